This is an optimization exercise on Yosys and OpenROAD, whose aim is small area, a short achievable clock period and few clock cycles per item, not a production implementation.
Only simulation tests tie the RTL to the original design; equivalence was not proved.
Runs are listed by start time; runs that overlapped did not see each other's results, and the first one shown may already differ from the original design.
The series may have gaps, and a smaller design here may also do less where the tests do not look.
No activity file was given, so power comes from the tool's default toggle rates.

==> flow/design.v <==
module deserializer (
    input wire clk,              
    input wire reset_n,          
    input wire ser_in,           
    input wire data_ready,       
    output wire [7:0] data_out,   
    output reg valid             
);
    reg [7:0] shift_reg;         
    reg [2:0] bit_cnt;           
    assign data_out = (valid)? shift_reg : 8'b00;
    always @(posedge clk or negedge reset_n) begin
        if (!reset_n) begin
            shift_reg <= 8'b0;
            bit_cnt <= 3'b000;
            valid <= 1'b0;
        end else begin
            valid <= 1'b0;
            if (data_ready) begin
                shift_reg <= {shift_reg[6:0], ser_in};   
                bit_cnt <= bit_cnt + 1;
                if (bit_cnt == 3'b111) begin
                    valid <= 1'b1;           
                    bit_cnt <= 3'b000;
                end 
            end
        end
    end
endmodule
module controller(
    input wire clk,
    input wire reset_n,
    input wire [1:0] mode,
    input wire [7:0] incoming_data,
    input wire incoming_data_valid,
    output reg [7:0] data_in_w,
    output reg [7:0] data_in_n,
    output reg [7:0] data_in_b,
    output reg [7:0] data_in_p1,
    output reg [7:0] data_in_p2,
    output reg we_w,
    output reg we_n,
    output reg we_b,
    output reg we_p1,
    output reg we_p2,
    output wire [18:0] addr_w,
    output wire [9:0] addr_n,
    output wire [9:0] addr_b,
    output wire [9:0] addr_p1,
    output wire [9:0] addr_p2,
    input  wire [7:0] data_out_w,
    input  wire [7:0] data_out_n,
    input  wire [7:0] data_out_b,
    input  wire [7:0] data_out_p1,
    input  wire [7:0] data_out_p2,
    output reg [3:0] result_data,
    output reg       result_valid,
    output reg [7:0] result_score
    );
    integer i;
    reg [4:0]   state, next_state;
    reg [18:0]  w_counter, w_counter_next;
    reg [9:0]   b_counter, b_counter_next;
    reg [9:0]   n_counter, n_counter_next;  
    reg [9:0]   p1_counter, p1_counter_next;
    reg [9:0]   p2_counter, p2_counter_next;
    reg [9:0]   r_counter, r_counter_next;
    reg [15:0]  acc, acc_next;
    reg [9:0]   mac_counter, mac_counter_next;
    reg [7:0]   node, node_next;
    reg [7:0]   weight, weight_next;
    reg [7:0] result_reg, result_reg_next;
    reg [7:0] MAX_VALUE, MAX_VALUE_NEXT;
    reg [9:0] MAX_INDEX, MAX_INDEX_NEXT;
    reg [3:0] result_data_next;
    reg       result_valid_next;
    reg [7:0] result_score_next;
    wire signed [15:0] sacc     = acc;
    wire signed [15:0] sacc_m6  = sacc + 16'sd6144;
    wire signed [15:0] sacc_sh9 = sacc >>> 9;
    wire signed [15:0] sacc_p3  = sacc - 16'sd3072;
    reg  [7:0] sig_out;
    always @(*) begin
        if (sacc < -16'sd6144)
            sig_out = 8'd0;
        else if (sacc < -16'sd3072)
            sig_out = 8'd10 + sacc_m6[15:8];
        else if (sacc < 16'sd3072)
            sig_out = 8'd128 + sacc_sh9[7:0];
        else if (sacc < 16'sd6144)
            sig_out = 8'd245 + sacc_p3[15:8];
        else
            sig_out = 8'd255;
    end
    parameter IDLE          = 5'b00000;
    parameter LOAD          = 5'b00001;
    parameter READ_L1       = 5'b00010;
    parameter BIAS_L1       = 5'b00011;
    parameter NODE_L1       = 5'b00100;
    parameter WEIGHT_L1     = 5'b00101;
    parameter MAC_L1        = 5'b00110;
    parameter WRITE_L1      = 5'b00111;
    parameter READ_L2       = 5'b01000;
    parameter BIAS_L2       = 5'b01001;
    parameter NODE_L2       = 5'b01010;
    parameter WEIGHT_L2     = 5'b01011;
    parameter MAC_L2	    = 5'b01100;
    parameter WRITE_L2      = 5'b01101;
    parameter READ_L3       = 5'b01110;
    parameter BIAS_L3       = 5'b01111;
    parameter NODE_L3       = 5'b10000;
    parameter WEIGHT_L3     = 5'b10001;
    parameter MAC_L3	    = 5'b10010;
    parameter WRITE_L3      = 5'b10011;
    parameter CHECK         = 5'b10100;
    parameter RESULT	    = 5'b10101;
    parameter WAIT1         = 5'b10110;
    parameter WAIT2         = 5'b10111;
    parameter WAIT3         = 5'b11000;
    parameter WAIT4         = 5'b11001;
    parameter WAIT5         = 5'b11010;
    parameter WAIT6         = 5'b11011;
    assign addr_n = n_counter;
    assign addr_w = w_counter;
    assign addr_b = b_counter;
    assign addr_p1 = p1_counter;
    assign addr_p2 = p2_counter;
    always @(posedge clk or negedge reset_n)begin
        if (!reset_n)begin
            state               <= IDLE;
            w_counter           <= 19'b0;
            b_counter           <= 10'b0;
            n_counter           <= 10'b0;
            p1_counter          <= 10'b0;
            p2_counter          <= 10'b0;
            r_counter           <= 10'b0;
            acc                 <= 16'b0;
            mac_counter         <= 10'b0;
            node                <= 8'b0;
            weight              <= 8'b0;
            MAX_VALUE           <= 8'b0;
            MAX_INDEX           <= 10'b0;
            result_reg          <= 8'b0;
            result_data         <= 4'b0;
            result_valid        <= 1'b0;
            result_score        <= 8'b0;
        end else begin
            state               <= next_state;
            w_counter           <= w_counter_next;
            b_counter           <= b_counter_next;
            n_counter           <= n_counter_next;
            p1_counter          <= p1_counter_next;
            p2_counter          <= p2_counter_next;
            r_counter           <= r_counter_next;
            acc                 <= acc_next;
            mac_counter         <= mac_counter_next;
            node                <= node_next;
            weight              <= weight_next;
            MAX_VALUE           <= MAX_VALUE_NEXT;
            MAX_INDEX           <= MAX_INDEX_NEXT;
            result_reg          <= result_reg_next;
            result_data         <= result_data_next;
            result_valid        <= result_valid_next;
            result_score        <= result_score_next;
        end
    end
    always @(*)begin
        next_state              = state;
        w_counter_next          = w_counter;
        b_counter_next          = b_counter;
        n_counter_next          = n_counter;
        p1_counter_next          = p1_counter;
        p2_counter_next         = p2_counter;
        r_counter_next          = r_counter;
        acc_next                = acc;
        mac_counter_next        = mac_counter;
        node_next               = node;
        weight_next             = weight;
        MAX_VALUE_NEXT          = MAX_VALUE;
        MAX_INDEX_NEXT          = MAX_INDEX;
        result_reg_next         = result_reg;
        result_data_next        = result_data;
        result_valid_next       = 1'b0;
        result_score_next       = result_score;
        we_w                    = 1'b0;
        we_n                    = 1'b0;
        we_b                    = 1'b0;
        we_p1                   = 1'b0;
        we_p2                   = 1'b0;
        data_in_w               = 8'b0;
        data_in_n               = 8'b0;
        data_in_b               = 8'b0;
        data_in_p1              = 8'b0;
        data_in_p2              = 8'b0;
        case(state)
	    IDLE:	begin
	    			if (mode == 2'b01)begin			         
	    				w_counter_next = 0;
	    				next_state = LOAD;
	    			end else if (mode == 2'b10)begin		 
	    				b_counter_next = 0;
	    				next_state = LOAD;
	    			end else if (mode == 2'b11)begin         
	    			    n_counter_next = 0;
	    			    b_counter_next = 0;
	    			    w_counter_next = 0;
	    			    p1_counter_next = 0;
	    			    p2_counter_next = 0;
	    				next_state = READ_L1;
	    			end 
	    		end
	    LOAD:	begin
	    			if(w_counter < 281700 && mode == 2'b01)begin
                        	if(incoming_data_valid)begin
                        		data_in_w = incoming_data;
                        		we_w = 1'b1;
                        		w_counter_next = w_counter + 1;
                    		end 
                    end else if (b_counter < 460 && mode == 2'b10)begin
                            if(incoming_data_valid)begin
                        		data_in_b = incoming_data;
                        		we_b = 1'b1;
                        		b_counter_next = b_counter + 1;
                    		end 
                    end else begin
                        next_state = IDLE;
                    end
	    		end
            READ_L1:   begin
                    if(n_counter < 784)begin
                        if(incoming_data_valid)begin
                            data_in_n = incoming_data;
                            we_n = 1'b1;
                            n_counter_next = n_counter + 1;
                        end
                    end else begin
                        n_counter_next = 0;
                        next_state = BIAS_L1;
                    end
                    end
            WAIT1:  begin
                    next_state = BIAS_L1;
                    end 
            BIAS_L1 : begin
                    acc_next = {8'b0, data_out_b};
                    next_state = WAIT2;
                    end
            WAIT2:  begin
                    next_state = NODE_L1;
                    end        
            NODE_L1: begin
                   weight_next = data_out_w;
                   node_next = data_out_n;
                   next_state = MAC_L1;
                   w_counter_next = w_counter + 1;
                   end            
            MAC_L1:     begin
                    if (n_counter < 784)begin
                            acc_next = acc + (node*weight);
                            n_counter_next = n_counter + 1;
                            next_state = WEIGHT_L1;
                    end else begin
                        next_state = WRITE_L1;
                        mac_counter_next = mac_counter + 1;
                        n_counter_next = 0;
			            b_counter_next = b_counter + 1;
			            w_counter_next = w_counter - 1;
                    end
                    end
            WEIGHT_L1: begin
                        next_state = WAIT2;
                        end
             WRITE_L1: begin
                    data_in_p1 = sig_out;
                    we_p1 = 1'b1;
                    if (mac_counter < 300)begin
			             next_state = WAIT1;
			             p1_counter_next = p1_counter + 1;
                    end else begin
                        mac_counter_next = 10'b0;
                        b_counter_next = 300;
                        p1_counter_next = 0;
                        w_counter_next = 235200;
                        next_state = WAIT3;   
                        end
                    end
             WAIT3 : begin             
                        next_state = BIAS_L2;
                        end
             BIAS_L2:   begin
                        acc_next = {8'b0, data_out_b};                         
                        next_state = WAIT4;
                        end
            WAIT4 : begin
                    next_state = NODE_L2;
                    end
            NODE_L2:    begin
                        node_next = data_out_p1;                                     
                        weight_next = data_out_w;                                  
                        w_counter_next = w_counter + 1;
                        next_state = MAC_L2;                       
                        end
	        MAC_L2:     begin
                        if (p1_counter < 300)begin
                            acc_next = acc + (node*weight);
                            p1_counter_next = p1_counter + 1;
                            next_state = WEIGHT_L2;
                        end else begin
                            next_state = WRITE_L2;
                            mac_counter_next = mac_counter + 1;
                            p1_counter_next = 0;
			                b_counter_next = b_counter + 1;
			                w_counter_next = w_counter - 1;
                        end
                        end
            WEIGHT_L2: begin            
                        next_state = WAIT4;
                       end 
	        WRITE_L2: begin
                    data_in_p2 = sig_out;
                    we_p2 = 1'b1;
                    if (mac_counter < 150)begin
			            next_state = WAIT3;
			            p2_counter_next = p2_counter + 1;
                    end else begin
                        mac_counter_next = 10'b0;
                        b_counter_next = 450;
                        p2_counter_next = 0;
                        w_counter_next = 280200;
                        next_state = WAIT5;   
                        end
                    end
             WAIT5 : begin
                        next_state = BIAS_L3;
                    end
             BIAS_L3:   begin
                        acc_next = {8'b0, data_out_b};                         
                        next_state = WAIT6;
                        end
            WAIT6:    begin
                        next_state = NODE_L3;                       
                        end
            NODE_L3:  begin
                        node_next = data_out_p2;                                     
                        weight_next = data_out_w;                                   
                        next_state = MAC_L3;
                        w_counter_next = w_counter + 1;
                        end
	        MAC_L3:     begin
                        if (p2_counter < 150)begin
                            acc_next = acc + (node*weight);
                            p2_counter_next = p2_counter + 1;
                            next_state = WEIGHT_L3;
                        end else begin
                            next_state = WRITE_L3;
                            mac_counter_next = mac_counter + 1;
                            b_counter_next = b_counter + 1;
                            p2_counter_next = 0;
                            w_counter_next = w_counter - 1;
                        end
                        end
              WEIGHT_L3: begin
                         next_state = WAIT6;
                         end
              WRITE_L3: begin
                    result_reg_next = sig_out;
                    next_state = RESULT;
                    r_counter_next = r_counter + 1;
                    end
        	RESULT: begin
            		if (result_reg > MAX_VALUE) begin
                			MAX_VALUE_NEXT = result_reg;
                			MAX_INDEX_NEXT = r_counter - 10'd1;
        			end
        		if (r_counter < 10)begin
        			next_state = WAIT5;
        		end else begin 
        		r_counter_next = 0;
        		if (MAX_INDEX_NEXT == 0)
        			result_data_next = 4'b1111;			 
        		else
        			result_data_next = MAX_INDEX_NEXT[3:0];	 
        		result_score_next = MAX_VALUE_NEXT;
        		result_valid_next = 1'b1;
        		MAX_VALUE_NEXT = 8'b0;
        		MAX_INDEX_NEXT = 10'b0;
        		mac_counter_next = 10'b0;
        		w_counter_next = 19'b0;
        		b_counter_next = 10'b0;
        		n_counter_next = 10'b0;
        		p1_counter_next = 10'b0;
        		p2_counter_next = 10'b0;
        		next_state = READ_L1;
        		end
            end
        	default:
			next_state = IDLE;
        endcase 
        end
endmodule
module mlp_top (
    input  wire        clk,
    input  wire        reset_n,
    input  wire        ser_data,
    input  wire        data_ready,
    input  wire [1:0]  mode,
    output wire [18:0] w_addr,
    output wire        w_we,
    output wire [7:0]  w_wdata,
    input  wire [7:0]  w_rdata,
    output wire [9:0]  n_addr,
    output wire        n_we,
    output wire [7:0]  n_wdata,
    input  wire [7:0]  n_rdata,
    output wire [9:0]  b_addr,
    output wire        b_we,
    output wire [7:0]  b_wdata,
    input  wire [7:0]  b_rdata,
    output wire [9:0]  p1_addr,
    output wire        p1_we,
    output wire [7:0]  p1_wdata,
    input  wire [7:0]  p1_rdata,
    output wire [9:0]  p2_addr,
    output wire        p2_we,
    output wire [7:0]  p2_wdata,
    input  wire [7:0]  p2_rdata,
    output wire [3:0]  result_data,
    output wire        result_valid,
    output wire [7:0]  result_score
);
    wire [7:0] incoming_data;
    wire       incoming_data_valid;
    reg  [7:0] w_rdata_q;
    always @(posedge clk) begin
        w_rdata_q <= w_rdata;
    end
    deserializer u_des (
        .clk(clk),
        .reset_n(reset_n),
        .ser_in(ser_data),
        .data_ready(data_ready),
        .data_out(incoming_data),
        .valid(incoming_data_valid)
    );
    controller mlp (
        .clk(clk),
        .reset_n(reset_n),
        .mode(mode),
        .incoming_data(incoming_data),
        .incoming_data_valid(incoming_data_valid),
        .data_in_w(w_wdata),
        .data_in_n(n_wdata),
        .data_in_p1(p1_wdata),
        .data_in_p2(p2_wdata),
        .data_in_b(b_wdata),
        .we_w(w_we),
        .we_n(n_we),
        .we_b(b_we),
        .we_p1(p1_we),
        .we_p2(p2_we),
        .addr_w(w_addr),
        .addr_n(n_addr),
        .addr_b(b_addr),
        .addr_p1(p1_addr),
        .addr_p2(p2_addr),
        .data_out_w(w_rdata_q),
        .data_out_n(n_rdata),
        .data_out_b(b_rdata),
        .data_out_p1(p1_rdata),
        .data_out_p2(p2_rdata),
        .result_data(result_data),
        .result_valid(result_valid),
        .result_score(result_score)
    );
endmodule
==> flow/run.sh <==
#!/bin/bash
# synth_recipe.tcl (not shown) runs the flow's synth.tcl, then flattens the netlist and writes it again
# the make line also repeats each setting of config.mk as NAME=value (left out here)
make -C /OpenROAD-flow-scripts/flow DESIGN_CONFIG=/design/flow/config.mk WORK_HOME=/design/flow/orfs CLKGATE_MAP_FILE= SYNTH_SCRIPT=/design/flow/synth_recipe.tcl finish
==> flow/config.mk <==
export PLATFORM = sky130hd
export DESIGN_NAME = mlp_top
export DESIGN_NICKNAME = mlp_top
export VERILOG_FILES = /design/flow/design.v
export SDC_FILE = /design/flow/constraint.sdc
export NUM_CORES = 4
export LEC_CHECK = 0
export CAP_MARGIN = 20
export CORE_MARGIN = 2
export CORE_UTILIZATION = 40
export SLEW_MARGIN = 20
==> flow/constraint.sdc <==
create_clock -name core_clock -period 7.0 [get_ports {clk}]
set_input_delay 1.4000 -clock core_clock [delete_from_list [all_inputs] [get_ports {clk}]]
set_output_delay 1.4000 -clock core_clock [all_outputs]
set_load 0.01 [all_outputs]
==> results of run 1 <==
## critical path, stage by stage
cell and delay, ns:
clkdlybuf4s50_1 0.53, ha_1 0.18, inv_1 0.08, nor3_1 0.29, nand2_1 0.10, nor2_1 0.45, and2_1 0.21, clkdlybuf4s50_1 0.54
## how the worst max path moves through the flow
stage                            start                       to  slack [ns]  depth (start not counted)
5_1_grt        mlp.acc[11]$_DFFE_PN0P_              p2_wdata[3]        1.60                          8
4_1_cts                        mode[0]               b_wdata[7]        1.81                          9
3_3_place_gp                   mode[0]               b_wdata[4]        1.89                          9
6_report                       mode[1]               b_wdata[2]        1.82                          8
2_1_floorplan  mlp.node[5]$_DFFE_PN0P_  mlp.acc[15]$_DFFE_PN0P_        2.15                         18
3_5_place_dp                   mode[0]               b_wdata[7]        1.81                          9
## cells by family after synthesis
logic type                 count (synthesis)
AOI/OAI and AO/OA                        406
and+or+nand+nor                          529
xor gates and xnor gates                  52
DFF                                      175
muxes                                     34
buffers and inverters                    194
adders and majority gates                133
## cells in the final DEF (no fill, tap or decap), types with 8 or more instances in the layout
master           netlist  routed
and3_1                33      33
xnor2_1               27      27
fa_1                  51      51
o21ai_0              146     146
nor3_1                25      25
a22oi_1               11      11
buf_4                  0      12
dfxtp_1                8       8
and2_1                67      67
o31ai_1               21      20
inv_1                132     132
mux2i_1                9       9
xor2_1                25      25
a21o_1                15      15
o21a_1                12      12
clkbuf_16              0      17
nor2_1               109     109
nor2b_1               20      20
a31oi_1               19      19
a211oi_1              15      15
nand2_1              161     161
dfrtp_1              167     167
a21oi_1               63      63
o211ai_1               8       8
nand3_1               30      30
clkdlybuf4s50_1        0     161
ha_1                  82      82
a22o_1                20      20
nand2b_1              26      26
nand4_1               10      10
o22ai_1               10      10
mux2_2                25      25
## layer usage
layer	share of wire [%]	track usage, %	vias up
li1	-	-	5584
met1	49	29.54	5472
met2	44	31.90	294
met3	5.5	4.225	23
met4	1.2	5.102	0
met5	0	0	-
## layout make-up
type / count / area [um2]
flip-flops and latches: 175 / 4339
clock buffers: 20 / 446.7
clock inverters: 12 / 175.2
repair buffers: 174 / 1713
well taps: 442 / 553.0
multi-input cells: 1154 / 8184
fillers: 3126 / 16700
inverters: 135 / 506.7
## per-stage QoR
step | utilization, % | setup slack [ns]
floorplan | - | 2.151
global placement | 46.84 | 1.890
detailed placement | 46.88 | 1.811
CTS | 48.78 | 1.806
global route | 48.80 | 1.605
finish | 48.80 | 1.821
## where the power goes
group | switching, mW | internal (mW)
registers | 0.118 | 1.09
logic | 1.10 | 0.849
clock network | 0.443 | 0.583
## cell usage after synthesis, types with 4 or more instances
cell type	instances	area, um2
buf_2	13	65.06
a22o_1	20	175.2
xnor2_1	27	236.5
a2111oi_0	6	52.55
inv_1	132	495.5
and2_1	67	419.2
ha_1	82	1026
nand2_1	161	604.3
a21boi_0	4	30.03
o221ai_1	5	43.79
a22oi_1	11	82.58
mux2_2	25	281.5
o21ai_0	146	730.7
nand3b_1	4	30.03
nor3_1	25	125.1
dfrtp_1	167	4179
nand3_1	30	150.1
a211oi_1	15	112.6
or2_2	4	25.02
dfxtp_1	8	160.2
buf_6	4	45.04
mux2i_1	9	90.09
or3_1	6	37.54
buf_1	6	22.52
xor2_1	25	219.0
nor4_1	6	37.54
o21bai_1	6	45.04
fa_1	51	1021
o22ai_1	10	62.56
nand4_1	10	62.56
o41ai_1	5	43.79
o211ai_1	8	60.06
o21ai_1	6	30.03
a21oi_1	63	315.3
nand2b_1	26	162.7
o21a_1	12	90.09
a31oi_1	19	118.9
nor2b_1	20	125.1
a211o_1	5	43.79
and3_1	33	206.5
clkbuf_1	36	135.1
o31ai_1	21	157.7
a21o_1	15	112.6
nor2_1	109	409.1
==> run_results.csv, run 1 <==
group,metric,value,unit
final_layout,fin_cells,2112,
pwr,ir_worst_vdd,0.2054,mV
route,wl,34120,um
outcome,outcome,"complete, no violations",
sta,hold_ws,0.4610,ns
clocking,postCtsHoldBufs,0,
clocking,h-tree-depth,4,
final_layout,fin_area,0.01592,mm2
setup_path,r2r_start,"mlp.node[1]$_DFFE_PN0P_",
final_layout,largest_reg_flops,19,
synthesis,netlist_area,0.01328,mm2
clocking,root_buffer,"clkbuf_16",
sta,period_share,73.99,%
synthesis,synth-edff-count,0,
sta,worst_pin_slew,0.9824,ns
global_routing,grt_max_degree,74,
min_path,holdPathStages,1,
route,dr.first_iter.drc_count,980,
pwr,power_density,262.4,mW/mm2
sta,fin_crit,5.179,ns
synthesis,synth_cells,1523,
synthesis,synth_xor_area_share,3.429,%
sta,rsz0062_at_grt,"false",
sta,slew_headroom,34.51,%
setup_path,critPathRequiredTime,5.60,ns
sta,hold_viol,0,
synthesis,yosys.area_share.simple,20.11,%
clocking,clkSinkCount,175,
setup_path,start_kind,"input port",
final_layout,max_flop_register,"mlp.w_counter",
setup_path,regToRegSetupSlack,1.88,ns
placed_design,placed_cell_area,0.01529,mm2
final_layout,largestRegisters,"mlp.w_counter (19), mlp.acc (16)",
clocking,cts_resized,0,
clocking,cts_buffers,17,
global_routing,grt_pass1_vias,10960,
floorplan,io-pin-count,163,
synthesis,avgSynthCellArea,8.720,um2
setup_path,rr_endpoint,"mlp.acc[15]$_DFFE_PN0P_",
synthesis,synth.distinct_cells,85,
route,drc,0,
global_routing,gr-usage-all-layers,20.61,%
synthesis,async_flop_share,95.43,%
synthesis,seq_area_frac_synth,32.67,%
synthesis,synth_top_family_by_area,"simple AND/OR/NAND/NOR gates",
floorplan,core-area,0.03262,mm2
clocking,cts.path.max_buffers,2,
sta,fmax,0.1931,GHz
min_path,hold-path-endpoint,"mlp.weight[0]$_DFFE_PN0P_",
synthesis,synth_seq_cells,175,
global_routing,overflow,0,
final_layout,nNetsFinal,1836,
final_layout,antennaDiodeCount,0,
placed_design,port_buffers,162,
route,post_drt_wl_per_cell,16.15,um
sta,setup_viol,0,
route,viasPerCell,5.385,
sta,finalMaxSlewViolations,0,
route,final_antenna_net_count,0,
floorplan,die_area,0.03467,mm2
synthesis,synth_compound_area_share,19.75,%
placed_design,place.gp.congestion,0.8658,
synthesis,ys.flop_type,"dfrtp_1",
clocking,clk_pin_slew_worst_paths,0.07,ns
global_routing,grt_first_pass_wirelength,56860,um
final_layout,drive_gt1_share,5.808,%
synthesis,synthAdderAreaFrac,15.41,%
clocking,cts_tree,"yes",
sta,setup_tns,0,ns
setup_path,crit_path_end_kind,"output port",
sta,clock_skew,0.01328,ns
placed_design,place_inst,2080,
run,max_cap_violations,0,
final_layout,syn2layout_area_growth,19.86,%
floorplan,initial_core_util,40.71,%
min_path,worstHoldStart,"w_rdata_q[0]$_DFF_P_",
floorplan,die_w,186.2,um
min_path,hold_path_class,"reg2reg",
pwr,fin_total_pwr,4.178,mW
synthesis,yosys_warnings,3,
floorplan,die_h,186.2,um
pwr,p_leak,7.122,nW
route,dr.pass1.iters,5,
setup_path,ff2ff_path_depth,17,
route,vias,11370,
placed_design,dp_hpwl,25460,um
setup_path,worstPathArrival,3.78,ns
setup_path,path_max_fanout,9,
floorplan,rows,66,
setup_path,criticalPathCategory,"in2out",
clocking,clk_latency,0.44,ns
synthesis,synthMuxAreaShare,2.798,%
global_routing,antenna_found_initial,0,
clocking,postCtsSetupBuffers,0,
Testbench counts, summed over its fixed seeds: cycles 9,086,744, images 8.
==> inputs of run 2 (changes only) <==
==> flow/design.v (replaced) <==
module deserializer (
    input  wire       clk,
    input  wire       reset_n,
    input  wire       ser_in,
    input  wire       data_ready,
    input  wire       ld,
    input  wire [7:0] ld_data,
    output reg  [7:0] data_out,
    output reg        valid
);
    reg [2:0] bit_cnt;
    always @(posedge clk or negedge reset_n) begin
        if (!reset_n) begin
            bit_cnt <= 3'd0;
            valid   <= 1'b0;
        end else begin
            valid <= data_ready & (&bit_cnt);
            if (data_ready)
                bit_cnt <= bit_cnt + 3'd1;
        end
    end
    always @(posedge clk) begin
        if (ld)
            data_out <= ld_data;
        else if (data_ready)
            data_out <= {data_out[6:0], ser_in};
    end
endmodule
module controller (
    input  wire        clk,
    input  wire        reset_n,
    input  wire [1:0]  mode,
    input  wire [7:0]  sr,
    input  wire        sr_valid,
    output wire        sr_ld,
    output wire [7:0]  sr_ld_data,
    output wire [18:0] w_addr,
    output wire        w_we,
    output wire [7:0]  w_wdata,
    input  wire [7:0]  w_rdata,
    output wire [9:0]  n_addr,
    output wire        n_we,
    output wire [7:0]  n_wdata,
    input  wire [7:0]  n_rdata,
    output wire [9:0]  b_addr,
    output wire        b_we,
    output wire [7:0]  b_wdata,
    input  wire [7:0]  b_rdata,
    output wire [9:0]  p1_addr,
    output wire        p1_we,
    output wire [7:0]  p1_wdata,
    input  wire [7:0]  p1_rdata,
    output wire [9:0]  p2_addr,
    output wire        p2_we,
    output wire [7:0]  p2_wdata,
    input  wire [7:0]  p2_rdata,
    output reg  [3:0]  result_data,
    output reg         result_valid,
    output reg  [7:0]  result_score
);
    reg [1:0]  mq;
    reg [8:0]  X;
    reg [9:0]  Y;
    reg        L2, L3;
    reg        run, busy;
    reg        f1, f2, f3;
    reg        lp1, lp2, lp3, lp4, lp5;
    reg [7:0]  wq, xq, bq;
    reg [15:0] pq, acc;
    wire L1  = ~L2 & ~L3;
    wire ldw = (mq == 2'b01);
    wire ldb = (mq == 2'b10);
    wire inf = (mq == 2'b11);
    wire stepW = sr_valid & ldw;
    wire stepB = sr_valid & ldb;
    wire stepR = sr_valid & inf & ~busy;
    wire step  = stepW | stepB | run;
    wire y_end    = L2 ? (Y == 10'd933) : L1 ? (Y == 10'd783) : (Y == 10'd934);
    wire x_end    = L2 ? (X == 9'd300)  : L1 ? (X == 9'd299)  : (X == 9'd312);
    wire in_last  = L2 ? x_end : y_end;
    wire out_last = L2 ? y_end : x_end;
    wire in_first = L2 ? (X == 9'd1) : L1 ? (Y == 10'd0) : (Y == 10'd785);
    wire il       = stepB | in_last;
    wire drain_done = busy & ~run & lp5;
    wire newlayer = (step & il & out_last & ~run) | drain_done;
    assign w_addr   = {X, Y};
    assign n_addr   = Y;
    assign p1_addr  = {1'b0, X};
    assign b_addr   = {1'b0, X} ^ Y;
    assign p2_addr  = Y;
    assign w_wdata  = sr;
    assign n_wdata  = sr;
    assign b_wdata  = sr;
    assign p1_wdata = sr;
    assign p2_wdata = sr;
    assign w_we     = stepW;
    assign b_we     = stepB;
    assign n_we     = stepR | (lp5 & L2);
    assign p1_we    = lp5 & L1;
    assign p2_we    = 1'b0;
    always @(posedge clk or negedge reset_n) begin
        if (!reset_n) begin
            mq   <= 2'b00;
            X    <= 9'd0;
            Y    <= 10'd0;
            L2   <= 1'b0;
            L3   <= 1'b0;
            run  <= 1'b0;
            busy <= 1'b0;
        end else begin
            mq <= mode;
            if (newlayer) begin
                if (L1) begin
                    L2 <= 1'b1; X <= 9'd1; Y <= 10'd784;
                end else if (L2) begin
                    L2 <= 1'b0; L3 <= 1'b1; X <= 9'd303; Y <= 10'd785;
                end else begin
                    L3 <= 1'b0; X <= 9'd0; Y <= 10'd0; busy <= 1'b0;
                end
                run <= busy & ~L3;
            end else if (step) begin
                if (!il) begin
                    if (L2) X <= X + 9'd1;
                    else    Y <= Y + 10'd1;
                end else begin
                    if (L2) begin
                        X <= 9'd1;
                        Y <= Y + 10'd1;
                    end else begin
                        Y <= L1 ? 10'd0 : 10'd785;
                        X <= X + 9'd1;
                    end
                    if (out_last) run <= 1'b0;
                end
            end else if (stepR) begin
                if (y_end) begin
                    Y <= 10'd0; run <= 1'b1; busy <= 1'b1;
                end else begin
                    Y <= Y + 10'd1;
                end
            end
        end
    end
    always @(posedge clk or negedge reset_n) begin
        if (!reset_n) begin
            lp1 <= 1'b0; lp2 <= 1'b0; lp3 <= 1'b0; lp4 <= 1'b0; lp5 <= 1'b0;
            result_valid <= 1'b0;
        end else begin
            lp1 <= run & in_last;
            lp2 <= lp1; lp3 <= lp2; lp4 <= lp3; lp5 <= lp4;
            result_valid <= drain_done & L3;
        end
    end
    always @(posedge clk) begin
        f1 <= run & in_first;
        f2 <= f1;
        f3 <= f2;
        wq <= w_rdata;
        xq <= L2 ? p1_rdata : n_rdata;
        if (f1) bq <= b_rdata;
        pq  <= wq * xq;
        acc <= (f3 ? {8'd0, bq} : acc) + pq;
    end
    wire signed [7:0] h = acc[15:8];
    reg  [7:0] sig;
    always @(*) begin
        if (h < -8'sd24)
            sig = 8'd0;
        else if (h < -8'sd12)
            sig = h + 8'd34;
        else if (h < 8'sd12)
            sig = 8'd128 + {h[7], h[7:1]};
        else if (h < 8'sd24)
            sig = h + 8'd233;
        else
            sig = 8'd255;
    end
    assign sr_ld      = lp4;
    assign sr_ld_data = sig;
    wire first_out = (X[3:0] == 4'd0);
    always @(posedge clk) begin
        if (lp5 & L3 & (first_out | (sr > result_score))) begin
            result_score <= sr;
            result_data  <= first_out ? 4'hF : X[3:0];
        end
    end
endmodule
module mlp_top (
    input  wire        clk,
    input  wire        reset_n,
    input  wire        ser_data,
    input  wire        data_ready,
    input  wire [1:0]  mode,
    output wire [18:0] w_addr,
    output wire        w_we,
    output wire [7:0]  w_wdata,
    input  wire [7:0]  w_rdata,
    output wire [9:0]  n_addr,
    output wire        n_we,
    output wire [7:0]  n_wdata,
    input  wire [7:0]  n_rdata,
    output wire [9:0]  b_addr,
    output wire        b_we,
    output wire [7:0]  b_wdata,
    input  wire [7:0]  b_rdata,
    output wire [9:0]  p1_addr,
    output wire        p1_we,
    output wire [7:0]  p1_wdata,
    input  wire [7:0]  p1_rdata,
    output wire [9:0]  p2_addr,
    output wire        p2_we,
    output wire [7:0]  p2_wdata,
    input  wire [7:0]  p2_rdata,
    output wire [3:0]  result_data,
    output wire        result_valid,
    output wire [7:0]  result_score
);
    wire [7:0] sr;
    wire       sr_valid;
    wire       sr_ld;
    wire [7:0] sr_ld_data;
    deserializer u_des (
        .clk(clk),
        .reset_n(reset_n),
        .ser_in(ser_data),
        .data_ready(data_ready),
        .ld(sr_ld),
        .ld_data(sr_ld_data),
        .data_out(sr),
        .valid(sr_valid)
    );
    controller mlp (
        .clk(clk),
        .reset_n(reset_n),
        .mode(mode),
        .sr(sr),
        .sr_valid(sr_valid),
        .sr_ld(sr_ld),
        .sr_ld_data(sr_ld_data),
        .w_addr(w_addr), .w_we(w_we), .w_wdata(w_wdata), .w_rdata(w_rdata),
        .n_addr(n_addr), .n_we(n_we), .n_wdata(n_wdata), .n_rdata(n_rdata),
        .b_addr(b_addr), .b_we(b_we), .b_wdata(b_wdata), .b_rdata(b_rdata),
        .p1_addr(p1_addr), .p1_we(p1_we), .p1_wdata(p1_wdata), .p1_rdata(p1_rdata),
        .p2_addr(p2_addr), .p2_we(p2_we), .p2_wdata(p2_wdata), .p2_rdata(p2_rdata),
        .result_data(result_data),
        .result_valid(result_valid),
        .result_score(result_score)
    );
endmodule
==> run 2 against run 1 <==
Compared with the run above: still clean; non-clock buffer count decreased by 19; total power is 13% lower; sequential cell count decreased by 61; setup slack improved by 0.60 ns; clock-buffer cell count grew 3; utilization rose by 1.3 points; hold slack worse by 0.14 ns; largest cell class unchanged; largest power group unchanged.
==> run_results.csv, run 2 <==
group,metric,value,unit
synthesis,synthAdderAreaFrac,19.34,%
route,drc,0,
placed_design,port_buffers,152,
route,dr.first_iter.drc_count,269,
clocking,h-tree-depth,4,
setup_path,regToRegSetupSlack,2.42,ns
synthesis,ys.flop_type,"dfxtp_1",
synthesis,synth.distinct_cells,70,
synthesis,synth_xor_area_share,4.119,%
clocking,cts_buffers,17,
sta,slew_headroom,36.05,%
final_layout,mostFrequentLayoutCells,"152 x clkdlybuf4s50_1, 77 x inv_1, 69 x ha_1",
global_routing,grt_max_degree,36,
setup_path,worstPathArrival,4.92,ns
clocking,cts_resized,0,
placed_design,place.gp.congestion,0.8752,
floorplan,io-pin-count,163,
setup_path,critPathCapture,"mlp.pq[15]$_DFF_P_",
floorplan,die_h,148.0,um
setup_path,rr_endpoint,"mlp.pq[15]$_DFF_P_",
synthesis,synth_most_common_cell,"inv_1",
final_layout,num-fill-cells,1903,
sta,fin_crit,4.583,ns
global_routing,antenna_found_initial,0,
pwr,p_leak,4.343,nW
route,wl,17090,um
min_path,hold_path_class,"reg2reg",
setup_path,r2r_start,"mlp.xq[7]$_DFF_P_",
setup_path,ff2ff_path_depth,14,
placed_design,post-place-ws,2.424,ns
synthesis,seq_area_frac_synth,33.01,%
synthesis,synthMuxAreaShare,3.048,%
global_routing,gr-usage-all-layers,16.06,%
setup_path,critPathRequiredTime,7.33,ns
route,viasPerCell,5.028,
clocking,clk_pin_slew_worst_paths,0.05,ns
pwr,ir_worst_vdd,0.2472,mV
synthesis,synth_compound_area_share,13.32,%
synthesis,synth.top_cell.area_share,12.31,%
synthesis,yosys_warnings,2,
final_layout,final_util,50.10,%
sta,clock_skew,0.005644,ns
synthesis,async_flop_share,30.70,%
sta,rsz0062_at_grt,"false",
final_layout,multi_input_area,0.004703,mm2
clocking,clk_latency,0.41,ns
floorplan,die_w,148.0,um
placed_design,placed_cell_area,0.009608,mm2
clocking,postCtsSetupBuffers,0,
global_routing,grt_first_pass_wirelength,28760,um
setup_path,path_max_fanout,8,
placed_design,dp_hpwl,12940,um
run,max_cap_violations,0,
final_layout,final_common_cell,"clkdlybuf4s50_1",
sta,setup_tns,0,ns
final_layout,nNetsFinal,1103,
global_routing,grt_pass1_vias,5858,
final_layout,largestRegisters,"mlp.acc (16), mlp.pq (16), mlp.Y (10)",
final_layout,regArea,0.002738,mm2
synthesis,synth_common_cells,"77 x inv_1, 69 x ha_1, 64 x buf_4",
final_layout,fin_area,0.01017,mm2
sta,setup_slack,2.417,ns
synthesis,netlist_area,0.008293,mm2
final_layout,antennaDiodeCount,0,
synthesis,avgSynthCellArea,9.609,um2
synthesis,synth.area.top_cells,"dfxtp_1 12%, dfrtp_1 11%, ha_1 10%, edfxtp_1 10%, fa_1 8.9%",
floorplan,initial_core_util,40.85,%
sta,period_share,65.47,%
clocking,clkSinkCount,114,
sta,hold_viol,0,
route,final_antenna_net_count,0,
sta,finalMaxSlewViolations,0,
final_layout,syn2layout_area_growth,22.65,%
synthesis,yosysTopAreaCell,"dfxtp_1",
synthesis,synth_cells,863,
final_layout,drive_gt1_share,6.432,%
route,dr.pass1.iters,5,
synthesis,synth_seq_cells,114,
floorplan,core-area,0.02030,mm2
synthesis,synth_top_family_by_area,"adder cells",
clocking,root_buffer,"clkbuf_16",
clocking,postCtsHoldBufs,0,
pwr,fin_total_pwr,3.628,mW
synthesis,synth-edff-count,28,
final_layout,fin_cells,1234,
outcome,outcome,"complete, no violations",
setup_path,criticalPathCategory,"reg2reg",
sta,fmax,0.2182,GHz
placed_design,place_inst,1202,
setup_path,start_kind,"register",
sta,setup_viol,0,
pwr,power_density,356.7,mW/mm2
route,post_drt_wl_per_cell,13.85,um
route,vias,6204,
synthesis,yosys.area_share.simple,16.75,%
floorplan,die_area,0.02190,mm2
global_routing,overflow,0,
clocking,cts_tree,"yes",
sta,worst_pin_slew,0.9489,ns
floorplan,rows,52,
setup_path,worstSetupStartpoint,"mlp.xq[7]$_DFF_P_",
sta,hold_ws,0.3231,ns
clocking,cts.path.max_buffers,2,
setup_path,crit_path_end_kind,"register",
==> run 2: cell types whose count changed in the layout (fill, tap and decap cells not counted), sizes merged, moves of 14 or more <==
cell | before | now
o21ai | 152 | 30
edfxtp | 0 | 28
a22o | 20 | 4
o31ai | 21 | 5
dfrtp | 167 | 35
dfxtp | 8 | 51
inv | 138 | 78
a21oi | 63 | 26
nor2 | 112 | 44
nand2b | 26 | 9
fa | 51 | 37
and3 | 35 | 7
nand2 | 163 | 55
==> run 2: report_power, final <==
part / leakage, nW / internal, mW / switching, mW
sequential: 1.13 / 0.842 / 0.225
combinational: 2.94 / 0.895 / 0.852
clock: 0.272 / 0.516 / 0.298
==> run 2: cell families (layout without fill, tap and decap cells) <==
logic type / count (synthesis) / after routing
XOR/XNOR: 39 / 39
adder cells (fa/ha/maj): 106 / 106
AND/OR/NAND/NOR: 260 / 260
multiplexers: 23 / 23
flip-flops: 114 / 114
buffers and inverters: 164 / 264
AO/OA/AOI/OAI: 156 / 156
other: 1 / 2
==> run 2: critical path: stages (launching register included) <==
cell and delay (ns):
dfxtp_1 0.47, nand2_1 0.12, fa_1 0.52, fa_1 0.54
inv_1 0.05, fa_1 0.53, inv_1 0.06, fa_1 0.53
inv_1 0.04, ha_1 0.33, a21boi_0 0.18, o41a_1 0.38
a41o_1 0.28, o41ai_1 0.30, xnor2_1 0.16
==> run 2: cell type report <==
type	instances	share of cell area [%]
inverters	77	2.842
repair buffers	155	15.18
clock inverters	9	0.7873
clock buffers	23	4.712
well taps	270	3.321
flip-flops and latches	114	26.92
multi-input cells	586	46.24
==> run 2: how the worst min path moves through the flow <==
stage                              start             end  slack (ns)  cells past startpoint
after floorplan           mlp.f2$_DFF_P_  mlp.f3$_DFF_P_        0.31                      0
after global placement    mlp.f2$_DFF_P_  mlp.f3$_DFF_P_        0.31                      0
after detailed placement  mlp.f2$_DFF_P_  mlp.f3$_DFF_P_        0.31                      0
after CTS                 mlp.f2$_DFF_P_  mlp.f3$_DFF_P_        0.33                      0
after global routing      mlp.f2$_DFF_P_  mlp.f3$_DFF_P_        0.34                      0
final                     mlp.f2$_DFF_P_  mlp.f3$_DFF_P_        0.32                      0
==> run 2: routing by layer <==
metal | up-vias | share of wire (%) | global-route usage (%)
met5 | - | 0 | 0
met4 | 0 | 1.3 | 5.619
met3 | 17 | 5.0 | 3.272
met2 | 170 | 47 | 25.69
met1 | 2922 | 47 | 21.69
li1 | 3095 | - | -
Testbench counts for the RTL of run 2, summed over its fixed seeds: cycles 2,303,904, images 8.
==> inputs of run 3 (changes only) <==
--- a/flow/design.v
+++ b/flow/design.v
@@ -67,5 +67,7 @@
     reg        lp1, lp2, lp3, lp4, lp5;
     reg [7:0]  wq, xq, bq;
-    reg [15:0] pq, acc;
+    reg [15:0] ps, pc, acc;
+    wire [15:0] ms, mc;
+    mul8_cs u_mul (.a(wq), .b(xq), .d(bq), .s(ms), .c(mc));
     wire L1  = ~L2 & ~L3;
     wire ldw = (mq == 2'b01);
@@ -158,7 +160,8 @@
         wq <= w_rdata;
         xq <= L2 ? p1_rdata : n_rdata;
-        if (f1) bq <= b_rdata;
-        pq  <= wq * xq;
-        acc <= (f3 ? {8'd0, bq} : acc) + pq;
+        bq <= b_rdata & {8{f1}};
+        ps  <= ms;
+        pc  <= mc;
+        acc <= (acc & {16{~f3}}) + ps + pc;
     end
     wire signed [7:0] h = acc[15:8];
@@ -186,4 +189,178 @@
     end
 endmodule
+module mul8_cs (
+    input  wire [7:0]  a,
+    input  wire [7:0]  b,
+    input  wire [7:0]  d,
+    output wire [15:0] s,
+    output wire [15:0] c
+);
+    wire [63:0] pp;
+    wire t1, t2, t3, t4, t5, t6, t7, t8, t9, t10, t11, t12, t13, t14, t15, t16, t17, t18, t19, t20, t21, t22, t23, t24, t25, t26, t27, t28, t29, t30, t31, t32, t33, t34, t35, t36, t37, t38, t39, t40, t41, t42, t43, t44, t45, t46, t47, t48, t49, t50, t51, t52, t53, t54, t55, t56, t57, t58, t59, t60, t61, t62, t63, t64, t65, t66, t67, t68, t69, t70, t71, t72, t73, t74, t75, t76, t77, t78, t79, t80, t81, t82, t83, t84, t85, t86, t87, t88, t89, t90, t91, t92, t93, t94, t95, t96, t97, t98;
+    assign pp[0] = a[0] & b[0];
+    assign pp[1] = a[1] & b[0];
+    assign pp[2] = a[2] & b[0];
+    assign pp[3] = a[3] & b[0];
+    assign pp[4] = a[4] & b[0];
+    assign pp[5] = a[5] & b[0];
+    assign pp[6] = a[6] & b[0];
+    assign pp[7] = a[7] & b[0];
+    assign pp[8] = a[0] & b[1];
+    assign pp[9] = a[1] & b[1];
+    assign pp[10] = a[2] & b[1];
+    assign pp[11] = a[3] & b[1];
+    assign pp[12] = a[4] & b[1];
+    assign pp[13] = a[5] & b[1];
+    assign pp[14] = a[6] & b[1];
+    assign pp[15] = a[7] & b[1];
+    assign pp[16] = a[0] & b[2];
+    assign pp[17] = a[1] & b[2];
+    assign pp[18] = a[2] & b[2];
+    assign pp[19] = a[3] & b[2];
+    assign pp[20] = a[4] & b[2];
+    assign pp[21] = a[5] & b[2];
+    assign pp[22] = a[6] & b[2];
+    assign pp[23] = a[7] & b[2];
+    assign pp[24] = a[0] & b[3];
+    assign pp[25] = a[1] & b[3];
+    assign pp[26] = a[2] & b[3];
+    assign pp[27] = a[3] & b[3];
+    assign pp[28] = a[4] & b[3];
+    assign pp[29] = a[5] & b[3];
+    assign pp[30] = a[6] & b[3];
+    assign pp[31] = a[7] & b[3];
+    assign pp[32] = a[0] & b[4];
+    assign pp[33] = a[1] & b[4];
+    assign pp[34] = a[2] & b[4];
+    assign pp[35] = a[3] & b[4];
+    assign pp[36] = a[4] & b[4];
+    assign pp[37] = a[5] & b[4];
+    assign pp[38] = a[6] & b[4];
+    assign pp[39] = a[7] & b[4];
+    assign pp[40] = a[0] & b[5];
+    assign pp[41] = a[1] & b[5];
+    assign pp[42] = a[2] & b[5];
+    assign pp[43] = a[3] & b[5];
+    assign pp[44] = a[4] & b[5];
+    assign pp[45] = a[5] & b[5];
+    assign pp[46] = a[6] & b[5];
+    assign pp[47] = a[7] & b[5];
+    assign pp[48] = a[0] & b[6];
+    assign pp[49] = a[1] & b[6];
+    assign pp[50] = a[2] & b[6];
+    assign pp[51] = a[3] & b[6];
+    assign pp[52] = a[4] & b[6];
+    assign pp[53] = a[5] & b[6];
+    assign pp[54] = a[6] & b[6];
+    assign pp[55] = a[7] & b[6];
+    assign pp[56] = a[0] & b[7];
+    assign pp[57] = a[1] & b[7];
+    assign pp[58] = a[2] & b[7];
+    assign pp[59] = a[3] & b[7];
+    assign pp[60] = a[4] & b[7];
+    assign pp[61] = a[5] & b[7];
+    assign pp[62] = a[6] & b[7];
+    assign pp[63] = a[7] & b[7];
+    assign t1 = pp[5] ^ pp[12];
+    assign t2 = pp[5] & pp[12];
+    assign t3 = pp[6] ^ pp[13] ^ pp[20];
+    assign t4 = (pp[6] & pp[13]) | (pp[20] & (pp[6] ^ pp[13]));
+    assign t5 = pp[27] ^ pp[34];
+    assign t6 = pp[27] & pp[34];
+    assign t7 = pp[7] ^ pp[14] ^ pp[21];
+    assign t8 = (pp[7] & pp[14]) | (pp[21] & (pp[7] ^ pp[14]));
+    assign t9 = pp[28] ^ pp[35] ^ pp[42];
+    assign t10 = (pp[28] & pp[35]) | (pp[42] & (pp[28] ^ pp[35]));
+    assign t11 = pp[49] ^ pp[56];
+    assign t12 = pp[49] & pp[56];
+    assign t13 = pp[15] ^ pp[22] ^ pp[29];
+    assign t14 = (pp[15] & pp[22]) | (pp[29] & (pp[15] ^ pp[22]));
+    assign t15 = pp[36] ^ pp[43] ^ pp[50];
+    assign t16 = (pp[36] & pp[43]) | (pp[50] & (pp[36] ^ pp[43]));
+    assign t17 = pp[23] ^ pp[30] ^ pp[37];
+    assign t18 = (pp[23] & pp[30]) | (pp[37] & (pp[23] ^ pp[30]));
+    assign t19 = pp[3] ^ pp[10];
+    assign t20 = pp[3] & pp[10];
+    assign t21 = pp[4] ^ pp[11] ^ pp[18];
+    assign t22 = (pp[4] & pp[11]) | (pp[18] & (pp[4] ^ pp[11]));
+    assign t23 = pp[25] ^ pp[32];
+    assign t24 = pp[25] & pp[32];
+    assign t25 = t1 ^ pp[19] ^ pp[26];
+    assign t26 = (t1 & pp[19]) | (pp[26] & (t1 ^ pp[19]));
+    assign t27 = pp[33] ^ pp[40] ^ d[5];
+    assign t28 = (pp[33] & pp[40]) | (d[5] & (pp[33] ^ pp[40]));
+    assign t29 = t3 ^ t5 ^ pp[41];
+    assign t30 = (t3 & t5) | (pp[41] & (t3 ^ t5));
+    assign t31 = pp[48] ^ d[6] ^ t2;
+    assign t32 = (pp[48] & d[6]) | (t2 & (pp[48] ^ d[6]));
+    assign t33 = t7 ^ t9 ^ t11;
+    assign t34 = (t7 & t9) | (t11 & (t7 ^ t9));
+    assign t35 = d[7] ^ t4 ^ t6;
+    assign t36 = (d[7] & t4) | (t6 & (d[7] ^ t4));
+    assign t37 = t13 ^ t15 ^ pp[57];
+    assign t38 = (t13 & t15) | (pp[57] & (t13 ^ t15));
+    assign t39 = t8 ^ t10 ^ t12;
+    assign t40 = (t8 & t10) | (t12 & (t8 ^ t10));
+    assign t41 = t17 ^ pp[44] ^ pp[51];
+    assign t42 = (t17 & pp[44]) | (pp[51] & (t17 ^ pp[44]));
+    assign t43 = pp[58] ^ t14 ^ t16;
+    assign t44 = (pp[58] & t14) | (t16 & (pp[58] ^ t14));
+    assign t45 = pp[31] ^ pp[38] ^ pp[45];
+    assign t46 = (pp[31] & pp[38]) | (pp[45] & (pp[31] ^ pp[38]));
+    assign t47 = pp[52] ^ pp[59] ^ t18;
+    assign t48 = (pp[52] & pp[59]) | (t18 & (pp[52] ^ pp[59]));
+    assign t49 = pp[39] ^ pp[46] ^ pp[53];
+    assign t50 = (pp[39] & pp[46]) | (pp[53] & (pp[39] ^ pp[46]));
+    assign t51 = pp[2] ^ pp[9];
+    assign t52 = pp[2] & pp[9];
+    assign t53 = t19 ^ pp[17] ^ pp[24];
+    assign t54 = (t19 & pp[17]) | (pp[24] & (t19 ^ pp[17]));
+    assign t55 = t21 ^ t23 ^ d[4];
+    assign t56 = (t21 & t23) | (d[4] & (t21 ^ t23));
+    assign t57 = t25 ^ t27 ^ t22;
+    assign t58 = (t25 & t27) | (t22 & (t25 ^ t27));
+    assign t59 = t29 ^ t31 ^ t26;
+    assign t60 = (t29 & t31) | (t26 & (t29 ^ t31));
+    assign t61 = t33 ^ t35 ^ t30;
+    assign t62 = (t33 & t35) | (t30 & (t33 ^ t35));
+    assign t63 = t37 ^ t39 ^ t34;
+    assign t64 = (t37 & t39) | (t34 & (t37 ^ t39));
+    assign t65 = t41 ^ t43 ^ t38;
+    assign t66 = (t41 & t43) | (t38 & (t41 ^ t43));
+    assign t67 = t45 ^ t47 ^ t42;
+    assign t68 = (t45 & t47) | (t42 & (t45 ^ t47));
+    assign t69 = t49 ^ pp[60] ^ t46;
+    assign t70 = (t49 & pp[60]) | (t46 & (t49 ^ pp[60]));
+    assign t71 = pp[47] ^ pp[54] ^ pp[61];
+    assign t72 = (pp[47] & pp[54]) | (pp[61] & (pp[47] ^ pp[54]));
+    assign t73 = pp[1] ^ pp[8];
+    assign t74 = pp[1] & pp[8];
+    assign t75 = t51 ^ pp[16] ^ d[2];
+    assign t76 = (t51 & pp[16]) | (d[2] & (t51 ^ pp[16]));
+    assign t77 = t53 ^ d[3] ^ t52;
+    assign t78 = (t53 & d[3]) | (t52 & (t53 ^ d[3]));
+    assign t79 = t55 ^ t20 ^ t54;
+    assign t80 = (t55 & t20) | (t54 & (t55 ^ t20));
+    assign t81 = t57 ^ t24 ^ t56;
+    assign t82 = (t57 & t24) | (t56 & (t57 ^ t24));
+    assign t83 = t59 ^ t28 ^ t58;
+    assign t84 = (t59 & t28) | (t58 & (t59 ^ t28));
+    assign t85 = t61 ^ t32 ^ t60;
+    assign t86 = (t61 & t32) | (t60 & (t61 ^ t32));
+    assign t87 = t63 ^ t36 ^ t62;
+    assign t88 = (t63 & t36) | (t62 & (t63 ^ t36));
+    assign t89 = t65 ^ t40 ^ t64;
+    assign t90 = (t65 & t40) | (t64 & (t65 ^ t40));
+    assign t91 = t67 ^ t44 ^ t66;
+    assign t92 = (t67 & t44) | (t66 & (t67 ^ t44));
+    assign t93 = t69 ^ t48 ^ t68;
+    assign t94 = (t69 & t48) | (t68 & (t69 ^ t48));
+    assign t95 = t71 ^ t50 ^ t70;
+    assign t96 = (t71 & t50) | (t70 & (t71 ^ t50));
+    assign t97 = pp[55] ^ pp[62] ^ t72;
+    assign t98 = (pp[55] & pp[62]) | (t72 & (pp[55] ^ pp[62]));
+    assign s = {1'b0, pp[63], t97, t95, t93, t91, t89, t87, t85, t83, t81, t79, t77, t75, t73, pp[0]};
+    assign c = {1'b0, t98, t96, t94, t92, t90, t88, t86, t84, t82, t80, t78, t76, t74, d[1], d[0]};
+endmodule
 module mlp_top (
     input  wire        clk,
--- a/flow/config.mk
+++ b/flow/config.mk
@@ -9,3 +9,4 @@
 export CORE_MARGIN = 2
 export CORE_UTILIZATION = 40
+export SETUP_SLACK_MARGIN = 4.4
 export SLEW_MARGIN = 20
==> run 3 against run 2 <==
Compared with the run above: still clean; clock power is 14% higher; via count is 9.1% higher; total power grew 5.4%; non-clock buffer count grew 139; cell count up 9.0%; hold slack about the same; sequential share of layout area down 1.1 points; clock skew is 0.0036 ns higher; design area increased by 15%; combinational power grew 7%; global-route usage is 3.1 points higher; sequential power decreased by 5%; largest cell class unchanged; highest routed layer unchanged.
==> run_results.csv, run 3 <==
group,metric,value,unit
synthesis,synth.distinct_cells,66,
placed_design,place.gp.congestion,0.8678,
setup_path,ff2ff_path_depth,7,
synthesis,synth_common_cells,"76 x inv_1, 73 x dfxtp_1, 65 x buf_4",
setup_path,slowest_stage,"dfrtp_2",
floorplan,die_h,147.8,um
setup_path,timing.critical_path.mode_cell,"buf_6",
global_routing,gr-usage-all-layers,19.12,%
route,dr.pass1.iters,6,
sta,setup_viol,0,
setup_path,crit_chain,"buf_6 -> buf_6 -> xor2_1 -> buf_2",
synthesis,synth_seq_cells,128,
floorplan,die_w,147.8,um
setup_path,worstPathArrival,1.36,ns
global_routing,grt_max_degree,36,
final_layout,syn2layout_area_growth,41.38,%
placed_design,post-place-ws,3.708,ns
min_path,hold_path_class,"reg2reg",
sta,fmax,0.3617,GHz
sta,slew_headroom,35.77,%
final_layout,max_flop_register,"mlp.acc",
pwr,p_leak,5.374,nW
sta,hold_viol,0,
synthesis,synth.top_cell.area_share,17.66,%
min_path,hold-path-endpoint,"mlp.f3$_DFF_P_",
sta,period_share,39.49,%
sta,finalMaxSlewViolations,0,
clocking,clk_latency,0.42,ns
final_layout,largestRegisters,"mlp.acc (16), mlp.pc (15), mlp.ps (15)",
route,wl,21310,um
setup_path,crit_path_end_kind,"output port",
min_path,holdPathStages,0,
clocking,h-tree-depth,4,
synthesis,avgSynthCellArea,9.849,um2
placed_design,dp_hpwl,13100,um
setup_path,r2r_start,"mlp.xq[2]$_DFF_P_",
sta,setup_tns,0,ns
clocking,clkSinkCount,128,
synthesis,async_flop_share,27.34,%
synthesis,netlist_area,0.008273,mm2
pwr,ir_worst_vdd,0.2322,mV
setup_path,rr_endpoint,"mlp.ps[9]$_DFF_P_",
final_layout,final_util,57.80,%
final_layout,antennaDiodeCount,0,
setup_path,regToRegSetupSlack,4.25,ns
sta,rsz0062_at_grt,"true",
floorplan,initial_core_util,40.89,%
floorplan,rows,52,
clocking,postCtsHoldBufs,0,
final_layout,final_common_cell,"buf_4",
route,final_antenna_net_count,0,
setup_path,criticalPathCategory,"reg2out",
final_layout,mostFrequentLayoutCells,"101 x buf_4, 69 x inv_1, 59 x nand2_1",
sta,hold_ws,0.3228,ns
global_routing,antenna_found_initial,0,
sta,clock_skew,0.009225,ns
outcome,outcome,"complete, no violations",
clocking,cts_buffers,17,
floorplan,core-area,0.02023,mm2
synthesis,ys.flop_type,"dfxtp_1",
route,dr.first_iter.drc_count,505,
final_layout,drive_gt1_share,38.60,%
setup_path,path_max_fanout,3,
synthesis,yosys_warnings,2,
synthesis,synth-edff-count,20,
synthesis,synth_most_common_cell,"inv_1",
sta,worst_pin_slew,0.9634,ns
clocking,root_buffer,"clkbuf_16",
route,viasPerCell,5.032,
final_layout,largest_reg_flops,16,
sta,fin_crit,2.764,ns
clocking,cts_tree,"yes",
final_layout,nNetsFinal,1205,
synthesis,seq_area_frac_synth,35.51,%
global_routing,grt_first_pass_wirelength,33410,um
clocking,cts.path.max_buffers,2,
min_path,worstHoldStart,"mlp.f2$_DFF_P_",
clocking,clk_pin_slew_worst_paths,0.06,ns
setup_path,slowest_delay,0.43,ns
synthesis,synth_cells,840,
pwr,power_density,326.9,mW/mm2
global_routing,overflow,0,
sta,setup_slack,4.236,ns
setup_path,start_kind,"register",
pwr,fin_total_pwr,3.824,mW
floorplan,io-pin-count,163,
route,drc,0,
route,vias,6768,
run,max_cap_violations,0,
floorplan,die_area,0.02185,mm2
placed_design,port_buffers,152,
synthesis,synth.area.top_cells,"dfxtp_1 18%, fa_1 14%, dfrtp_1 11%, edfxtp_1 7.3%, buf_4 5.9%",
synthesis,yosysTopAreaCell,"dfxtp_1",
setup_path,critPathRequiredTime,5.60,ns
global_routing,grt_pass1_vias,6633,
route,post_drt_wl_per_cell,15.84,um
## run 3: kinds of logic after synthesis
kind of cell,share of synthesized area [%]
compound gates,10.81
mux,2.132
buf+inv,11.07
fa+ha+maj,19.93
flops,35.51
xor+xnor,3.600
other cells,0.04533
simple gates,16.89
## run 3: final cells by class
type | count | area (um2)
Fill cell | 1714 | 8538
Multi-Input combinational cell | 544 | 4989
Sequential cell | 128 | 3020
Timing Repair Buffer | 294 | 2432
Clock buffer | 21 | 496.7
Tap cell | 270 | 337.8
Inverter | 77 | 296.5
Clock inverter | 11 | 123.9
## run 3: critical path, delay by kind of cell (launching register included)
family                    cells  cell delay [ns]
xor gates and xnor gates      1             0.13
buffers and inverters         3             0.39
DFF                           1             0.43
## run 3: per-stage QoR
stage | cells | instance area (um2)
after floorplan | 841 | 8339
after global placement | 1170 | 9557
after detailed placement | 1170 | 9560
after CTS | 1310 | 11080
after global routing | 1345 | 11700
final | 1345 | 11700
## run 3: what timing repair did
| item | in CTS | in global routing |
|---|---|---|
| hold endpoints to repair | 0 | 0 |
| setup endpoints to repair | 154 | 98 |
| pin swaps | 39 | 48 |
| setup buffers | 107 | 35 |
| cloned | 1 | 0 |
| resized for setup | 419 | 142 |
## run 3: worst max-delay path by stage
stage                              start                   end  cells past startpoint
floorplan                 mlp.f3$_DFF_P_   mlp.acc[13]$_DFF_P_                     13
global placement      mlp.L2$_DFFE_PN0P_  mlp.Y[4]$_DFFE_PN0P_                      7
detailed placement    mlp.L2$_DFFE_PN0P_                 p1_we                      3
CTS                   mlp.L2$_DFFE_PN0P_                 p1_we                      3
global route              mlp.f3$_DFF_P_   mlp.acc[13]$_DFF_P_                     12
finish              mlp.X[4]$_DFFE_PN0P_             b_addr[4]                      4
## run 3: layer usage
layer,track usage [%],vias to the layer above,part of all wire (%)
met2,30.67,202,49
met5,0,-,0
li1,-,3209,-
met4,6.143,0,1.7
met1,25.96,3324,45
met3,4.074,33,4.5
## run 3: where the power goes
part	internal, mW	switching (mW)	leakage (nW)
Sequential	0.898	0.123	1.23
Combinational	0.959	0.916	3.84
Clock	0.581	0.347	0.304
Testbench counts for the RTL of run 3, summed over its fixed seeds: cycles 2,303,904, images 8.
==> inputs of run 4 (changes only) <==
--- a/flow/config.mk
+++ b/flow/config.mk
@@ -6,4 +6,5 @@
 export NUM_CORES = 4
 export LEC_CHECK = 0
+export ABC_CLOCK_PERIOD_IN_PS = 2600
 export CAP_MARGIN = 20
 export CORE_MARGIN = 2
==> run 4 against run 3 <==
Compared with the run above: via count is the same; clock-buffer cell count unchanged; fmax unchanged; first-iteration DRC count unchanged; design area unchanged.
==> run_results.csv, run 4 <==
group,metric,value,unit
outcome,outcome,"complete, no violations",
route,dr.pass1.iters,6,
route,post_drt_wl_per_cell,15.84,um
route,dr.first_iter.drc_count,505,
clocking,root_buffer,"clkbuf_16",
placed_design,dp_hpwl,13100,um
synthesis,seq_area_frac_synth,35.51,%
clocking,cts_tree,"yes",
final_layout,mostFrequentLayoutCells,"101 x buf_4, 69 x inv_1, 59 x nand2_1",
route,drc,0,
synthesis,ys.flop_type,"dfxtp_1",
clocking,clk_pin_slew_worst_paths,0.06,ns
final_layout,largest_reg_flops,16,
global_routing,overflow,0,
run,max_cap_violations,0,
floorplan,die_h,147.8,um
placed_design,placed_cell_area,0.009560,mm2
route,viasPerCell,5.032,
sta,finalMaxSlewViolations,0,
setup_path,crit_buf_inv,3,
final_layout,antennaDiodeCount,0,
global_routing,grt_max_degree,36,
synthesis,synth_most_common_cell,"inv_1",
synthesis,synth-edff-count,20,
sta,fmax,0.3617,GHz
clocking,clkSinkCount,128,
sta,clock_skew,0.009225,ns
global_routing,grt_pass1_vias,6633,
setup_path,slowest_delay,0.43,ns
final_layout,num-fill-cells,1714,
setup_path,cp_top_family,"flip-flops",
final_layout,largestRegisters,"mlp.acc (16), mlp.pc (15), mlp.ps (15)",
global_routing,grt_first_pass_wirelength,33410,um
clocking,postCtsHoldBufs,0,
clocking,cts.path.max_buffers,2,
setup_path,worstPathArrival,1.36,ns
placed_design,port_buffers,152,
floorplan,io-pin-count,163,
synthesis,synth.area.top_cells,"dfxtp_1 18%, fa_1 14%, dfrtp_1 11%, edfxtp_1 7.3%, buf_4 5.9%",
sta,slew_headroom,35.77,%
sta,setup_tns,0,ns
floorplan,rows,52,
setup_path,critPathRequiredTime,5.60,ns
final_layout,regArea,0.003020,mm2
clocking,h-tree-depth,4,
route,vias,6768,
sta,fin_crit,2.764,ns
final_layout,fin_area,0.01170,mm2
final_layout,max_flop_register,"mlp.acc",
synthesis,async_flop_share,27.34,%
min_path,hold_path_class,"reg2reg",
floorplan,initial_core_util,40.89,%
sta,hold_viol,0,
synthesis,synth.distinct_cells,66,
synthesis,yosysTopAreaCell,"dfxtp_1",
pwr,fin_total_pwr,3.824,mW
floorplan,core-area,0.02023,mm2
synthesis,synth_seq_cells,128,
setup_path,criticalPathCategory,"reg2out",
sta,rsz0062_at_grt,"true",
synthesis,synth.top_cell.area_share,17.66,%
placed_design,place.gp.congestion,0.8678,
setup_path,slowest_stage,"dfrtp_2",
sta,hold_ws,0.3228,ns
global_routing,antenna_found_initial,0,
global_routing,gr-usage-all-layers,19.12,%
synthesis,synth_common_cells,"76 x inv_1, 73 x dfxtp_1, 65 x buf_4",
pwr,power_density,326.9,mW/mm2
pwr,ir_worst_vdd,0.2322,mV
final_layout,final_common_cell,"buf_4",
synthesis,synth_cells,840,
setup_path,crit_path_end_kind,"output port",
route,final_antenna_net_count,0,
floorplan,die_area,0.02185,mm2
sta,period_share,39.49,%
clocking,cts_buffers,17,
synthesis,yosys_warnings,2,
sta,worst_pin_slew,0.9634,ns
floorplan,die_w,147.8,um
setup_path,crit_chain,"buf_6 -> buf_6 -> xor2_1 -> buf_2",
synthesis,netlist_area,0.008273,mm2
pwr,p_leak,5.374,nW
setup_path,path_max_fanout,3,
setup_path,start_kind,"register",
sta,setup_viol,0,
setup_path,timing.critical_path.mode_cell,"buf_6",
final_layout,syn2layout_area_growth,41.38,%
final_layout,nNetsFinal,1205,
final_layout,multi_input_area,0.004989,mm2
route,wl,21310,um
clocking,clk_latency,0.42,ns
final_layout,drive_gt1_share,38.60,%
synthesis,avgSynthCellArea,9.849,um2
-- run 4: cell counts in the layout (fill, tap and decap cells not counted) --
Identical to the previous run, type by type.
-- run 4: report_power, final --
part | internal (mW) | switching [mW] | total (mW)
combinational | 0.959 | 0.916 | 1.88
sequential | 0.898 | 0.123 | 1.02
clock | 0.581 | 0.347 | 0.928
total | 2.44 | 1.39 | 3.82
-- run 4: layout make-up --
| cell class | count | share of cell area, % |
|---|---|---|
| Timing Repair Buffer | 294 | 20.80 |
| Sequential cell | 128 | 25.82 |
| Multi-Input combinational cell | 544 | 42.65 |
| Clock buffer | 21 | 4.247 |
| Tap cell | 270 | 2.888 |
| Inverter | 77 | 2.535 |
| Clock inverter | 11 | 1.059 |
-- run 4: cells by family (layout without fill, tap and decap cells) --
logic type	after synthesis	after routing	synth area share (%)
XOR/XNOR	34	34	3.600
AO/OA/AOI/OAI	133	134	10.81
flip-flops	128	128	35.51
multiplexers	16	16	2.132
other	1	2	0.04533
AND/OR/NAND/NOR	261	261	16.89
buffers and inverters	170	403	11.07
adder cells (fa/ha/maj)	97	97	19.93
-- run 4: routing by layer --
metal	vias to the layer above	GRT usage (%)	part of all wire [%]
li1	3209	-	-
met1	3324	25.96	45
met2	202	30.67	49
met3	33	4.074	4.5
met4	0	6.143	1.7
met5	-	0	0
-- run 4: worst reg2reg max path: cells and delay by family (launching register included) --
| kind | cells | cell delay (ns) |
|---|---|---|
| adders and majority gates | 4 | 2.03 |
| DFF | 1 | 0.36 |
| and+or+nand+nor | 1 | 0.16 |
| buffers and inverters | 2 | 0.08 |
-- run 4: timing repair --
action	CTS	global route
cloned	1	0
endpoints found under the setup margin	154	98
pin swaps	39	48
buffers inserted	107	35
resized for setup	419	142
-- run 4: final timing paths --
check / startpoint / to / slack [ns] / cells past startpoint
max: mlp.X[4]$_DFFE_PN0P_ / b_addr[4] / 4.24 / 4
min: mlp.f2$_DFF_P_ / mlp.f3$_DFF_P_ / 0.32 / 0
max reg2reg: mlp.xq[2]$_DFF_P_ / mlp.ps[9]$_DFF_P_ / 4.25 / 7
min reg2reg: mlp.f2$_DFF_P_ / mlp.f3$_DFF_P_ / 0.32 / 0
max in group asynchronous: reset_n / mlp.L2$_DFFE_PN0P_ / 5.17 / 1
min in group asynchronous: reset_n / mlp.X[3]$_DFFE_PN0P_ / 1.12 / 1
-- run 4: metrics by stage --
stage          worst slack, ns  std cells  util (%)
2_1_floorplan            4.173        841         -
3_3_place_gp             3.691       1170     47.23
3_5_place_dp             3.708       1170     47.25
4_1_cts                  4.210       1310     54.77
5_1_grt                  4.083       1345     57.80
6_report                 4.236       1345     57.80
==> inputs of run 5 (changes only) <==
==> flow/design.v (replaced) <==
module deserializer (
    input  wire       clk,
    input  wire       reset_n,
    input  wire       ser_in,
    input  wire       data_ready,
    input  wire       ld,
    input  wire [7:0] ld_data,
    output reg  [7:0] data_out,
    output wire       last_bit,
    output reg        valid
);
    reg [2:0] bit_cnt;
    assign last_bit = data_ready & (&bit_cnt);
    always @(posedge clk or negedge reset_n) begin
        if (!reset_n) begin
            bit_cnt <= 3'd0;
            valid   <= 1'b0;
        end else begin
            valid <= last_bit;
            if (data_ready)
                bit_cnt <= bit_cnt + 3'd1;
        end
    end
    always @(posedge clk) begin
        if (ld)
            data_out <= ld_data;
        else if (data_ready)
            data_out <= {data_out[6:0], ser_in};
    end
endmodule
module controller (
    input  wire        clk,
    input  wire        reset_n,
    input  wire [1:0]  mode,
    input  wire [7:0]  sr,
    input  wire        sr_valid,
    input  wire        sr_last,
    output wire        sr_ld,
    output wire [7:0]  sr_ld_data,
    output wire [18:0] w_addr,
    output reg         w_we,
    output wire [7:0]  w_wdata,
    input  wire [7:0]  w_rdata,
    output wire [9:0]  n_addr,
    output reg         n_we,
    output wire [7:0]  n_wdata,
    input  wire [7:0]  n_rdata,
    output wire [9:0]  b_addr,
    output wire        b_we,
    output wire [7:0]  b_wdata,
    input  wire [7:0]  b_rdata,
    output wire [9:0]  p1_addr,
    output reg         p1_we,
    output wire [7:0]  p1_wdata,
    input  wire [7:0]  p1_rdata,
    output wire [9:0]  p2_addr,
    output wire        p2_we,
    output wire [7:0]  p2_wdata,
    input  wire [7:0]  p2_rdata,
    output reg  [3:0]  result_data,
    output reg         result_valid,
    output reg  [7:0]  result_score
);
    localparam [8:0] X_0   = 9'd1,   X_1   = 9'd2,   X_299 = 9'd116,
                     X_300 = 9'd233, X_303 = 9'd329, X_312 = 9'd471;
    localparam [9:0] Y_0   = 10'd1,   Y_1   = 10'd2,   Y_784 = 10'd970,
                     Y_785 = 10'd916, Y_786 = 10'd809, Y_934 = 10'd142,
                     Y_935 = 10'd284;
    reg [1:0]  mq;
    reg [8:0]  X;
    reg [9:0]  Y;
    reg        L2, L3;
    reg        run, busy;
    reg        f1, f2, f3;
    reg        lp1, lp2, lp3, lp4, lp5;
    reg [7:0]  wq, xq;
    reg [15:0] ps, pc, acc;
    reg        cy;
    wire [15:0] ms, mc;
    mul8_cs u_mul (.a(wq), .b(xq), .s(ms), .c(mc));
    wire [8:0] Xn = {X[7:0], X[8] ^ X[4]};
    wire [9:0] Yn = {Y[8:0], Y[9] ^ Y[6]};
    wire L1  = ~L2 & ~L3;
    wire ldw = (mq == 2'b01);
    wire ldb = (mq == 2'b10);
    wire inf = (mq == 2'b11);
    wire stepW = sr_valid & ldw;
    wire stepB = sr_valid & ldb;
    wire stepR = sr_valid & inf & ~busy;
    wire step  = stepW | stepB | run;
    wire y_end    = L2 ? (Y == Y_934) : L1 ? (Y == Y_784) : (Y == Y_935);
    wire x_end    = L2 ? (X == X_300) : L1 ? (X == X_299) : (X == X_312);
    wire in_last  = L2 ? x_end : y_end;
    wire out_last = L2 ? y_end : x_end;
    wire in_slot  = L2 ? (X == X_0) : L1 ? (Y == Y_0) : (Y == Y_785);
    wire il       = stepB | in_last;
    wire drain_done = busy & ~run & lp5;
    wire newlayer = (step & il & out_last & ~run) | drain_done;
    assign w_addr   = {X, Y};
    assign n_addr   = Y;
    assign p1_addr  = {1'b0, X};
    assign w_wdata  = sr;
    assign n_wdata  = sr;
    assign p1_wdata = sr;
    assign b_addr   = 10'd0;
    assign b_we     = 1'b0;
    assign b_wdata  = 8'd0;
    assign p2_addr  = 10'd0;
    assign p2_we    = 1'b0;
    assign p2_wdata = 8'd0;
    always @(posedge clk or negedge reset_n) begin
        if (!reset_n) begin
            mq   <= 2'b00;
            X    <= X_0;
            Y    <= Y_1;
            L2   <= 1'b0;
            L3   <= 1'b0;
            run  <= 1'b0;
            busy <= 1'b0;
        end else begin
            mq <= mode;
            if (newlayer) begin
                if (L1) begin
                    L2 <= 1'b1; X <= ldw ? X_1 : X_0; Y <= Y_785;
                end else if (L2) begin
                    L2 <= 1'b0; L3 <= 1'b1; X <= X_303; Y <= ldw ? Y_786 : Y_785;
                end else begin
                    L3 <= 1'b0; X <= X_0; Y <= ldw ? Y_0 : Y_1; busy <= 1'b0;
                end
                run <= busy & ~L3;
            end else if (step) begin
                if (!il) begin
                    if (L2) X <= Xn;
                    else    Y <= Yn;
                end else begin
                    if (L2) begin
                        X <= ldw ? X_1 : X_0;
                        Y <= Yn;
                    end else begin
                        Y <= L1 ? (ldw ? Y_1 : Y_0) : (ldw ? Y_786 : Y_785);
                        X <= Xn;
                    end
                    if (out_last) run <= 1'b0;
                end
            end else if (stepR) begin
                if (y_end) begin
                    Y <= Y_0; run <= 1'b1; busy <= 1'b1;
                end else begin
                    Y <= Yn;
                end
            end
        end
    end
    always @(posedge clk or negedge reset_n) begin
        if (!reset_n) begin
            lp1 <= 1'b0; lp2 <= 1'b0; lp3 <= 1'b0; lp4 <= 1'b0; lp5 <= 1'b0;
            result_valid <= 1'b0;
            w_we  <= 1'b0;
            n_we  <= 1'b0;
            p1_we <= 1'b0;
        end else begin
            lp1 <= run & in_last;
            lp2 <= lp1; lp3 <= lp2; lp4 <= lp3; lp5 <= lp4;
            result_valid <= drain_done & L3;
            w_we  <= sr_last & (ldw | ldb);
            n_we  <= (sr_last & inf & ~busy) | (lp4 & L2);
            p1_we <= lp4 & L1;
        end
    end
    wire [15:0] a0  = acc & {16{~f3}};
    wire        cy0 = cy & ~f3;
    wire [15:0] s3  = a0 ^ ps ^ pc;
    wire [15:0] c3  = {(a0[14:0] & ps[14:0]) | (a0[14:0] & pc[14:0]) | (ps[14:0] & pc[14:0]), 1'b0};
    wire [8:0]  lo  = {1'b0, s3[7:0]} + {1'b0, c3[7:0]};
    wire [8:0]  hi  = {s3[15:8], 1'b1} + {c3[15:8], cy0};
    always @(posedge clk) begin
        f1 <= run & in_slot;
        f2 <= f1;
        f3 <= f2;
        wq <= w_rdata;
        xq <= f1 ? 8'd1 : L2 ? p1_rdata : n_rdata;
        ps <= ms;
        pc <= mc;
        acc <= {hi[8:1], lo[7:0]};
        cy  <= lo[8];
    end
    wire signed [7:0] h = acc[15:8] + {7'd0, cy};
    reg  [7:0] sig;
    always @(*) begin
        if (h < -8'sd24)
            sig = 8'd0;
        else if (h < -8'sd12)
            sig = h + 8'd34;
        else if (h < 8'sd12)
            sig = 8'd128 + {h[7], h[7:1]};
        else if (h < 8'sd24)
            sig = h + 8'd233;
        else
            sig = 8'd255;
    end
    assign sr_ld      = lp4;
    assign sr_ld_data = sig;
    wire [3:0] key = {X[6], X[5], X[3], X[0]};
    reg  [3:0] idx;
    always @(*) begin
        case (key)
            4'b0001: idx = 4'hF;    
            4'b0101: idx = 4'd1;
            4'b1011: idx = 4'd2;
            4'b0010: idx = 4'd3;
            4'b0111: idx = 4'd4;
            4'b1110: idx = 4'd5;
            4'b1101: idx = 4'd6;
            4'b1111: idx = 4'd7;
            4'b1001: idx = 4'd8;
            4'b0110: idx = 4'd9;
            default: idx = 4'd0;
        endcase
    end
    wire first_out = (key == 4'b0001);
    always @(posedge clk) begin
        if (lp5 & L3 & (first_out | (sr > result_score))) begin
            result_score <= sr;
            result_data  <= idx;
        end
    end
endmodule
module mul8_cs (
    input  wire [7:0]  a,
    input  wire [7:0]  b,
    output wire [15:0] s,
    output wire [15:0] c
);
    wire [63:0] pp;
    wire t1, t2, t3, t4, t5, t6, t7, t8, t9, t10, t11, t12, t13, t14, t15, t16, t17, t18, t19, t20, t21, t22, t23, t24, t25, t26, t27, t28, t29, t30, t31, t32, t33, t34, t35, t36, t37, t38, t39, t40, t41, t42, t43, t44, t45, t46, t47, t48, t49, t50, t51, t52, t53, t54, t55, t56, t57, t58, t59, t60, t61, t62, t63, t64, t65, t66, t67, t68, t69, t70, t71, t72, t73, t74, t75, t76, t77, t78, t79, t80, t81, t82, t83, t84;
    assign pp[0] = a[0] & b[0];
    assign pp[1] = a[1] & b[0];
    assign pp[2] = a[2] & b[0];
    assign pp[3] = a[3] & b[0];
    assign pp[4] = a[4] & b[0];
    assign pp[5] = a[5] & b[0];
    assign pp[6] = a[6] & b[0];
    assign pp[7] = a[7] & b[0];
    assign pp[8] = a[0] & b[1];
    assign pp[9] = a[1] & b[1];
    assign pp[10] = a[2] & b[1];
    assign pp[11] = a[3] & b[1];
    assign pp[12] = a[4] & b[1];
    assign pp[13] = a[5] & b[1];
    assign pp[14] = a[6] & b[1];
    assign pp[15] = a[7] & b[1];
    assign pp[16] = a[0] & b[2];
    assign pp[17] = a[1] & b[2];
    assign pp[18] = a[2] & b[2];
    assign pp[19] = a[3] & b[2];
    assign pp[20] = a[4] & b[2];
    assign pp[21] = a[5] & b[2];
    assign pp[22] = a[6] & b[2];
    assign pp[23] = a[7] & b[2];
    assign pp[24] = a[0] & b[3];
    assign pp[25] = a[1] & b[3];
    assign pp[26] = a[2] & b[3];
    assign pp[27] = a[3] & b[3];
    assign pp[28] = a[4] & b[3];
    assign pp[29] = a[5] & b[3];
    assign pp[30] = a[6] & b[3];
    assign pp[31] = a[7] & b[3];
    assign pp[32] = a[0] & b[4];
    assign pp[33] = a[1] & b[4];
    assign pp[34] = a[2] & b[4];
    assign pp[35] = a[3] & b[4];
    assign pp[36] = a[4] & b[4];
    assign pp[37] = a[5] & b[4];
    assign pp[38] = a[6] & b[4];
    assign pp[39] = a[7] & b[4];
    assign pp[40] = a[0] & b[5];
    assign pp[41] = a[1] & b[5];
    assign pp[42] = a[2] & b[5];
    assign pp[43] = a[3] & b[5];
    assign pp[44] = a[4] & b[5];
    assign pp[45] = a[5] & b[5];
    assign pp[46] = a[6] & b[5];
    assign pp[47] = a[7] & b[5];
    assign pp[48] = a[0] & b[6];
    assign pp[49] = a[1] & b[6];
    assign pp[50] = a[2] & b[6];
    assign pp[51] = a[3] & b[6];
    assign pp[52] = a[4] & b[6];
    assign pp[53] = a[5] & b[6];
    assign pp[54] = a[6] & b[6];
    assign pp[55] = a[7] & b[6];
    assign pp[56] = a[0] & b[7];
    assign pp[57] = a[1] & b[7];
    assign pp[58] = a[2] & b[7];
    assign pp[59] = a[3] & b[7];
    assign pp[60] = a[4] & b[7];
    assign pp[61] = a[5] & b[7];
    assign pp[62] = a[6] & b[7];
    assign pp[63] = a[7] & b[7];
    assign t1 = pp[6] ^ pp[13];
    assign t2 = pp[6] & pp[13];
    assign t3 = pp[7] ^ pp[14] ^ pp[21];
    assign t4 = (pp[7] & pp[14]) | (pp[21] & (pp[7] ^ pp[14]));
    assign t5 = pp[28] ^ pp[35];
    assign t6 = pp[28] & pp[35];
    assign t7 = pp[15] ^ pp[22] ^ pp[29];
    assign t8 = (pp[15] & pp[22]) | (pp[29] & (pp[15] ^ pp[22]));
    assign t9 = pp[36] ^ pp[43];
    assign t10 = pp[36] & pp[43];
    assign t11 = pp[23] ^ pp[30] ^ pp[37];
    assign t12 = (pp[23] & pp[30]) | (pp[37] & (pp[23] ^ pp[30]));
    assign t13 = pp[4] ^ pp[11];
    assign t14 = pp[4] & pp[11];
    assign t15 = pp[5] ^ pp[12] ^ pp[19];
    assign t16 = (pp[5] & pp[12]) | (pp[19] & (pp[5] ^ pp[12]));
    assign t17 = pp[26] ^ pp[33];
    assign t18 = pp[26] & pp[33];
    assign t19 = t1 ^ pp[20] ^ pp[27];
    assign t20 = (t1 & pp[20]) | (pp[27] & (t1 ^ pp[20]));
    assign t21 = pp[34] ^ pp[41] ^ pp[48];
    assign t22 = (pp[34] & pp[41]) | (pp[48] & (pp[34] ^ pp[41]));
    assign t23 = t3 ^ t5 ^ pp[42];
    assign t24 = (t3 & t5) | (pp[42] & (t3 ^ t5));
    assign t25 = pp[49] ^ pp[56] ^ t2;
    assign t26 = (pp[49] & pp[56]) | (t2 & (pp[49] ^ pp[56]));
    assign t27 = t7 ^ t9 ^ pp[50];
    assign t28 = (t7 & t9) | (pp[50] & (t7 ^ t9));
    assign t29 = pp[57] ^ t4 ^ t6;
    assign t30 = (pp[57] & t4) | (t6 & (pp[57] ^ t4));
    assign t31 = t11 ^ pp[44] ^ pp[51];
    assign t32 = (t11 & pp[44]) | (pp[51] & (t11 ^ pp[44]));
    assign t33 = pp[58] ^ t8 ^ t10;
    assign t34 = (pp[58] & t8) | (t10 & (pp[58] ^ t8));
    assign t35 = pp[31] ^ pp[38] ^ pp[45];
    assign t36 = (pp[31] & pp[38]) | (pp[45] & (pp[31] ^ pp[38]));
    assign t37 = pp[52] ^ pp[59] ^ t12;
    assign t38 = (pp[52] & pp[59]) | (t12 & (pp[52] ^ pp[59]));
    assign t39 = pp[39] ^ pp[46] ^ pp[53];
    assign t40 = (pp[39] & pp[46]) | (pp[53] & (pp[39] ^ pp[46]));
    assign t41 = pp[3] ^ pp[10];
    assign t42 = pp[3] & pp[10];
    assign t43 = t13 ^ pp[18] ^ pp[25];
    assign t44 = (t13 & pp[18]) | (pp[25] & (t13 ^ pp[18]));
    assign t45 = t15 ^ t17 ^ pp[40];
    assign t46 = (t15 & t17) | (pp[40] & (t15 ^ t17));
    assign t47 = t19 ^ t21 ^ t16;
    assign t48 = (t19 & t21) | (t16 & (t19 ^ t21));
    assign t49 = t23 ^ t25 ^ t20;
    assign t50 = (t23 & t25) | (t20 & (t23 ^ t25));
    assign t51 = t27 ^ t29 ^ t24;
    assign t52 = (t27 & t29) | (t24 & (t27 ^ t29));
    assign t53 = t31 ^ t33 ^ t28;
    assign t54 = (t31 & t33) | (t28 & (t31 ^ t33));
    assign t55 = t35 ^ t37 ^ t32;
    assign t56 = (t35 & t37) | (t32 & (t35 ^ t37));
    assign t57 = t39 ^ pp[60] ^ t36;
    assign t58 = (t39 & pp[60]) | (t36 & (t39 ^ pp[60]));
    assign t59 = pp[47] ^ pp[54] ^ pp[61];
    assign t60 = (pp[47] & pp[54]) | (pp[61] & (pp[47] ^ pp[54]));
    assign t61 = pp[2] ^ pp[9];
    assign t62 = pp[2] & pp[9];
    assign t63 = t41 ^ pp[17] ^ pp[24];
    assign t64 = (t41 & pp[17]) | (pp[24] & (t41 ^ pp[17]));
    assign t65 = t43 ^ pp[32] ^ t42;
    assign t66 = (t43 & pp[32]) | (t42 & (t43 ^ pp[32]));
    assign t67 = t45 ^ t14 ^ t44;
    assign t68 = (t45 & t14) | (t44 & (t45 ^ t14));
    assign t69 = t47 ^ t18 ^ t46;
    assign t70 = (t47 & t18) | (t46 & (t47 ^ t18));
    assign t71 = t49 ^ t22 ^ t48;
    assign t72 = (t49 & t22) | (t48 & (t49 ^ t22));
    assign t73 = t51 ^ t26 ^ t50;
    assign t74 = (t51 & t26) | (t50 & (t51 ^ t26));
    assign t75 = t53 ^ t30 ^ t52;
    assign t76 = (t53 & t30) | (t52 & (t53 ^ t30));
    assign t77 = t55 ^ t34 ^ t54;
    assign t78 = (t55 & t34) | (t54 & (t55 ^ t34));
    assign t79 = t57 ^ t38 ^ t56;
    assign t80 = (t57 & t38) | (t56 & (t57 ^ t38));
    assign t81 = t59 ^ t40 ^ t58;
    assign t82 = (t59 & t40) | (t58 & (t59 ^ t40));
    assign t83 = pp[55] ^ pp[62] ^ t60;
    assign t84 = (pp[55] & pp[62]) | (t60 & (pp[55] ^ pp[62]));
    assign s = {1'b0, pp[63], t83, t81, t79, t77, t75, t73, t71, t69, t67, t65, t63, t61, pp[1], pp[0]};
    assign c = {1'b0, t84, t82, t80, t78, t76, t74, t72, t70, t68, t66, t64, t62, pp[16], pp[8], 1'b0};
endmodule
module mlp_top (
    input  wire        clk,
    input  wire        reset_n,
    input  wire        ser_data,
    input  wire        data_ready,
    input  wire [1:0]  mode,
    output wire [18:0] w_addr,
    output wire        w_we,
    output wire [7:0]  w_wdata,
    input  wire [7:0]  w_rdata,
    output wire [9:0]  n_addr,
    output wire        n_we,
    output wire [7:0]  n_wdata,
    input  wire [7:0]  n_rdata,
    output wire [9:0]  b_addr,
    output wire        b_we,
    output wire [7:0]  b_wdata,
    input  wire [7:0]  b_rdata,
    output wire [9:0]  p1_addr,
    output wire        p1_we,
    output wire [7:0]  p1_wdata,
    input  wire [7:0]  p1_rdata,
    output wire [9:0]  p2_addr,
    output wire        p2_we,
    output wire [7:0]  p2_wdata,
    input  wire [7:0]  p2_rdata,
    output wire [3:0]  result_data,
    output wire        result_valid,
    output wire [7:0]  result_score
);
    wire [7:0] sr;
    wire       sr_valid;
    wire       sr_last;
    wire       sr_ld;
    wire [7:0] sr_ld_data;
    deserializer u_des (
        .clk(clk),
        .reset_n(reset_n),
        .ser_in(ser_data),
        .data_ready(data_ready),
        .ld(sr_ld),
        .ld_data(sr_ld_data),
        .data_out(sr),
        .last_bit(sr_last),
        .valid(sr_valid)
    );
    controller mlp (
        .clk(clk),
        .reset_n(reset_n),
        .mode(mode),
        .sr(sr),
        .sr_valid(sr_valid),
        .sr_last(sr_last),
        .sr_ld(sr_ld),
        .sr_ld_data(sr_ld_data),
        .w_addr(w_addr), .w_we(w_we), .w_wdata(w_wdata), .w_rdata(w_rdata),
        .n_addr(n_addr), .n_we(n_we), .n_wdata(n_wdata), .n_rdata(n_rdata),
        .b_addr(b_addr), .b_we(b_we), .b_wdata(b_wdata), .b_rdata(b_rdata),
        .p1_addr(p1_addr), .p1_we(p1_we), .p1_wdata(p1_wdata), .p1_rdata(p1_rdata),
        .p2_addr(p2_addr), .p2_we(p2_we), .p2_wdata(p2_wdata), .p2_rdata(p2_rdata),
        .result_data(result_data),
        .result_valid(result_valid),
        .result_score(result_score)
    );
endmodule
--- a/flow/config.mk
+++ b/flow/config.mk
@@ -6,5 +6,4 @@
 export NUM_CORES = 4
 export LEC_CHECK = 0
-export ABC_CLOCK_PERIOD_IN_PS = 2600
 export CAP_MARGIN = 20
 export CORE_MARGIN = 2
==> run 5 against run 4 <==
Compared with the run above: sequential share of layout area is 1.5 points higher; hold slack better by 0.0019 ns; critical path type is now reg2reg; non-clock buffer count is 98 lower; utilization is 5.1 points lower; setup slack better by 0.048 ns; design area is 9.0% lower; sequential cell count is 5 lower; global-route usage is 1.7 points lower; clock-buffer cell count is 4 lower; die area is 1.1% lower; fmax is 1.8% higher; total power is 6.2% lower.
==> run_results.csv, run 5 <==
group,metric,value,unit
synthesis,avgSynthCellArea,9.857,um2
pwr,switching_share,37.26,%
sta,rsz0062_at_grt,"true",
floorplan,io-pin-count,163,
outcome,outcome,"complete, no violations",
pwr,power_frac_comb,46.7,%
clocking,cts_tree,"yes",
sta,slew_headroom,43.29,%
pwr,p_int,2.249,mW
setup_path,crit_path_end_kind,"register",
setup_path,crit_chain,"inv_8 -> ha_4 -> or4bb_4 -> a21oi_4 -> nand2_4 -> o32ai_4 -> a21oi_4 -> a211oi_2 -> mux2_1",
synthesis,netlist_area,0.008182,mm2
route,drc,0,
sta,fin_crit,2.717,ns
synthesis,async_flop_share,30.89,%
setup_path,criticalPathCategory,"reg2reg",
placed_design,placed_cell_area,0.009121,mm2
sta,hold_viol,0,
placed_design,port_buffers,107,
synthesis,synth.distinct_cells,83,
min_path,worstHoldStart,"mlp.f2$_DFF_P_",
placed_design,place.gp.congestion,0.8438,
sta,setup_tns,0,ns
final_layout,syn2layout_area_growth,30.02,%
synthesis,yosysTopAreaCell,"dfxtp_1",
floorplan,rows,52,
pwr,p_sw,1.336,mW
setup_path,timing.critical_path.mode_cell,"a21oi_4",
route,dr.pass1.iters,5,
floorplan,core-area,0.02017,mm2
clocking,clk_latency,0.42,ns
min_path,hold_path_class,"reg2reg",
synthesis,synth.top_cell.area_share,15.90,%
synthesis,yosys_warnings,2,
final_layout,fin_area,0.01064,mm2
final_layout,fin_cells,1271,
sta,setup_viol,0,
global_routing,antenna_found_initial,0,
setup_path,worstPathArrival,3.01,ns
route,dr.first_iter.drc_count,320,
pwr,ir_worst_vdd,0.2279,mV
setup_path,slowest_delay,0.54,ns
placed_design,place_inst,1150,
setup_path,slowest_stage,"or4bb_4",
sta,setup_slack,4.283,ns
clocking,h-tree-depth,4,
synthesis,synth.area.top_cells,"dfxtp_1 16%, fa_1 12%, dfrtp_1 11%, ha_1 7.6%, edfxtp_1 7.3%",
global_routing,gr-usage-all-layers,17.43,%
synthesis,synth_most_common_cell,"buf_4",
setup_path,cp_top_family,"compound AO/OA/AOI/OAI gates",
synthesis,synth_seq_cells,123,
clocking,cts_buffers,17,
placed_design,dp_hpwl,12330,um
sta,fmax,0.3681,GHz
final_layout,largest_reg_flops,16,
pwr,seqPwrFrac,28.9,%
clocking,clkSinkCount,123,
sta,period_share,38.81,%
route,viasPerCell,4.816,
pwr,clockPowerShare,24.4,%
placed_design,post-place-ws,3.850,ns
global_routing,grt_max_degree,39,
setup_path,start_kind,"register",
route,post_drt_wl_per_cell,14.50,um
setup_path,r2r_start,"mlp.L2$_DFFE_PN0P_",
synthesis,synth_common_cells,"76 x buf_4, 72 x inv_1, 69 x nand2_1",
setup_path,path_max_fanout,5,
pwr,power_density,337.0,mW/mm2
synthesis,synth_cells,830,
sta,worst_pin_slew,0.8506,ns
synthesis,ys.flop_type,"dfxtp_1",
synthesis,synth-edff-count,20,
clocking,root_buffer,"clkbuf_16",
floorplan,die_h,147.0,um
setup_path,critPathRequiredTime,7.30,ns
run,max_cap_violations,0,
final_layout,nNetsFinal,1135,
setup_path,worstSetupStartpoint,"mlp.L2$_DFFE_PN0P_",
floorplan,initial_core_util,40.56,%
clocking,cts.path.max_buffers,2,
route,final_antenna_net_count,0,
route,vias,6121,
final_layout,final_common_cell,"buf_4",
final_layout,antennaDiodeCount,0,
global_routing,overflow,0,
global_routing,grt_pass1_vias,5971,
final_layout,largestRegisters,"mlp.acc (16), mlp.ps (15), mlp.pc (14)",
sta,finalMaxSlewViolations,0,
sta,clock_skew,0.01019,ns
clocking,clk_pin_slew_worst_paths,0.06,ns
route,wl,18420,um
final_layout,max_flop_register,"mlp.acc",
synthesis,seq_area_frac_synth,34.90,%
floorplan,die_w,147.0,um
setup_path,crit_buf_inv,1,
pwr,p_leak,4.873,nW
sta,hold_ws,0.3247,ns
global_routing,grt_first_pass_wirelength,30020,um
floorplan,die_area,0.02161,mm2
final_layout,mostFrequentLayoutCells,"74 x buf_4, 71 x inv_1, 68 x nand2_1",
final_layout,drive_gt1_share,24.18,%
[run 5: cell types whose count changed in the layout (fill, tap and decap cells not counted), moves of 12 or more]
cell and delta:
buf_2 -40, buf_6 -37, conb_1 +37, buf_4 -27, nor2_1 +20, dlygate4sd2_1 +18, ha_1 +15, mux2i_1 +12
[run 5: power groups by stage]
| stage | clock (mW) | sequential [mW] | combinational [mW] |
|---|---|---|---|
| finish | 0.874 | 1.04 | 1.68 |
| global route | 0.923 | 1.06 | 1.89 |
| CTS | 0.892 | 1.03 | 1.60 |
| detailed placement | 0 | 1.07 | 1.47 |
| global placement | 0 | 1.07 | 1.45 |
| floorplan | 0 | 1.02 | 1.17 |
[run 5: timing repair]
| item | 4_1_cts | 5_1_grt |
|---|---|---|
| setup buffers | 73 | 14 |
| hold endpoints to repair | 0 | 0 |
| pin swaps | 18 | 22 |
| gates resized for setup | 165 | 79 |
| hold buffers | 0 | 0 |
| setup endpoints to repair | 122 | 72 |
| cloned | 1 | 0 |
[run 5: layout make-up]
| type | instances | area (um2) |
|---|---|---|
| sequential | 123 | 2912 |
| fill | 1836 | 9532 |
| multi-input combinational | 577 | 4848 |
| timing repair buffer | 196 | 1670 |
| clock buffer | 17 | 425.4 |
| tap | 270 | 337.8 |
| clock inverter | 15 | 162.7 |
| inverter | 73 | 281.5 |
[run 5: logic make-up (layout without fill, tap and decap cells)]
group,Yosys count,count (layout),synth area share (%)
and+or+nand+nor,259,259,16.55
buffers and inverters,169,301,11.45
AOI/OAI and AO/OA,126,127,10.83
DFF,123,123,34.90
adders and majority gates,101,101,20.13
xor gates and xnor gates,29,29,3.288
muxes,22,22,2.814
other,1,39,0.04583
[run 5: through the flow]
stage               utilization [%]  total power, mW
finish                        52.74            3.585
global route                  52.74            3.871
CTS                           51.33            3.526
detailed placement            45.22            2.538
global placement              45.22            2.514
floorplan                         -            2.189
[run 5: final timing paths]
check,slack [ns],depth (start not counted),to
worst max-delay path,4.28,9,mlp.run$_DFFE_PN0P_
worst min-delay path,0.32,0,mlp.f3$_DFF_P_
worst max register to register,4.28,9,mlp.run$_DFFE_PN0P_
worst min register to register,0.32,0,mlp.f3$_DFF_P_
max in group asynchronous,5.31,1,mlp.X[4]$_DFFE_PN0P_
min in group asynchronous,1.08,1,mlp.X[7]$_DFFE_PN0P_
[run 5: layer usage]
layer	up-vias	global-route usage, %	wire length, um
met4	0	5.817	292
met5	-	0	0
met1	2922	24.27	8793
met2	199	27.09	8375
li1	2972	-	-
met3	28	3.820	963
[run 5: worst register-to-register path, cell delays in order (launching register included)]
cell and delay [ns]:
dfrtp_2 0.47, inv_8 0.10, ha_4 0.19, or4bb_4 0.54
a21oi_4 0.17, nand2_4 0.08, o32ai_4 0.32, a21oi_4 0.13
a211oi_2 0.27, mux2_1 0.33
Testbench counts for the RTL of run 5, summed over its fixed seeds: cycles 2,307,584, images 8.
==> inputs of run 6 (changes only) <==
==> flow/flow/run.sh (new file) <==
#!/bin/bash
# The standard layout (standard.sh), with buf_1 as the buffer that
# buffer_ports puts on every input and output port, in place of the cell it
# would pick by itself; timing repair still resizes it where timing needs.
# The make run's full output goes to standard.log; ORFS keeps each step's
# own log under orfs/logs/.
set -euo pipefail
export BUFFER_PORTS_ARGS="-buffer_cell sky130_fd_sc_hd__buf_1"
bash standard.sh > standard.log 2>&1
==> flow/standard.sh (new file) <==
#!/bin/bash
# synth_recipe.tcl (not shown) runs the flow's synth.tcl, then flattens the netlist and writes it again
# the make line also repeats each setting of config.mk as NAME=value (left out here)
make -C /OpenROAD-flow-scripts/flow DESIGN_CONFIG=/design/flow/config.mk WORK_HOME=/design/flow/orfs CLKGATE_MAP_FILE= SYNTH_SCRIPT=/design/flow/synth_recipe.tcl "${@:-finish}"
removed: flow/run.sh
==> run 6 against run 5 <==
Compared with the run above: still clean; hold slack better by 0.00099 ns; highest routed layer unchanged; setup slack improved by 0.034 ns; synthesized cell count unchanged; global-route usage fell by 1.2 points; non-clock buffer count is 60 lower; critical path type unchanged.
==> run_results.csv, run 6 <==
group,metric,value,unit
route,dr.pass1.iters,5,
sta,rsz0062_at_grt,"true",
route,final_antenna_net_count,0,
global_routing,grt_pass1_vias,5506,
sta,setup_viol,0,
setup_path,slowest_delay,0.52,ns
setup_path,path_max_fanout,5,
setup_path,timing.critical_path.mode_cell,"fa_1",
pwr,clockPowerShare,28.0,%
synthesis,synth_compound_area_share,10.83,%
clocking,clkSinkCount,123,
floorplan,initial_core_util,40.56,%
final_layout,nNetsFinal,1074,
placed_design,port_buffers,107,
placed_design,dp_hpwl,11730,um
setup_path,criticalPathCategory,"reg2reg",
setup_path,critPathRequiredTime,7.29,ns
final_layout,largestRegisters,"mlp.acc (16), mlp.ps (15), mlp.pc (14)",
final_layout,max_flop_register,"mlp.acc",
setup_path,start_kind,"register",
setup_path,worstPathArrival,2.98,ns
sta,hold_viol,0,
placed_design,place.gp.congestion,0.8202,
synthesis,synth.top_cell.area_share,15.90,%
final_layout,drive_gt1_share,16.06,%
sta,worst_pin_slew,0.8853,ns
floorplan,die_area,0.02161,mm2
final_layout,syn2layout_area_growth,17.66,%
sta,fin_crit,2.683,ns
pwr,power_frac_comb,42.1,%
synthesis,yosys_warnings,2,
synthesis,yosysTopAreaCell,"dfxtp_1",
floorplan,die_w,147.0,um
global_routing,grt_first_pass_wirelength,28060,um
final_layout,mostFrequentLayoutCells,"104 x buf_1, 69 x inv_1, 68 x nand2_1",
synthesis,avgSynthCellArea,9.857,um2
floorplan,core-area,0.02017,mm2
clocking,clk_pin_slew_worst_paths,0.06,ns
setup_path,crit_buf_inv,2,
pwr,power_density,368.9,mW/mm2
global_routing,gr-usage-all-layers,16.25,%
clocking,cts_tree,"yes",
min_path,worstHoldStart,"mlp.f2$_DFF_P_",
route,post_drt_wl_per_cell,14.00,um
synthesis,synth.area.top_cells,"dfxtp_1 16%, fa_1 12%, dfrtp_1 11%, ha_1 7.6%, edfxtp_1 7.3%",
synthesis,ys.flop_type,"dfxtp_1",
pwr,switching_share,36.47,%
route,vias,5754,
synthesis,synth_xor_area_share,3.288,%
route,wl,16940,um
outcome,outcome,"complete, no violations",
synthesis,synth_top_family_by_area,"adder cells",
synthesis,netlist_area,0.008182,mm2
synthesis,async_flop_share,30.89,%
pwr,p_leak,4.207,nW
route,dr.first_iter.drc_count,287,
clocking,cts_buffers,17,
floorplan,die_h,147.0,um
setup_path,cp_top_family,"adder cells",
final_layout,largest_reg_flops,16,
clocking,postCtsHoldBufs,0,
synthesis,synth_seq_cells,123,
global_routing,overflow,0,
final_layout,fin_area,0.009627,mm2
pwr,seqPwrFrac,29.9,%
setup_path,crit_path_end_kind,"register",
route,viasPerCell,4.755,
route,drc,0,
final_layout,final_common_cell,"buf_1",
min_path,hold_path_class,"reg2reg",
setup_path,slowest_stage,"fa_1",
clocking,clk_latency,0.42,ns
setup_path,r2r_start,"mlp.wq[5]$_DFF_P_",
pwr,ir_worst_vdd,0.2268,mV
synthesis,yosys.area_share.simple,16.55,%
synthesis,synth.distinct_cells,83,
synthesis,seq_area_frac_synth,34.90,%
run,max_cap_violations,0,
synthesis,synth_most_common_cell,"buf_4",
pwr,p_sw,1.295,mW
synthesis,synth-edff-count,20,
synthesis,synth_common_cells,"76 x buf_4, 72 x inv_1, 69 x nand2_1",
floorplan,io-pin-count,163,
floorplan,rows,52,
synthesis,synthAdderAreaFrac,20.13,%
clocking,cts.path.max_buffers,2,
final_layout,antennaDiodeCount,0,
pwr,p_int,2.256,mW
synthesis,synth_cells,830,
sta,clock_skew,0.01252,ns
synthesis,synthMuxAreaShare,2.814,%
sta,fmax,0.3727,GHz
sta,period_share,38.33,%
global_routing,grt_max_degree,39,
setup_path,crit_chain,"and2_4 -> fa_1 -> inv_1 -> fa_1 -> inv_1 -> fa_1 -> fa_2",
sta,finalMaxSlewViolations,0,
sta,setup_tns,0,ns
clocking,root_buffer,"clkbuf_16",
global_routing,antenna_found_initial,0,
clocking,h-tree-depth,4,
placed_design,placed_cell_area,0.008458,mm2
sta,slew_headroom,40.98,%
setup_path,worstSetupStartpoint,"mlp.wq[5]$_DFF_P_",
-- run 6: worst paths after layout --
check	end	slack, ns	cells past startpoint
min in group asynchronous	mlp.Y[8]$_DFFE_PN0P_	1.10	1
max	mlp.ps[9]$_DFF_P_	4.32	7
max reg2reg	mlp.ps[9]$_DFF_P_	4.32	7
min	mlp.f3$_DFF_P_	0.33	0
min reg2reg	mlp.f3$_DFF_P_	0.33	0
max in group asynchronous	mlp.L3$_DFFE_PN0P_	5.28	1
-- run 6: metal layers --
layer / global-route usage (%) / routed length, um / vias to the layer above
met5: 0 / 0 / -
met4: 5.625 / 238 / 0
met3: 3.354 / 807 / 13
met2: 25.02 / 7741 / 178
met1: 22.90 / 8154 / 2713
li1: - / - / 2850
-- run 6: cell type report --
| class | count | area, um2 |
|---|---|---|
| clock buffers | 17 | 425.4 |
| multi-input cells | 576 | 4785 |
| clock inverters | 15 | 246.5 |
| flip-flops and latches | 123 | 2895 |
| fillers | 1921 | 10540 |
| inverters | 73 | 281.5 |
| well taps | 270 | 337.8 |
| repair buffers | 136 | 655.6 |
-- run 6: cells by family after synthesis --
| family | after synthesis |
|---|---|
| mux | 22 |
| compound gates | 126 |
| xor+xnor | 29 |
| fa+ha+maj | 101 |
| flops | 123 |
| simple gates | 259 |
| buf+inv | 169 |
| other cells | 1 |
-- run 6: repair_timing --
item | CTS | global route
setup endpoints to repair | 52 | 45
pin swaps | 14 | 21
setup buffers | 25 | 3
gates resized for setup | 32 | 50
-- run 6: through the flow --
| step | hold WS, ns | utilization [%] | instances | setup WS (ns) | power [mW] |
|---|---|---|---|---|---|
| after global routing | 0.3414 | 47.73 | 1210 | 4.259 | 3.834 |
| after CTS | 0.3294 | 46.83 | 1207 | 4.297 | 3.492 |
| final | 0.3257 | 47.73 | 1210 | 4.317 | 3.551 |
| after global placement | 0.3105 | 41.94 | 1150 | 3.847 | 2.407 |
| after detailed placement | 0.3192 | 41.94 | 1150 | 3.896 | 2.429 |
| after floorplan | 0.3095 | - | 868 | 4.289 | 2.189 |
-- run 6: power groups by stage --
stage               sequential [mW]  clock [mW]  combinational, mW
global route                   1.09        1.05               1.70
finish                         1.06       0.996               1.49
global placement               1.06           0               1.34
floorplan                      1.02           0               1.17
detailed placement             1.07           0               1.36
CTS                            1.06        1.01               1.42
==> inputs of run 7 (changes only) <==
--- a/flow/design.v
+++ b/flow/design.v
@@ -62,9 +62,9 @@
     output reg  [7:0]  result_score
 );
-    localparam [8:0] X_0   = 9'd1,   X_1   = 9'd2,   X_299 = 9'd116,
-                     X_300 = 9'd233, X_303 = 9'd329, X_312 = 9'd471;
-    localparam [9:0] Y_0   = 10'd1,   Y_1   = 10'd2,   Y_784 = 10'd970,
-                     Y_785 = 10'd916, Y_786 = 10'd809, Y_934 = 10'd142,
-                     Y_935 = 10'd284;
+    localparam [8:0] X_0   = 9'd1,   X_1   = 9'd2,   X_298 = 9'd314,
+                     X_299 = 9'd116, X_303 = 9'd329, X_311 = 9'd491;
+    localparam [9:0] Y_0   = 10'd1,   Y_1   = 10'd2,   Y_783 = 10'd997,
+                     Y_785 = 10'd916, Y_786 = 10'd809, Y_933 = 10'd583,
+                     Y_934 = 10'd142;
     reg [1:0]  mq;
     reg [8:0]  X;
@@ -72,4 +72,5 @@
     reg        L2, L3;
     reg        run, busy;
+    reg        IL, OL;      
     reg        f1, f2, f3;
     reg        lp1, lp2, lp3, lp4, lp5;
@@ -89,12 +90,10 @@
     wire stepR = sr_valid & inf & ~busy;
     wire step  = stepW | stepB | run;
-    wire y_end    = L2 ? (Y == Y_934) : L1 ? (Y == Y_784) : (Y == Y_935);
-    wire x_end    = L2 ? (X == X_300) : L1 ? (X == X_299) : (X == X_312);
-    wire in_last  = L2 ? x_end : y_end;
-    wire out_last = L2 ? y_end : x_end;
+    wire il_next  = L2 ? (X == X_299) : L1 ? (Y == Y_783) : (Y == Y_934);
+    wire ol_next  = L2 ? (Y == Y_933) : L1 ? (X == X_298) : (X == X_311);
     wire in_slot  = L2 ? (X == X_0) : L1 ? (Y == Y_0) : (Y == Y_785);
-    wire il       = stepB | in_last;
+    wire il       = stepB | IL;
     wire drain_done = busy & ~run & lp5;
-    wire newlayer = (step & il & out_last & ~run) | drain_done;
+    wire newlayer = (step & il & OL & ~run) | drain_done;
     assign w_addr   = {X, Y};
     assign n_addr   = Y;
@@ -118,4 +117,6 @@
             run  <= 1'b0;
             busy <= 1'b0;
+            IL   <= 1'b0;
+            OL   <= 1'b0;
         end else begin
             mq <= mode;
@@ -129,9 +130,14 @@
                 end
                 run <= busy & ~L3;
+                IL  <= 1'b0;
+                OL  <= 1'b0;
             end else if (step) begin
                 if (!il) begin
                     if (L2) X <= Xn;
                     else    Y <= Yn;
+                    IL <= il_next;
                 end else begin
+                    IL <= 1'b0;
+                    OL <= ol_next;
                     if (L2) begin
                         X <= ldw ? X_1 : X_0;
@@ -141,11 +147,11 @@
                         X <= Xn;
                     end
-                    if (out_last) run <= 1'b0;
+                    if (OL) run <= 1'b0;
                 end
             end else if (stepR) begin
-                if (y_end) begin
-                    Y <= Y_0; run <= 1'b1; busy <= 1'b1;
+                if (IL) begin
+                    Y <= Y_0; run <= 1'b1; busy <= 1'b1; IL <= 1'b0;
                 end else begin
-                    Y <= Yn;
+                    Y <= Yn; IL <= il_next;
                 end
             end
@@ -160,5 +166,5 @@
             p1_we <= 1'b0;
         end else begin
-            lp1 <= run & in_last;
+            lp1 <= run & IL;
             lp2 <= lp1; lp3 <= lp2; lp4 <= lp3; lp5 <= lp4;
             result_valid <= drain_done & L3;
==> run 7 against run 6 <==
Compared with the run above: wire length is 10% lower; clock-buffer cell count stayed put; critical path depth is 1 higher; area after synthesis is 0.43% higher; first-iteration DRC count is 9.4% higher; non-clock buffer count is 17 lower; setup slack better by 0.020 ns; sequential share of layout area is 1.6 points higher; total power is 2.3% lower; utilization is 1.7 points lower; largest cell class unchanged; highest routed layer unchanged.
==> run_results.csv, run 7 <==
group,metric,value,unit
outcome,outcome,"complete, no violations",
synthesis,synth.top_cell.area_share,15.84,%
pwr,power_density,373.4,mW/mm2
placed_design,post-place-ws,4.150,ns
final_layout,multi_input_area,0.004462,mm2
run,max_cap_violations,0,
floorplan,rows,52,
sta,setup_slack,4.337,ns
sta,slew_headroom,39.19,%
synthesis,synth.distinct_cells,69,
setup_path,worstSetupStartpoint,"mlp.wq[7]$_DFF_P_",
clocking,clkSinkCount,125,
synthesis,seq_area_frac_synth,35.36,%
setup_path,start_kind,"register",
clocking,h-tree-depth,4,
setup_path,worstPathArrival,2.96,ns
min_path,worstHoldStart,"mlp.f2$_DFF_P_",
floorplan,die_w,147.3,um
setup_path,slowest_delay,0.52,ns
global_routing,gr-usage-all-layers,14.54,%
pwr,p_leak,4.106,nW
floorplan,die_h,147.3,um
floorplan,initial_core_util,40.74,%
clocking,clk_pin_slew_worst_paths,0.06,ns
synthesis,yosys_warnings,2,
clocking,clk_latency,0.43,ns
synthesis,synth.area.top_cells,"dfxtp_1 16%, fa_1 12%, dfrtp_1 12%, edfxtp_1 7.3%, ha_1 7.2%",
min_path,hold_path_class,"reg2reg",
setup_path,crit_buf_inv,3,
global_routing,grt_first_pass_wirelength,25740,um
final_layout,fin_cells,1234,
final_layout,largest_reg_flops,16,
clocking,cts_tree,"yes",
pwr,ir_worst_vdd,0.2531,mV
global_routing,overflow,0,
synthesis,netlist_area,0.008217,mm2
route,viasPerCell,4.686,
min_path,holdPathStages,0,
sta,finalMaxSlewViolations,0,
floorplan,io-pin-count,163,
floorplan,core-area,0.02017,mm2
synthesis,ys.flop_type,"dfxtp_1",
final_layout,antennaDiodeCount,0,
placed_design,place_inst,1191,
synthesis,synth_cells,872,
route,dr.first_iter.drc_count,314,
synthesis,synth_most_common_cell,"inv_1",
synthesis,synth_common_cells,"114 x inv_1, 79 x nand2_1, 75 x buf_4",
setup_path,regToRegSetupSlack,4.34,ns
global_routing,grt_max_degree,41,
setup_path,crit_path_end_kind,"register",
synthesis,synth-edff-count,20,
clocking,cts.path.max_buffers,2,
setup_path,crit_cells,8,
floorplan,die_area,0.02170,mm2
setup_path,slowest_stage,"fa_1",
final_layout,num-fill-cells,1954,
setup_path,path_max_fanout,4,
setup_path,critPathRequiredTime,7.30,ns
synthesis,async_flop_share,32.00,%
route,dr.pass1.iters,4,
sta,period_share,38.04,%
final_layout,largestRegisters,"mlp.acc (16), mlp.ps (15), mlp.pc (14)",
route,drc,0,
placed_design,port_buffers,107,
synthesis,yosysTopAreaCell,"dfxtp_1",
sta,worst_pin_slew,0.9121,ns
placed_design,dp_hpwl,11240,um
setup_path,ff2ff_path_depth,8,
sta,setup_tns,0,ns
sta,fmax,0.3756,GHz
route,final_antenna_net_count,0,
final_layout,drive_gt1_share,9.855,%
sta,setup_viol,0,
sta,clock_skew,0.01194,ns
placed_design,place.gp.congestion,0.8137,
clocking,root_buffer,"clkbuf_16",
final_layout,regArea,0.002947,mm2
final_layout,nNetsFinal,1095,
route,vias,5783,
synthesis,avgSynthCellArea,9.423,um2
final_layout,syn2layout_area_growth,13.07,%
setup_path,crit_chain,"nand2_2 -> fa_1 -> inv_1 -> fa_2 -> inv_1 -> fa_1 -> inv_1 -> fa_1",
synthesis,synth_seq_cells,125,
route,wl,15220,um
route,post_drt_wl_per_cell,12.33,um
setup_path,r2r_start,"mlp.wq[7]$_DFF_P_",
clocking,cts_buffers,17,
sta,fin_crit,2.663,ns
setup_path,cp_top_family,"adder cells",
global_routing,antenna_found_initial,0,
final_layout,final_common_cell,"inv_1",
final_layout,max_flop_register,"mlp.acc",
sta,rsz0062_at_grt,"true",
global_routing,grt_pass1_vias,5260,
setup_path,criticalPathCategory,"reg2reg",
final_layout,mostFrequentLayoutCells,"113 x inv_1, 106 x buf_1, 74 x nand2_1",
sta,hold_viol,0,
[run 7: changes by cell type after synthesis, moves of 8 or more]
cell,delta
inv_1,+42
nand2_1,+10
nand2b_1,+8
nand4_1,+10
nor2_1,-16
o21ai_0,+12
[run 7: report_power, final]
group          switching [mW]  internal (mW)
combinational           0.798          0.682
sequential              0.172          0.899
clock                   0.373          0.545
[run 7: worst paths after layout]
| kind | to |
|---|---|
| worst max-delay path | mlp.ps[7]$_DFF_P_ |
| worst min register to register | mlp.f3$_DFF_P_ |
| worst max register to register | mlp.ps[7]$_DFF_P_ |
| min in group asynchronous | mlp.X[4]$_DFFE_PN0P_ |
| max in group asynchronous | mlp.X[6]$_DFFE_PN0P_ |
| worst min-delay path | mlp.f3$_DFF_P_ |
[run 7: timing repair]
action | CTS | global route
hold buffers | 0 | 0
buffers inserted | 9 | 2
endpoints found under the setup margin | 53 | 38
gates resized for setup | 20 | 21
pin swaps | 8 | 10
[run 7: per-stage QoR]
step                      instance area [um2]  utilization (%)  hold slack, ns  total power, mW
after CTS                                9205            45.64          0.3303            3.441
after global routing                     9290            46.06          0.3306            3.779
final                                    9290            46.06          0.3263            3.469
after global placement                   8473            42.01          0.3111            2.468
after detailed placement                 8473            42.01          0.3178            2.496
after floorplan                          8381                -          0.3096            2.264
[run 7: cells by family (layout without fill, tap and decap cells)]
group / after synthesis / after routing / synth area share, %
AOI/OAI and AO/OA: 137 / 137 / 10.93
xor gates and xnor gates: 23 / 23 / 2.452
adders and majority gates: 98 / 98 / 19.58
buffers and inverters: 213 / 267 / 13.28
DFF: 125 / 125 / 35.36
muxes: 15 / 15 / 1.888
other: 1 / 39 / 0.04564
and+or+nand+nor: 260 / 260 / 16.46
[run 7: final cells by class]
class,count,area share [%]
clock inverter,15,2.047
multi-input combinational,572,48.03
inverter,116,4.687
timing repair buffer,119,5.306
sequential,125,31.72
clock buffer,17,4.579
tap,270,3.636
[run 7: routing by layer]
metal  global-route usage (%)  wire length [um]
met2                    21.43              6778
met1                    21.25              7606
met3                    3.012               619
met5                        0                 0
met4                    5.000               212
[run 7: worst reg2reg max path, delay by kind of cell (launching register included)]
kind | cells | cell delay [ns]
buffers and inverters | 3 | 0.15
and+or+nand+nor | 1 | 0.06
DFF | 1 | 0.37
adders and majority gates | 4 | 1.96
Testbench counts for the RTL of run 7, summed over its fixed seeds: cycles 2,307,584, images 8.
==> inputs of run 8 (changes only) <==
==> flow/flow/run.sh (replaced) <==
#!/bin/bash
# The standard layout (standard.sh) with two changes:
# - buffer_ports puts buf_1 on every input and output port, in place of the
#   cell it would pick by itself; timing repair still resizes it where
#   timing needs;
# - clock tree synthesis builds the tree from a clkbuf_16 root and clkbuf_8
#   buffers, without dummy loads.
# The make run's full output goes to standard.log; ORFS keeps each step's
# own log under orfs/logs/.
set -euo pipefail
export BUFFER_PORTS_ARGS="-buffer_cell sky130_fd_sc_hd__buf_1"
export CTS_ARGS="-sink_clustering_enable -repair_clock_nets -dont_use_dummy_load -root_buf sky130_fd_sc_hd__clkbuf_16 -buf_list sky130_fd_sc_hd__clkbuf_8"
bash standard.sh > standard.log 2>&1
==> run 8 against run 7 <==
Compared with the run above: sequential share of layout area is 1.1 points higher; wire length decreased by 1.1%; clock-buffer cell count unchanged; non-clock buffer count up 3; clock skew is 0.032 ns higher; register-to-register slack lost 0.02 ns; fmax is 0.61% lower; utilization decreased by 1.6 points; critical path depth did not move; first-iteration DRC count is 7.3% lower; highest routed layer unchanged.
==> run_results.csv, run 8 <==
group,metric,value,unit
min_path,hold_path_class,"reg2reg",
route,met2_length,6675,um
final_layout,largest_reg_flops,16,
setup_path,ff2ff_path_depth,8,
setup_path,path_max_fanout,6,
sta,period_share,38.27,%
setup_path,rr_endpoint,"mlp.ps[7]$_DFF_P_",
synthesis,yosys_warnings,2,
global_routing,gr-usage-all-layers,14.35,%
placed_design,place.gp.congestion,0.8137,
placed_design,dp_hpwl,11240,um
route,drc,0,
sta,worst_pin_slew,0.9148,ns
final_layout,mostFrequentLayoutCells,"109 x inv_1, 106 x buf_1, 74 x nand2_1",
synthesis,synth-edff-count,20,
floorplan,die_w,147.3,um
synthesis,yosysTopAreaCell,"dfxtp_1",
pwr,power_density,336.4,mW/mm2
synthesis,yosys.area_share.simple,16.46,%
synthesis,synthAdderAreaFrac,19.58,%
synthesis,synth_top_family_by_area,"adder cells",
sta,hold_viol,0,
route,post_drt_wl_per_cell,12.32,um
floorplan,die_h,147.3,um
floorplan,io-pin-count,163,
setup_path,crit_path_end_kind,"register",
global_routing,grt_max_degree,41,
global_routing,antenna_found_initial,0,
sta,fmax,0.3733,GHz
setup_path,criticalPathCategory,"reg2reg",
route,viasPerCell,4.682,
sta,rsz0062_at_grt,"true",
pwr,fin_total_pwr,3.016,mW
route,top_layer,"met4",
final_layout,antennaDiodeCount,0,
route,dr.pass1.iters,4,
synthesis,synth_compound_area_share,10.93,%
sta,finalMaxSlewViolations,0,
clocking,cts_buffers,17,
final_layout,largestRegisters,"mlp.acc (16), mlp.ps (15), mlp.pc (14)",
placed_design,port_buffers,107,
synthesis,synth_common_cells,"114 x inv_1, 79 x nand2_1, 75 x buf_4",
synthesis,synth_xor_area_share,2.452,%
setup_path,critPathRequiredTime,7.22,ns
synthesis,synth_most_common_cell,"inv_1",
setup_path,regToRegSetupSlack,4.32,ns
route,dr_wl_met3,527,um
sta,clock_skew,0.04434,ns
clocking,h-tree-depth,4,
synthesis,synth.area.top_cells,"dfxtp_1 16%, fa_1 12%, dfrtp_1 12%, edfxtp_1 7.3%, ha_1 7.2%",
route,wl,15050,um
final_layout,drive_gt1_share,9.244,%
synthesis,seq_area_frac_synth,35.36,%
clocking,postCtsHoldBufs,0,
pwr,p_int,1.808,mW
clocking,cts_tree,"yes",
route,final_antenna_net_count,0,
clocking,clk_pin_slew_worst_paths,0.06,ns
global_routing,overflow,0,
final_layout,syn2layout_area_growth,9.121,%
pwr,switching_share,40.05,%
synthesis,async_flop_share,32.00,%
synthesis,synth_seq_cells,125,
pwr,clockPowerShare,15.4,%
route,dr.first_iter.drc_count,291,
floorplan,core-area,0.02017,mm2
sta,fin_crit,2.679,ns
synthesis,synth.distinct_cells,69,
floorplan,rows,52,
synthesis,netlist_area,0.008217,mm2
setup_path,worstSetupStartpoint,"mlp.wq[5]$_DFF_P_",
route,met1_length,7664,um
sta,slew_headroom,39.02,%
pwr,p_sw,1.208,mW
synthesis,synth.top_cell.area_share,15.84,%
clocking,clk_latency,0.39,ns
sta,setup_viol,0,
pwr,p_leak,3.949,nW
clocking,root_buffer,"clkbuf_16",
outcome,outcome,"complete, no violations",
min_path,worstHoldStart,"mlp.f2$_DFF_P_",
final_layout,final_common_cell,"inv_1",
pwr,seqPwrFrac,35.6,%
final_layout,max_flop_register,"mlp.acc",
route,vias,5721,
final_layout,nNetsFinal,1098,
sta,setup_tns,0,ns
setup_path,r2r_start,"mlp.wq[5]$_DFF_P_",
global_routing,grt_first_pass_wirelength,25370,um
placed_design,placed_cell_area,0.008473,mm2
clocking,cts.path.max_buffers,2,
run,max_cap_violations,0,
setup_path,critPathCapture,"mlp.ps[7]$_DFF_P_",
global_routing,grt_pass1_vias,5222,
synthesis,avgSynthCellArea,9.423,um2
final_layout,fin_area,0.008966,mm2
setup_path,start_kind,"register",
clocking,clkSinkCount,125,
floorplan,initial_core_util,40.74,%
synthesis,synth_cells,872,
setup_path,worstPathArrival,2.90,ns
synthesis,ys.flop_type,"dfxtp_1",
synthesis,synthMuxAreaShare,1.888,%
pwr,ir_worst_vdd,0.2143,mV
pwr,power_frac_comb,49.0,%
floorplan,die_area,0.02170,mm2
[run 8: kinds of logic after synthesis]
| family | after synthesis |
|---|---|
| AO/OA/AOI/OAI | 137 |
| XOR/XNOR | 23 |
| adder cells (fa/ha/maj) | 98 |
| buffers and inverters | 213 |
| flip-flops | 125 |
| multiplexers | 15 |
| other | 1 |
| AND/OR/NAND/NOR | 260 |
[run 8: how the worst min path moves through the flow]
| stage | end | depth (start not counted) |
|---|---|---|
| after global routing | mlp.f3$_DFF_P_ | 0 |
| after CTS | mlp.f3$_DFF_P_ | 0 |
| after floorplan | mlp.f3$_DFF_P_ | 0 |
| final | mlp.f3$_DFF_P_ | 0 |
| after global placement | mlp.f3$_DFF_P_ | 0 |
| after detailed placement | mlp.f3$_DFF_P_ | 0 |
[run 8: area by class of cell]
class	count	area [um2]
flip-flops and latches	125	2944
inverters	116	435.4
multi-input cells	572	4481
repair buffers	122	523.0
fillers	1987	11200
clock buffers	17	245.2
well taps	270	337.8
[run 8: metal layers]
metal	GRT usage (%)	vias to the layer above
met3	3.199	14
met5	0	-
li1	-	2908
met2	21.29	118
met4	4.615	0
met1	20.83	2681
[run 8: power groups by stage]
stage	Sequential [mW]	Clock [mW]	Combinational, mW
2_1_floorplan	1.03	0	1.24
3_3_place_gp	1.08	0	1.39
3_5_place_dp	1.08	0	1.41
4_1_cts	1.07	0.485	1.43
5_1_grt	1.10	0.513	1.71
6_report	1.07	0.464	1.48
[run 8: through the flow]
stage                     std cells  hold WS (ns)  worst slack (ns)  util, %
after floorplan                 910        0.3096             4.391        -
after global placement         1191        0.3111             4.190    42.01
after detailed placement       1191        0.3178             4.150    42.01
after CTS                      1214        0.3305             4.305    43.67
after global routing           1222        0.3332             4.237    44.45
final                          1222        0.3276             4.321    44.45
[run 8: repair_timing]
item / CTS / global route
setup endpoints to repair: 49 / 38
gates resized for setup: 18 / 31
buffers inserted: 6 / 8
pin swaps: 2 / 13
hold endpoints to repair: 0 / 0
[run 8: worst max-delay path, cell delays in order, from the launching register on]
cell	delay, ns
dfxtp_4	0.37
nand2_2	0.06
fa_1	0.52
inv_1	0.05
fa_2	0.52
inv_1	0.05
fa_1	0.50
inv_1	0.05
fa_1	0.42
==> inputs of run 9 (changes only) <==
--- a/flow/config.mk
+++ b/flow/config.mk
@@ -9,4 +9,4 @@
 export CORE_MARGIN = 2
 export CORE_UTILIZATION = 40
-export SETUP_SLACK_MARGIN = 4.4
+export SETUP_SLACK_MARGIN = 4.55
 export SLEW_MARGIN = 20
==> run 9 against run 8 <==
Compared with the run above: still clean on timing, DRC and antenna; sequential power about the same; wire length grew 5.4%; non-clock buffer count up 30; hold slack lost 0.0041 ns; area after synthesis unchanged; total power grew 3.8%; cell count increased by 2.5%; die area unchanged; register-to-register slack about the same; synthesized cell count is the same; critical endpoint is now mlp.ps[9]$_DFF_P_; largest cell class unchanged; largest power group unchanged.
==> run_results.csv, run 9 <==
group,metric,value,unit
setup_path,ff2ff_path_depth,7,
synthesis,synthMuxAreaShare,1.888,%
route,wl,15860,um
synthesis,synth_cells,872,
synthesis,synth_seq_cells,125,
clocking,cts.path.max_buffers,2,
final_layout,final_util,46.27,%
final_layout,max_flop_register,"mlp.acc",
sta,fmax,0.3731,GHz
synthesis,netlist_area,0.008217,mm2
route,dr.pass1.iters,4,
final_layout,syn2layout_area_growth,13.57,%
placed_design,placed_cell_area,0.008483,mm2
setup_path,regToRegSetupSlack,4.32,ns
synthesis,yosysTopAreaCell,"dfxtp_1",
sta,setup_viol,0,
setup_path,start_kind,"register",
clocking,h-tree-depth,4,
floorplan,die_w,147.3,um
synthesis,async_flop_share,32.00,%
sta,slew_headroom,38.88,%
min_path,holdPathStages,0,
final_layout,fin_cells,1252,
route,final_antenna_net_count,0,
synthesis,synth.area.top_cells,"dfxtp_1 16%, fa_1 12%, dfrtp_1 12%, edfxtp_1 7.3%, ha_1 7.2%",
sta,setup_slack,4.320,ns
clocking,cts_buffers,17,
clocking,clkSinkCount,125,
run,max_cap_violations,0,
global_routing,overflow,0,
sta,hold_viol,0,
setup_path,crit_path_end_kind,"register",
route,viasPerCell,4.660,
sta,fin_crit,2.680,ns
pwr,fin_total_pwr,3.132,mW
global_routing,grt_first_pass_wirelength,26510,um
synthesis,avgSynthCellArea,9.423,um2
placed_design,post-place-ws,4.189,ns
global_routing,grt_max_degree,41,
floorplan,io-pin-count,163,
floorplan,rows,52,
synthesis,yosys_warnings,2,
min_path,hold-path-endpoint,"mlp.f3$_DFF_P_",
synthesis,synth_xor_area_share,2.452,%
sta,rsz0062_at_grt,"true",
synthesis,synthAdderAreaFrac,19.58,%
synthesis,synth.distinct_cells,69,
final_layout,fin_area,0.009331,mm2
global_routing,gr-usage-all-layers,14.92,%
synthesis,yosys.area_share.simple,16.46,%
route,post_drt_wl_per_cell,12.67,um
synthesis,synth.top_cell.area_share,15.84,%
placed_design,place.gp.congestion,0.8174,
min_path,hold_path_class,"reg2reg",
clocking,clk_pin_slew_worst_paths,0.06,ns
clocking,cts_tree,"yes",
synthesis,seq_area_frac_synth,35.36,%
floorplan,initial_core_util,40.74,%
placed_design,port_buffers,107,
route,drc,0,
pwr,p_leak,4.095,nW
final_layout,nNetsFinal,1128,
global_routing,antenna_found_initial,0,
pwr,power_density,335.7,mW/mm2
setup_path,critPathRequiredTime,7.29,ns
synthesis,synth_most_common_cell,"inv_1",
synthesis,synth_common_cells,"114 x inv_1, 79 x nand2_1, 75 x buf_4",
synthesis,ys.flop_type,"dfxtp_1",
sta,worst_pin_slew,0.9168,ns
setup_path,rr_endpoint,"mlp.ps[9]$_DFF_P_",
synthesis,synth_top_family_by_area,"adder cells",
global_routing,grt_pass1_vias,5523,
clocking,root_buffer,"clkbuf_16",
sta,hold_ws,0.3235,ns
setup_path,r2r_start,"mlp.wq[5]$_DFF_P_",
final_layout,largest_reg_flops,16,
sta,clock_skew,0.03862,ns
final_layout,largestRegisters,"mlp.acc (16), mlp.ps (15), mlp.pc (14)",
floorplan,core-area,0.02017,mm2
sta,period_share,38.29,%
setup_path,worstSetupStartpoint,"mlp.wq[5]$_DFF_P_",
min_path,worstHoldStart,"mlp.f2$_DFF_P_",
setup_path,criticalPathCategory,"reg2reg",
setup_path,path_max_fanout,6,
placed_design,dp_hpwl,11400,um
final_layout,final_common_cell,"inv_1",
final_layout,mostFrequentLayoutCells,"107 x inv_1, 102 x buf_1, 72 x nand2_1",
sta,finalMaxSlewViolations,0,
route,dr.first_iter.drc_count,273,
route,vias,5834,
final_layout,drive_gt1_share,15.68,%
floorplan,die_area,0.02170,mm2
setup_path,worstPathArrival,2.97,ns
floorplan,die_h,147.3,um
outcome,outcome,"complete, no violations",
sta,setup_tns,0,ns
placed_design,place_inst,1191,
pwr,ir_worst_vdd,0.2254,mV
clocking,clk_latency,0.38,ns
final_layout,antennaDiodeCount,0,
synthesis,synth-edff-count,20,
synthesis,synth_compound_area_share,10.93,%
==> run 9: how the worst max path moves through the flow <==
stage | to | slack, ns | depth (start not counted)
after global routing | mlp.ps[7]$_DFF_P_ | 4.25 | 8
after CTS | mlp.ps[7]$_DFF_P_ | 4.33 | 8
after global placement | mlp.acc[13]$_DFF_P_ | 4.19 | 10
after detailed placement | mlp.acc[13]$_DFF_P_ | 4.19 | 10
final | mlp.ps[9]$_DFF_P_ | 4.32 | 7
after floorplan | mlp.ps[8]$_DFF_P_ | 4.42 | 8
==> run 9: cell type report <==
type,instances,area [um2]
timing repair buffer,152,772.0
multi-input combinational,572,4573
clock buffer,17,245.2
fill,1969,10840
inverter,116,435.4
sequential,125,2968
tap,270,337.8
==> run 9: what timing repair did <==
action / 4_1_cts / 5_1_grt
hold buffers: 0 / 0
pin swaps: 24 / 19
buffers inserted: 28 / 16
endpoints found under the setup margin: 88 / 86
gates resized for setup: 49 / 40
==> run 9: cells by family after synthesis <==
kind of cell | count (synthesis)
flops | 125
compound gates | 137
fa+ha+maj | 98
simple gates | 260
buf+inv | 213
mux | 15
xor+xnor | 23
other cells | 1
==> run 9: critical path: stages (launching register included) <==
cell	delay (ns)
dfxtp_4	0.38
buf_6	0.11
nand2_4	0.04
fa_2	0.56
inv_2	0.04
fa_2	0.52
fa_1	0.43
fa_2	0.52
==> run 9: power breakdown <==
group	total, mW	switching (mW)	leakage, nW	internal [mW]
clock network	0.466	0.239	0.127	0.228
registers	1.08	0.174	1.24	0.907
logic	1.58	0.828	2.73	0.757
total	3.13	1.24	4.10	1.89
==> run 9: per-layer routing <==
metal  vias to the layer above  track usage (%)  part of all wire [%]
met4                         0            4.231                  0.95
met3                        10            3.075                   4.0
met5                         -                0                     0
met2                       133            23.55                    46
li1                       2964                -                     -
met1                      2727            20.87                    49
==> inputs of run 10 (changes only) <==
--- a/flow/config.mk
+++ b/flow/config.mk
@@ -8,5 +8,5 @@
 export CAP_MARGIN = 20
 export CORE_MARGIN = 2
-export CORE_UTILIZATION = 40
-export SETUP_SLACK_MARGIN = 4.55
+export CORE_UTILIZATION = 50
+export SETUP_SLACK_MARGIN = 4.4
 export SLEW_MARGIN = 20
==> run 10 against run 9 <==
Compared with the run above: fmax grew 0.10%; non-clock buffer count decreased by 28; register-to-register slack about the same; synthesized cell count unchanged; utilization rose by 9.3 points; still clean; sequential power about the same; largest cell class unchanged; setup slack improved by 0.0027 ns.
==> run_results.csv, run 10 <==
group,metric,value,unit
outcome,outcome,"complete, no violations",
placed_design,port_buffers,107,
setup_path,crit_path_end_kind,"register",
floorplan,initial_core_util,51.35,%
sta,fin_crit,2.678,ns
synthesis,synth_seq_cells,125,
clocking,cts.path.max_buffers,2,
synthesis,ys.flop_type,"dfxtp_1",
floorplan,io-pin-count,163,
clocking,cts_buffers,17,
final_layout,syn2layout_area_growth,8.269,%
synthesis,synth_cells,872,
synthesis,synth_common_cells,"114 x inv_1, 79 x nand2_1, 75 x buf_4",
synthesis,avgSynthCellArea,9.423,um2
sta,setup_viol,0,
final_layout,antennaDiodeCount,0,
placed_design,dp_hpwl,11440,um
route,dr.first_iter.drc_count,332,
final_layout,max_flop_register,"mlp.acc",
clocking,clk_latency,0.36,ns
min_path,hold_path_class,"reg2reg",
final_layout,fin_cells,1170,
route,post_drt_wl_per_cell,13.31,um
route,wl,15570,um
clocking,h-tree-depth,4,
final_layout,final_util,55.60,%
final_layout,mostFrequentLayoutCells,"112 x inv_1, 106 x buf_1, 74 x nand2_1",
final_layout,drive_gt1_share,9.434,%
clocking,root_buffer,"clkbuf_16",
setup_path,worstPathArrival,2.92,ns
synthesis,synth_most_common_cell,"inv_1",
sta,hold_viol,0,
sta,setup_slack,4.322,ns
final_layout,final_common_cell,"inv_1",
synthesis,yosysTopAreaCell,"dfxtp_1",
placed_design,placed_cell_area,0.008406,mm2
final_layout,largest_reg_flops,16,
floorplan,die_area,0.01747,mm2
pwr,p_leak,3.951,nW
clocking,postCtsHoldBufs,0,
sta,hold_ws,0.3226,ns
global_routing,grt_pass1_vias,5275,
synthesis,synth.distinct_cells,69,
global_routing,grt_max_degree,41,
pwr,fin_total_pwr,3.045,mW
sta,clock_skew,0.02889,ns
synthesis,netlist_area,0.008217,mm2
sta,period_share,38.25,%
placed_design,post-place-ws,4.082,ns
sta,setup_tns,0,ns
setup_path,start_kind,"register",
sta,worst_pin_slew,0.8733,ns
synthesis,synth-edff-count,20,
route,viasPerCell,4.859,
sta,rsz0062_at_grt,"true",
route,vias,5685,
placed_design,place.gp.congestion,0.8120,
floorplan,die_h,132.2,um
synthesis,yosys_warnings,2,
final_layout,nNetsFinal,1100,
global_routing,overflow,0,
synthesis,async_flop_share,32.00,%
route,drc,0,
synthesis,synth.area.top_cells,"dfxtp_1 16%, fa_1 12%, dfrtp_1 12%, edfxtp_1 7.3%, ha_1 7.2%",
clocking,clk_pin_slew_worst_paths,0.05,ns
route,dr.pass1.iters,4,
floorplan,rows,46,
final_layout,largestRegisters,"mlp.acc (16), mlp.ps (15), mlp.pc (14)",
setup_path,critPathRequiredTime,7.24,ns
sta,finalMaxSlewViolations,0,
global_routing,grt_first_pass_wirelength,26250,um
sta,slew_headroom,41.78,%
final_layout,num-fill-cells,1479,
placed_design,place_inst,1137,
synthesis,seq_area_frac_synth,35.36,%
pwr,ir_worst_vdd,0.2195,mV
floorplan,die_w,132.2,um
pwr,power_density,342.2,mW/mm2
clocking,clkSinkCount,125,
floorplan,core-area,0.01600,mm2
sta,fmax,0.3735,GHz
global_routing,antenna_found_initial,0,
clocking,cts_tree,"yes",
setup_path,criticalPathCategory,"reg2reg",
synthesis,synth.top_cell.area_share,15.84,%
route,final_antenna_net_count,0,
global_routing,gr-usage-all-layers,18.33,%
final_layout,fin_area,0.008896,mm2
run,max_cap_violations,0,
setup_path,path_max_fanout,8,
[run 10: timing repair]
item / CTS / global route
endpoints found under the setup margin: 40 / 38
buffers inserted: 7 / 9
resized for setup: 17 / 27
pin swaps: 3 / 19
[run 10: critical path, cell delays in order (launching register included)]
cell and delay, ns:
dfxtp_4 0.39, nand2_1 0.08, fa_1 0.48, inv_1 0.05, fa_1 0.46, fa_1 0.49
inv_1 0.06, fa_2 0.55, inv_1 0.04
[run 10: final cells by class]
type                    count  area, um2  area share, %
multi-input cells         572       4466          50.20
flip-flops and latches    125       2949          33.15
repair buffers            124      530.5          5.963
inverters                 116      435.4          4.895
well taps                 216      270.3          3.038
clock buffers              17      245.2          2.757
[run 10: report_power, final]
| part | internal (mW) | switching (mW) |
|---|---|---|
| sequential | 0.900 | 0.180 |
| combinational | 0.695 | 0.813 |
| clock | 0.228 | 0.228 |
[run 10: cells by family (layout without fill, tap and decap cells)]
kind of cell,after synthesis,after routing,share of synthesized area (%)
AND/OR/NAND/NOR,260,260,16.46
buffers and inverters,213,257,13.28
AO/OA/AOI/OAI,137,137,10.93
flip-flops,125,125,35.36
adder cells (fa/ha/maj),98,98,19.58
XOR/XNOR,23,23,2.452
multiplexers,15,15,1.888
other,1,39,0.04564
[run 10: path summary, 6_finish.rpt]
kind	start	end	slack, ns	cells past startpoint
worst max-delay path	mlp.xq[3]$_SDFF_PP0_	mlp.ps[8]$_DFF_P_	4.32	8
worst min-delay path	mlp.f2$_DFF_P_	mlp.f3$_DFF_P_	0.32	0
worst max register to register	mlp.xq[3]$_SDFF_PP0_	mlp.ps[8]$_DFF_P_	4.32	8
worst min register to register	mlp.f2$_DFF_P_	mlp.f3$_DFF_P_	0.32	0
max in group asynchronous	reset_n	mlp.X[6]$_DFFE_PN0P_	5.25	1
min in group asynchronous	reset_n	mlp.X[2]$_DFFE_PN0P_	1.15	1
[run 10: metal layers]
| layer | wire length (um) | GRT usage [%] | vias to the layer above |
|---|---|---|---|
| met2 | 6886 | 26.82 | 125 |
| met3 | 584 | 4.152 | 14 |
| met1 | 7952 | 27.27 | 2633 |
| met4 | 148 | 5.197 | 0 |
| met5 | 0 | 0 | - |
| li1 | - | - | 2913 |
==> inputs of run 11 (changes only) <==
--- a/flow/design.v
+++ b/flow/design.v
@@ -176,6 +176,7 @@
     wire [15:0] a0  = acc & {16{~f3}};
     wire        cy0 = cy & ~f3;
-    wire [15:0] s3  = a0 ^ ps ^ pc;
-    wire [15:0] c3  = {(a0[14:0] & ps[14:0]) | (a0[14:0] & pc[14:0]) | (ps[14:0] & pc[14:0]), 1'b0};
+    wire [15:0] psn = ~ps, pcn = ~pc;
+    wire [15:0] s3  = a0 ^ psn ^ pcn;
+    wire [15:0] c3  = {(a0[14:0] & psn[14:0]) | (a0[14:0] & pcn[14:0]) | (psn[14:0] & pcn[14:0]), 1'b0};
     wire [8:0]  lo  = {1'b0, s3[7:0]} + {1'b0, c3[7:0]};
     wire [8:0]  hi  = {s3[15:8], 1'b1} + {c3[15:8], cy0};
@@ -186,6 +187,6 @@
         wq <= w_rdata;
         xq <= f1 ? 8'd1 : L2 ? p1_rdata : n_rdata;
-        ps <= ms;
-        pc <= mc;
+        ps <= ~ms;
+        pc <= ~mc;
         acc <= {hi[8:1], lo[7:0]};
         cy  <= lo[8];
--- a/flow/config.mk
+++ b/flow/config.mk
@@ -8,5 +8,5 @@
 export CAP_MARGIN = 20
 export CORE_MARGIN = 2
-export CORE_UTILIZATION = 50
-export SETUP_SLACK_MARGIN = 4.4
+export CORE_UTILIZATION = 40
+export SETUP_SLACK_MARGIN = 4.3
 export SLEW_MARGIN = 20
==> run 11 against run 10 <==
Compared with the run above: still clean; first-iteration DRC count increased by 9.0%; clock skew shrank 0.0015 ns; via count increased by 0.99%; sequential power increased by 29%; register-to-register slack lost 0.02 ns; clock-buffer cell count did not move; fmax down 0.92%; global-route usage down 3.5 points; setup slack worse by 0.025 ns; cell count grew 3.0%; critical path type unchanged.
==> run_results.csv, run 11 <==
group,metric,value,unit
outcome,outcome,"complete, no violations",
floorplan,die_w,147.4,um
clocking,cts.path.max_buffers,2,
placed_design,dp_hpwl,11540,um
global_routing,gr-usage-all-layers,14.87,%
route,wl,15550,um
sta,setup_tns,0,ns
sta,period_share,38.61,%
setup_path,crit_path_end_kind,"register",
setup_path,cp_top_family,"adder cells",
floorplan,core-area,0.02023,mm2
setup_path,worstPathArrival,2.93,ns
pwr,p_int,2.347,mW
setup_path,ff2ff_path_depth,8,
synthesis,synth.top_cell.area_share,15.82,%
final_layout,drive_gt1_share,7.273,%
global_routing,overflow,0,
global_routing,grt_max_degree,41,
final_layout,syn2layout_area_growth,7.455,%
sta,setup_viol,0,
setup_path,slowest_stage,"fa_1",
synthesis,async_flop_share,32.00,%
global_routing,grt_pass1_vias,5507,
setup_path,timing.critical_path.mode_cell,"fa_1",
clocking,clk_latency,0.37,ns
floorplan,die_h,147.4,um
floorplan,rows,52,
sta,finalMaxSlewViolations,0,
setup_path,critPathRequiredTime,7.23,ns
sta,rsz0062_at_grt,"true",
synthesis,synth.distinct_cells,70,
synthesis,synth_most_common_cell,"inv_1",
clocking,h-tree-depth,4,
pwr,power_density,481.7,mW/mm2
synthesis,ys.flop_type,"dfxtp_1",
route,viasPerCell,4.764,
pwr,clockPowerShare,11.0,%
final_layout,final_common_cell,"buf_1",
min_path,hold_path_class,"reg2reg",
setup_path,path_max_fanout,4,
pwr,p_leak,3.811,nW
min_path,holdPathStages,0,
final_layout,antennaDiodeCount,0,
route,dr.first_iter.drc_count,362,
setup_path,criticalPathCategory,"reg2reg",
synthesis,synth-edff-count,20,
synthesis,synth.area.top_cells,"dfxtp_1 16%, fa_1 12%, dfrtp_1 12%, edfxtp_1 7.3%, ha_1 7.2%",
pwr,seqPwrFrac,32.7,%
final_layout,max_flop_register,"mlp.acc",
sta,hold_viol,0,
synthesis,seq_area_frac_synth,35.33,%
global_routing,grt_first_pass_wirelength,26640,um
pwr,p_sw,1.910,mW
sta,slew_headroom,39.04,%
clocking,cts_buffers,17,
synthesis,netlist_area,0.008224,mm2
route,post_drt_wl_per_cell,12.91,um
final_layout,final_util,43.67,%
clocking,cts_tree,"yes",
setup_path,crit_chain,"and2_4 -> fa_1 -> inv_1 -> fa_1 -> inv_2 -> fa_1 -> inv_1 -> fa_1",
final_layout,mostFrequentLayoutCells,"106 x buf_1, 91 x inv_1, 74 x nand2_1",
clocking,clkSinkCount,125,
setup_path,slowest_delay,0.53,ns
floorplan,initial_core_util,40.64,%
final_layout,largestRegisters,"mlp.acc (16), mlp.ps (15), mlp.pc (14)",
synthesis,avgSynthCellArea,9.475,um2
global_routing,antenna_found_initial,0,
clocking,root_buffer,"clkbuf_16",
route,vias,5741,
placed_design,place.gp.congestion,0.8097,
floorplan,io-pin-count,163,
run,max_cap_violations,0,
synthesis,synth_seq_cells,125,
route,drc,0,
setup_path,start_kind,"register",
clocking,clk_pin_slew_worst_paths,0.07,ns
sta,fin_crit,2.702,ns
final_layout,largest_reg_flops,16,
sta,fmax,0.3700,GHz
setup_path,crit_cells,8,
setup_path,crit_buf_inv,3,
synthesis,yosys_warnings,2,
pwr,switching_share,44.86,%
placed_design,port_buffers,107,
synthesis,synth_common_cells,"94 x inv_1, 75 x buf_4, 74 x nand2_1",
route,final_antenna_net_count,0,
pwr,power_frac_comb,56.3,%
synthesis,yosysTopAreaCell,"dfxtp_1",
route,dr.pass1.iters,5,
sta,worst_pin_slew,0.9143,ns
floorplan,die_area,0.02172,mm2
sta,clock_skew,0.02738,ns
synthesis,synth_cells,868,
final_layout,nNetsFinal,1081,
pwr,ir_worst_vdd,0.2476,mV
[run 11: changes by cell type after synthesis, moves of 7 or more]
cell,previous run,this run
inv_1,114,94
a21oi_1,31,43
clkbuf_1,11,21
nor2_1,35,45
and2_1,51,44
nand3_1,12,19
[run 11: layout make-up]
class,count,area (um2)
clock buffers,17,245.2
fillers,2003,11400
inverters,95,356.6
multi-input cells,584,4507
flip-flops and latches,125,2935
well taps,270,337.8
repair buffers,114,455.4
[run 11: worst paths after layout]
kind,endpoint,slack (ns),from
setup / recovery,mlp.ps[7]$_DFF_P_,4.30,mlp.xq[2]$_SDFF_PP0_
hold / removal,mlp.f3$_DFF_P_,0.33,mlp.f2$_DFF_P_
setup reg to reg,mlp.ps[7]$_DFF_P_,4.30,mlp.xq[2]$_SDFF_PP0_
hold reg to reg,mlp.f3$_DFF_P_,0.33,mlp.f2$_DFF_P_
max in group asynchronous,mlp.busy$_DFFE_PN0P_,5.25,reset_n
min in group asynchronous,u_des.bit_cnt[1]$_DFFE_PN0P_,1.17,reset_n
[run 11: metrics by stage]
stage          instances  total power [mW]  instance area, um2  hold slack [ns]  worst slack [ns]
2_1_floorplan        906             3.350                8372           0.3096             4.327
3_3_place_gp        1183             3.718                8452           0.3116             3.826
3_5_place_dp        1183             3.768                8452           0.3121             3.802
4_1_cts             1204             4.263                8780           0.3271             4.249
5_1_grt             1205             4.747                8837           0.3397             4.230
6_report            1205             4.257                8837           0.3289             4.298
[run 11: cell families after synthesis]
| group | synth area share (%) |
|---|---|
| and+or+nand+nor | 17.24 |
| buffers and inverters | 12.55 |
| adders and majority gates | 19.56 |
| other | 0.04560 |
| DFF | 35.33 |
| AOI/OAI and AO/OA | 11.11 |
| muxes | 1.506 |
| xor gates and xnor gates | 2.662 |
[run 11: routing by layer]
| metal | wire length, um | vias to the layer above | global-route usage [%] |
|---|---|---|---|
| met3 | 523 | 21 | 2.531 |
| met5 | 0 | - | 0 |
| met1 | 7916 | 2691 | 21.50 |
| li1 | - | 2904 | - |
| met2 | 6860 | 125 | 22.78 |
| met4 | 255 | 0 | 4.904 |
[run 11: what timing repair did]
| action | in CTS | in global routing |
|---|---|---|
| hold endpoints to repair | 0 | 0 |
| hold buffers | 0 | 0 |
| gates resized for setup | 22 | 15 |
| setup endpoints to repair | 23 | 17 |
| pin swaps | 8 | 3 |
| buffers inserted | 4 | 1 |
[run 11: power groups by stage]
stage	combinational (mW)	sequential (mW)	clock, mW
2_1_floorplan	2.07	1.28	0
3_3_place_gp	2.33	1.39	0
3_5_place_dp	2.37	1.40	0
4_1_cts	2.39	1.39	0.485
5_1_grt	2.79	1.45	0.511
6_report	2.40	1.39	0.467
Testbench counts for the RTL of run 11, summed over its fixed seeds: cycles 2,307,584, images 8.
==> inputs of run 12 (changes only) <==
--- a/flow/design.v
+++ b/flow/design.v
@@ -7,6 +7,5 @@
     input  wire [7:0] ld_data,
     output reg  [7:0] data_out,
-    output wire       last_bit,
-    output reg        valid
+    output wire       last_bit
 );
     reg [2:0] bit_cnt;
@@ -15,7 +14,5 @@
         if (!reset_n) begin
             bit_cnt <= 3'd0;
-            valid   <= 1'b0;
         end else begin
-            valid <= last_bit;
             if (data_ready)
                 bit_cnt <= bit_cnt + 3'd1;
@@ -34,5 +31,4 @@
     input  wire [1:0]  mode,
     input  wire [7:0]  sr,
-    input  wire        sr_valid,
     input  wire        sr_last,
     output wire        sr_ld,
@@ -74,5 +70,5 @@
     reg        IL, OL;      
     reg        f1, f2, f3;
-    reg        lp1, lp2, lp3, lp4, lp5;
+    reg        lp1, lp5;
     reg [7:0]  wq, xq;
     reg [15:0] ps, pc, acc;
@@ -86,7 +82,7 @@
     wire ldb = (mq == 2'b10);
     wire inf = (mq == 2'b11);
-    wire stepW = sr_valid & ldw;
-    wire stepB = sr_valid & ldb;
-    wire stepR = sr_valid & inf & ~busy;
+    wire stepW = w_we & ldw;
+    wire stepB = w_we & ldb;
+    wire stepR = n_we & ~busy;
     wire step  = stepW | stepB | run;
     wire il_next  = L2 ? (X == X_299) : L1 ? (Y == Y_783) : (Y == Y_934);
@@ -160,5 +156,6 @@
     always @(posedge clk or negedge reset_n) begin
         if (!reset_n) begin
-            lp1 <= 1'b0; lp2 <= 1'b0; lp3 <= 1'b0; lp4 <= 1'b0; lp5 <= 1'b0;
+            lp1 <= 1'b0; lp5 <= 1'b0;
+            f1 <= 1'b0; f2 <= 1'b0; f3 <= 1'b0;
             result_valid <= 1'b0;
             w_we  <= 1'b0;
@@ -167,9 +164,12 @@
         end else begin
             lp1 <= run & IL;
-            lp2 <= lp1; lp3 <= lp2; lp4 <= lp3; lp5 <= lp4;
+            f1 <= (run & in_slot) | (lp1 & ~run);
+            f2 <= f1;
+            f3 <= f2;
+            lp5 <= f3;
             result_valid <= drain_done & L3;
             w_we  <= sr_last & (ldw | ldb);
-            n_we  <= (sr_last & inf & ~busy) | (lp4 & L2);
-            p1_we <= lp4 & L1;
+            n_we  <= (sr_last & inf & ~busy) | (f3 & L2);
+            p1_we <= f3 & L1;
         end
     end
@@ -182,7 +182,4 @@
     wire [8:0]  hi  = {s3[15:8], 1'b1} + {c3[15:8], cy0};
     always @(posedge clk) begin
-        f1 <= run & in_slot;
-        f2 <= f1;
-        f3 <= f2;
         wq <= w_rdata;
         xq <= f1 ? 8'd1 : L2 ? p1_rdata : n_rdata;
@@ -206,5 +203,5 @@
             sig = 8'd255;
     end
-    assign sr_ld      = lp4;
+    assign sr_ld      = f3;
     assign sr_ld_data = sig;
     wire [3:0] key = {X[6], X[5], X[3], X[0]};
@@ -423,5 +420,4 @@
 );
     wire [7:0] sr;
-    wire       sr_valid;
     wire       sr_last;
     wire       sr_ld;
@@ -435,6 +431,5 @@
         .ld_data(sr_ld_data),
         .data_out(sr),
-        .last_bit(sr_last),
-        .valid(sr_valid)
+        .last_bit(sr_last)
     );
     controller mlp (
@@ -443,5 +438,4 @@
         .mode(mode),
         .sr(sr),
-        .sr_valid(sr_valid),
         .sr_last(sr_last),
         .sr_ld(sr_ld),
--- a/flow/config.mk
+++ b/flow/config.mk
@@ -9,4 +9,4 @@
 export CORE_MARGIN = 2
 export CORE_UTILIZATION = 40
-export SETUP_SLACK_MARGIN = 4.3
+export SETUP_SLACK_MARGIN = 4.4
 export SLEW_MARGIN = 20
==> run 12 against run 11 <==
Compared with the run above: setup slack worse by 0.022 ns; clock-buffer cell count stayed put; wire length rose by 10%; still clean; sequential cell count down 4; clock power barely moved; die area is essentially flat; critical path depth unchanged.
==> run_results.csv, run 12 <==
group,metric,value,unit
clocking,clk_pin_slew_worst_paths,0.08,ns
setup_path,crit_path_end_kind,"register",
synthesis,synth_seq_cells,121,
clocking,h-tree-depth,4,
sta,fmax,0.3671,GHz
floorplan,die_w,147.4,um
route,wl,17160,um
pwr,power_density,375.5,mW/mm2
synthesis,async_flop_share,32.23,%
setup_path,rr_endpoint,"mlp.ps[7]$_DFF_P_",
global_routing,met3_usage,3.827,%
sta,hold_viol,0,
route,post_drt_wl_per_cell,13.98,um
final_layout,drive_gt1_share,13.26,%
clocking,cts_buffers,17,
route,drc,0,
sta,rsz0062_at_grt,"true",
min_path,holdPathStages,0,
clocking,cts.path.max_buffers,2,
global_routing,antenna_found_initial,0,
route,dr.pass1.iters,5,
final_layout,final_common_cell,"buf_1",
final_layout,largestRegisters,"mlp.acc (16), mlp.ps (15), mlp.pc (14)",
sta,finalMaxSlewViolations,0,
sta,slew_headroom,40.74,%
route,vias,5957,
min_path,hold-path-endpoint,"mlp.f3$_DFF_PN0_",
global_routing,grt_first_pass_wirelength,27800,um
sta,fin_crit,2.724,ns
placed_design,place_inst,1184,
synthesis,synth.distinct_cells,73,
global_routing,gr-usage-all-layers,16.04,%
sta,setup_viol,0,
final_layout,max_flop_register,"mlp.acc",
floorplan,initial_core_util,40.66,%
min_path,hold_path_class,"reg2reg",
synthesis,synth-edff-count,20,
synthesis,synth_most_common_cell,"inv_1",
route,dr.first_iter.drc_count,344,
sta,period_share,38.92,%
global_routing,met1_usage,22.80,%
floorplan,io-pin-count,163,
pwr,p_leak,3.977,nW
synthesis,yosys_warnings,2,
synthesis,synth.area.top_cells,"dfxtp_1 15%, fa_1 12%, dfrtp_1 11%, edfxtp_1 7.3%, ha_1 7.1%",
final_layout,mostFrequentLayoutCells,"106 x buf_1, 96 x inv_1, 80 x nand2_1",
synthesis,seq_area_frac_synth,34.28,%
synthesis,synth_cells,871,
final_layout,antennaDiodeCount,0,
final_layout,nNetsFinal,1104,
setup_path,critPathRequiredTime,7.22,ns
final_layout,largest_reg_flops,16,
setup_path,r2r_start,"mlp.xq[2]$_SDFF_PP0_",
synthesis,avgSynthCellArea,9.446,um2
clocking,clkSinkCount,121,
setup_path,regToRegSetupSlack,4.28,ns
clocking,cts_tree,"yes",
setup_path,worstPathArrival,2.95,ns
final_layout,final_util,45.23,%
min_path,worstHoldStart,"mlp.f2$_DFF_PN0_",
setup_path,criticalPathCategory,"reg2reg",
global_routing,busiest_layer,"met2",
final_layout,fin_cells,1228,
global_routing,grt_max_degree,40,
floorplan,rows,52,
placed_design,port_buffers,107,
setup_path,ff2ff_path_depth,8,
synthesis,ys.flop_type,"dfxtp_1",
outcome,outcome,"complete, no violations",
sta,worst_pin_slew,0.8888,ns
pwr,ir_worst_vdd,0.1948,mV
clocking,postCtsHoldBufs,0,
global_routing,overflow,0,
global_routing,grt_pass1_vias,5562,
placed_design,place.gp.congestion,0.8499,
synthesis,netlist_area,0.008228,mm2
floorplan,die_area,0.02173,mm2
global_routing,use_met2,24.63,%
synthesis,synth.top_cell.area_share,15.09,%
setup_path,start_kind,"register",
clocking,root_buffer,"clkbuf_16",
floorplan,die_h,147.4,um
final_layout,syn2layout_area_growth,11.24,%
route,viasPerCell,4.851,
sta,clock_skew,0.03366,ns
route,final_antenna_net_count,0,
run,max_cap_violations,0,
clocking,clk_latency,0.38,ns
synthesis,synth_common_cells,"104 x inv_1, 85 x nand2_1, 74 x buf_4",
sta,setup_tns,0,ns
synthesis,yosysTopAreaCell,"dfxtp_1",
floorplan,core-area,0.02023,mm2
setup_path,path_max_fanout,4,
placed_design,dp_hpwl,12220,um
-- run 12: cell types whose count changed after synthesis, moves of 5 or more --
cell,previous run,this run
nand2b_1,17,5
nor2_1,45,35
xnor2_1,19,14
nand4_1,12,7
o22a_1,1,7
inv_1,94,104
a22oi_1,0,7
a21oi_1,43,28
a32o_1,5,0
nand2_1,74,85
-- run 12: worst max path at each step --
| stage | cells after the start | start | slack, ns | to |
|---|---|---|---|---|
| CTS | 8 | mlp.xq[2]$_SDFF_PP0_ | 4.28 | mlp.ps[7]$_DFF_P_ |
| detailed placement | 11 | mlp.cy$_DFF_P_ | 3.87 | u_des.data_out[5]$_DFFE_PP_ |
| global route | 7 | mlp.wq[5]$_DFF_P_ | 4.23 | mlp.ps[9]$_DFF_P_ |
| floorplan | 16 | mlp.f3$_DFF_PN0_ | 4.32 | mlp.acc[7]$_DFF_P_ |
| global placement | 12 | mlp.f3$_DFF_PN0_ | 3.91 | mlp.acc[14]$_DFF_P_ |
| finish | 8 | mlp.xq[2]$_SDFF_PP0_ | 4.28 | mlp.ps[7]$_DFF_P_ |
-- run 12: area by class of cell --
class | instances | area [um2]
clock buffers | 17 | 245.2
multi-input cells | 580 | 4668
flip-flops and latches | 121 | 2850
well taps | 270 | 337.8
repair buffers | 135 | 639.4
inverters | 104 | 402.9
repair inverters | 1 | 8.758
fillers | 1955 | 11080
-- run 12: stage by stage --
stage	cell area (um2)	power, mW	setup WS (ns)	hold WS, ns
5_1_grt	9153	3.769	4.228	0.3644
3_5_place_dp	8469	2.750	3.870	0.3358
3_3_place_gp	8469	2.709	3.910	0.3323
4_1_cts	8991	3.341	4.278	0.3545
2_1_floorplan	8433	2.463	4.317	0.3312
6_report	9153	3.437	4.276	0.3499
-- run 12: cell families after synthesis --
group / share of synthesized area (%)
compound gates: 11.60
xor+xnor: 2.433
fa+ha+maj: 19.56
buf+inv: 13.15
flops: 34.28
mux: 2.007
other cells: 0.04558
simple gates: 16.93
-- run 12: what timing repair did --
item / in CTS / in global routing
gates resized for setup: 37 / 33
cloned: 1 / 0
pin swaps: 19 / 23
setup buffers: 17 / 9
setup endpoints to repair: 43 / 35
-- run 12: where the power goes --
group          internal, mW  leakage (nW)  switching, mW  total, mW
Combinational         0.889          2.65          0.970       1.86
Clock                 0.228         0.127          0.236      0.464
Sequential            0.895          1.20          0.218       1.11
-- run 12: worst max-delay path, cell delays in order, from the launching register on --
cell and delay (ns):
dfxtp_4 0.35, and2_4 0.16, fa_1 0.52, inv_1 0.05, fa_1 0.52, inv_2 0.05, fa_1 0.49, inv_1 0.05
fa_1 0.42
-- run 12: metal layers --
layer  share of wire [%]  up-vias
met5                   0        -
met3                 4.0        9
met4                0.76        0
met1                  49     2845
li1                    -     2963
met2                  46      140
Testbench counts for the RTL of run 12, summed over its fixed seeds: cycles 2,307,584, images 8.
==> inputs of run 13 (changes only) <==
--- a/flow/config.mk
+++ b/flow/config.mk
@@ -9,4 +9,4 @@
 export CORE_MARGIN = 2
 export CORE_UTILIZATION = 40
-export SETUP_SLACK_MARGIN = 4.4
+export SETUP_SLACK_MARGIN = 4.3
 export SLEW_MARGIN = 20
==> run 13 against run 12 <==
Compared with the run above: still clean on timing, DRC and antenna; design area is 0.55% lower; fmax decreased by 0.21%; clock-buffer cell count unchanged; hold slack improved by 0.0083 ns; critical path type unchanged; largest power group unchanged.
==> run_results.csv, run 13 <==
group,metric,value,unit
sta,worst_pin_slew,0.9838,ns
global_routing,grt_max_degree,40,
run,max_cap_violations,0,
global_routing,grt_pass1_vias,5459,
setup_path,crit_path_end_kind,"register",
final_layout,largestRegisters,"mlp.acc (16), mlp.ps (15), mlp.pc (14)",
floorplan,initial_core_util,40.66,%
floorplan,io-pin-count,163,
pwr,power_density,379.0,mW/mm2
pwr,ir_worst_vdd,0.2334,mV
synthesis,synth.distinct_cells,73,
final_layout,largest_reg_flops,16,
clocking,clk_pin_slew_worst_paths,0.07,ns
floorplan,rows,52,
sta,slew_headroom,34.17,%
global_routing,overflow,0,
sta,setup_viol,0,
sta,finalMaxSlewViolations,0,
pwr,fin_total_pwr,3.450,mW
floorplan,die_area,0.02173,mm2
clocking,h-tree-depth,4,
min_path,hold_path_class,"reg2reg",
synthesis,ys.flop_type,"dfxtp_1",
min_path,worstHoldStart,"mlp.f2$_DFF_PN0_",
clocking,root_buffer,"clkbuf_16",
min_path,hold-path-endpoint,"mlp.f3$_DFF_PN0_",
setup_path,start_kind,"register",
synthesis,avgSynthCellArea,9.446,um2
clocking,clk_latency,0.38,ns
clocking,cts_buffers,17,
synthesis,synth.area.top_cells,"dfxtp_1 15%, fa_1 12%, dfrtp_1 11%, edfxtp_1 7.3%, ha_1 7.1%",
final_layout,fin_cells,1223,
floorplan,core-area,0.02023,mm2
setup_path,r2r_start,"mlp.xq[2]$_SDFF_PP0_",
synthesis,async_flop_share,32.23,%
clocking,cts.path.max_buffers,2,
sta,rsz0062_at_grt,"true",
final_layout,drive_gt1_share,11.44,%
setup_path,rr_endpoint,"mlp.ps[7]$_DFF_P_",
route,dr.pass1.iters,6,
min_path,holdPathStages,0,
synthesis,seq_area_frac_synth,34.28,%
final_layout,mostFrequentLayoutCells,"106 x buf_1, 99 x inv_1, 80 x nand2_1",
pwr,p_leak,3.945,nW
clocking,cts_tree,"yes",
global_routing,grt_first_pass_wirelength,26870,um
sta,clock_skew,0.03307,ns
global_routing,antenna_found_initial,0,
sta,fmax,0.3663,GHz
synthesis,synth_common_cells,"104 x inv_1, 85 x nand2_1, 74 x buf_4",
setup_path,regToRegSetupSlack,4.27,ns
synthesis,synth_most_common_cell,"inv_1",
placed_design,place_inst,1184,
placed_design,place.gp.congestion,0.8431,
setup_path,criticalPathCategory,"reg2reg",
setup_path,ff2ff_path_depth,8,
clocking,clkSinkCount,121,
setup_path,worstPathArrival,3.02,ns
synthesis,yosysTopAreaCell,"dfxtp_1",
route,vias,6028,
floorplan,die_h,147.4,um
sta,period_share,39.00,%
synthesis,synth.top_cell.area_share,15.09,%
synthesis,netlist_area,0.008228,mm2
synthesis,synth_seq_cells,121,
synthesis,synth_cells,871,
placed_design,port_buffers,107,
setup_path,critPathRequiredTime,7.29,ns
setup_path,path_max_fanout,4,
floorplan,die_w,147.4,um
sta,setup_tns,0,ns
sta,fin_crit,2.730,ns
route,drc,0,
synthesis,synth-edff-count,20,
final_layout,nNetsFinal,1099,
final_layout,antennaDiodeCount,0,
global_routing,gr-usage-all-layers,15.26,%
final_layout,final_common_cell,"buf_1",
route,dr.first_iter.drc_count,223,
route,final_antenna_net_count,0,
sta,hold_viol,0,
outcome,outcome,"complete, no violations",
route,wl,16600,um
final_layout,syn2layout_area_growth,10.63,%
route,post_drt_wl_per_cell,13.57,um
synthesis,yosys_warnings,2,
placed_design,dp_hpwl,11990,um
route,viasPerCell,4.929,
final_layout,max_flop_register,"mlp.acc",
## run 13: cell count changes in the layout (fill, tap and decap cells not counted), sizes merged
| cell | change |
|---|---|
| buf | -4 |
| clkbuf | -1 |
| clkinvlp | +2 |
| inv | -2 |
## run 13: routing by layer
layer  share of wire, %  routed length [um]  global-route usage, %
met2                 46                7687                  23.29
met4                1.4                 232                  5.673
met1                 48                7997                  21.89
met5                  0                   0                      0
met3                4.1                 679                  2.531
## run 13: repair_timing
action,CTS,global route
endpoints found under the setup margin,36,25
hold buffers,0,0
cloned,1,0
gates resized for setup,31,36
setup buffers,12,9
pin swaps,17,24
## run 13: where the power goes
group	total (mW)	internal, mW	switching (mW)	leakage (nW)
sequential	1.11	0.894	0.217	1.20
combinational	1.88	0.910	0.972	2.61
clock	0.457	0.227	0.230	0.127
total	3.45	2.03	1.42	3.94
## run 13: cell families after synthesis
family          synth area share, %
simple gates                  16.93
buf+inv                       13.15
compound gates                11.60
flops                         34.28
fa+ha+maj                     19.56
xor+xnor                      2.433
mux                           2.007
other cells                 0.04558
## run 13: worst max-delay path by stage
stage | slack [ns] | startpoint | endpoint
global placement | 3.60 | mlp.f3$_DFF_PN0_ | mlp.acc[13]$_DFF_P_
CTS | 4.26 | mlp.xq[2]$_SDFF_PP0_ | mlp.ps[7]$_DFF_P_
finish | 4.27 | mlp.xq[2]$_SDFF_PP0_ | mlp.ps[7]$_DFF_P_
global route | 4.16 | mlp.f3$_DFF_PN0_ | mlp.acc[7]$_DFF_P_
floorplan | 4.28 | mlp.f3$_DFF_PN0_ | mlp.acc[7]$_DFF_P_
detailed placement | 3.61 | mlp.f3$_DFF_PN0_ | mlp.acc[13]$_DFF_P_
## run 13: per-stage QoR
step	setup WS, ns	hold WS, ns	utilization (%)	area [um2]
after floorplan	4.277	0.3312	-	8406
after detailed placement	3.612	0.3402	41.72	8442
after CTS	4.255	0.3580	43.87	8877
after global routing	4.157	0.3717	44.99	9102
after global placement	3.599	0.3319	41.72	8442
final	4.270	0.3583	44.99	9102
## run 13: cell type report
type	count	area, um2
Clock buffer	17	245.2
Fill cell	1976	11130
Inverter	104	394.1
Multi-Input combinational cell	580	4654
Sequential cell	121	2843
Tap cell	270	337.8
Timing Repair Buffer	130	620.6
Timing Repair inverter	1	7.507
## run 13: critical path: stages, from the launching register on
cell     delay (ns)
dfxtp_4        0.34
and2_4         0.15
fa_1           0.53
inv_1          0.05
fa_1           0.51
inv_2          0.04
fa_1           0.49
inv_1          0.05
fa_2           0.51
==> inputs of run 14 (changes only) <==
==> flow/design.v: back to that of run 11 <==
--- a/flow/config.mk
+++ b/flow/config.mk
@@ -9,4 +9,4 @@
 export CORE_MARGIN = 2
 export CORE_UTILIZATION = 40
-export SETUP_SLACK_MARGIN = 4.3
+export SETUP_SLACK_MARGIN = 4.2
 export SLEW_MARGIN = 20
==> run 14 against run 13 <==
Compared with the run above: setup slack worse by 0.027 ns; register-to-register slack worse by 0.03 ns; combinational power is 29% higher; non-clock buffer count is 13 lower; utilization is 1.2 points lower; hold slack worse by 0.033 ns; wire length is 4.1% lower; area after synthesis hardly changed; fmax is 0.98% lower; critical endpoint unchanged.
==> run_results.csv, run 14 <==
group,metric,value,unit
min_path,hold_path_class,"reg2reg",
sta,hold_ws,0.3249,ns
clocking,postCtsHoldBufs,0,
synthesis,synth_most_common_cell,"inv_1",
pwr,ir_worst_vdd,0.2695,mV
route,dr.pass1.iters,5,
clocking,h-tree-depth,4,
final_layout,largest_reg_flops,16,
final_layout,drive_gt1_share,6.823,%
synthesis,synth-edff-count,20,
final_layout,largestRegisters,"mlp.acc (16), mlp.ps (15), mlp.pc (14)",
clocking,clk_latency,0.37,ns
synthesis,yosys_warnings,2,
global_routing,overflow,0,
synthesis,async_flop_share,32.00,%
global_routing,grt_first_pass_wirelength,26280,um
synthesis,synth.top_cell.area_share,15.82,%
sta,fmax,0.3627,GHz
setup_path,worstPathArrival,2.99,ns
global_routing,grt_max_degree,41,
sta,finalMaxSlewViolations,0,
pwr,p_leak,3.827,nW
synthesis,synth_seq_cells,125,
route,post_drt_wl_per_cell,13.17,um
floorplan,io-pin-count,163,
sta,slew_headroom,39.33,%
final_layout,mostFrequentLayoutCells,"106 x buf_1, 91 x inv_1, 74 x nand2_1",
synthesis,synth_cells,868,
placed_design,placed_cell_area,0.008451,mm2
floorplan,rows,52,
clocking,cts_tree,"yes",
sta,fin_crit,2.757,ns
placed_design,dp_hpwl,11730,um
setup_path,criticalPathCategory,"reg2reg",
synthesis,seq_area_frac_synth,35.33,%
clocking,cts.path.max_buffers,2,
floorplan,die_area,0.02172,mm2
sta,setup_tns,0,ns
route,drc,0,
run,max_cap_violations,0,
route,final_antenna_net_count,0,
sta,rsz0062_at_grt,"true",
setup_path,path_max_fanout,2,
pwr,power_density,482.8,mW/mm2
sta,clock_skew,0.01854,ns
clocking,cts_buffers,17,
sta,worst_pin_slew,0.9101,ns
clocking,clk_pin_slew_worst_paths,0.06,ns
floorplan,die_w,147.4,um
final_layout,num-fill-cells,2026,
clocking,root_buffer,"clkbuf_16",
final_layout,final_util,43.76,%
clocking,clkSinkCount,125,
placed_design,place.gp.congestion,0.8384,
global_routing,gr-usage-all-layers,15.06,%
global_routing,grt_pass1_vias,5279,
placed_design,port_buffers,107,
setup_path,crit_path_end_kind,"register",
final_layout,antennaDiodeCount,0,
synthesis,avgSynthCellArea,9.475,um2
route,dr.first_iter.drc_count,326,
final_layout,final_common_cell,"buf_1",
final_layout,nNetsFinal,1084,
final_layout,fin_cells,1208,
synthesis,synth.distinct_cells,70,
final_layout,syn2layout_area_growth,7.668,%
final_layout,max_flop_register,"mlp.acc",
synthesis,synth.area.top_cells,"dfxtp_1 16%, fa_1 12%, dfrtp_1 12%, edfxtp_1 7.3%, ha_1 7.2%",
synthesis,netlist_area,0.008224,mm2
setup_path,start_kind,"register",
floorplan,die_h,147.4,um
global_routing,antenna_found_initial,0,
route,wl,15910,um
synthesis,yosysTopAreaCell,"dfxtp_1",
setup_path,critPathRequiredTime,7.24,ns
floorplan,initial_core_util,40.64,%
synthesis,ys.flop_type,"dfxtp_1",
sta,hold_viol,0,
sta,setup_viol,0,
placed_design,place_inst,1183,
final_layout,fin_area,0.008855,mm2
route,vias,5764,
sta,period_share,39.39,%
route,viasPerCell,4.772,
floorplan,core-area,0.02023,mm2
synthesis,synth_common_cells,"94 x inv_1, 75 x buf_4, 74 x nand2_1",
outcome,outcome,"complete, no violations",
==> run 14: repair_timing <==
item | CTS | global route
endpoints found under the setup margin | 13 | 16
pin swaps | 6 | 9
setup buffers | 6 | 2
resized for setup | 18 | 15
==> run 14: path summary, 6_finish.rpt <==
path / startpoint / endpoint / slack, ns / depth (start not counted)
min: mlp.f2$_DFF_P_ / mlp.f3$_DFF_P_ / 0.32 / 0
min reg2reg: mlp.f2$_DFF_P_ / mlp.f3$_DFF_P_ / 0.32 / 0
max reg2reg: mlp.wq[5]$_DFF_P_ / mlp.ps[7]$_DFF_P_ / 4.24 / 8
max: mlp.wq[5]$_DFF_P_ / mlp.ps[7]$_DFF_P_ / 4.24 / 8
max in group asynchronous: reset_n / mlp.X[8]$_DFFE_PN0P_ / 5.26 / 1
min in group asynchronous: reset_n / u_des.bit_cnt[1]$_DFFE_PN0P_ / 1.15 / 1
==> run 14: per-stage QoR <==
step           worst slack (ns)  power (mW)
2_1_floorplan             4.208       3.349
3_3_place_gp              3.815       3.721
3_5_place_dp              3.855       3.785
4_1_cts                   4.206       4.293
5_1_grt                   4.095       4.744
6_report                  4.243       4.275
==> run 14: power by group <==
| group | switching [mW] | internal [mW] | total (mW) |
|---|---|---|---|
| Sequential | 0.335 | 1.05 | 1.39 |
| Combinational | 1.35 | 1.07 | 2.42 |
| Clock | 0.240 | 0.228 | 0.468 |
==> run 14: cell type report <==
| class | count | area, um2 | share of cell area [%] |
|---|---|---|---|
| Inverter | 95 | 356.6 | 4.027 |
| Clock buffer | 17 | 245.2 | 2.770 |
| Sequential cell | 125 | 2937 | 33.16 |
| Timing Repair Buffer | 117 | 481.7 | 5.440 |
| Multi-Input combinational cell | 584 | 4497 | 50.78 |
| Tap cell | 270 | 337.8 | 3.815 |
==> run 14: logic make-up (layout without fill, tap and decap cells) <==
family | count (synthesis) | count (layout) | share of synthesized area, %
AOI/OAI and AO/OA | 139 | 139 | 11.11
xor gates and xnor gates | 25 | 25 | 2.662
other | 1 | 39 | 0.04560
muxes | 12 | 12 | 1.506
DFF | 125 | 125 | 35.33
and+or+nand+nor | 271 | 271 | 17.24
adders and majority gates | 98 | 98 | 19.56
buffers and inverters | 197 | 229 | 12.55
==> run 14: worst max-delay path: stages, from the launching register on <==
cell and delay [ns]:
dfxtp_4 0.34, and2_4 0.16, fa_1 0.54, inv_1 0.05
fa_1 0.51, inv_2 0.05, fa_1 0.52, inv_1 0.05
fa_1 0.42
==> run 14: per-layer routing <==
layer  global-route usage (%)  up-vias  wire length, um  part of all wire (%)
li1                         -     2897                -                     -
met1                    21.67     2699             7905                    50
met2                    22.64      148             7177                    45
met3                    3.241       20              598                   3.8
met4                    5.096        0              231                   1.5
met5                        0        -                0                     0
Testbench counts for the RTL of run 14, summed over its fixed seeds: cycles 2,307,584, images 8.
==> inputs of run 15 (changes only) <==
--- a/flow/config.mk
+++ b/flow/config.mk
@@ -9,4 +9,5 @@
 export CORE_MARGIN = 2
 export CORE_UTILIZATION = 40
-export SETUP_SLACK_MARGIN = 4.2
+export GPL_TIMING_DRIVEN = 1
+export SETUP_SLACK_MARGIN = 4.3
 export SLEW_MARGIN = 20
==> run 15 against run 14 <==
Compared with the run above: utilization fell by 0.087 points; sequential cell count did not move; combinational power barely moved; register-to-register slack improved by 0.05 ns; hold slack improved by 0.0041 ns; cell count fell by 0.25%; non-clock buffer count fell by 3; largest cell class unchanged.
==> run_results.csv, run 15 <==
group,metric,value,unit
final_layout,mostFrequentLayoutCells,"106 x buf_1, 91 x inv_1, 74 x nand2_1",
setup_path,critPathRequiredTime,7.23,ns
sta,period_share,38.61,%
final_layout,syn2layout_area_growth,7.455,%
clocking,cts_tree,"yes",
pwr,p_leak,3.811,nW
placed_design,place_inst,1183,
global_routing,antenna_found_initial,0,
synthesis,yosys_warnings,2,
synthesis,synth-edff-count,20,
placed_design,place.gp.congestion,0.8097,
placed_design,port_buffers,107,
setup_path,crit_chain,"and2_4 -> fa_1 -> inv_1 -> fa_1 -> inv_2 -> fa_1 -> inv_1 -> fa_1",
final_layout,num-fill-cells,2003,
route,met1_length,7916,um
sta,setup_viol,0,
route,post_drt_wl_per_cell,12.91,um
min_path,hold_path_class,"reg2reg",
route,vias,5741,
final_layout,largest_reg_flops,16,
synthesis,synth_cells,868,
route,top_layer,"met4",
final_layout,nNetsFinal,1081,
clocking,clk_pin_slew_worst_paths,0.07,ns
synthesis,synth_seq_cells,125,
route,drc,0,
floorplan,die_area,0.02172,mm2
setup_path,crit_path_end_kind,"register",
synthesis,synth_common_cells,"94 x inv_1, 75 x buf_4, 74 x nand2_1",
setup_path,worstPathArrival,2.93,ns
floorplan,die_w,147.4,um
setup_path,slowest_stage,"fa_1",
sta,setup_tns,0,ns
pwr,ir_worst_vdd,0.2476,mV
final_layout,antennaDiodeCount,0,
placed_design,post-place-ws,3.802,ns
route,final_antenna_net_count,0,
synthesis,synth_most_common_cell,"inv_1",
setup_path,criticalPathCategory,"reg2reg",
synthesis,yosysTopAreaCell,"dfxtp_1",
setup_path,crit_buf_inv,3,
clocking,cts_buffers,17,
final_layout,final_common_cell,"buf_1",
placed_design,dp_hpwl,11540,um
clocking,root_buffer,"clkbuf_16",
setup_path,path_max_fanout,4,
pwr,power_density,481.7,mW/mm2
synthesis,synth.top_cell.area_share,15.82,%
sta,rsz0062_at_grt,"true",
floorplan,die_h,147.4,um
route,dr.first_iter.drc_count,362,
route,dr_wl_met3,523,um
synthesis,netlist_area,0.008224,mm2
sta,worst_pin_slew,0.9143,ns
global_routing,grt_max_degree,41,
clocking,h-tree-depth,4,
sta,clock_skew,0.02738,ns
sta,hold_viol,0,
setup_path,timing.critical_path.mode_cell,"fa_1",
sta,finalMaxSlewViolations,0,
final_layout,largestRegisters,"mlp.acc (16), mlp.ps (15), mlp.pc (14)",
floorplan,core-area,0.02023,mm2
sta,setup_slack,4.298,ns
route,dr.pass1.iters,5,
final_layout,fin_cells,1205,
sta,fmax,0.3700,GHz
clocking,cts.path.max_buffers,2,
synthesis,synth.area.top_cells,"dfxtp_1 16%, fa_1 12%, dfrtp_1 12%, edfxtp_1 7.3%, ha_1 7.2%",
global_routing,gr-usage-all-layers,14.87,%
floorplan,initial_core_util,40.64,%
synthesis,seq_area_frac_synth,35.33,%
floorplan,rows,52,
setup_path,start_kind,"register",
sta,fin_crit,2.702,ns
clocking,clk_latency,0.37,ns
outcome,outcome,"complete, no violations",
synthesis,avgSynthCellArea,9.475,um2
synthesis,ys.flop_type,"dfxtp_1",
global_routing,grt_pass1_vias,5507,
sta,slew_headroom,39.04,%
synthesis,synth.distinct_cells,70,
final_layout,max_flop_register,"mlp.acc",
route,met2_length,6860,um
final_layout,drive_gt1_share,7.273,%
global_routing,grt_first_pass_wirelength,26640,um
sta,hold_ws,0.3289,ns
clocking,clkSinkCount,125,
route,viasPerCell,4.764,
setup_path,cp_top_family,"adder cells",
synthesis,async_flop_share,32.00,%
global_routing,overflow,0,
floorplan,io-pin-count,163,
clocking,postCtsHoldBufs,0,
run,max_cap_violations,0,
setup_path,slowest_delay,0.53,ns
route,wl,15550,um
## run 15: cell counts after synthesis
Identical to the previous run, type by type.
## run 15: worst paths after layout
| path | startpoint | end | slack [ns] | cells past startpoint |
|---|---|---|---|---|
| worst min register to register | mlp.f2$_DFF_P_ | mlp.f3$_DFF_P_ | 0.33 | 0 |
| worst min-delay path | mlp.f2$_DFF_P_ | mlp.f3$_DFF_P_ | 0.33 | 0 |
| worst max register to register | mlp.xq[2]$_SDFF_PP0_ | mlp.ps[7]$_DFF_P_ | 4.30 | 8 |
| max in group asynchronous | reset_n | mlp.busy$_DFFE_PN0P_ | 5.25 | 1 |
| worst max-delay path | mlp.xq[2]$_SDFF_PP0_ | mlp.ps[7]$_DFF_P_ | 4.30 | 8 |
| min in group asynchronous | reset_n | u_des.bit_cnt[1]$_DFFE_PN0P_ | 1.17 | 1 |
## run 15: layout make-up
type	count	area (um2)	share of cell area (%)
repair buffers	114	455.4	5.154
flip-flops and latches	125	2935	33.22
inverters	95	356.6	4.035
clock buffers	17	245.2	2.775
well taps	270	337.8	3.823
multi-input cells	584	4507	51.00
## run 15: where the power goes
group / internal (mW) / switching [mW]
Combinational: 1.07 / 1.33
Sequential: 1.05 / 0.339
Clock: 0.228 / 0.239
## run 15: metrics by stage
stage,power [mW],utilization [%],area [um2]
2_1_floorplan,3.350,-,8372
3_3_place_gp,3.718,41.77,8452
3_5_place_dp,3.768,41.77,8452
4_1_cts,4.263,43.39,8780
5_1_grt,4.747,43.67,8837
6_report,4.257,43.67,8837
## run 15: repair_timing
| item | in CTS | in global routing |
|---|---|---|
| setup buffers | 4 | 1 |
| gates resized for setup | 22 | 15 |
| pin swaps | 8 | 3 |
| endpoints found under the setup margin | 23 | 17 |
## run 15: cells by family after synthesis
group	count (synthesis)	synth area share, %
AND/OR/NAND/NOR	271	17.24
buffers and inverters	197	12.55
AO/OA/AOI/OAI	139	11.11
flip-flops	125	35.33
adder cells (fa/ha/maj)	98	19.56
XOR/XNOR	25	2.662
multiplexers	12	1.506
other	1	0.04560
## run 15: metal layers
layer,vias up,GRT usage [%]
li1,2904,-
met1,2691,21.50
met2,125,22.78
met3,21,2.531
met4,0,4.904
met5,-,0
==> inputs of run 16 (changes only) <==
--- a/flow/config.mk
+++ b/flow/config.mk
@@ -9,5 +9,5 @@
 export CORE_MARGIN = 2
 export CORE_UTILIZATION = 40
-export GPL_TIMING_DRIVEN = 1
+export PLACE_DENSITY = 0.75
 export SETUP_SLACK_MARGIN = 4.3
 export SLEW_MARGIN = 20
==> run 16 against run 15 <==
Compared with the run above: hold slack got worse by 0.0039 ns; non-clock buffer count did not move; sequential share of layout area fell by 0.10 points; cell count did not move; via count rose by 1.9%; critical endpoint unchanged; largest cell class unchanged.
==> run_results.csv, run 16 <==
group,metric,value,unit
sta,hold_ws,0.3251,ns
synthesis,seq_area_frac_synth,35.33,%
min_path,hold_path_class,"reg2reg",
sta,worst_pin_slew,0.9012,ns
route,dr.pass1.iters,5,
final_layout,final_common_cell,"buf_1",
route,drc,0,
floorplan,die_area,0.02172,mm2
final_layout,nNetsFinal,1081,
setup_path,r2r_start,"mlp.wq[6]$_DFF_P_",
setup_path,ff2ff_path_depth,8,
synthesis,synth_compound_area_share,11.11,%
synthesis,synth_xor_area_share,2.662,%
final_layout,antennaDiodeCount,0,
pwr,p_leak,3.817,nW
synthesis,synth.distinct_cells,70,
synthesis,synthMuxAreaShare,1.506,%
synthesis,avgSynthCellArea,9.475,um2
global_routing,overflow,0,
sta,fin_crit,2.735,ns
synthesis,ys.flop_type,"dfxtp_1",
min_path,holdPathStages,0,
sta,fmax,0.3656,GHz
sta,clock_skew,0.03469,ns
floorplan,die_h,147.4,um
sta,hold_viol,0,
global_routing,grt_pass1_vias,5622,
sta,setup_tns,0,ns
synthesis,synth_cells,868,
final_layout,fin_area,0.008869,mm2
placed_design,place.gp.congestion,0.8416,
placed_design,dp_hpwl,11980,um
setup_path,criticalPathCategory,"reg2reg",
placed_design,placed_cell_area,0.008452,mm2
route,vias,5849,
pwr,power_density,486.6,mW/mm2
pwr,ir_worst_vdd,0.2479,mV
synthesis,synth.top_cell.area_share,15.82,%
placed_design,port_buffers,107,
global_routing,gr-usage-all-layers,15.10,%
clocking,root_buffer,"clkbuf_16",
clocking,postCtsHoldBufs,0,
final_layout,largestRegisters,"mlp.acc (16), mlp.ps (15), mlp.pc (14)",
clocking,cts.path.max_buffers,2,
global_routing,grt_max_degree,41,
synthesis,netlist_area,0.008224,mm2
clocking,clkSinkCount,125,
synthesis,yosys_warnings,2,
final_layout,max_flop_register,"mlp.acc",
clocking,cts_buffers,17,
route,post_drt_wl_per_cell,13.02,um
min_path,worstHoldStart,"mlp.f2$_DFF_P_",
synthesis,synth_top_family_by_area,"adder cells",
setup_path,critPathRequiredTime,7.23,ns
synthesis,synth_seq_cells,125,
route,dr.first_iter.drc_count,373,
floorplan,initial_core_util,40.64,%
synthesis,yosysTopAreaCell,"dfxtp_1",
global_routing,antenna_found_initial,0,
setup_path,worstPathArrival,2.96,ns
route,wl,15700,um
synthesis,synth_most_common_cell,"inv_1",
sta,setup_viol,0,
outcome,outcome,"complete, no violations",
clocking,clk_latency,0.38,ns
route,viasPerCell,4.854,
clocking,cts_tree,"yes",
final_layout,drive_gt1_share,7.594,%
floorplan,rows,52,
synthesis,yosys.area_share.simple,17.24,%
setup_path,path_max_fanout,3,
floorplan,die_w,147.4,um
setup_path,regToRegSetupSlack,4.26,ns
synthesis,synth-edff-count,20,
route,final_antenna_net_count,0,
clocking,clk_pin_slew_worst_paths,0.06,ns
setup_path,rr_endpoint,"mlp.ps[7]$_DFF_P_",
floorplan,io-pin-count,163,
clocking,h-tree-depth,4,
final_layout,regArea,0.002937,mm2
synthesis,async_flop_share,32.00,%
floorplan,core-area,0.02023,mm2
final_layout,largest_reg_flops,16,
global_routing,grt_first_pass_wirelength,26720,um
min_path,hold-path-endpoint,"mlp.f3$_DFF_P_",
synthesis,synth.area.top_cells,"dfxtp_1 16%, fa_1 12%, dfrtp_1 12%, edfxtp_1 7.3%, ha_1 7.2%",
final_layout,multi_input_area,0.004537,mm2
sta,rsz0062_at_grt,"true",
setup_path,crit_path_end_kind,"register",
run,max_cap_violations,0,
final_layout,mostFrequentLayoutCells,"106 x buf_1, 90 x inv_1, 74 x nand2_1",
sta,slew_headroom,39.92,%
final_layout,num-fill-cells,1932,
synthesis,synth_common_cells,"94 x inv_1, 75 x buf_4, 74 x nand2_1",
setup_path,start_kind,"register",
final_layout,syn2layout_area_growth,7.835,%
sta,finalMaxSlewViolations,0,
sta,period_share,39.07,%
synthesis,synthAdderAreaFrac,19.56,%
run 16: critical path: stages (launching register included):
cell	delay (ns)
dfxtp_4	0.34
and2_4	0.16
fa_1	0.56
inv_2	0.04
fa_1	0.53
inv_2	0.04
fa_1	0.49
inv_1	0.05
fa_1	0.41
run 16: layout make-up:
type / count / area share, %
multi-input cells: 584 / 51.16
repair buffers: 114 / 5.135
well taps: 270 / 3.809
flip-flops and latches: 125 / 33.11
inverters: 95 / 4.021
clock buffers: 17 / 2.765
run 16: metrics by stage:
stage | utilization (%) | cells | setup WS, ns | power [mW]
2_1_floorplan | - | 906 | 4.327 | 3.350
3_3_place_gp | 41.77 | 1183 | 3.854 | 3.666
3_5_place_dp | 41.77 | 1183 | 3.746 | 3.803
4_1_cts | 43.27 | 1202 | 4.231 | 4.304
5_1_grt | 43.83 | 1205 | 4.169 | 4.792
6_report | 43.83 | 1205 | 4.265 | 4.315
run 16: metal layers:
metal	part of all wire [%]	global-route usage (%)	vias up
li1	-	-	2895
met1	46	20.50	2784
met3	3.7	2.901	22
met4	1.9	5.769	0
met2	48	24.07	148
met5	0	0	-
run 16: cells by family after synthesis:
family / Yosys count
adders and majority gates: 98
AOI/OAI and AO/OA: 139
other: 1
muxes: 12
buffers and inverters: 197
xor gates and xnor gates: 25
DFF: 125
and+or+nand+nor: 271
run 16: where the power goes:
part	switching, mW	internal [mW]	total [mW]
logic	1.37	1.09	2.46
clock network	0.235	0.227	0.462
registers	0.343	1.05	1.40
run 16: worst max-delay path by stage:
stage	startpoint	endpoint	slack [ns]	cells past startpoint
3_3_place_gp	mlp.cy$_DFF_P_	u_des.data_out[5]$_DFFE_PP_	3.85	9
4_1_cts	mlp.cy$_DFF_P_	u_des.data_out[5]$_DFFE_PP_	4.23	9
5_1_grt	mlp.wq[6]$_DFF_P_	mlp.ps[7]$_DFF_P_	4.17	8
3_5_place_dp	mlp.cy$_DFF_P_	u_des.data_out[5]$_DFFE_PP_	3.75	9
2_1_floorplan	mlp.wq[7]$_DFF_P_	mlp.ps[7]$_DFF_P_	4.33	8
6_report	mlp.wq[6]$_DFF_P_	mlp.ps[7]$_DFF_P_	4.26	8
run 16: what timing repair did:
item | in CTS | in global routing
setup buffers | 2 | 3
endpoints found under the setup margin | 30 | 22
endpoints found under the hold margin | 0 | 0
resized for setup | 15 | 30
pin swaps | 4 | 13
==> inputs of run 17 (changes only) <==
--- a/flow/config.mk
+++ b/flow/config.mk
@@ -9,5 +9,5 @@
 export CORE_MARGIN = 2
 export CORE_UTILIZATION = 40
-export PLACE_DENSITY = 0.75
 export SETUP_SLACK_MARGIN = 4.3
 export SLEW_MARGIN = 20
+export TNS_END_PERCENT = 10
==> run 17 against run 16 <==
Compared with the run above: total power fell by 1.8%; sequential share of layout area rose by 0.16 points; setup slack improved by 0.0061 ns; register-to-register slack barely moved; via count fell by 2.2%; utilization fell by 0.31 points; global-route usage fell by 0.26 points; highest routed layer unchanged; non-clock buffer count fell by 2; largest cell class unchanged; cell count fell by 0.17%; fmax rose by 0.23%; clock-buffer cell count did not move; largest power group unchanged; critical path type unchanged; sequential power barely moved.
==> run_results.csv, run 17 <==
group,metric,value,unit
outcome,outcome,"complete, no violations",
synthesis,ys.flop_type,"dfxtp_1",
pwr,ir_worst_vdd,0.2502,mV
clocking,clk_latency,0.37,ns
placed_design,dp_hpwl,11540,um
synthesis,netlist_area,0.008224,mm2
clocking,cts_tree,"yes",
global_routing,gr-usage-all-layers,14.84,%
pwr,clockPowerShare,11.0,%
synthesis,yosys_warnings,2,
min_path,holdPathStages,0,
sta,setup_tns,0,ns
setup_path,r2r_start,"mlp.wq[7]$_DFF_P_",
clocking,clkSinkCount,125,
synthesis,synth_seq_cells,125,
pwr,power_frac_comb,56.2,%
synthesis,synth_common_cells,"94 x inv_1, 75 x buf_4, 74 x nand2_1",
sta,slew_headroom,38.80,%
placed_design,place.gp.congestion,0.8097,
floorplan,die_w,147.4,um
route,final_antenna_net_count,0,
floorplan,initial_core_util,40.64,%
setup_path,critPathRequiredTime,7.23,ns
sta,worst_pin_slew,0.9180,ns
synthesis,synth.distinct_cells,70,
final_layout,largestRegisters,"mlp.acc (16), mlp.ps (15), mlp.pc (14)",
final_layout,multi_input_area,0.004496,mm2
floorplan,io-pin-count,163,
global_routing,overflow,0,
route,dr.first_iter.drc_count,312,
global_routing,grt_first_pass_wirelength,26590,um
sta,hold_viol,0,
setup_path,regToRegSetupSlack,4.27,ns
pwr,p_sw,1.900,mW
final_layout,fin_area,0.008806,mm2
sta,finalMaxSlewViolations,0,
sta,rsz0062_at_grt,"true",
synthesis,avgSynthCellArea,9.475,um2
pwr,power_density,481.4,mW/mm2
final_layout,mostFrequentLayoutCells,"106 x buf_1, 94 x inv_1, 74 x nand2_1",
floorplan,core-area,0.02023,mm2
final_layout,max_flop_register,"mlp.acc",
final_layout,num-fill-cells,2004,
min_path,hold_path_class,"reg2reg",
pwr,p_leak,3.799,nW
setup_path,crit_path_end_kind,"register",
clocking,cts_buffers,17,
floorplan,rows,52,
pwr,p_int,2.339,mW
pwr,seqPwrFrac,32.8,%
floorplan,die_area,0.02172,mm2
final_layout,syn2layout_area_growth,7.074,%
final_layout,fin_cells,1203,
synthesis,synth.area.top_cells,"dfxtp_1 16%, fa_1 12%, dfrtp_1 12%, edfxtp_1 7.3%, ha_1 7.2%",
route,post_drt_wl_per_cell,12.77,um
final_layout,antennaDiodeCount,0,
sta,fmax,0.3664,GHz
final_layout,drive_gt1_share,6.109,%
clocking,root_buffer,"clkbuf_16",
synthesis,synth_most_common_cell,"inv_1",
setup_path,criticalPathCategory,"reg2reg",
final_layout,final_common_cell,"buf_1",
sta,setup_viol,0,
setup_path,path_max_fanout,4,
final_layout,largest_reg_flops,16,
global_routing,antenna_found_initial,0,
route,drc,0,
placed_design,placed_cell_area,0.008452,mm2
synthesis,seq_area_frac_synth,35.33,%
setup_path,ff2ff_path_depth,8,
floorplan,die_h,147.4,um
min_path,hold-path-endpoint,"mlp.f3$_DFF_P_",
placed_design,place_inst,1183,
synthesis,synth_cells,868,
synthesis,synth-edff-count,20,
sta,hold_ws,0.3289,ns
final_layout,regArea,0.002930,mm2
global_routing,grt_max_degree,41,
clocking,clk_pin_slew_worst_paths,0.07,ns
final_layout,nNetsFinal,1079,
synthesis,async_flop_share,32.00,%
clocking,cts.path.max_buffers,2,
pwr,switching_share,44.82,%
setup_path,start_kind,"register",
route,wl,15360,um
route,dr.pass1.iters,5,
sta,fin_crit,2.729,ns
setup_path,worstPathArrival,2.96,ns
min_path,worstHoldStart,"mlp.f2$_DFF_P_",
clocking,h-tree-depth,4,
synthesis,yosysTopAreaCell,"dfxtp_1",
synthesis,synth.top_cell.area_share,15.82,%
setup_path,rr_endpoint,"mlp.ps[7]$_DFF_P_",
route,viasPerCell,4.756,
route,vias,5722,
global_routing,grt_pass1_vias,5483,
sta,period_share,38.98,%
sta,clock_skew,0.02798,ns
placed_design,port_buffers,107,
run,max_cap_violations,0,
-- run 17: logic make-up after synthesis --
family / after synthesis / share of synthesized area [%]
flip-flops: 125 / 35.33
other: 1 / 0.04560
AND/OR/NAND/NOR: 271 / 17.24
adder cells (fa/ha/maj): 98 / 19.56
XOR/XNOR: 25 / 2.662
multiplexers: 12 / 1.506
buffers and inverters: 197 / 12.55
AO/OA/AOI/OAI: 139 / 11.11
-- run 17: final cells by class --
class | instances | share of cell area (%)
clock buffers | 17 | 2.785
inverters | 95 | 4.049
multi-input cells | 584 | 51.05
flip-flops and latches | 125 | 33.28
well taps | 270 | 3.836
repair buffers | 112 | 5.001
-- run 17: critical path, stage by stage, from the launching register on --
cell and delay, ns:
dfxtp_4 0.36, and2_4 0.16, fa_1 0.53, inv_1 0.05
fa_1 0.49, inv_1 0.06, fa_1 0.49, inv_1 0.05
fa_1 0.42
-- run 17: power groups by stage --
stage | logic, mW | clock network, mW | registers, mW
final | 2.38 | 0.465 | 1.39
after floorplan | 2.07 | 0 | 1.28
after detailed placement | 2.37 | 0 | 1.40
after CTS | 2.39 | 0.486 | 1.39
after global placement | 2.33 | 0 | 1.39
after global routing | 2.78 | 0.511 | 1.45
-- run 17: through the flow --
stage | utilization (%) | worst slack (ns) | total power [mW]
5_1_grt | 43.52 | 4.213 | 4.735
2_1_floorplan | - | 4.327 | 3.350
3_3_place_gp | 41.77 | 3.826 | 3.718
3_5_place_dp | 41.77 | 3.802 | 3.768
6_report | 43.52 | 4.271 | 4.239
4_1_cts | 43.15 | 4.208 | 4.259
-- run 17: worst max-delay path by stage --
stage,from,to,slack (ns),cells past startpoint
2_1_floorplan,mlp.wq[7]$_DFF_P_,mlp.ps[7]$_DFF_P_,4.33,8
3_3_place_gp,mlp.cy$_DFF_P_,u_des.data_out[5]$_DFFE_PP_,3.83,9
3_5_place_dp,mlp.cy$_DFF_P_,u_des.data_out[5]$_DFFE_PP_,3.80,9
4_1_cts,mlp.wq[7]$_DFF_P_,mlp.ps[7]$_DFF_P_,4.21,8
5_1_grt,mlp.wq[7]$_DFF_P_,mlp.ps[7]$_DFF_P_,4.21,8
6_report,mlp.wq[7]$_DFF_P_,mlp.ps[7]$_DFF_P_,4.27,8
-- run 17: per-layer routing --
layer	track usage [%]	share of wire, %	up-vias
met3	2.531	3.5	22
met4	4.904	1.6	0
li1	-	-	2900
met5	0	0	-
met1	21.50	51	2663
met2	22.69	44	137
-- run 17: timing repair --
| item | in CTS | in global routing |
|---|---|---|
| pin swaps | 0 | 6 |
| hold endpoints to repair | 0 | 0 |
| hold buffers | 0 | 0 |
| endpoints found under the setup margin | 23 | 20 |
| buffers inserted | 1 | 2 |
| gates resized for setup | 10 | 15 |
==> inputs of run 18 (changes only) <==
--- a/flow/config.mk
+++ b/flow/config.mk
@@ -9,5 +9,5 @@
 export CORE_MARGIN = 2
 export CORE_UTILIZATION = 40
-export SETUP_SLACK_MARGIN = 4.3
+export SETUP_SLACK_MARGIN = 4.4
 export SLEW_MARGIN = 20
 export TNS_END_PERCENT = 10
==> run 18 against run 17 <==
Compared with the run above: largest cell class unchanged; cell count up 0.42%; register-to-register slack better by 0.02 ns; fmax up 0.80%; sequential cell count unchanged; area after synthesis unchanged; highest routed layer unchanged.
==> run_results.csv, run 18 <==
group,metric,value,unit
outcome,outcome,"complete, no violations",
synthesis,synth_xor_area_share,2.662,%
synthesis,yosysTopAreaCell,"dfxtp_1",
clocking,clk_pin_slew_worst_paths,0.07,ns
synthesis,seq_area_frac_synth,35.33,%
setup_path,timing.critical_path.mode_cell,"fa_1",
floorplan,rows,52,
clocking,postCtsHoldBufs,0,
final_layout,fin_cells,1208,
final_layout,syn2layout_area_growth,7.926,%
global_routing,grt_max_degree,41,
route,dr.first_iter.drc_count,303,
final_layout,antennaDiodeCount,0,
final_layout,largest_reg_flops,16,
route,post_drt_wl_per_cell,13.33,um
floorplan,io-pin-count,163,
min_path,hold_path_class,"reg2reg",
floorplan,initial_core_util,40.64,%
sta,setup_tns,0,ns
pwr,power_density,489.4,mW/mm2
synthesis,synthMuxAreaShare,1.506,%
final_layout,regArea,0.002934,mm2
synthesis,synth_most_common_cell,"inv_1",
global_routing,gr-usage-all-layers,15.26,%
global_routing,overflow,0,
setup_path,crit_chain,"and2_4 -> fa_1 -> inv_1 -> fa_1 -> fa_1 -> fa_1",
route,wl,16100,um
route,final_antenna_net_count,0,
synthesis,synth.area.top_cells,"dfxtp_1 16%, fa_1 12%, dfrtp_1 12%, edfxtp_1 7.3%, ha_1 7.2%",
setup_path,r2r_start,"mlp.wq[7]$_DFF_P_",
synthesis,yosys.area_share.simple,17.24,%
setup_path,ff2ff_path_depth,6,
setup_path,crit_path_end_kind,"register",
sta,finalMaxSlewViolations,0,
synthesis,synthAdderAreaFrac,19.56,%
synthesis,synth-edff-count,20,
sta,worst_pin_slew,0.9171,ns
final_layout,num-fill-cells,1994,
sta,setup_viol,0,
synthesis,synth_top_family_by_area,"adder cells",
route,dr.pass1.iters,5,
placed_design,place.gp.congestion,0.8368,
synthesis,synth.top_cell.area_share,15.82,%
pwr,ir_worst_vdd,0.2147,mV
synthesis,async_flop_share,32.00,%
pwr,fin_total_pwr,4.344,mW
floorplan,die_area,0.02172,mm2
sta,fin_crit,2.707,ns
setup_path,criticalPathCategory,"reg2reg",
route,vias,5784,
setup_path,critPathRequiredTime,7.24,ns
route,drc,0,
final_layout,mostFrequentLayoutCells,"106 x buf_1, 93 x inv_1, 74 x nand2_1",
route,viasPerCell,4.788,
final_layout,final_util,43.87,%
global_routing,grt_pass1_vias,5380,
setup_path,rr_endpoint,"mlp.ps[8]$_DFF_P_",
final_layout,largestRegisters,"mlp.acc (16), mlp.ps (15), mlp.pc (14)",
global_routing,grt_first_pass_wirelength,26760,um
final_layout,max_flop_register,"mlp.acc",
synthesis,netlist_area,0.008224,mm2
clocking,cts_buffers,17,
clocking,clkSinkCount,125,
sta,slew_headroom,38.86,%
global_routing,antenna_found_initial,0,
sta,clock_skew,0.02374,ns
setup_path,slowest_stage,"fa_1",
synthesis,ys.flop_type,"dfxtp_1",
min_path,holdPathStages,0,
final_layout,multi_input_area,0.004524,mm2
pwr,p_leak,3.837,nW
floorplan,core-area,0.02023,mm2
clocking,h-tree-depth,4,
sta,hold_viol,0,
setup_path,start_kind,"register",
final_layout,nNetsFinal,1084,
setup_path,slowest_delay,0.53,ns
synthesis,synth_seq_cells,125,
synthesis,synth_common_cells,"94 x inv_1, 75 x buf_4, 74 x nand2_1",
synthesis,synth.distinct_cells,70,
min_path,worstHoldStart,"mlp.f2$_DFF_P_",
min_path,hold-path-endpoint,"mlp.f3$_DFF_P_",
floorplan,die_h,147.4,um
floorplan,die_w,147.4,um
sta,rsz0062_at_grt,"true",
final_layout,drive_gt1_share,7.783,%
run,max_cap_violations,0,
setup_path,worstPathArrival,2.94,ns
synthesis,avgSynthCellArea,9.475,um2
placed_design,place_inst,1184,
synthesis,synth_cells,868,
final_layout,final_common_cell,"buf_1",
clocking,clk_latency,0.38,ns
clocking,cts_tree,"yes",
clocking,root_buffer,"clkbuf_16",
synthesis,synth_compound_area_share,11.11,%
setup_path,path_max_fanout,4,
synthesis,yosys_warnings,2,
placed_design,port_buffers,107,
setup_path,regToRegSetupSlack,4.29,ns
clocking,cts.path.max_buffers,2,
placed_design,dp_hpwl,11840,um
sta,period_share,38.68,%
sta,fmax,0.3694,GHz
-- run 18: cell counts after synthesis --
No cell type changed its count.
-- run 18: report_power, final --
| group | total (mW) | leakage (nW) | internal (mW) | switching [mW] |
|---|---|---|---|---|
| combinational | 2.48 | 2.47 | 1.09 | 1.38 |
| sequential | 1.39 | 1.24 | 1.05 | 0.341 |
| clock | 0.474 | 0.127 | 0.228 | 0.247 |
-- run 18: worst max-delay path by stage --
stage	to	slack [ns]	startpoint
CTS	mlp.ps[8]$_DFF_P_	4.27	mlp.xq[1]$_SDFF_PP0_
floorplan	mlp.ps[7]$_DFF_P_	4.37	mlp.xq[2]$_SDFF_PP0_
global placement	u_des.data_out[5]$_DFFE_PP_	3.84	mlp.cy$_DFF_P_
finish	mlp.ps[8]$_DFF_P_	4.29	mlp.wq[7]$_DFF_P_
global route	mlp.ps[8]$_DFF_P_	4.23	mlp.wq[7]$_DFF_P_
detailed placement	u_des.data_out[5]$_DFFE_PP_	3.88	mlp.cy$_DFF_P_
-- run 18: kinds of logic after synthesis --
family	count (synthesis)
AO/OA/AOI/OAI	139
XOR/XNOR	25
adder cells (fa/ha/maj)	98
buffers and inverters	197
flip-flops	125
multiplexers	12
other	1
AND/OR/NAND/NOR	271
-- run 18: timing repair --
action / 4_1_cts / 5_1_grt
pin swaps: 5 / 2
resized for setup: 15 / 21
endpoints found under the setup margin: 30 / 36
buffers inserted: 4 / 3
-- run 18: metal layers --
| metal | up-vias | global-route usage [%] | share of wire (%) |
|---|---|---|---|
| met3 | 17 | 3.426 | 3.9 |
| met2 | 131 | 23.43 | 45 |
| met1 | 2728 | 21.72 | 50 |
| li1 | 2908 | - | - |
| met5 | - | 0 | 0 |
| met4 | 0 | 4.423 | 1.2 |
-- run 18: layout make-up --
| type | instances | share of cell area, % |
|---|---|---|
| multi-input combinational | 584 | 50.97 |
| tap | 270 | 3.806 |
| inverter | 95 | 4.017 |
| timing repair buffer | 117 | 5.385 |
| clock buffer | 17 | 2.763 |
| sequential | 125 | 33.06 |
-- run 18: through the flow --
stage	hold slack, ns	setup WS, ns	area [um2]
after floorplan	0.3096	4.374	8381
after global placement	0.3101	3.839	8461
after detailed placement	0.3266	3.878	8468
after CTS	0.3200	4.271	8785
after global routing	0.3275	4.227	8876
final	0.3135	4.293	8876
-- run 18: critical path: cells and delay by family (launching register included) --
kind,cells,cell delay (ns)
adder cells (fa/ha/maj),4,1.98
flip-flops,1,0.36
AND/OR/NAND/NOR,1,0.16
buffers and inverters,1,0.06
==> inputs of run 19 (changes only) <==
--- a/flow/design.v
+++ b/flow/design.v
@@ -7,6 +7,5 @@
     input  wire [7:0] ld_data,
     output reg  [7:0] data_out,
-    output wire       last_bit,
-    output reg        valid
+    output wire       last_bit
 );
     reg [2:0] bit_cnt;
@@ -15,7 +14,5 @@
         if (!reset_n) begin
             bit_cnt <= 3'd0;
-            valid   <= 1'b0;
         end else begin
-            valid <= last_bit;
             if (data_ready)
                 bit_cnt <= bit_cnt + 3'd1;
@@ -34,5 +31,4 @@
     input  wire [1:0]  mode,
     input  wire [7:0]  sr,
-    input  wire        sr_valid,
     input  wire        sr_last,
     output wire        sr_ld,
@@ -74,5 +70,5 @@
     reg        IL, OL;      
     reg        f1, f2, f3;
-    reg        lp1, lp2, lp3, lp4, lp5;
+    reg        lp1, lp5;
     reg [7:0]  wq, xq;
     reg [15:0] ps, pc, acc;
@@ -86,7 +82,7 @@
     wire ldb = (mq == 2'b10);
     wire inf = (mq == 2'b11);
-    wire stepW = sr_valid & ldw;
-    wire stepB = sr_valid & ldb;
-    wire stepR = sr_valid & inf & ~busy;
+    wire stepW = w_we & ldw;
+    wire stepB = w_we & ldb;
+    wire stepR = n_we & ~busy;
     wire step  = stepW | stepB | run;
     wire il_next  = L2 ? (X == X_299) : L1 ? (Y == Y_783) : (Y == Y_934);
@@ -110,5 +106,4 @@
     always @(posedge clk or negedge reset_n) begin
         if (!reset_n) begin
-            mq   <= 2'b00;
             X    <= X_0;
             Y    <= Y_1;
@@ -120,5 +115,4 @@
             OL   <= 1'b0;
         end else begin
-            mq <= mode;
             if (newlayer) begin
                 if (L1) begin
@@ -160,5 +154,6 @@
     always @(posedge clk or negedge reset_n) begin
         if (!reset_n) begin
-            lp1 <= 1'b0; lp2 <= 1'b0; lp3 <= 1'b0; lp4 <= 1'b0; lp5 <= 1'b0;
+            lp1 <= 1'b0; lp5 <= 1'b0;
+            f1 <= 1'b0; f2 <= 1'b0; f3 <= 1'b0;
             result_valid <= 1'b0;
             w_we  <= 1'b0;
@@ -167,9 +162,12 @@
         end else begin
             lp1 <= run & IL;
-            lp2 <= lp1; lp3 <= lp2; lp4 <= lp3; lp5 <= lp4;
+            f1 <= (run & in_slot) | (lp1 & ~run);
+            f2 <= f1;
+            f3 <= f2;
+            lp5 <= f3;
             result_valid <= drain_done & L3;
             w_we  <= sr_last & (ldw | ldb);
-            n_we  <= (sr_last & inf & ~busy) | (lp4 & L2);
-            p1_we <= lp4 & L1;
+            n_we  <= (sr_last & inf & ~busy) | (f3 & L2);
+            p1_we <= f3 & L1;
         end
     end
@@ -182,7 +180,5 @@
     wire [8:0]  hi  = {s3[15:8], 1'b1} + {c3[15:8], cy0};
     always @(posedge clk) begin
-        f1 <= run & in_slot;
-        f2 <= f1;
-        f3 <= f2;
+        mq <= mode;
         wq <= w_rdata;
         xq <= f1 ? 8'd1 : L2 ? p1_rdata : n_rdata;
@@ -206,5 +202,5 @@
             sig = 8'd255;
     end
-    assign sr_ld      = lp4;
+    assign sr_ld      = f3;
     assign sr_ld_data = sig;
     wire [3:0] key = {X[6], X[5], X[3], X[0]};
@@ -226,6 +222,10 @@
     end
     wire first_out = (key == 4'b0001);
+    wire [7:0] gb = sr & ~result_score;
+    wire [7:0] nb = sr | ~result_score;
+    wire gt = gb[7] | nb[7] & (gb[6] | nb[6] & (gb[5] | nb[5] & (gb[4] |
+              nb[4] & (gb[3] | nb[3] & (gb[2] | nb[2] & (gb[1] | nb[1] & gb[0]))))));
     always @(posedge clk) begin
-        if (lp5 & L3 & (first_out | (sr > result_score))) begin
+        if (lp5 & L3 & (first_out | gt)) begin
             result_score <= sr;
             result_data  <= idx;
@@ -423,5 +423,4 @@
 );
     wire [7:0] sr;
-    wire       sr_valid;
     wire       sr_last;
     wire       sr_ld;
@@ -435,6 +434,5 @@
         .ld_data(sr_ld_data),
         .data_out(sr),
-        .last_bit(sr_last),
-        .valid(sr_valid)
+        .last_bit(sr_last)
     );
     controller mlp (
@@ -443,5 +441,4 @@
         .mode(mode),
         .sr(sr),
-        .sr_valid(sr_valid),
         .sr_last(sr_last),
         .sr_ld(sr_ld),
--- a/flow/config.mk
+++ b/flow/config.mk
@@ -9,5 +9,4 @@
 export CORE_MARGIN = 2
 export CORE_UTILIZATION = 40
-export SETUP_SLACK_MARGIN = 4.4
+export SETUP_SLACK_MARGIN = 4.3
 export SLEW_MARGIN = 20
-export TNS_END_PERCENT = 10
==> run 19 against run 18 <==
Compared with the run above: register-to-register slack improved by 0.04 ns; fmax up 1.6%; hold slack gained 0.037 ns; combinational power grew 8.9%; global-route usage up 0.64 points; total power is 4.7% higher; sequential power about the same; sequential share of layout area is 1.1 points lower; design area grew 0.42%; cell count is 2.6% higher; setup slack gained 0.041 ns; largest power group unchanged.
==> run_results.csv, run 19 <==
group,metric,value,unit
outcome,outcome,"complete, no violations",
final_layout,largest_reg_flops,16,
run,max_cap_violations,0,
setup_path,rr_endpoint,"mlp.result_data[3]$_DFFE_PP_",
sta,setup_tns,0,ns
synthesis,ys.flop_type,"dfxtp_1",
pwr,seqPwrFrac,30.5,%
min_path,hold_path_class,"reg2reg",
setup_path,criticalPathCategory,"reg2reg",
synthesis,yosys_warnings,2,
setup_path,path_max_fanout,5,
final_layout,drive_gt1_share,10.32,%
route,dr.first_iter.drc_count,340,
setup_path,ff2ff_path_depth,8,
final_layout,max_flop_register,"mlp.acc",
pwr,fin_total_pwr,4.549,mW
synthesis,netlist_area,0.008095,mm2
clocking,cts_tree,"yes",
sta,finalMaxSlewViolations,0,
route,final_antenna_net_count,0,
global_routing,grt_first_pass_wirelength,27860,um
global_routing,overflow,0,
setup_path,worstSetupStartpoint,"mlp.result_score[0]$_DFFE_PP_",
global_routing,grt_max_degree,38,
synthesis,synth.top_cell.area_share,15.83,%
pwr,clockPowerShare,10.2,%
sta,hold_viol,0,
synthesis,avgSynthCellArea,9.075,um2
final_layout,antennaDiodeCount,0,
placed_design,port_buffers,107,
synthesis,yosysTopAreaCell,"dfxtp_1",
sta,setup_slack,4.334,ns
floorplan,io-pin-count,163,
floorplan,rows,52,
final_layout,largestRegisters,"mlp.acc (16), mlp.ps (15), mlp.pc (14)",
pwr,p_sw,2.086,mW
synthesis,synthMuxAreaShare,1.546,%
final_layout,mostFrequentLayoutCells,"118 x inv_1, 106 x buf_1, 82 x nand2_1",
clocking,cts_buffers,17,
floorplan,core-area,0.02004,mm2
global_routing,gr-usage-all-layers,15.89,%
floorplan,die_h,146.3,um
setup_path,r2r_start,"mlp.result_score[0]$_DFFE_PP_",
placed_design,place_inst,1206,
route,dr.pass1.iters,5,
clocking,clk_pin_slew_worst_paths,0.08,ns
sta,rsz0062_at_grt,"true",
final_layout,nNetsFinal,1107,
pwr,power_frac_comb,59.3,%
synthesis,synth_compound_area_share,12.04,%
synthesis,async_flop_share,30.58,%
route,vias,5959,
synthesis,synth_seq_cells,121,
clocking,root_buffer,"clkbuf_16",
synthesis,synth_top_family_by_area,"adder cells",
setup_path,critPathCapture,"mlp.result_data[3]$_DFFE_PP_",
synthesis,synth_cells,892,
setup_path,worstPathArrival,2.73,ns
clocking,cts.path.max_buffers,2,
clocking,clkSinkCount,121,
final_layout,syn2layout_area_growth,10.11,%
synthesis,synth_xor_area_share,2.921,%
route,wl,16380,um
sta,period_share,38.08,%
sta,fin_crit,2.666,ns
sta,clock_skew,0.02760,ns
synthesis,synth.distinct_cells,64,
clocking,h-tree-depth,4,
floorplan,die_area,0.02139,mm2
placed_design,dp_hpwl,11800,um
synthesis,synth-edff-count,20,
setup_path,regToRegSetupSlack,4.33,ns
route,viasPerCell,4.810,
floorplan,die_w,146.3,um
final_layout,fin_cells,1239,
route,drc,0,
sta,worst_pin_slew,0.9270,ns
setup_path,crit_path_end_kind,"register",
sta,fmax,0.3751,GHz
placed_design,place.gp.congestion,0.8360,
global_routing,grt_pass1_vias,5691,
floorplan,initial_core_util,40.40,%
final_layout,num-fill-cells,2039,
sta,hold_ws,0.3501,ns
sta,setup_viol,0,
synthesis,synth_common_cells,"118 x inv_1, 86 x nand2_1, 74 x buf_4",
route,post_drt_wl_per_cell,13.22,um
synthesis,yosys.area_share.simple,15.55,%
pwr,switching_share,45.87,%
synthesis,synth.area.top_cells,"dfxtp_1 16%, fa_1 13%, dfrtp_1 11%, edfxtp_1 7.4%, buf_4 6.9%",
synthesis,seq_area_frac_synth,34.71,%
pwr,p_leak,3.971,nW
placed_design,post-place-ws,3.856,ns
setup_path,start_kind,"register",
global_routing,antenna_found_initial,0,
synthesis,synthAdderAreaFrac,19.34,%
setup_path,critPathRequiredTime,7.06,ns
clocking,clk_latency,0.37,ns
pwr,ir_worst_vdd,0.1899,mV
pwr,power_density,510.3,mW/mm2
final_layout,final_common_cell,"inv_1",
pwr,p_int,2.462,mW
clocking,postCtsHoldBufs,0,
sta,slew_headroom,38.20,%
synthesis,synth_most_common_cell,"inv_1",
-- run 19: cell count changes after synthesis, sizes merged, moves of 5 or more --
cell / change
nand4: -8
and2: -12
nand2: +11
a32o: -5
nand3: -6
inv: +24
nor2: +13
o22ai: +6
a31oi: +7
maj3: +5
ha: -8
nand2b: -10
o21a: -6
-- run 19: metrics by stage --
step	utilization [%]	area, um2
final	44.48	8914
after detailed placement	41.65	8346
after global placement	41.65	8346
after floorplan	-	8272
after CTS	43.76	8770
after global routing	44.48	8914
-- run 19: final cells by class --
| type | count | area, um2 | area share [%] |
|---|---|---|---|
| well taps | 270 | 337.8 | 3.790 |
| clock buffers | 17 | 245.2 | 2.751 |
| inverters | 118 | 442.9 | 4.969 |
| flip-flops and latches | 121 | 2848 | 31.95 |
| multi-input cells | 587 | 4483 | 50.29 |
| repair buffers | 126 | 556.8 | 6.246 |
-- run 19: layer usage --
metal	global-route usage, %	wire length [um]	vias to the layer above	part of all wire, %
li1	-	-	2964	-
met1	23.21	8089	2801	49
met2	23.51	7312	173	45
met3	3.063	699	21	4.3
met4	5.728	276	0	1.7
met5	0	0	-	0
-- run 19: worst min-delay path by stage --
| stage | from | to | slack, ns | depth (start not counted) |
|---|---|---|---|---|
| after detailed placement | mlp.f2$_DFF_PN0_ | mlp.f3$_DFF_PN0_ | 0.33 | 0 |
| after CTS | mlp.f2$_DFF_PN0_ | mlp.f3$_DFF_PN0_ | 0.35 | 0 |
| final | mlp.f2$_DFF_PN0_ | mlp.f3$_DFF_PN0_ | 0.35 | 0 |
| after floorplan | mlp.f2$_DFF_PN0_ | mlp.f3$_DFF_PN0_ | 0.33 | 0 |
| after global routing | mlp.f2$_DFF_PN0_ | mlp.f3$_DFF_PN0_ | 0.36 | 0 |
| after global placement | mlp.f2$_DFF_PN0_ | mlp.f3$_DFF_PN0_ | 0.33 | 0 |
-- run 19: repair_timing --
| item | in CTS | in global routing |
|---|---|---|
| pin swaps | 13 | 25 |
| buffers inserted | 13 | 3 |
| endpoints found under the setup margin | 35 | 39 |
| gates resized for setup | 26 | 36 |
-- run 19: kinds of logic (layout without fill, tap and decap cells) --
kind of cell,after synthesis,count (layout)
and+or+nand+nor,259,259
buffers and inverters,222,261
AOI/OAI and AO/OA,155,155
DFF,121,121
adders and majority gates,95,95
xor gates and xnor gates,27,27
muxes,12,12
other,1,39
-- run 19: power groups by stage --
stage / combinational [mW] / sequential [mW] / clock (mW)
5_1_grt: 3.11 / 1.44 / 0.512
3_3_place_gp: 2.42 / 1.40 / 0
2_1_floorplan: 2.14 / 1.27 / 0
3_5_place_dp: 2.47 / 1.41 / 0
4_1_cts: 2.59 / 1.38 / 0.484
6_report: 2.70 / 1.39 / 0.465
-- run 19: worst max-delay path: stages (launching register included) --
cell and delay, ns:
edfxtp_1 0.39, nand2b_4 0.15, maj3_2 0.29, maj3_2 0.29, maj3_2 0.31, maj3_2 0.30
maj3_2 0.34, o22ai_4 0.15, buf_6 0.15
Testbench counts for the RTL of run 19, summed over its fixed seeds: cycles 2,307,584, images 8.

static timing again, ports no longer ideal:
How much do the figures lean on ideal ports? The routed layouts below were timed once more, with nothing changed but the port constraints.
Step 1 assumes that a clkbuf_16 drives the clock port and a buf_2 every other input.
Step 2 adds t to the input delays and takes it off the output delays; t is the mean of the earliest and latest rising clock arrival at the registers after step 1. Input paths then give back, and output paths get back, about the clock's delay inside the block.
Slacks: ideal / step 1 / step 2; pairs: ideal / step 1.
run | shift t [ns] | setup WS [ns] | hold slack, ns
run 1 | 0.486 | 1.821 / 1.788 / 1.795 | 0.461 / 0.461 / 0.461
run 2 | 0.450 | 2.417 / 2.417 / 2.417 | 0.323 / 0.323 / 0.323
run 3 | 0.467 | 4.236 / 4.189 / 4.251 | 0.323 / 0.323 / 0.323
run 4 | 0.467 | 4.236 / 4.189 / 4.251 | 0.323 / 0.323 / 0.323
run 5 | 0.457 | 4.283 / 4.283 / 4.283 | 0.325 / 0.325 / 0.325
run 6 | 0.462 | 4.317 / 4.317 / 4.317 | 0.326 / 0.326 / 0.326
run 7 | 0.464 | 4.337 / 4.337 / 4.337 | 0.326 / 0.326 / 0.326
run 8 | 0.409 | 4.321 / 4.321 / 4.321 | 0.328 / 0.328 / 0.328
run 9 | 0.402 | 4.320 / 4.320 / 4.320 | 0.324 / 0.324 / 0.324
run 10 | 0.389 | 4.322 / 4.322 / 4.322 | 0.323 / 0.323 / 0.323
run 11 | 0.399 | 4.298 / 4.298 / 4.298 | 0.329 / 0.329 / 0.329
run 12 | 0.402 | 4.276 / 4.276 / 4.276 | 0.350 / 0.350 / 0.350
run 13 | 0.400 | 4.270 / 4.270 / 4.270 | 0.358 / 0.358 / 0.358
run 14 | 0.403 | 4.243 / 4.243 / 4.243 | 0.325 / 0.325 / 0.325
run 15 | 0.399 | 4.298 / 4.298 / 4.298 | 0.329 / 0.329 / 0.329
run 16 | 0.402 | 4.265 / 4.265 / 4.265 | 0.325 / 0.325 / 0.325
run 17 | 0.399 | 4.271 / 4.271 / 4.271 | 0.329 / 0.329 / 0.329
run 18 | 0.407 | 4.293 / 4.293 / 4.293 | 0.314 / 0.314 / 0.314
run 19 | 0.401 | 4.334 / 4.334 / 4.334 | 0.350 / 0.350 / 0.350
After both steps setup and hold are still met in every run listed. For run 1, which loses most, drivers alone change the setup slack by -0.033 ns; drivers and shift together by -0.026 ns.
